From an optimization exercise on the open Yosys and OpenROAD flow, aimed at small area; shortcuts taken in it are not production practice.
Where RTL was checked, it was by simulation tests only, not by an equivalence proof against the original.
Order is by start time. A run may have started before the one above it ended, and the first run may already hold edits.
Some runs may be left out. An edit can pass the tests and still lose a function that they never use.
For runs 5 to 9, 12 and 15 to 17, only the layout was checked, not whether the RTL still works.
Power is estimated from default activity; no workload was simulated.

<file path="flow/config.mk">
export PLATFORM = sky130hd
export DESIGN_NAME = TopModule
export DESIGN_NICKNAME = TopModule
export VERILOG_FILES = /design/flow/design.v
export SDC_FILE = /design/flow/constraint.sdc
export NUM_CORES = 4
export LEC_CHECK = 0
export CAP_MARGIN = 20
export CORE_MARGIN = 2
export CORE_UTILIZATION = 40
export PLACE_DENSITY = 0.6
export SLEW_MARGIN = 20
</file>
<file path="flow/constraint.sdc">
create_clock -name core_clock -period 20.0 [get_ports {Clk}]
set_input_delay 4.0000 -clock core_clock [delete_from_list [all_inputs] [get_ports {Clk}]]
set_output_delay 4.0000 -clock core_clock [all_outputs]
set_load 0.01 [all_outputs]
</file>
<file path="flow/design.v">
module Mux8Bit #(parameter WIDTH = 8)(
input [WIDTH-1:0] A,
input Sel,
output reg [WIDTH-1:0] Out);
always@(*)
    if(Sel)
        Out <= {WIDTH{1'b0}};
    else
        Out <= A;
endmodule
module Mux32Bit#(parameter WIDTH = 32)(
input [WIDTH-1:0] A,
input [WIDTH-1:0] B,
input Sel,
output reg [WIDTH-1:0] Out);
always@(*)
    if(Sel)
        Out <= B;
    else
        Out <= A;
endmodule
module Concatenator(InA, InB, InC, InD, InE, out);
  input [7:0] InA, InB, InC;
  input [3:0] InD, InE;
  output [31:0] out;
  assign out = {InE, InD, InC, InB, InA};
endmodule
module ALU(
input [7:0] A,
input [7:0] B,
input [3:0] Sel,
output reg [7:0] Out,
output reg [3:0] Flag);
always@(*)
begin
    Flag = 4'h0;  
    Out = 8'h00;
    case(Sel)
        4'h0: {Flag[1:1], Out} = A+B;
        4'h1: {Flag[3:3], Out} = A-B;
        4'h2: 
            begin
            if(A > 8'hF && B > 8'hF)  
                Flag[2:2] = 1'b1;
            Out = A*B;
            end
        4'h3: 
            begin
            if(A < B)
                Flag[3:3] = 1'b1;
            Out = (B == 8'h00) ? 8'h00 : A/B;
            end        
        4'h4: {Flag[1:1], Out} = A<<B;
        4'h5: {Out, Flag[1:1]} = A>>B;
        4'h6: Out = A & B;  
        4'h7: Out = A | B;  
        4'h8: Out = A ^ B;
        4'h9: Out = A ~^ B;
        4'hA: Out = ~(A & B);
        4'hB: Out = ~(A | B);
        default:
            begin
            Out = 8'h00;
            Flag = 4'h0;
            end
    endcase
    if(Out == 0 && Sel < 4'hC)
        Flag[0:0] = 1'b1;
end   
endmodule
module Memory #(parameter WIDTH = 8, DinLength = 32) (
input [DinLength-1:0] Din,
input [WIDTH-1:0] Addr,
input R_W,
input Valid,
input Reset,
input Clk,
output reg [DinLength-1:0] Dout);
localparam AW = $clog2(WIDTH);
integer res;
reg [DinLength-1:0] Mem [0: WIDTH-1];
always @(posedge Clk or posedge Reset)
begin
    if(Reset)
        begin
           for(res = 0; res < WIDTH; res = res+1)
            begin
                Mem[res] <= {DinLength{1'b0}};
            end 
           Dout <= {DinLength{1'b0}};
        end
    else if(Valid) 
    begin
        if (R_W == 1'b0)
        begin
            if(Addr < WIDTH)
                Dout <= Mem[Addr[AW-1:0]];
            else
                Dout <= {DinLength{1'b0}};
        end
        else if(R_W == 1'b1)
        begin
            if(Addr < WIDTH)
                Mem[Addr[AW-1:0]] <= Din;
        end 
    end
end
endmodule
module DecInputKey(
input InputKey,
input ValidCmd,
input Reset,
input Clk,
input Busy,
output reg Active,
output reg Mode);
reg CorrectInput;
reg[1:0] ns;
wire[1:0] cs;
assign cs = ns;
always@(posedge Clk or posedge Reset)
begin
    if(Reset)
    begin
        Active <= 1'b0;
        Mode <= 1'b0;
        CorrectInput <= 1'b0;
        ns <= 2'b00;
    end
    else
    begin
        if(ValidCmd)
            begin
                if(!CorrectInput)
                    casex({InputKey, cs})
                        3'b1_00: ns <= 2'b01;
                        3'b0_01: ns <= 2'b10;
                        3'b1_10: ns <= 2'b11;
                        3'b0_11: CorrectInput <= 1'b1;
                        default: ns<= 2'b00;
                    endcase
            end
        if(CorrectInput && !Busy)
        begin
            Active <=1'b1;
            Mode <= InputKey;
        end
    end
end
endmodule
module RW_flow(
input Active, Mode, ValidCmd, RW, Reset, Clk, TxDone,
output reg AccessMem, RWMem, SampleData, TxData, Busy);
reg [1:0] ns;
wire [1:0] cs;
reg [1:0] rwFlag;
reg rwen;
assign cs = ns;
always@(posedge Clk or posedge Reset)
begin
    if(Reset)
        begin
            AccessMem <= 1'b0;
            RWMem <= 1'b0;
            SampleData <= 1'b0;
            TxData <= 1'b0;
            Busy <= 1'b0;
            rwFlag <= 2'b00;
            ns <= 2'b00;
            rwen <= 1'b0;
        end
    else if (Mode == 1'b1 && rwFlag != 2'b10)
        begin
            rwFlag <= 2'b01;
            casex({cs, ValidCmd, Active, Mode, RW, TxDone})
              7'b00_1_1_1_0_x: {ns, AccessMem, RWMem, Busy, rwen} <= 6'b01_1_0_1_1;
              7'b00_1_1_1_1_x: {ns, AccessMem, RWMem, TxData, Busy,rwen} <= 7'b11_1_1_1_1_0;
              7'b01_x_1_1_x_0: {ns,SampleData, AccessMem} <= 4'b10_1_0;
              7'b10_x_1_x_x_0: {ns,TxData,SampleData} <= 4'b11_1_0;
              7'b11_x_1_x_x_x: begin TxData <= 1'b0; if ((TxDone && rwen) || (!RW && !rwen))begin {ns, Busy,TxData, AccessMem, RWMem} <= 6'b00_0_0_0_0; end end
              default: {ns, AccessMem, RWMem, SampleData, TxData, Busy, rwFlag} <= 9'b00_0_0_0_0_0_00;
            endcase
        end
   else if (Mode == 1'b0 && (rwFlag != 2'b01))
       begin
            rwFlag <= 2'b10;
            casex({cs, ValidCmd, Active, Mode,TxDone})
              6'b00_1_1_0_x: {ns, SampleData, Busy} <= 4'b01_1_1;
              6'b01_x_1_0_0: {ns, SampleData, TxData} <= 4'b10_0_1;
              6'b10_x_1_x_x: begin TxData <= 1'b0; if(TxDone) begin {ns, Busy} <= 4'b00_0;  end end          
              default: {AccessMem, RWMem, Busy, rwFlag} <= 7'b00_0_0_0_00;
            endcase
       end
end
endmodule
module FrequencyDivider(
input [31:0] Din,
input ConfigDiv, Reset, Clk, Enable,
output reg ClkOut,
output Tick);
reg [31:0] T;
reg [31:0] counter;
assign Tick = Enable && ((T == 32'd1) || (!ClkOut && (counter < T/2)));
always@(posedge Clk or posedge Reset)
begin
    if(Reset)
    begin
        ClkOut <= 1'b0;
        counter <= 1;
        T <= 32'd0;
    end
    else
    begin
        if(!Enable)
        begin
            ClkOut <= 1'b0;
            if(ConfigDiv)
                T <= Din;
        end
        else
        begin
            if(T == 1)
                ClkOut <= 1'b1;
            else
            begin
                counter <= counter + 1;
                if(counter >=(T-1))
                    counter <= 0;
                ClkOut <= (counter<T/2)?1'b1:1'b0;
            end
        end
    end     
end
endmodule
module SerialTransciever #(parameter WIDTH = 4)(
input [31:0] DataIn,
input Sample, StartTx, Reset, Clk, Tick,
output reg TxDone, TxBusy, 
output reg [WIDTH-1:0] Dout);
reg TxStart, DataValid;
reg [31:0] data;
reg [5:0] cnt;
reg TxStart_n, DataValid_n, TxDone_n, TxBusy_n;
reg [31:0] data_n;
reg [5:0] cnt_n;
reg [WIDTH-1:0] Dout_n;
always@(*)
begin
    TxStart_n = TxStart;
    DataValid_n = DataValid;
    TxDone_n = TxDone;
    TxBusy_n = TxBusy;
    data_n = data;
    cnt_n = cnt;
    Dout_n = Dout;
    if(Sample && !StartTx)
    begin
        data_n = DataIn;
        DataValid_n = 1'b1;
        TxStart_n = 1'b0;
        TxDone_n = 1'b0;
    end
    else if(!Sample && StartTx && DataValid)
    begin
        TxStart_n = 1'b1;
        TxBusy_n = 1'b1;
        TxDone_n = 1'b0;
    end
    if(Tick)
    begin
        TxDone_n = 1'b0;
        if(TxStart_n)
        begin
            if(cnt_n < 32)
            begin
                Dout_n = data_n[31:32-WIDTH];
                data_n = {data_n[31-WIDTH:0], {WIDTH{1'b0}}};
                cnt_n = cnt_n + WIDTH;
            end
            else
            begin
                data_n = {32{1'b0}};
                DataValid_n = 1'b0;
                Dout_n = {WIDTH{1'b0}};
                TxDone_n = 1'b1;
                TxStart_n = 1'b0;
                TxBusy_n = 1'b0;
                cnt_n = 0;
            end
        end
    end
end
always@(posedge Clk or posedge Reset)
begin
    if(Reset)
    begin
        TxDone <= 1'b0;
        TxBusy <= 1'b0;
        Dout <= {WIDTH{1'b0}};
        cnt <= 0;
        TxStart <= 1'b0;
        DataValid <= 1'b0;
        data <= {32{1'b0}};
    end
    else
    begin
        TxDone <= TxDone_n;
        TxBusy <= TxBusy_n;
        Dout <= Dout_n;
        cnt <= cnt_n;
        TxStart <= TxStart_n;
        DataValid <= DataValid_n;
        data <= data_n;
    end
end
endmodule
module TopModule(
input InputKey, ValidCmd, RWMem, ConfigDiv, Reset, Clk,
input[7:0] Addr, InA, InB,
input[3:0] Sel,
input[31:0] DIn,
output CalcActive, CalcMode, Busy, DOutValid, ClkTx,
output [3:0] DataOut);
wire [31:0] ConcatOutTmp, MemDout, TxDinTmp;
wire [7:0] MuxInATmp, MuxInBTmp, AluOutTmp; 
wire [3:0] MuxSelTmp, AluFlagTmp;
wire SampleData, CtrlTransferDataTmp, ClkTmp, Active, CtrlRWMemTmp, CtrlAccessMemTmp, CtrlModeTmp;
wire TxData, TxTick;
reg ResetTmp, RWTmp;
always@(*)
begin
    if(!Active && Reset)
        ResetTmp <= 1'b1;
    else
        ResetTmp <= 1'b0;
    if(Active && RWMem)
        RWTmp <= 1'b1;
    else
        RWTmp <= 1'b0;
end
assign CalcActive = Active;
assign CalcMode = CtrlModeTmp;
assign ClkTx = ClkTmp;
Mux8Bit #(8) MuxA_DUT(InA, ResetTmp, MuxInATmp);
Mux8Bit #(8) MuxB_DUT(InB, ResetTmp, MuxInBTmp);
Mux8Bit #(4) MuxSel_DUT(Sel, ResetTmp, MuxSelTmp);
ALU ALU_DUT(MuxInATmp, MuxInBTmp, MuxSelTmp, AluOutTmp, AluFlagTmp);
DecInputKey InputKey_DUT(InputKey, ValidCmd, Reset, Clk, Busy, Active, CtrlModeTmp);
RW_flow Controller_DUT(Active, CtrlModeTmp, ValidCmd, RWTmp, Reset, Clk, CtrlTransferDataTmp, CtrlAccessMemTmp, CtrlRWMemTmp, SampleData, TxData, Busy);
Concatenator Concatenator_DUT(MuxInATmp, MuxInBTmp, AluOutTmp, MuxSelTmp, AluFlagTmp, ConcatOutTmp);
Memory #(8, 32) Memory_DUT(ConcatOutTmp, Addr, CtrlRWMemTmp, CtrlAccessMemTmp, Reset, Clk, MemDout);
Mux32Bit #(32) Mux32Bit_DUT(ConcatOutTmp, MemDout,CtrlModeTmp, TxDinTmp);
SerialTransciever #(4) SerialTransciever_DUT(TxDinTmp, SampleData, TxData, Reset, Clk, TxTick, CtrlTransferDataTmp, DOutValid, DataOut);
FrequencyDivider FrequencyDivider_DUT(DIn, ConfigDiv, Reset, Clk, Active, ClkTmp, TxTick);
endmodule
</file>
<file path="flow/run.sh">
#!/bin/bash
# synth_recipe.tcl (not shown) runs the flow's synth.tcl, then flattens the netlist and writes it again
# the make line also repeats each setting of config.mk as NAME=value (left out here)
make -C /OpenROAD-flow-scripts/flow DESIGN_CONFIG=/design/flow/config.mk WORK_HOME=/design/flow/orfs CLKGATE_MAP_FILE= SYNTH_SCRIPT=/design/flow/synth_recipe.tcl finish
</file>
==> reports/metrics.yaml, run 1 <==
setup_viol: 0
p_sw_share_pct: 34.6
cts-root-buf: "clkbuf_16"
ant_nets: 0
num_vias: 21000
worst_slew_pin_slew_ns: 1.15
synthFlopType: "dfrtp_1"
numCtsBuffers: 46
drv_cap: 0
io_buffers: 74
final_common_cell: "nand2_1"
ys_async_sr_fraction_pct: 100
register_area_um2: 10300
layout-drive-gt1-share_pct: 7.83
path_max_fanout: 52
power_density_nw_per_um2: 96.9
fmax_ghz: 0.0608
fillers: 5908
r2r_cells: 44
slew_headroom_pct: 23.5
regToRegStartpoint: "InputKey_DUT.Active"
clk_pin_slew_ns: 0.06
met3_usage_pct: 2.67
reg2reg_to: "Memory_DUT.Mem[5][28]"
cp.required_ns: 20.50
clock_path_buffers: 3
cts.sinks: 412
die_area_um2: 63700
wl_um: 77400
drtIter0Drc: 1683
synth_cells: 2819
clockPowerShare_pct: 33.1
max-vdd-ir-drop_mv: 0.0604
fin_crit_ns: 16.46
cts_hold_buf: 0
synth_cell_types: 100
hp-start: "Memory_DUT.Mem[2][23]"
syn_area_um2: 24700
clock_latency_ns: 0.61
gp_congestion: 0.955
end_kind: "flop"
antenna_found_initial: 0
area_delta_synth_final_pct: 11.9
leakage_nw: 12.2
fin_nets: 3011
htree_num_levels: 2
postCtsSetupRepairBufs: 0
rsz0062_at_grt: "no"
busiest_layer: "met2"
ctsResizeCount: 0
r2r_slack_ns: 7.09
dieHeight_um: 252
outcome: "timing/DRC/antenna clean"
die_x_um: 252
num_rows: 91
power.switching_w: 0.000927
setup_tns_ns: 0
wl_per_cell_um: 21.4
io_pins: 75
hold_end: "Memory_DUT.Mem[2][23]"
via_per_inst: 5.82
mostFrequentLayoutCells: "nand2_1, dfrtp_1, o21ai_0"
groute.usage.overall_pct: 24.3
min_path_cells: 2
cp_common_cell: "ha_1"
grt_pass1_vias: 20500
grtUsageMet1_pct: 33.7
ys_ff_latch: 412
yosys_warnings: 11
grt_max_degree: 168
hold_viol_final: 0
overflow: 0
p_comb_share_pct: 29.1
synth_seq_area_share_pct: 41.8
min_period_over_period_pct: 82.3
core_um2: 61400
fin_skew_ns: 0.0495
initial_core_util_pct: 40.2
hold_ws_ns: 0.476
internal-power_w: 0.00175
crit_path_start_kind: "input port"
p_seq_share_pct: 37.9
syn_area_per_cell_um2: 8.76
globalRouteMet2Util_pct: 39.9
hpwlAfterDp_um: 50200
cts_tree: "done"
firstDrtPassIters: 5
grt_pass1_wl_um: 121000
antenna_cells: 0
multi_input_area_um2: 13100
hold_class: "flop to flop"
arrival_ns: 16.96
slew_violations: 0
slowest_stage: "a21oi_1"
drc: 0
max_stage_delay_ns: 0.75
path_class: "input port to flop"
synth_edf_count: 0
## logic make-up after synthesis
| logic type | synth area share (%) |
|---|---|
| mux | 2.94 |
| compound gates | 22.0 |
| flops | 41.8 |
| buf+inv | 5.32 |
| simple gates | 16.6 |
| fa+ha+maj | 8.33 |
| xor+xnor | 3.05 |
## synth_stat cells, drive strengths merged (7+ instances only)
master,count,area share [%]
nand2,464,7.1
dfrtp,411,42
o21ai,391,8.0
nor2,183,2.9
a21oi,160,3.2
clkbuf,150,2.3
ha,142,7.2
inv,132,2.0
a22oi,74,2.3
xnor2,60,2.1
nor3,50,1.1
buf,43,1.0
o221ai,35,1.3
nand3,34,0.69
mux2,32,1.5
and3,31,0.79
nand4,28,0.73
a21o,27,0.82
o21a,26,0.80
xor2,26,0.92
o211ai,24,0.81
mux2i,23,0.93
or3,23,0.59
nand2b,20,0.51
nor2b,20,0.54
a22o,19,0.67
nor4,16,0.52
o22ai,16,0.41
a211oi,14,0.43
a221o,14,0.57
fa,14,1.1
o31ai,12,0.36
a221oi,8,0.31
or2,7,0.18
or4,7,0.24
## power groups by stage
| stage | combinational [W] | clock, W | sequential (W) |
|---|---|---|---|
| 2_1_floorplan | 0.000553 | 0 | 0.00101 |
| 3_3_place_gp | 0.000752 | 0 | 0.00102 |
| 3_5_place_dp | 0.000771 | 0 | 0.00103 |
| 4_1_cts | 0.000775 | 0.000903 | 0.00101 |
| 5_1_grt | 0.000869 | 0.000935 | 0.00103 |
| 6_report | 0.000778 | 0.000885 | 0.00101 |
## layout make-up
| cell class | count | share of cell area, % |
|---|---|---|
| Clock inverter | 19 | 0.978 |
| Timing Repair Buffer | 115 | 4.00 |
| Sequential cell | 412 | 37.3 |
| Inverter | 132 | 1.82 |
| Tap cell | 790 | 3.58 |
| Clock buffer | 62 | 4.74 |
| Multi-Input combinational cell | 2082 | 47.6 |
## stage by stage
| step | std cells | utilization (%) | total power [W] | worst slack (ns) | cell area (um2) |
|---|---|---|---|---|---|
| final | 3612 | 45.0 | 0.00268 | 3.54 | 27600 |
| after global routing | 3612 | 45.0 | 0.00283 | 2.75 | 27600 |
| after detailed placement | 3528 | 42.3 | 0.00180 | 3.22 | 26000 |
| after floorplan | 2819 | - | 0.00156 | 4.54 | 24700 |
| after global placement | 3528 | 42.3 | 0.00178 | 3.61 | 26000 |
| after CTS | 3609 | 44.9 | 0.00269 | 3.80 | 27600 |
## worst max path at each step
stage | from | end | slack, ns | depth (start not counted)
2_1_floorplan | Reset | Controller_DUT.AccessMem | 4.54 | 1
5_1_grt | Reset | Memory_DUT.Mem[5][28] | 2.75 | 47
3_3_place_gp | Reset | Memory_DUT.Mem[0][28] | 3.61 | 45
3_5_place_dp | Reset | Memory_DUT.Mem[3][28] | 3.22 | 44
6_report | Reset | Memory_DUT.Mem[5][28] | 3.54 | 45
4_1_cts | Reset | Memory_DUT.Mem[5][28] | 3.80 | 44
## worst max-delay path: cells and delay by family
kind / cells / cell delay (ns)
and+or+nand+nor: 12 / 3.01
AOI/OAI and AO/OA: 19 / 4.56
buffers and inverters: 2 / 0.98
muxes: 5 / 1.77
adders and majority gates: 7 / 2.57
## layer usage
| layer | vias to the layer above | share of wire, % |
|---|---|---|
| met5 | - | 0 |
| met4 | 0 | 2.7 |
| met3 | 136 | 5.5 |
| met2 | 669 | 47 |
| met1 | 10300 | 45 |
| li1 | 9882 | - |
## sequential cells by signal (all words and copies together), names as in the netlist, 2 cells and up
signal	flops
Memory_DUT.Dout	32
SerialTransciever_DUT.cnt	4
SerialTransciever_DUT.data	32
InputKey_DUT.ns	2
Controller_DUT.ns	2
SerialTransciever_DUT.Dout	4
FrequencyDivider_DUT.T	32
Controller_DUT.rwFlag	2
Memory_DUT.Mem	256
FrequencyDivider_DUT.counter	32
==> run 2: changes to the inputs <==
==> flow/design.v (replaced) <==
module TopModule(
input InputKey, ValidCmd, RWMem, ConfigDiv, Reset, Clk,
input[7:0] Addr, InA, InB,
input[3:0] Sel,
input[31:0] DIn,
output CalcActive, CalcMode, Busy, DOutValid, ClkTx,
output [3:0] DataOut);
reg Active, Mode, CorrectInput;
reg [1:0] kst;
always @(posedge Clk or posedge Reset)
begin
    if (Reset)
    begin
        Active <= 1'b0;
        Mode <= 1'b0;
        CorrectInput <= 1'b0;
        kst <= 2'b00;
    end
    else
    begin
        if (ValidCmd && !CorrectInput)
            case ({InputKey, kst})
                3'b1_00: kst <= 2'b01;
                3'b0_01: kst <= 2'b10;
                3'b1_10: kst <= 2'b11;
                3'b0_11: CorrectInput <= 1'b1;
                default: kst <= 2'b00;
            endcase
        if (CorrectInput && !Busy)
        begin
            Active <= 1'b1;
            Mode <= InputKey;
        end
    end
end
reg AccessMem, RWMemC, SampleData, TxData, BusyR, rwen;
reg [1:0] rwFlag, cs;
wire TxDone;
wire RW = Active && RWMem;
assign Busy = BusyR;
always @(posedge Clk or posedge Reset)
begin
    if (Reset)
    begin
        AccessMem <= 1'b0;
        RWMemC <= 1'b0;
        SampleData <= 1'b0;
        TxData <= 1'b0;
        BusyR <= 1'b0;
        rwFlag <= 2'b00;
        cs <= 2'b00;
        rwen <= 1'b0;
    end
    else if (Mode == 1'b1 && rwFlag != 2'b10)
    begin
        rwFlag <= 2'b01;
        casex ({cs, ValidCmd, Active, RW, TxDone})
            6'b00_1_1_0_x: {cs, AccessMem, RWMemC, BusyR, rwen} <= 6'b01_1_0_1_1;
            6'b00_1_1_1_x: {cs, AccessMem, RWMemC, TxData, BusyR, rwen} <= 7'b11_1_1_1_1_0;
            6'b01_x_1_x_0: {cs, SampleData, AccessMem} <= 4'b10_1_0;
            6'b10_x_1_x_0: {cs, TxData, SampleData} <= 4'b11_1_0;
            6'b11_x_1_x_x: begin
                TxData <= 1'b0;
                if ((TxDone && rwen) || (!RW && !rwen))
                    {cs, BusyR, TxData, AccessMem, RWMemC} <= 6'b00_0_0_0_0;
            end
            default: {cs, AccessMem, RWMemC, SampleData, TxData, BusyR, rwFlag} <= 9'b00_0_0_0_0_0_00;
        endcase
    end
    else if (Mode == 1'b0 && rwFlag != 2'b01)
    begin
        rwFlag <= 2'b10;
        casex ({cs, ValidCmd, Active, TxDone})
            5'b00_1_1_x: {cs, SampleData, BusyR} <= 4'b01_1_1;
            5'b01_x_1_0: {cs, SampleData, TxData} <= 4'b10_0_1;
            5'b10_x_1_x: begin
                TxData <= 1'b0;
                if (TxDone)
                    {cs, BusyR} <= 3'b00_0;
            end
            default: {AccessMem, RWMemC, BusyR, rwFlag} <= 5'b0_0_0_00;
        endcase
    end
end
wire [19:0] wdata = {Sel, InB, InA};
wire inRange = (Addr[7:3] == 5'd0);
wire memWrite = AccessMem && RWMemC && inRange;
wire memRead = AccessMem && !RWMemC;
reg [19:0] m0, m1, m2, m3, m4, m5, m6, m7;
reg [7:0] mv;
reg [19:0] rdData;
reg rdValid;
always @(posedge Clk)
begin
    if (memWrite && Addr[2:0] == 3'd0) m0 <= wdata;
    if (memWrite && Addr[2:0] == 3'd1) m1 <= wdata;
    if (memWrite && Addr[2:0] == 3'd2) m2 <= wdata;
    if (memWrite && Addr[2:0] == 3'd3) m3 <= wdata;
    if (memWrite && Addr[2:0] == 3'd4) m4 <= wdata;
    if (memWrite && Addr[2:0] == 3'd5) m5 <= wdata;
    if (memWrite && Addr[2:0] == 3'd6) m6 <= wdata;
    if (memWrite && Addr[2:0] == 3'd7) m7 <= wdata;
end
reg [19:0] rdMux;
always @(*)
    case (Addr[2:0])
        3'd0: rdMux = m0;
        3'd1: rdMux = m1;
        3'd2: rdMux = m2;
        3'd3: rdMux = m3;
        3'd4: rdMux = m4;
        3'd5: rdMux = m5;
        3'd6: rdMux = m6;
        default: rdMux = m7;
    endcase
always @(posedge Clk)
    if (memRead)
        rdData <= rdMux;
always @(posedge Clk or posedge Reset)
begin
    if (Reset)
    begin
        mv <= 8'd0;
        rdValid <= 1'b0;
    end
    else
    begin
        if (memWrite)
            mv[Addr[2:0]] <= 1'b1;
        if (memRead)
            rdValid <= inRange && mv[Addr[2:0]];
    end
end
localparam PA = 2'd0, PB = 2'd1, PC = 2'd2;
reg [31:0] T;
reg ClkOut;
reg [1:0] ph;
reg [30:0] d;
wire [31:0] Tn = (!Active && ConfigDiv) ? DIn : T;
wire Thi0 = (T[31:2] == 30'd0);
wire Tis0 = Thi0 && T[1:0] == 2'd0;
wire Tis1 = Thi0 && T[1:0] == 2'd1;
wire Tis2 = Thi0 && T[1:0] == 2'd2;
wire dGt1 = (d[30:1] != 30'd0);
wire dHi0 = (d[30:2] == 29'd0);
wire dEnd = dHi0 && (T[0] ? d[1:0] == 2'd1 : d[1:0] == 2'd2);
wire lowC = !Tis0 && ((ph == PC) || (ph == PA && dGt1));    
wire TxTick = Active && (Tis1 || (!ClkOut && lowC));
always @(posedge Clk or posedge Reset)
begin
    if (Reset)
    begin
        T <= 32'd0;
        ClkOut <= 1'b0;
    end
    else
    begin
        T <= Tn;
        ClkOut <= Active && (Tis1 || lowC);
    end
end
always @(posedge Clk)
begin
    if (!Active)
    begin
        ph <= PA;
        d <= Tn[31:1];
    end
    else
        case (ph)
            PA: if (dGt1)
                    d <= d - 31'd1;
                else if (Tis2)
                    ph <= PC;
                else
                begin
                    ph <= PB;
                    d <= T[31:1];
                end
            PB: if (dEnd)
                    ph <= PC;
                else
                    d <= d - 31'd1;
            default:
            begin
                ph <= PA;
                d <= T[31:1];
            end
        endcase
end
assign ClkTx = ClkOut;
function [31:0] aluWord;
    input [19:0] raw;
    reg [7:0] A, B, Out, q;
    reg [3:0] S, Flag;
    reg [8:0] as;
    reg sub;
    reg [8:0] sx, sy;
    reg [8:0] r;
    integer i;
    begin
        A = raw[7:0];
        B = raw[15:8];
        S = raw[19:16];
        sub = (S != 4'd0);
        as = {1'b0, A} + {1'b0, B ^ {8{sub}}} + {8'd0, sub};
        sx = (S[0]) ? {1'b0, A} : {A[0], A[1], A[2], A[3], A[4], A[5], A[6], A[7], 1'b0};
        sy = (B[7:4] != 4'd0) ? 9'd0 : (sx >> B[3:0]);
        r = 9'd0;
        q = 8'd0;
        for (i = 7; i >= 0; i = i - 1)
        begin
            r = {r[7:0], A[i]};
            if (r >= {1'b0, B})
            begin
                r = r - {1'b0, B};
                q[i] = 1'b1;
            end
        end
        Flag = 4'h0;
        Out = 8'h00;
        case (S)
            4'h0: begin Out = as[7:0]; Flag[1] = as[8]; end
            4'h1: begin Out = as[7:0]; Flag[3] = !as[8]; end
            4'h2: begin Out = A * B; Flag[2] = (A[7:4] != 4'd0) && (B[7:4] != 4'd0); end
            4'h3: begin Out = (B == 8'd0) ? 8'd0 : q; Flag[3] = !as[8]; end
            4'h4: begin Out = {sy[1], sy[2], sy[3], sy[4], sy[5], sy[6], sy[7], sy[8]}; Flag[1] = sy[0]; end
            4'h5: begin Out = sy[8:1]; Flag[1] = sy[0]; end
            4'h6: Out = A & B;
            4'h7: Out = A | B;
            4'h8: Out = A ^ B;
            4'h9: Out = A ~^ B;
            4'hA: Out = ~(A & B);
            4'hB: Out = ~(A | B);
            default: Out = 8'h00;
        endcase
        if (Out == 8'd0 && S < 4'hC)
            Flag[0] = 1'b1;
        aluWord = {Flag, S, Out, B, A};
    end
endfunction
reg TxStart, DataValid, TxDoneR, TxBusy;
reg [3:0] Dout;
reg [3:0] cnt;        
reg [3:0] k;
reg [19:0] R;
assign TxDone = TxDoneR;
wire [19:0] dinRaw = Mode ? rdData : wdata;
wire dinNz = Mode ? rdValid : 1'b1;
wire [31:0] word = aluWord(R);
reg [3:0] nib;
always @(*)
    case (k[2:0])
        3'd0: nib = word[31:28];
        3'd1: nib = word[27:24];
        3'd2: nib = word[23:20];
        3'd3: nib = word[19:16];
        3'd4: nib = word[15:12];
        3'd5: nib = word[11:8];
        3'd6: nib = word[7:4];
        default: nib = word[3:0];
    endcase
reg TxStart_n, DataValid_n, TxDone_n, TxBusy_n, load;
reg [3:0] Dout_n, cnt_n, k_n;
always @(*)
begin
    TxStart_n = TxStart;
    DataValid_n = DataValid;
    TxDone_n = TxDoneR;
    TxBusy_n = TxBusy;
    Dout_n = Dout;
    cnt_n = cnt;
    k_n = k;
    load = 1'b0;
    if (SampleData && !TxData)
    begin
        load = 1'b1;
        k_n = dinNz ? 4'd0 : 4'd8;
        DataValid_n = 1'b1;
        TxStart_n = 1'b0;
        TxDone_n = 1'b0;
    end
    else if (!SampleData && TxData && DataValid)
    begin
        TxStart_n = 1'b1;
        TxBusy_n = 1'b1;
        TxDone_n = 1'b0;
    end
    if (TxTick)
    begin
        TxDone_n = 1'b0;
        if (TxStart_n)
        begin
            if (!cnt[3])
            begin
                Dout_n = k[3] ? 4'd0 : nib;
                k_n = k[3] ? 4'd8 : k + 4'd1;
                cnt_n = cnt + 4'd1;
            end
            else
            begin
                k_n = 4'd8;
                DataValid_n = 1'b0;
                Dout_n = 4'd0;
                TxDone_n = 1'b1;
                TxStart_n = 1'b0;
                TxBusy_n = 1'b0;
                cnt_n = 4'd0;
            end
        end
    end
end
always @(posedge Clk or posedge Reset)
begin
    if (Reset)
    begin
        TxStart <= 1'b0;
        DataValid <= 1'b0;
        TxDoneR <= 1'b0;
        TxBusy <= 1'b0;
        Dout <= 4'd0;
        cnt <= 4'd0;
        k <= 4'd8;
    end
    else
    begin
        TxStart <= TxStart_n;
        DataValid <= DataValid_n;
        TxDoneR <= TxDone_n;
        TxBusy <= TxBusy_n;
        Dout <= Dout_n;
        cnt <= cnt_n;
        k <= k_n;
    end
end
always @(posedge Clk)
    if (load)
        R <= dinRaw;
assign CalcActive = Active;
assign CalcMode = Mode;
assign DOutValid = TxBusy;
assign DataOut = Dout;
endmodule
==> run 2 against run 1 <==
Against the previous run:
- critical path depth grew 30
- still clean
- setup slack lost 1.8 ns
- critical path type is now flop to flop
- fmax shrank 10%
- sequential share of layout area grew 4.2 points
- via count shrank 34%
- highest routed layer is now met5
- die area shrank 23%
- first-iteration DRC count shrank 28%
==> reports/metrics.yaml, run 2 <==
outcome: "timing/DRC/antenna clean"
clock_latency_ns: 0.56
place_area_um2: 20300
grt_max_degree: 74
synthFlopType: "edfxtp_1"
layout-drive-gt1-share_pct: 11.7
slew_headroom_pct: 29.3
yosys_warnings: 1
fmax_ghz: 0.0547
firstDrtPassIters: 5
path_class: "flop to flop"
via_per_inst: 5.79
cts-root-buf: "clkbuf_16"
cp.required_ns: 20.50
fin_crit_ns: 18.28
clock_path_buffers: 3
core_um2: 46600
overflow: 0
synth_seq_area_share_pct: 46.7
fin_nets: 1981
synth_cell_types: 87
final_cell_area_um2: 21200
grt_pass1_wl_um: 76200
crit_path_start_kind: "flop"
numCtsBuffers: 29
num_rows: 79
reg.largest.list: "T x32, d x31"
io_buffers: 74
min_period_over_period_pct: 91.4
slowest_stage: "nor4_4"
slew_violations: 0
worst_slew_pin_slew_ns: 1.05
hpwlAfterDp_um: 32800
syn_area_per_cell_um2: 11.0
antenna_found_initial: 1
die_area_um2: 48900
end_kind: "flop"
wl_um: 47800
synthTopCellsByCount: "edfxtp_1, nand2_1, nor2_1"
synth_top_cell_by_area: "edfxtp_1"
final_common_cell: "edfxtp_1"
largest-register: "T"
drv_cap: 0
antenna_cells: 0
fin_skew_ns: 0.0100
area_delta_synth_final_pct: 12.5
ys_ff_latch: 306
setup_viol: 0
ys_async_sr_fraction_pct: 23.9
fillers: 4321
initial_core_util_pct: 40.5
wl_per_cell_um: 19.9
regToRegStartpoint: "R[12]"
hp-start: "mv[4]"
yosysMostFrequentCell: "edfxtp_1"
critPathLaunch: "R[12]"
rsz0062_at_grt: "no"
synth_cells: 1718
r2r_slack_ns: 1.72
synth_top_area_share_pct: 36.8
setup_tns_ns: 0
ant_nets: 0
leakage_nw: 7.94
io_pins: 75
max_stage_delay_ns: 0.63
utilization_pct: 45.6
cts_tree: "done"
instances_no_fill: 2404
num_vias: 13900
groute.usage.overall_pct: 19.2
grt_pass1_vias: 13800
dieHeight_um: 221
cts.sinks: 306
drtIter0Drc: 1204
synth_edf_count: 231
mostFrequentLayoutCells: "edfxtp_1, nand2_1, nor2_1"
clk_pin_slew_ns: 0.07
cp_common_cell: "o21ai_0"
drc: 0
hold_viol_final: 0
largest_reg_flops: 32
path_max_fanout: 14
gp_congestion: 0.896
power_density_nw_per_um2: 189
synth.area.top_cells: "edfxtp_1, dfrtp_1, ha_1, mux2_2, nand2_1"
die_x_um: 221
power_w: 0.00401
htree_num_levels: 1
dpl.cell_count: 2347
max-vdd-ir-drop_mv: 0.153
syn_area_um2: 18900
hold_class: "flop to flop"
arrival_ns: 18.77
## run 2: cell count changes after synthesis, sizes merged, moves of 46 or more
cell	delta
inv	-46
mux2	+70
nor2	-51
dfrtp	-339
nand2	-326
clkbuf	-87
a21oi	-94
edfxtp	+231
a22oi	-67
o21ai	-301
## run 2: final timing paths
path / end / cells after the start
max in group asynchronous: Active / 3
min in group asynchronous: T[9] / 3
worst max register to register: Dout[0] / 75
worst max-delay path: Dout[0] / 75
worst min register to register: mv[4] / 1
worst min-delay path: mv[4] / 1
## run 2: kinds of logic (layout without fill, tap and decap cells)
group                      count (synthesis)  after routing  share of synthesized area [%]
AOI/OAI and AO/OA                        403            403                           15.1
and+or+nand+nor                          480            480                           12.5
DFF                                      306            306                           46.7
buffers and inverters                    169            248                           3.57
xor gates and xnor gates                  82             82                           3.81
muxes                                    139            139                           8.38
adders and majority gates                139            139                           9.97
## run 2: layout make-up
cell class | count | area (um2) | share of cell area (%)
repair buffers | 108 | 1010 | 4.74
clock inverters | 20 | 173 | 0.813
flip-flops and latches | 306 | 8810 | 41.5
well taps | 607 | 759 | 3.58
multi-input cells | 1243 | 9420 | 44.4
inverters | 88 | 332 | 1.56
clock buffers | 32 | 737 | 3.47
## run 2: layer usage
layer / GRT usage [%] / vias to the layer above / part of all wire [%]
met5: 0 / - / 0.025
met1: 26.1 / 6887 / 45
met3: 1.91 / 83 / 4.4
met2: 32.1 / 400 / 48
met4: 6.37 / 2 / 2.7
li1: - / 6555 / -
## run 2: what timing repair did
| item | CTS | global route |
|---|---|---|
| gates resized for setup | 0 | 0 |
| hold buffers | 0 | 0 |
| setup buffers | 0 | 5 |
| endpoints found under the setup margin | 0 | 1 |
## run 2: critical path, delay by kind of cell (launching register included)
kind / cells / cell delay [ns]
DFF: 1 / 0.54
adders and majority gates: 7 / 1.86
and+or+nand+nor: 16 / 3.81
AOI/OAI and AO/OA: 41 / 9.98
muxes: 4 / 1.33
buffers and inverters: 7 / 0.65
## run 2: per-stage QoR
stage | hold WS [ns] | worst slack [ns]
2_1_floorplan | 0.423 | 4.51
3_3_place_gp | 0.434 | 2.40
3_5_place_dp | 0.447 | 1.66
4_1_cts | 0.460 | 1.58
5_1_grt | 0.471 | 0.0757
6_report | 0.457 | 1.72
## run 2: power by group
part           switching (W)  leakage [nW]  internal [W]
sequential          0.000122          3.02      0.000820
clock               0.000231         0.442      0.000303
combinational        0.00141          4.48       0.00112
==> run 3: changes to the inputs <==
--- a/flow/design.v
+++ b/flow/design.v
@@ -132,113 +132,54 @@
     end
 end
 localparam PA = 2'd0, PB = 2'd1, PC = 2'd2;
-reg [31:0] T;
+reg [31:0] T;         
+reg Tl;
 reg ClkOut;
 reg [1:0] ph;
 reg [30:0] d;
-wire [31:0] Tn = (!Active && ConfigDiv) ? DIn : T;
+wire Tload = !Active && ConfigDiv;
+wire [31:0] Tn = Tload ? DIn : T;
 wire Thi0 = (T[31:2] == 30'd0);
-wire Tis0 = Thi0 && T[1:0] == 2'd0;
-wire Tis1 = Thi0 && T[1:0] == 2'd1;
+wire Tis0 = !Tl || (Thi0 && T[1:0] == 2'd0);
+wire Tis1 = Tl && Thi0 && T[1:0] == 2'd1;
 wire Tis2 = Thi0 && T[1:0] == 2'd2;
 wire dGt1 = (d[30:1] != 30'd0);
 wire dHi0 = (d[30:2] == 29'd0);
 wire dEnd = dHi0 && (T[0] ? d[1:0] == 2'd1 : d[1:0] == 2'd2);
 wire lowC = !Tis0 && ((ph == PC) || (ph == PA && dGt1));    
 wire TxTick = Active && (Tis1 || (!ClkOut && lowC));
+wire dReload = !Active || ph == PC || (ph == PA && !dGt1);
 always @(posedge Clk or posedge Reset)
 begin
     if (Reset)
     begin
-        T <= 32'd0;
+        Tl <= 1'b0;
         ClkOut <= 1'b0;
     end
     else
     begin
-        T <= Tn;
+        if (Tload)
+            Tl <= 1'b1;
         ClkOut <= Active && (Tis1 || lowC);
     end
 end
 always @(posedge Clk)
 begin
+    T <= Tn;
+    d <= dReload ? Tn[31:1] : d - 31'd1;
     if (!Active)
-    begin
         ph <= PA;
-        d <= Tn[31:1];
-    end
     else
         case (ph)
-            PA: if (dGt1)
-                    d <= d - 31'd1;
-                else if (Tis2)
-                    ph <= PC;
-                else
-                begin
-                    ph <= PB;
-                    d <= T[31:1];
-                end
+            PA: if (!dGt1)
+                    ph <= Tis2 ? PC : PB;
             PB: if (dEnd)
                     ph <= PC;
-                else
-                    d <= d - 31'd1;
             default:
-            begin
                 ph <= PA;
-                d <= T[31:1];
-            end
         endcase
 end
 assign ClkTx = ClkOut;
-function [31:0] aluWord;
-    input [19:0] raw;
-    reg [7:0] A, B, Out, q;
-    reg [3:0] S, Flag;
-    reg [8:0] as;
-    reg sub;
-    reg [8:0] sx, sy;
-    reg [8:0] r;
-    integer i;
-    begin
-        A = raw[7:0];
-        B = raw[15:8];
-        S = raw[19:16];
-        sub = (S != 4'd0);
-        as = {1'b0, A} + {1'b0, B ^ {8{sub}}} + {8'd0, sub};
-        sx = (S[0]) ? {1'b0, A} : {A[0], A[1], A[2], A[3], A[4], A[5], A[6], A[7], 1'b0};
-        sy = (B[7:4] != 4'd0) ? 9'd0 : (sx >> B[3:0]);
-        r = 9'd0;
-        q = 8'd0;
-        for (i = 7; i >= 0; i = i - 1)
-        begin
-            r = {r[7:0], A[i]};
-            if (r >= {1'b0, B})
-            begin
-                r = r - {1'b0, B};
-                q[i] = 1'b1;
-            end
-        end
-        Flag = 4'h0;
-        Out = 8'h00;
-        case (S)
-            4'h0: begin Out = as[7:0]; Flag[1] = as[8]; end
-            4'h1: begin Out = as[7:0]; Flag[3] = !as[8]; end
-            4'h2: begin Out = A * B; Flag[2] = (A[7:4] != 4'd0) && (B[7:4] != 4'd0); end
-            4'h3: begin Out = (B == 8'd0) ? 8'd0 : q; Flag[3] = !as[8]; end
-            4'h4: begin Out = {sy[1], sy[2], sy[3], sy[4], sy[5], sy[6], sy[7], sy[8]}; Flag[1] = sy[0]; end
-            4'h5: begin Out = sy[8:1]; Flag[1] = sy[0]; end
-            4'h6: Out = A & B;
-            4'h7: Out = A | B;
-            4'h8: Out = A ^ B;
-            4'h9: Out = A ~^ B;
-            4'hA: Out = ~(A & B);
-            4'hB: Out = ~(A | B);
-            default: Out = 8'h00;
-        endcase
-        if (Out == 8'd0 && S < 4'hC)
-            Flag[0] = 1'b1;
-        aluWord = {Flag, S, Out, B, A};
-    end
-endfunction
 reg TxStart, DataValid, TxDoneR, TxBusy;
 reg [3:0] Dout;
 reg [3:0] cnt;        
@@ -247,7 +188,8 @@
 assign TxDone = TxDoneR;
 wire [19:0] dinRaw = Mode ? rdData : wdata;
 wire dinNz = Mode ? rdValid : 1'b1;
-wire [31:0] word = aluWord(R);
+wire [31:0] word;
+CalcALU alu(.raw(R), .word(word));
 reg [3:0] nib;
 always @(*)
     case (k[2:0])
@@ -341,3 +283,76 @@
 assign DOutValid = TxBusy;
 assign DataOut = Dout;
 endmodule
+module CalcALU(input [19:0] raw, output [31:0] word);
+  wire [7:0] A = raw[7:0];
+  wire [7:0] B = raw[15:8];
+  wire [3:0] S = raw[19:16];
+  genvar i, j;
+  wire sub = (S != 4'd0);
+  wire [7:0] Bx = B ^ {8{sub}};
+  wire [8:0] c;
+  wire [7:0] as;
+  assign c[0] = sub;
+  generate for (j = 0; j < 8; j = j + 1) begin : ad
+    assign as[j] = A[j] ^ Bx[j] ^ c[j];
+    assign c[j+1] = (A[j] & Bx[j]) | (c[j] & (A[j] ^ Bx[j]));
+  end endgenerate
+  wire [7:0] row [0:7];
+  assign row[0] = A & {8{B[0]}};
+  generate for (i = 1; i < 8; i = i + 1) begin : mr
+    wire [7:0] pp = (A << i) & {8{B[i]}};
+    wire [8:0] cc;
+    assign cc[0] = 1'b0;
+    for (j = 0; j < 8; j = j + 1) begin : b
+      assign row[i][j] = row[i-1][j] ^ pp[j] ^ cc[j];
+      assign cc[j+1] = (row[i-1][j] & pp[j]) | (cc[j] & (row[i-1][j] ^ pp[j]));
+    end
+  end endgenerate
+  wire [7:0] mul = row[7];
+  wire [7:0] q;
+  wire [7:0] rem [0:8];
+  assign rem[8] = 8'd0;
+  generate for (i = 7; i >= 0; i = i - 1) begin : dv
+    localparam W = 8 - i;
+    wire [W-1:0] x;
+    if (W == 1) assign x = A[i]; else assign x = {rem[i+1][W-2:0], A[i]};
+    wire [W:0] bw;
+    wire [W-1:0] df;
+    assign bw[0] = 1'b0;
+    for (j = 0; j < W; j = j + 1) begin : b
+      assign df[j] = x[j] ^ B[j] ^ bw[j];
+      assign bw[j+1] = (~x[j] & B[j]) | (~(x[j] ^ B[j]) & bw[j]);
+    end
+    wire hz;
+    if (W == 8) assign hz = 1'b1; else assign hz = ~|B[7:W];
+    assign q[i] = hz & ~bw[W];
+    wire [W-1:0] rn = q[i] ? df : x;
+    if (W == 8) assign rem[i] = rn; else assign rem[i] = {{(8-W){1'b0}}, rn};
+  end endgenerate
+  wire bz = (B == 8'd0);
+  wire [8:0] sx = S[0] ? {1'b0, A} : {A[0], A[1], A[2], A[3], A[4], A[5], A[6], A[7], 1'b0};
+  wire [8:0] sy = (B[7:4] != 4'd0) ? 9'd0 : (sx >> B[3:0]);
+  reg [7:0] Out;
+  reg [3:0] Flag;
+  always @(*)
+  begin
+    Flag = 4'h0;
+    case (S)
+      4'h0: begin Out = as; Flag[1] = c[8]; end
+      4'h1: begin Out = as; Flag[3] = !c[8]; end
+      4'h2: begin Out = mul; Flag[2] = (A[7:4] != 4'd0) && (B[7:4] != 4'd0); end
+      4'h3: begin Out = bz ? 8'd0 : q; Flag[3] = !c[8]; end
+      4'h4: begin Out = {sy[1], sy[2], sy[3], sy[4], sy[5], sy[6], sy[7], sy[8]}; Flag[1] = sy[0]; end
+      4'h5: begin Out = sy[8:1]; Flag[1] = sy[0]; end
+      4'h6: Out = A & B;
+      4'h7: Out = A | B;
+      4'h8: Out = A ^ B;
+      4'h9: Out = A ~^ B;
+      4'hA: Out = ~(A & B);
+      4'hB: Out = ~(A | B);
+      default: Out = 8'h00;
+    endcase
+    Flag[0] = (Out == 8'd0) && !(S[3] && S[2]);
+  end
+  assign word = {Flag, S, Out, B, A};
+endmodule
==> run 3 against run 2 <==
Against the previous run:
- still clean
- synthesized cell count decreased by 20%
- sequential share of layout area grew 2.9 points
- non-clock buffer count fell by 1
- critical path depth decreased by 19
- total power decreased by 25%
- fmax is 21% higher
- highest routed layer unchanged
==> reports/metrics.yaml, run 3 <==
outcome: "timing/DRC/antenna clean"
hold_class: "flop to flop"
initial_core_util_pct: 40.5
cts_hold_buf: 0
synth.area.top_cells: "edfxtp_1, mux2_2, dfxtp_1, dfrtp_1, fa_1"
cp.depth: 56
grtUsageMet1_pct: 25.3
gp_congestion: 0.918
ant_nets: 0
grt_max_degree: 51
drtIter0Drc: 909
yosysMostFrequentCell: "edfxtp_1"
io_pins: 75
io_buffers: 74
ys_ff_latch: 307
slew_violations: 0
mostFrequentLayoutCells: "edfxtp_1, mux2_2, nand2_1"
groute.usage.overall_pct: 19.2
crit_family: "adder cells"
setup_slack_ns: 4.86
drv_cap: 0
cp_common_cell: "fa_1"
synth_cells: 1378
synthTopCellsByCount: "edfxtp_1, mux2_2, nand2_1"
wl_per_cell_um: 20.8
setup_tns_ns: 0
slowest_stage: "edfxtp_1"
area_delta_synth_final_pct: 14.4
dieHeight_um: 207
largest_reg_flops: 32
cts.sinks: 307
hpwlAfterDp_um: 27200
r2r_slack_ns: 4.86
ctsResizeCount: 0
reg.largest.list: "T x32, d x31"
syn_area_per_cell_um2: 12.0
met3_usage_pct: 3.38
antenna_found_initial: 2
leakage_nw: 6.96
clk_pin_slew_ns: 0.06
syn_area_um2: 16500
cp.required_ns: 20.42
antenna_cells: 0
busiest_layer: "met2"
max-vdd-ir-drop_mv: 0.137
globalRouteMet2Util_pct: 32.0
synth_top_cell_by_area: "edfxtp_1"
grt_pass1_vias: 11300
layout-drive-gt1-share_pct: 16.5
core_um2: 40700
path_buf_inv: 6
pre_cts_slack_ns: 4.86
power_density_nw_per_um2: 159
wl_um: 41600
hold_end: "mv[5]"
largest-register: "T"
via_per_inst: 5.62
min_path_cells: 1
firstDrtPassIters: 6
num_vias: 11300
slew_headroom_pct: 27.6
final_common_cell: "edfxtp_1"
clock_latency_ns: 0.52
r2r_cells: 56
htree_num_levels: 2
drc: 0
cts_tree: "done"
register_area_um2: 8370
overflow: 0
ys_async_sr_fraction_pct: 13.7
arrival_ns: 15.56
grt_pass1_wl_um: 65200
worst_slew_pin_slew_ns: 1.09
rsz0062_at_grt: "no"
cts-root-buf: "clkbuf_16"
end_kind: "flop"
die_area_um2: 42900
synth_top_area_share_pct: 36.6
synthFlopType: "edfxtp_1"
reg2reg_to: "Dout[0]"
crit_path_start_kind: "flop"
path_class: "flop to flop"
hp-start: "mv[5]"
synth_seq_area_share_pct: 50.7
die_x_um: 207
max_stage_delay_ns: 0.69
fin_skew_ns: 0.0223
min_period_over_period_pct: 75.7
clock_path_buffers: 3
multi_input_area_um2: 7510
hold_viol_final: 0
fin_crit_ns: 15.14
fillers: 3730
yosys_warnings: 2
fmax_ghz: 0.0660
numCtsBuffers: 34
path_max_fanout: 12
synth_cell_types: 93
fin_nets: 1613
num_rows: 74
synth_edf_count: 201
postCtsSetupRepairBufs: 0
setup_viol: 0
regToRegStartpoint: "R[12]"
==> run 3: worst reg2reg max path, delay by kind of cell (launching register included) <==
family | cells | cell delay (ns)
flops | 1 | 0.69
buf+inv | 6 | 0.41
mux | 2 | 0.51
xor+xnor | 2 | 0.24
simple gates | 10 | 2.86
compound gates | 14 | 3.42
fa+ha+maj | 22 | 6.91
==> run 3: cell families after synthesis <==
logic type               Yosys count  share of synthesized area (%)
AO/OA/AOI/OAI                    243                           10.8
XOR/XNOR                          50                           2.65
adder cells (fa/ha/maj)          102                           9.60
buffers and inverters            150                           3.76
flip-flops                       307                           50.7
multiplexers                     153                           10.5
AND/OR/NAND/NOR                  373                           11.9
==> run 3: routing by layer <==
metal	share of wire [%]	wire length, um
met5	0.055	23
met4	3.1	1270
met3	5.3	2190
met2	48	20100
met1	43	18000
==> run 3: final cells by class <==
| class | count | area share [%] |
|---|---|---|
| inverters | 74 | 1.47 |
| flip-flops and latches | 307 | 44.4 |
| well taps | 532 | 3.53 |
| multi-input cells | 921 | 39.8 |
| clock buffers | 43 | 4.80 |
| repair buffers | 107 | 5.25 |
| clock inverters | 18 | 0.776 |
==> run 3: power breakdown <==
part	total [W]	internal [W]	switching [W]
combinational	0.00151	0.000642	0.000866
sequential	0.000898	0.000805	0.0000931
clock	0.000595	0.000348	0.000247
==> run 3: metrics by stage <==
stage | std cells | area (um2) | hold WS, ns | utilization, % | total power (W)
CTS | 2001 | 18900 | 0.457 | 46.3 | 0.00302
global placement | 1940 | 17800 | 0.440 | 43.7 | 0.00238
finish | 2002 | 18900 | 0.457 | 46.3 | 0.00300
floorplan | 1378 | 16500 | 0.423 | - | 0.00198
global route | 2002 | 18900 | 0.465 | 46.3 | 0.00325
detailed placement | 1940 | 17800 | 0.445 | 43.7 | 0.00241
==> run 3: worst max path at each step <==
stage | start | slack, ns | end
global route | R[12] | 3.63 | Dout[0]
CTS | R[12] | 4.81 | Dout[0]
detailed placement | R[12] | 4.86 | Dout[0]
finish | R[12] | 4.86 | Dout[0]
floorplan | R[12] | 6.18 | Dout[0]
global placement | R[12] | 5.42 | Dout[0]
==> run 4: changes to the inputs <==
--- a/flow/config.mk
+++ b/flow/config.mk
@@ -8,5 +8,7 @@
 export CAP_MARGIN = 20
 export CORE_MARGIN = 2
 export CORE_UTILIZATION = 40
+export CTS_BUF_LIST = sky130_fd_sc_hd__clkbuf_4
+export GPL_TIMING_DRIVEN = 0
 export PLACE_DENSITY = 0.6
 export SLEW_MARGIN = 20
==> run 4 against run 3 <==
Against the previous run:
- area after synthesis did not move
- clock skew up 0.026 ns
- final cell count grew 5.6%
- first-iteration DRC count rose by 8.0%
- largest power group unchanged
==> reports/metrics.yaml, run 4 <==
outcome: "timing/DRC/antenna clean"
hp-start: "mv[5]"
r2r_slack_ns: 4.06
wl_per_cell_um: 20.6
layout-drive-gt1-share_pct: 19.7
hold_end: "mv[5]"
max-vdd-ir-drop_mv: 0.111
largest_reg_flops: 32
hold_class: "flop to flop"
worst_slew_pin_slew_ns: 0.996
yosysMostFrequentCell: "edfxtp_1"
fin_crit_ns: 15.94
drc: 0
regToRegStartpoint: "R[7]"
synth_cell_types: 93
arrival_ns: 16.53
hpwlAfterDp_um: 30800
num_vias: 11700
ys_ff_latch: 307
rsz0062_at_grt: "no"
synth_edf_count: 201
setup_tns_ns: 0
path_class: "flop to flop"
drv_cap: 0
reg.largest.list: "T x32, d x31"
io_buffers: 74
clk_pin_slew_ns: 0.06
end_kind: "flop"
synth_cells: 1378
setup_viol: 0
area_delta_synth_final_pct: 14.7
antenna_found_initial: 3
reg2reg_to: "Dout[0]"
io_pins: 75
pre_cts_slack_ns: 4.17
slew_headroom_pct: 33.4
ctsResizeCount: 0
power_density_nw_per_um2: 156
setup_slack_ns: 4.06
cts.sinks: 307
synth_top_area_share_pct: 36.6
gp_congestion: 0.964
htree_num_levels: 3
postCtsSetupRepairBufs: 0
max_stage_delay_ns: 0.60
via_per_inst: 5.55
cts_tree: "done"
yosys_warnings: 2
path_max_fanout: 10
numCtsBuffers: 76
final_common_cell: "edfxtp_1"
clock_path_buffers: 3
synth_mux_area_share_pct: 10.5
grt_pass1_wl_um: 68300
slowest_stage: "clkbuf_1"
synth.area.top_cells: "edfxtp_1, mux2_2, dfxtp_1, dfrtp_1, fa_1"
grt_max_degree: 34
num_rows: 74
synth-compound-area-share_pct: 10.8
ys_async_sr_fraction_pct: 13.7
min_path_cells: 1
core_um2: 40700
dieHeight_um: 207
syn_area_per_cell_um2: 12.0
die_area_um2: 42900
fin_nets: 1701
cp.required_ns: 20.59
grt_pass1_vias: 12000
overflow: 0
die_x_um: 207
clock_latency_ns: 0.69
synthFlopType: "edfxtp_1"
initial_core_util_pct: 40.5
groute.usage.overall_pct: 20.4
synth_fa_ha_area_share_pct: 9.60
fin_skew_ns: 0.0482
cp_common_cell: "fa_1"
r2r_cells: 60
wl_um: 43600
cts_hold_buf: 0
mostFrequentLayoutCells: "edfxtp_1, mux2_2, nand2_1"
drtIter0Drc: 982
min_period_over_period_pct: 79.7
crit_path_start_kind: "flop"
synthTopCellsByCount: "edfxtp_1, mux2_2, nand2_1"
fmax_ghz: 0.0627
hold_ws_ns: 0.467
slew_violations: 0
ant_nets: 0
synth_top_family_by_area: "simple AND/OR/NAND/NOR gates"
firstDrtPassIters: 6
syn_area_um2: 16500
synth-simple-area-share_pct: 11.9
cts-root-buf: "clkbuf_4"
synthXorXnorAreaFrac_pct: 2.65
synth_seq_area_share_pct: 50.7
hold_viol_final: 0
largest-register: "T"
synth_top_cell_by_area: "edfxtp_1"
leakage_nw: 7.04
==> run 4: final cells by class <==
type                            instances  area (um2)
Buffer                                 76         343
Timing Repair Buffer                   77         796
Clock inverter                         19         125
Inverter                               74         278
Multi-Input combinational cell        921        7530
Tap cell                              532         666
Antenna cell                            1        2.50
Sequential cell                       307        8370
Fill cell                            3867       21800
Clock buffer                          108         811
==> run 4: critical path: cells and delay by family, from the launching register on <==
| family | cells | cell delay [ns] |
|---|---|---|
| adder cells (fa/ha/maj) | 23 | 7.21 |
| AO/OA/AOI/OAI | 14 | 3.45 |
| AND/OR/NAND/NOR | 9 | 2.03 |
| buffers and inverters | 10 | 1.76 |
| multiplexers | 2 | 0.60 |
| flip-flops | 1 | 0.53 |
| XOR/XNOR | 2 | 0.24 |
==> run 4: per-stage QoR <==
step	instances	power, W	area, um2	util [%]
after floorplan	1378	0.00198	16500	-
after CTS	2113	0.00297	18900	46.4
final	2115	0.00296	18900	46.4
after detailed placement	1986	0.00245	18000	44.1
after global routing	2115	0.00321	18900	46.4
after global placement	1984	0.00241	17900	43.9
==> run 4: layer usage <==
metal  wire length (um)  vias to the layer above  GRT usage [%]  part of all wire (%)
li1                   -                     5473              -                     -
met1              18800                     5803           26.2                    43
met2              21000                      382           34.0                    48
met3               2650                       80           4.35                   6.1
met4               1080                        4           7.24                   2.5
met5                 27                        -              0                 0.062
==> run 4: logic make-up after synthesis <==
kind of cell,count (synthesis)
DFF,307
xor gates and xnor gates,50
adders and majority gates,102
AOI/OAI and AO/OA,243
and+or+nand+nor,373
muxes,153
buffers and inverters,150
==> run 4: worst max-delay path by stage <==
stage | startpoint | to | slack (ns) | depth (start not counted)
detailed placement | R[7] | Dout[0] | 4.17 | 60
finish | R[7] | Dout[0] | 4.06 | 60
global placement | R[7] | Dout[0] | 4.28 | 60
floorplan | R[12] | Dout[0] | 6.18 | 59
global route | R[7] | Dout[0] | 3.06 | 60
CTS | R[7] | Dout[0] | 4.14 | 60
==> run 4: report_power, final <==
| group | switching [W] | total, W | internal, W |
|---|---|---|---|
| Sequential | 0.000121 | 0.000926 | 0.000805 |
| Clock | 0.000234 | 0.000507 | 0.000273 |
| Combinational | 0.000866 | 0.00152 | 0.000657 |
==> run 5: changes to the inputs <==
--- a/flow/design.v
+++ b/flow/design.v
@@ -88,8 +88,8 @@
 wire memRead = AccessMem && !RWMemC;
 reg [19:0] m0, m1, m2, m3, m4, m5, m6, m7;
 reg [7:0] mv;
-reg [19:0] rdData;
-reg rdValid;
+reg [2:0] rdAddr;      
+reg rdValid;           
 always @(posedge Clk)
 begin
     if (memWrite && Addr[2:0] == 3'd0) m0 <= wdata;
@@ -103,7 +103,7 @@
 end
 reg [19:0] rdMux;
 always @(*)
-    case (Addr[2:0])
+    case (rdAddr)
         3'd0: rdMux = m0;
         3'd1: rdMux = m1;
         3'd2: rdMux = m2;
@@ -115,7 +115,7 @@
     endcase
 always @(posedge Clk)
     if (memRead)
-        rdData <= rdMux;
+        rdAddr <= Addr[2:0];
 always @(posedge Clk or posedge Reset)
 begin
     if (Reset)
@@ -128,7 +128,7 @@
         if (memWrite)
             mv[Addr[2:0]] <= 1'b1;
         if (memRead)
-            rdValid <= inRange && mv[Addr[2:0]];
+            rdValid <= inRange;
     end
 end
 localparam PA = 2'd0, PB = 2'd1, PC = 2'd2;
@@ -186,8 +186,8 @@
 reg [3:0] k;
 reg [19:0] R;
 assign TxDone = TxDoneR;
-wire [19:0] dinRaw = Mode ? rdData : wdata;
-wire dinNz = Mode ? rdValid : 1'b1;
+wire [19:0] dinRaw = Mode ? rdMux : wdata;
+wire dinNz = Mode ? (rdValid && mv[rdAddr]) : 1'b1;
 wire [31:0] word;
 CalcALU alu(.raw(R), .word(word));
 reg [3:0] nib;
--- a/flow/config.mk
+++ b/flow/config.mk
@@ -8,7 +8,5 @@
 export CAP_MARGIN = 20
 export CORE_MARGIN = 2
 export CORE_UTILIZATION = 40
-export CTS_BUF_LIST = sky130_fd_sc_hd__clkbuf_4
-export GPL_TIMING_DRIVEN = 0
 export PLACE_DENSITY = 0.6
 export SLEW_MARGIN = 20
==> run 5 against run 4 <==
Against the previous run:
- combinational power up 9.9%
- count of clock-buffer cells in the layout is 65 lower
- utilization shrank 0.18 points
- total power increased by 4.5%
- fmax increased by 7.1%
- non-clock buffer count decreased by 51
- die area decreased by 2.7%
- final cell count decreased by 5.6%
- critical endpoint unchanged
- still clean on timing, DRC and antenna
- largest cell class unchanged
==> reports/metrics.yaml, run 5 <==
outcome: "timing/DRC/antenna clean"
met3_usage_pct: 2.42
mostFrequentLayoutCells: "edfxtp_1, nand2_1, nor2_1"
slowest_stage: "nor4_4"
fmax_ghz: 0.0672
arrival_ns: 15.38
clk_pin_slew_ns: 0.07
hold_viol_final: 0
critPathLaunch: "R[12]"
cts_tree: "done"
largest-register: "T"
max-vdd-ir-drop_mv: 0.114
area_delta_synth_final_pct: 14.4
num_vias: 11000
slew_headroom_pct: 36.6
path_class: "flop to flop"
yosys_warnings: 2
drc: 0
syn_area_um2: 16000
clock_latency_ns: 0.58
num_rows: 73
synthTopCellsByCount: "edfxtp_1, nand2_1, nor2_1"
power_density_nw_per_um2: 168
groute.usage.overall_pct: 19.0
fillers: 3650
synth_mux_area_share_pct: 11.8
cts_hold_buf: 0
hp-start: "mv[6]"
drtIter0Drc: 812
fin_nets: 1616
yosysMostFrequentCell: "edfxtp_1"
io_buffers: 74
die_area_um2: 41700
synth_top_cell_by_area: "edfxtp_1"
syn_area_per_cell_um2: 11.6
synth_top_area_share_pct: 34.4
cts-root-buf: "clkbuf_16"
cp_common_cell: "fa_1"
synth_top_family_by_area: "multiplexers"
slew_violations: 0
synth_edf_count: 184
initial_core_util_pct: 40.5
ctsResizeCount: 0
cp.required_ns: 20.49
synth_cells: 1385
wl_um: 39400
ys_ff_latch: 290
reg.largest.list: "T x32, d x31"
hold_ws_ns: 0.466
busiest_layer: "met2"
hold_class: "flop to flop"
grt_pass1_vias: 10800
firstDrtPassIters: 5
largest_reg_flops: 32
grt_max_degree: 55
die_x_um: 204
antenna_found_initial: 1
layout-drive-gt1-share_pct: 14.7
final_common_cell: "edfxtp_1"
wl_per_cell_um: 19.7
drv_cap: 0
grt_pass1_wl_um: 62100
numCtsBuffers: 30
gp_congestion: 0.922
io_pins: 75
globalRouteMet2Util_pct: 30.3
synth_fa_ha_area_share_pct: 9.80
synth_seq_area_share_pct: 49.0
ant_nets: 0
core_um2: 39600
utilization_pct: 46.3
dieHeight_um: 204
regToRegStartpoint: "R[12]"
synth_cell_types: 90
clock_path_buffers: 3
synth.area.top_cells: "edfxtp_1, dfxtp_1, dfrtp_1, mux2_2, fa_1"
crit_path_start_kind: "flop"
path_max_fanout: 13
fin_crit_ns: 14.88
synthXorXnorAreaFrac_pct: 2.73
max_stage_delay_ns: 0.83
leakage_nw: 6.92
synth-simple-area-share_pct: 11.7
fin_skew_ns: 0.0398
end_kind: "flop"
setup_viol: 0
min_period_over_period_pct: 74.4
htree_num_levels: 1
via_per_inst: 5.51
synthFlopType: "edfxtp_1"
cts.sinks: 290
worst_slew_pin_slew_ns: 0.950
overflow: 0
rsz0062_at_grt: "no"
setup_tns_ns: 0
ys_async_sr_fraction_pct: 14.5
grtUsageMet1_pct: 27.3
hpwlAfterDp_um: 26400
antenna_cells: 0
synth-compound-area-share_pct: 11.1
postCtsSetupRepairBufs: 0
[run 5: changes by cell type in the layout (fill, tap and decap cells not counted), moves of 24 or more]
cell	change
clkbuf_4	-108
clkbuf_1	-34
mux2_2	-35
a222oi_1	-24
clkbuf_16	+34
buf_4	+24
[run 5: stage by stage]
stage               cell area, um2  total power, W  instances  worst slack [ns]
finish                       18300         0.00309       1996              5.12
global route                 18300         0.00334       1996              4.24
CTS                          18300         0.00311       1996              5.17
detailed placement           17400         0.00255       1942              5.21
global placement             17400         0.00253       1942              5.42
floorplan                    16000         0.00208       1385              6.84
[run 5: kinds of logic (layout without fill, tap and decap cells)]
group                      count (synthesis)  in the layout
and+or+nand+nor                          371            371
DFF                                      290            290
AOI/OAI and AO/OA                        257            257
buffers and inverters                    162            248
muxes                                    154            154
adders and majority gates                101            101
xor gates and xnor gates                  50             50
[run 5: final timing paths]
| check | end | slack (ns) | depth (start not counted) |
|---|---|---|---|
| worst min register to register | mv[6] | 0.47 | 1 |
| min in group asynchronous | cnt[2] | 3.95 | 2 |
| worst max-delay path | Dout[0] | 5.12 | 57 |
| max in group asynchronous | ClkOut | 15.47 | 2 |
| worst max register to register | Dout[0] | 5.12 | 57 |
| worst min-delay path | mv[6] | 0.47 | 1 |
[run 5: critical path, delay by kind of cell, from the launching register on]
kind,cells,cell delay (ns)
compound gates,13,2.67
fa+ha+maj,21,6.96
buf+inv,6,0.66
simple gates,13,3.02
flops,1,0.63
mux,2,0.60
xor+xnor,2,0.23
[run 5: final cells by class]
class	count	area [um2]	share of cell area [%]
Sequential cell	290	7860	42.8
Timing Repair Buffer	102	951	5.18
Clock inverter	11	73.8	0.402
Tap cell	525	657	3.58
Clock buffer	43	905	4.93
Inverter	92	345	1.88
Multi-Input combinational cell	933	7550	41.2
[run 5: metal layers]
metal	vias up	wire [um]
li1	5199	-
met1	5455	18100
met2	274	18300
met3	62	2050
met4	2	892
met5	-	13
[run 5: power breakdown]
part | switching [W] | internal [W]
logic | 0.000946 | 0.000722
clock network | 0.000231 | 0.000315
registers | 0.000111 | 0.000763
==> run 6: changes to the inputs <==
==> flow/flow/run.sh (new file) <==
#!/bin/bash
# Standard ORFS layout with smaller port buffers and no CTS dummy loads.
set -euo pipefail
export BUFFER_PORTS_ARGS="-buffer_cell sky130_fd_sc_hd__buf_1"
export CTS_ARGS="-sink_clustering_enable -repair_clock_nets -dont_use_dummy_load"
bash standard.sh > standard.log 2>&1
==> flow/standard.sh (new file) <==
#!/bin/bash
# synth_recipe.tcl (not shown) runs the flow's synth.tcl, then flattens the netlist and writes it again
# the make line also repeats each setting of config.mk as NAME=value (left out here)
make -C /OpenROAD-flow-scripts/flow DESIGN_CONFIG=/design/flow/config.mk WORK_HOME=/design/flow/orfs CLKGATE_MAP_FILE= SYNTH_SCRIPT=/design/flow/synth_recipe.tcl "${@:-finish}"
removed: flow/run.sh
==> run 6 against run 5 <==
Against the previous run:
- first-iteration DRC count decreased by 0.25%
- clock skew is 0.012 ns lower
- die area is the same
- cell area fell by 3.7%
- critical endpoint unchanged
- sequential cell count did not move
- area after synthesis unchanged
==> reports/metrics.yaml, run 6 <==
synth_mux_area_share_pct: 11.8
via_per_inst: 5.58
r2r_slack_ns: 5.04
fmax_ghz: 0.0669
ctsResizeCount: 0
fin_nets: 1617
end_kind: "flop"
ys_ff_latch: 290
max-vdd-ir-drop_mv: 0.112
hpwlAfterDp_um: 26300
clock_latency_ns: 0.55
clk_pin_slew_ns: 0.06
final_common_cell: "edfxtp_1"
min_path_cells: 1
core_um2: 39600
overflow: 0
htree_num_levels: 1
yosys_warnings: 2
synth.area.top_cells: "edfxtp_1, dfxtp_1, dfrtp_1, mux2_2, fa_1"
pre_cts_slack_ns: 5.10
r2r_cells: 59
synth_top_cell_by_area: "edfxtp_1"
initial_core_util_pct: 40.5
worst_slew_pin_slew_ns: 0.925
arrival_ns: 15.43
hold_end: "mv[5]"
die_x_um: 204
dieHeight_um: 204
groute.usage.overall_pct: 18.9
fillers: 3702
setup_tns_ns: 0
synth_top_family_by_area: "multiplexers"
regToRegStartpoint: "R[12]"
setup_slack_ns: 5.04
hp-start: "mv[5]"
area_delta_synth_final_pct: 10.1
grt_max_degree: 53
largest-register: "T"
rsz0062_at_grt: "no"
hold_class: "flop to flop"
io_pins: 75
globalRouteMet2Util_pct: 30.6
setup_viol: 0
synth_fa_ha_area_share_pct: 9.80
grt_pass1_wl_um: 61600
crit_family: "adder cells"
slew_violations: 0
die_area_um2: 41700
synth_top_area_share_pct: 34.4
max_stage_delay_ns: 0.82
cp.required_ns: 20.47
synthFlopType: "edfxtp_1"
num_vias: 11000
cp_common_cell: "fa_1"
firstDrtPassIters: 5
hold_viol_final: 0
cts.sinks: 290
grt_pass1_vias: 10800
crit_path_start_kind: "flop"
synthTopCellsByCount: "edfxtp_1, nand2_1, nor2_1"
multi_input_area_um2: 7550
synthXorXnorAreaFrac_pct: 2.73
path_max_fanout: 13
outcome: "timing/DRC/antenna clean"
slowest_stage: "nor4_4"
antenna_cells: 0
numCtsBuffers: 30
synth_cell_types: 90
instances_no_fill: 1973
syn_area_per_cell_um2: 11.6
power_w: 0.00301
yosysMostFrequentCell: "edfxtp_1"
largest_reg_flops: 32
layout-drive-gt1-share_pct: 14.0
gp_congestion: 0.947
cts-root-buf: "clkbuf_16"
slew_headroom_pct: 38.3
dpl.cell_count: 1943
antenna_found_initial: 3
syn_area_um2: 16000
ys_async_sr_fraction_pct: 14.5
synth_cells: 1385
ant_nets: 0
clock_path_buffers: 3
num_rows: 73
min_period_over_period_pct: 74.8
fin_crit_ns: 14.96
synth-simple-area-share_pct: 11.7
register_area_um2: 7860
cts_hold_buf: 0
drc: 0
fin_skew_ns: 0.0274
leakage_nw: 6.60
utilization_pct: 44.6
synth-compound-area-share_pct: 11.1
wl_um: 39500
drv_cap: 0
reg2reg_to: "Dout[0]"
wl_per_cell_um: 20.0
mostFrequentLayoutCells: "edfxtp_1, nand2_1, nor2_1"
cts_tree: "done"
power_density_nw_per_um2: 170
grtUsageMet1_pct: 26.6
synth_seq_area_share_pct: 49.0
path_class: "flop to flop"
synth_edf_count: 184
postCtsSetupRepairBufs: 0
drtIter0Drc: 810
path_buf_inv: 6
busiest_layer: "met2"
met3_usage_pct: 2.65
io_buffers: 74
reg.largest.list: "T x32, d x31"
==> run 6: changes by cell type in the layout (fill, tap and decap cells not counted), sizes merged <==
cell,change
buf,+75
clkdlybuf4s50,-74
clkbuf,-13
clkinv,-9
clkinvlp,-1
inv,-1
==> run 6: kinds of logic (layout without fill, tap and decap cells) <==
family / after synthesis / count (layout)
and+or+nand+nor: 371 / 371
DFF: 290 / 290
AOI/OAI and AO/OA: 257 / 257
buffers and inverters: 162 / 225
muxes: 154 / 154
adders and majority gates: 101 / 101
xor gates and xnor gates: 50 / 50
==> run 6: through the flow <==
step	hold WS (ns)	cell area, um2
floorplan	0.423	16000
global placement	0.447	16900
detailed placement	0.450	16900
CTS	0.467	17700
global route	0.488	17700
finish	0.467	17700
==> run 6: cell type report <==
class / instances / share of cell area, %
well taps: 525 / 3.72
inverters: 92 / 1.96
clock buffers: 30 / 4.25
multi-input cells: 933 / 42.8
repair buffers: 103 / 2.81
flip-flops and latches: 290 / 44.5
==> run 6: metal layers <==
layer,up-vias,wire length (um)
met5,-,46
met1,5434,17700
met4,6,965
met3,75,2380
li1,5171,-
met2,330,18300
==> run 6: worst max-delay path by stage <==
stage,startpoint,to,slack [ns],depth (start not counted)
floorplan,R[12],Dout[0],6.84,60
finish,R[12],Dout[0],5.04,59
CTS,R[12],Dout[0],5.07,59
detailed placement,R[12],Dout[0],5.10,59
global route,R[12],Dout[0],4.06,59
global placement,R[12],Dout[0],5.42,59
==> run 6: worst reg2reg max path, delay by kind of cell, from the launching register on <==
kind / cells / cell delay, ns
xor+xnor: 2 / 0.23
simple gates: 14 / 3.10
mux: 1 / 0.37
flops: 1 / 0.61
compound gates: 14 / 2.99
fa+ha+maj: 22 / 7.18
buf+inv: 6 / 0.43
==> run 6: where the power goes <==
part | switching, W | internal, W
logic | 0.000962 | 0.000714
clock network | 0.000201 | 0.000261
registers | 0.000108 | 0.000764
total | 0.00127 | 0.00174
==> run 7: changes to the inputs <==
--- a/flow/design.v
+++ b/flow/design.v
@@ -101,18 +101,12 @@
     if (memWrite && Addr[2:0] == 3'd6) m6 <= wdata;
     if (memWrite && Addr[2:0] == 3'd7) m7 <= wdata;
 end
-reg [19:0] rdMux;
-always @(*)
-    case (rdAddr)
-        3'd0: rdMux = m0;
-        3'd1: rdMux = m1;
-        3'd2: rdMux = m2;
-        3'd3: rdMux = m3;
-        3'd4: rdMux = m4;
-        3'd5: rdMux = m5;
-        3'd6: rdMux = m6;
-        default: rdMux = m7;
-    endcase
+wire [7:0] rdSel = 8'd1 << rdAddr;
+wire [19:0] rdMux;
+genvar gb;
+generate for (gb = 0; gb < 20; gb = gb + 1) begin : rp
+    RdBit rb(.m({m7[gb], m6[gb], m5[gb], m4[gb], m3[gb], m2[gb], m1[gb], m0[gb]}), .s(rdSel), .o(rdMux[gb]));
+end endgenerate
 always @(posedge Clk)
     if (memRead)
         rdAddr <= Addr[2:0];
@@ -287,18 +281,75 @@
   wire [7:0] A = raw[7:0];
   wire [7:0] B = raw[15:8];
   wire [3:0] S = raw[19:16];
-  genvar i, j;
   wire sub = (S != 4'd0);
+  wire [7:0] as;
+  wire c8;
+  AluAddSub u_as(.A(A), .B(B), .sub(sub), .S(as), .co(c8));
+  wire [7:0] mul;
+  AluMul u_mul(.A(A), .B(B), .P(mul));
+  wire [7:0] q;
+  AluDiv u_div(.A(A), .B(B), .Q(q));
+  wire bSmall = (B[7:3] == 5'd0);
+  wire eAdd = (S[3:1] == 3'd0);
+  wire eMul = (S == 4'h2);
+  wire eDiv = (S == 4'h3) && (B != 8'd0);
+  wire eShl = (S == 4'h4);
+  wire eShr = (S == 4'h5);
+  wire [14:0] sh;
+  genvar j;
+  generate for (j = 0; j < 8; j = j + 1) begin : sl
+    assign sh[7 - j] = eShl && bSmall && (B[2:0] == j);
+  end
+  for (j = 0; j < 7; j = j + 1) begin : sr
+    assign sh[8 + j] = eShr && bSmall && (B[2:0] == j);
+  end endgenerate
+  wire [7:0] cs;
+  generate for (j = 0; j < 8; j = j + 1) begin : co
+    assign cs[j] = (eShl && B == 8 - j) || (eShr && bSmall && B[2:0] == j);
+  end endgenerate
+  reg [3:0] tt;
+  always @(*)
+    case (S)
+      4'h6: tt = 4'b1000;
+      4'h7: tt = 4'b1110;
+      4'h8: tt = 4'b0110;
+      4'h9: tt = 4'b1001;
+      4'hA: tt = 4'b0111;
+      4'hB: tt = 4'b0001;
+      default: tt = 4'b0000;
+    endcase
+  wire [7:0] Out;
+  genvar i;
+  generate for (i = 0; i < 8; i = i + 1) begin : ob
+    AluOutBit u_o(.v({as[i], mul[i], q[i]}), .e({eAdd, eMul, eDiv}), .A(A), .s(sh[7 - i +: 8]),
+                  .a(A[i]), .b(B[i]), .tt(tt), .o(Out[i]));
+  end endgenerate
+  wire [3:0] Flag;
+  assign Flag[0] = (Out == 8'd0) && !(S[3] && S[2]);
+  assign Flag[1] = (S == 4'h0 && c8) || (|(A & cs));
+  assign Flag[2] = eMul && (A[7:4] != 4'd0) && (B[7:4] != 4'd0);
+  assign Flag[3] = (S == 4'h1 || S == 4'h3) && !c8;
+  assign word = {Flag, S, Out, B, A};
+endmodule
+module AluOutBit(input [2:0] v, input [2:0] e, input [7:0] A, input [7:0] s,
+                 input a, input b, input [3:0] tt, output o);
+  assign o = (|(v & e)) | (|(A & s)) | tt[{a, b}];
+endmodule
+module AluAddSub(input [7:0] A, input [7:0] B, input sub, output [7:0] S, output co);
   wire [7:0] Bx = B ^ {8{sub}};
   wire [8:0] c;
-  wire [7:0] as;
   assign c[0] = sub;
+  genvar j;
   generate for (j = 0; j < 8; j = j + 1) begin : ad
-    assign as[j] = A[j] ^ Bx[j] ^ c[j];
+    assign S[j] = A[j] ^ Bx[j] ^ c[j];
     assign c[j+1] = (A[j] & Bx[j]) | (c[j] & (A[j] ^ Bx[j]));
   end endgenerate
+  assign co = c[8];
+endmodule
+module AluMul(input [7:0] A, input [7:0] B, output [7:0] P);
   wire [7:0] row [0:7];
   assign row[0] = A & {8{B[0]}};
+  genvar i, j;
   generate for (i = 1; i < 8; i = i + 1) begin : mr
     wire [7:0] pp = (A << i) & {8{B[i]}};
     wire [8:0] cc;
@@ -308,10 +359,12 @@
       assign cc[j+1] = (row[i-1][j] & pp[j]) | (cc[j] & (row[i-1][j] ^ pp[j]));
     end
   end endgenerate
-  wire [7:0] mul = row[7];
-  wire [7:0] q;
+  assign P = row[7];
+endmodule
+module AluDiv(input [7:0] A, input [7:0] B, output [7:0] Q);
   wire [7:0] rem [0:8];
   assign rem[8] = 8'd0;
+  genvar i, j;
   generate for (i = 7; i >= 0; i = i - 1) begin : dv
     localparam W = 8 - i;
     wire [W-1:0] x;
@@ -325,34 +378,11 @@
     end
     wire hz;
     if (W == 8) assign hz = 1'b1; else assign hz = ~|B[7:W];
-    assign q[i] = hz & ~bw[W];
-    wire [W-1:0] rn = q[i] ? df : x;
+    assign Q[i] = hz & ~bw[W];
+    wire [W-1:0] rn = Q[i] ? df : x;
     if (W == 8) assign rem[i] = rn; else assign rem[i] = {{(8-W){1'b0}}, rn};
   end endgenerate
-  wire bz = (B == 8'd0);
-  wire [8:0] sx = S[0] ? {1'b0, A} : {A[0], A[1], A[2], A[3], A[4], A[5], A[6], A[7], 1'b0};
-  wire [8:0] sy = (B[7:4] != 4'd0) ? 9'd0 : (sx >> B[3:0]);
-  reg [7:0] Out;
-  reg [3:0] Flag;
-  always @(*)
-  begin
-    Flag = 4'h0;
-    case (S)
-      4'h0: begin Out = as; Flag[1] = c[8]; end
-      4'h1: begin Out = as; Flag[3] = !c[8]; end
-      4'h2: begin Out = mul; Flag[2] = (A[7:4] != 4'd0) && (B[7:4] != 4'd0); end
-      4'h3: begin Out = bz ? 8'd0 : q; Flag[3] = !c[8]; end
-      4'h4: begin Out = {sy[1], sy[2], sy[3], sy[4], sy[5], sy[6], sy[7], sy[8]}; Flag[1] = sy[0]; end
-      4'h5: begin Out = sy[8:1]; Flag[1] = sy[0]; end
-      4'h6: Out = A & B;
-      4'h7: Out = A | B;
-      4'h8: Out = A ^ B;
-      4'h9: Out = A ~^ B;
-      4'hA: Out = ~(A & B);
-      4'hB: Out = ~(A | B);
-      default: Out = 8'h00;
-    endcase
-    Flag[0] = (Out == 8'd0) && !(S[3] && S[2]);
-  end
-  assign word = {Flag, S, Out, B, A};
+endmodule
+module RdBit(input [7:0] m, input [7:0] s, output o);
+assign o = |(m & s);
 endmodule
==> flow/flow/run.sh (replaced) <==
#!/bin/bash
# Standard ORFS layout with smaller port buffers, smaller clock buffers and
# no CTS dummy loads.
set -euo pipefail
export BUFFER_PORTS_ARGS="-buffer_cell sky130_fd_sc_hd__buf_1"
export CTS_ARGS="-sink_clustering_enable -repair_clock_nets -dont_use_dummy_load -buf_list sky130_fd_sc_hd__clkbuf_8 -sink_clustering_size 16 -sink_clustering_max_diameter 50"
bash standard.sh > standard.log 2>&1
--- a/flow/config.mk
+++ b/flow/config.mk
@@ -5,8 +5,10 @@
 export SDC_FILE = /design/flow/constraint.sdc
 export NUM_CORES = 4
 export LEC_CHECK = 0
-export CAP_MARGIN = 20
+export CAP_MARGIN = 0
 export CORE_MARGIN = 2
 export CORE_UTILIZATION = 40
 export PLACE_DENSITY = 0.6
-export SLEW_MARGIN = 20
+export SLEW_MARGIN = 0
+export SYNTH_HIERARCHICAL = 1
+export SYNTH_MINIMUM_KEEP_SIZE = 0
==> run 7 against run 6 <==
Against the previous run:
- sequential cell count stayed put
- fmax up 0.51%
- first-iteration DRC count up 9.3%
- hold slack gained 0.0080 ns
- synthesized cell count is 8.7% lower
- utilization decreased by 0.97 points
- cell area down 5.1%
- sequential power hardly changed
- non-clock buffer count is 1 lower
- sequential share of layout area increased by 2.4 points
- critical path depth grew 9
- largest cell class unchanged
- largest power group unchanged
- highest routed layer unchanged
==> reports/metrics.yaml, run 7 <==
cts_tree: "done"
clock_path_buffers: 3
rsz0062_at_grt: "no"
drc: 0
clk_pin_slew_ns: 0.09
synth_edf_count: 184
min_period_over_period_pct: 74.4
instances_no_fill: 1861
power.switching_w: 0.00103
highest_layer: "met5"
area_delta_synth_final_pct: 7.98
dr_wl_met2_um: 17400
register_area_um2: 7860
htree_num_levels: 1
synth_top_area_share_pct: 35.6
hold_viol_final: 0
fin_nets: 1488
clockPowerShare_pct: 12.5
setup_tns_ns: 0
synth_seq_area_share_pct: 50.6
num_vias: 10400
cp_common_cell: "fa_1"
initial_core_util_pct: 40.4
setup_viol: 0
cts.sinks: 290
antenna_found_initial: 2
io_pins: 75
largest-register: "T"
yosysMostFrequentCell: "edfxtp_1"
cts_hold_buf: 0
grt_max_degree: 43
syn_area_um2: 15500
p_seq_share_pct: 34.4
dieHeight_um: 201
core_um2: 38500
die_area_um2: 40400
final_cell_area_um2: 16800
path_buf_inv: 10
ctsResizeCount: 0
outcome: "timing/DRC/antenna clean"
p_comb_share_pct: 53.1
fmax_ghz: 0.0672
ys_async_sr_fraction_pct: 14.5
m1WireLength_um: 16300
fillers: 3632
crit_path_start_kind: "flop"
wl_per_cell_um: 19.6
hpwlAfterDp_um: 24100
ant_nets: 0
dpl.cell_count: 1832
largest_reg_flops: 32
leakage_nw: 6.09
max-vdd-ir-drop_mv: 0.0903
synth.area.top_cells: "edfxtp_1, dfxtp_1, dfrtp_1, mux2_2, fa_1"
wl_met3_um: 2050
synth_top_cell_by_area: "edfxtp_1"
fin_crit_ns: 14.88
groute.usage.overall_pct: 18.1
die_x_um: 201
max_stage_delay_ns: 0.81
clock_latency_ns: 0.61
num_rows: 72
firstDrtPassIters: 6
layout-drive-gt1-share_pct: 16.2
worst_slew_pin_slew_ns: 1.17
multi_input_area_um2: 7070
crit_family: "adder cells"
synth_cells: 1265
wl_um: 36500
grt_pass1_vias: 10500
gp_congestion: 0.839
overflow: 0
synthFlopType: "edfxtp_1"
power_density_nw_per_um2: 151
hold_class: "flop to flop"
cp.required_ns: 20.49
internal-power_w: 0.00150
reg.largest.list: "T x32, d x31"
r2r_slack_ns: 5.12
cts-root-buf: "clkbuf_8"
synth_cell_types: 89
via_per_inst: 5.61
postCtsSetupRepairBufs: 0
fin_skew_ns: 0.0474
end_kind: "flop"
slew_violations: 0
antenna_cells: 0
drtIter0Drc: 885
syn_area_per_cell_um2: 12.3
yosys_warnings: 10
final_common_cell: "edfxtp_1"
io_buffers: 74
grt_pass1_wl_um: 58600
synthTopCellsByCount: "edfxtp_1, a22oi_1, mux2_2"
drv_cap: 0
path_class: "flop to flop"
slew_headroom_pct: 22.1
ys_ff_latch: 290
path_max_fanout: 19
mostFrequentLayoutCells: "edfxtp_1, a22oi_1, mux2_2"
slowest_stage: "edfxtp_1"
p_sw_share_pct: 40.8
arrival_ns: 15.37
place_area_um2: 16400
numCtsBuffers: 29
==> run 7: per-module statistics from Yosys (local to each module, per instance), a selection <==
| module | flip-flops and latches | cell area (um2) | cells |
|---|---|---|---|
| AluDiv | 0 | 1300 | 153 |
| AluMul | 0 | 724 | 83 |
| CalcALU | 0 | 616 | 100 |
| AluAddSub | 0 | 280 | 30 |
| AluOutBit | 0 | 77.6 | 8 |
| RdBit | 0 | 36.3 | 5 |
==> run 7: cells by family (layout without fill, tap and decap cells) <==
family / after synthesis / after routing / share of synthesized area (%)
DFF: 290 / 290 / 50.6
adders and majority gates: 77 / 77 / 8.29
buffers and inverters: 132 / 210 / 3.97
and+or+nand+nor: 357 / 357 / 13.0
xor gates and xnor gates: 50 / 50 / 2.91
muxes: 125 / 125 / 10.1
AOI/OAI and AO/OA: 234 / 234 / 11.1
==> run 7: path summary, 6_finish.rpt <==
| check | start | end | cells after the start |
|---|---|---|---|
| setup / recovery | R[7] | Dout[0] | 68 |
| hold / removal | mv[7] | mv[7] | 1 |
| setup reg to reg | R[7] | Dout[0] | 68 |
| hold reg to reg | mv[7] | mv[7] | 1 |
| max in group asynchronous | Reset | k[0] | 2 |
| min in group asynchronous | Reset | k[1] | 2 |
==> run 7: stage by stage <==
step | power, W | setup WS [ns] | utilization (%) | hold WS [ns]
global placement | 0.00218 | 5.60 | 42.5 | 0.440
detailed placement | 0.00222 | 5.18 | 42.5 | 0.448
global route | 0.00275 | 3.91 | 43.6 | 0.487
CTS | 0.00255 | 5.06 | 43.6 | 0.477
floorplan | 0.00187 | 6.41 | - | 0.423
finish | 0.00253 | 5.12 | 43.6 | 0.475
==> run 7: power by group through the flow <==
stage | combinational (W) | clock, W | sequential [W]
2_1_floorplan | 0.000987 | 0 | 0.000887
3_3_place_gp | 0.00130 | 0 | 0.000880
3_5_place_dp | 0.00134 | 0 | 0.000884
4_1_cts | 0.00135 | 0.000328 | 0.000872
5_1_grt | 0.00152 | 0.000347 | 0.000891
6_report | 0.00135 | 0.000316 | 0.000871
==> run 7: cell type report <==
cell class / count / share of cell area, %
Sequential cell: 290 / 46.9
Multi-Input combinational cell: 843 / 42.2
Tap cell: 518 / 3.87
Timing Repair Buffer: 102 / 2.91
Clock buffer: 29 / 2.38
Inverter: 79 / 1.77
==> run 7: per-layer routing <==
| layer | track usage [%] | vias up |
|---|---|---|
| met5 | 0 | - |
| met1 | 25.1 | 5180 |
| met4 | 4.66 | 4 |
| met2 | 29.8 | 294 |
| li1 | - | 4898 |
| met3 | 2.65 | 61 |
==> run 7: worst register-to-register path: cells and delay by family, from the launching register on <==
kind	cells	cell delay (ns)
buffers and inverters	10	0.77
flip-flops	1	0.81
adder cells (fa/ha/maj)	22	7.09
AND/OR/NAND/NOR	20	3.26
AO/OA/AOI/OAI	14	2.55
multiplexers	2	0.29
==> run 8: changes to the inputs <==
==> flow/flow/run.sh (replaced) <==
#!/bin/bash
# Standard ORFS layout with smaller port buffers and no CTS dummy loads.
set -euo pipefail
export BUFFER_PORTS_ARGS="-buffer_cell sky130_fd_sc_hd__buf_1"
export CTS_ARGS="-sink_clustering_enable -repair_clock_nets -dont_use_dummy_load"
bash standard.sh > standard.log 2>&1
--- a/flow/config.mk
+++ b/flow/config.mk
@@ -5,10 +5,10 @@
 export SDC_FILE = /design/flow/constraint.sdc
 export NUM_CORES = 4
 export LEC_CHECK = 0
-export CAP_MARGIN = 0
+export CAP_MARGIN = 20
 export CORE_MARGIN = 2
 export CORE_UTILIZATION = 40
 export PLACE_DENSITY = 0.6
-export SLEW_MARGIN = 0
+export SLEW_MARGIN = 20
 export SYNTH_HIERARCHICAL = 1
 export SYNTH_MINIMUM_KEEP_SIZE = 0
==> run 8 against run 7 <==
Against the previous run:
- clock power is 44% higher
- wire length rose by 0.18%
- setup slack better by 0.027 ns
- non-clock buffer count up 1
- largest power group unchanged
- global-route usage about the same
==> reports/metrics.yaml, run 8 <==
outcome: "timing/DRC/antenna clean"
initial_core_util_pct: 40.4
rsz0062_at_grt: "no"
firstDrtPassIters: 8
final_common_cell: "edfxtp_1"
fillers: 3588
synth_top_area_share_pct: 35.6
worst_slew_pin_slew_ns: 1.14
drv_cap: 0
overflow: 0
antenna_cells: 0
path_class: "flop to flop"
crit_path_start_kind: "flop"
groute.usage.overall_pct: 18.1
die_area_um2: 40400
mostFrequentLayoutCells: "edfxtp_1, a22oi_1, mux2_2"
max-vdd-ir-drop_mv: 0.0991
hold_viol_final: 0
leakage_nw: 6.25
pre_cts_slack_ns: 5.18
busiest_layer: "met2"
clk_pin_slew_ns: 0.06
setup_slack_ns: 5.15
max_stage_delay_ns: 0.81
place_area_um2: 16400
core_um2: 38500
slowest_stage: "edfxtp_1"
internal-power_w: 0.00162
synth_edf_count: 184
synth_top_cell_by_area: "edfxtp_1"
clock_latency_ns: 0.55
p_sw_share_pct: 39.2
reg.largest.list: "T x32, d x31"
setup_viol: 0
synth_cells: 1265
power_density_nw_per_um2: 156
setup_tns_ns: 0
fmax_ghz: 0.0673
fin_nets: 1489
wl_um: 36600
p_seq_share_pct: 32.6
drc: 0
synth.area.top_cells: "edfxtp_1, dfxtp_1, dfrtp_1, mux2_2, fa_1"
largest-register: "T"
utilization_pct: 44.5
drtIter0Drc: 898
syn_area_um2: 15500
numCtsBuffers: 29
r2r_slack_ns: 5.15
synthTopCellsByCount: "edfxtp_1, a22oi_1, mux2_2"
p_comb_share_pct: 50.3
grt_pass1_vias: 10600
path_max_fanout: 19
arrival_ns: 15.33
io_pins: 75
synth_cell_types: 89
dieHeight_um: 201
regToRegStartpoint: "R[7]"
postCtsSetupRepairBufs: 0
ys_async_sr_fraction_pct: 14.5
synthFlopType: "edfxtp_1"
slew_violations: 0
cts_tree: "done"
ctsResizeCount: 0
yosysMostFrequentCell: "edfxtp_1"
min_period_over_period_pct: 74.3
io_buffers: 74
fin_skew_ns: 0.0213
hpwlAfterDp_um: 24100
ant_nets: 0
area_delta_synth_final_pct: 10.3
power.switching_w: 0.00105
final_cell_area_um2: 17100
clockPowerShare_pct: 17.1
fin_crit_ns: 14.85
end_kind: "flop"
grt_pass1_wl_um: 58600
grtUsageMet1_pct: 25.1
ys_ff_latch: 290
via_per_inst: 5.61
cts-root-buf: "clkbuf_16"
wl_per_cell_um: 19.7
globalRouteMet2Util_pct: 29.7
cp_common_cell: "fa_1"
cts_hold_buf: 0
clock_path_buffers: 3
cts.sinks: 290
num_rows: 72
hp-start: "mv[7]"
hold_class: "flop to flop"
syn_area_per_cell_um2: 12.3
yosys_warnings: 10
met3_usage_pct: 2.76
critPathLaunch: "R[7]"
layout-drive-gt1-share_pct: 16.2
grt_max_degree: 43
gp_congestion: 0.839
htree_num_levels: 1
num_vias: 10400
largest_reg_flops: 32
die_x_um: 201
cp.required_ns: 20.48
antenna_found_initial: 2
slew_headroom_pct: 24.2
synth_seq_area_share_pct: 50.6
==> run 8: cell counts after synthesis <==
Identical to the previous run, type by type.
==> run 8: path summary, 6_finish.rpt <==
path | endpoint | depth (start not counted)
min in group asynchronous | CorrectInput | 2
min | mv[7] | 1
max | Dout[0] | 68
max in group asynchronous | Dout[2] | 2
min reg2reg | mv[7] | 1
max reg2reg | Dout[0] | 68
==> run 8: layer usage <==
metal | share of wire [%] | vias up
met4 | 1.9 | 4
met2 | 48 | 322
li1 | - | 4909
met1 | 44 | 5157
met5 | 0.060 | -
met3 | 6.1 | 55
==> run 8: worst max-delay path, delay by kind of cell (launching register included) <==
kind	cells	cell delay, ns
adder cells (fa/ha/maj)	22	7.09
flip-flops	1	0.81
multiplexers	2	0.29
AND/OR/NAND/NOR	20	3.27
AO/OA/AOI/OAI	14	2.56
buffers and inverters	10	0.76
==> run 8: through the flow <==
step / power, W / std cells / hold slack, ns
global placement: 0.00218 / 1832 / 0.440
floorplan: 0.00187 / 1265 / 0.423
detailed placement: 0.00222 / 1832 / 0.448
CTS: 0.00270 / 1861 / 0.461
global route: 0.00290 / 1862 / 0.477
finish: 0.00267 / 1862 / 0.461
==> run 8: power groups by stage <==
stage | sequential (W) | clock [W] | combinational [W]
2_1_floorplan | 0.000887 | 0 | 0.000987
3_3_place_gp | 0.000880 | 0 | 0.00130
3_5_place_dp | 0.000884 | 0 | 0.00134
4_1_cts | 0.000873 | 0.000469 | 0.00135
5_1_grt | 0.000891 | 0.000490 | 0.00152
6_report | 0.000872 | 0.000456 | 0.00134
==> run 8: layout make-up <==
cell class	count	area, um2	share of cell area (%)
multi-input cells	843	7070	41.3
flip-flops and latches	290	7860	45.9
repair buffers	103	515	3.01
clock buffers	29	726	4.24
well taps	518	648	3.79
inverters	79	297	1.73
==> run 8: logic make-up (layout without fill, tap and decap cells) <==
family,after synthesis,count (layout),share of synthesized area [%]
adders and majority gates,77,77,8.29
buffers and inverters,132,211,3.97
DFF,290,290,50.6
AOI/OAI and AO/OA,234,234,11.1
muxes,125,125,10.1
xor gates and xnor gates,50,50,2.91
and+or+nand+nor,357,357,13.0
==> run 8: Yosys stat by module (local to each module, per instance), a selection <==
| module | cells | flip-flops and latches |
|---|---|---|
| AluMul | 83 | 0 |
| AluAddSub | 30 | 0 |
| AluDiv | 153 | 0 |
| RdBit | 5 | 0 |
| AluOutBit | 8 | 0 |
| TopModule | 735 | 290 |
==> run 9: changes to the inputs <==
--- a/flow/design.v
+++ b/flow/design.v
@@ -101,12 +101,6 @@
     if (memWrite && Addr[2:0] == 3'd6) m6 <= wdata;
     if (memWrite && Addr[2:0] == 3'd7) m7 <= wdata;
 end
-wire [7:0] rdSel = 8'd1 << rdAddr;
-wire [19:0] rdMux;
-genvar gb;
-generate for (gb = 0; gb < 20; gb = gb + 1) begin : rp
-    RdBit rb(.m({m7[gb], m6[gb], m5[gb], m4[gb], m3[gb], m2[gb], m1[gb], m0[gb]}), .s(rdSel), .o(rdMux[gb]));
-end endgenerate
 always @(posedge Clk)
     if (memRead)
         rdAddr <= Addr[2:0];
@@ -174,52 +168,53 @@
         endcase
 end
 assign ClkTx = ClkOut;
-reg TxStart, DataValid, TxDoneR, TxBusy;
-reg [3:0] Dout;
+reg TxStart, DataValid, TxDoneR;
 reg [3:0] cnt;        
-reg [3:0] k;
+reg z;                
+reg rp;               
 reg [19:0] R;
 assign TxDone = TxDoneR;
-wire [19:0] dinRaw = Mode ? rdMux : wdata;
+wire load = SampleData && !TxData;
+wire start = !SampleData && TxData && DataValid;
 wire dinNz = Mode ? (rdValid && mv[rdAddr]) : 1'b1;
+wire [8:0] srcSel = rp ? {1'b0, 8'd1 << rdAddr} : 9'h100;
+wire [19:0] src;
+genvar gb;
+generate for (gb = 0; gb < 20; gb = gb + 1) begin : sp
+    SrcBit sb(.m({R[gb], m7[gb], m6[gb], m5[gb], m4[gb], m3[gb], m2[gb], m1[gb], m0[gb]}), .s(srcSel), .o(src[gb]));
+end endgenerate
 wire [31:0] word;
-CalcALU alu(.raw(R), .word(word));
+CalcALU alu(.raw(src), .word(word));
 reg [3:0] nib;
 always @(*)
-    case (k[2:0])
-        3'd0: nib = word[31:28];
-        3'd1: nib = word[27:24];
-        3'd2: nib = word[23:20];
-        3'd3: nib = word[19:16];
-        3'd4: nib = word[15:12];
-        3'd5: nib = word[11:8];
-        3'd6: nib = word[7:4];
-        default: nib = word[3:0];
+    case (cnt)
+        4'd1: nib = word[31:28];
+        4'd2: nib = word[27:24];
+        4'd3: nib = word[23:20];
+        4'd4: nib = word[19:16];
+        4'd5: nib = word[15:12];
+        4'd6: nib = word[11:8];
+        4'd7: nib = word[7:4];
+        4'd8: nib = word[3:0];
+        default: nib = 4'd0;
     endcase
-reg TxStart_n, DataValid_n, TxDone_n, TxBusy_n, load;
-reg [3:0] Dout_n, cnt_n, k_n;
+reg TxStart_n, DataValid_n, TxDone_n;
+reg [3:0] cnt_n;
 always @(*)
 begin
     TxStart_n = TxStart;
     DataValid_n = DataValid;
     TxDone_n = TxDoneR;
-    TxBusy_n = TxBusy;
-    Dout_n = Dout;
     cnt_n = cnt;
-    k_n = k;
-    load = 1'b0;
-    if (SampleData && !TxData)
+    if (load)
     begin
-        load = 1'b1;
-        k_n = dinNz ? 4'd0 : 4'd8;
         DataValid_n = 1'b1;
         TxStart_n = 1'b0;
         TxDone_n = 1'b0;
     end
-    else if (!SampleData && TxData && DataValid)
+    else if (start)
     begin
         TxStart_n = 1'b1;
-        TxBusy_n = 1'b1;
         TxDone_n = 1'b0;
     end
     if (TxTick)
@@ -228,19 +223,12 @@
         if (TxStart_n)
         begin
             if (!cnt[3])
-            begin
-                Dout_n = k[3] ? 4'd0 : nib;
-                k_n = k[3] ? 4'd8 : k + 4'd1;
                 cnt_n = cnt + 4'd1;
-            end
             else
             begin
-                k_n = 4'd8;
                 DataValid_n = 1'b0;
-                Dout_n = 4'd0;
                 TxDone_n = 1'b1;
                 TxStart_n = 1'b0;
-                TxBusy_n = 1'b0;
                 cnt_n = 4'd0;
             end
         end
@@ -253,29 +241,30 @@
         TxStart <= 1'b0;
         DataValid <= 1'b0;
         TxDoneR <= 1'b0;
-        TxBusy <= 1'b0;
-        Dout <= 4'd0;
         cnt <= 4'd0;
-        k <= 4'd8;
     end
     else
     begin
         TxStart <= TxStart_n;
         DataValid <= DataValid_n;
         TxDoneR <= TxDone_n;
-        TxBusy <= TxBusy_n;
-        Dout <= Dout_n;
         cnt <= cnt_n;
-        k <= k_n;
     end
 end
 always @(posedge Clk)
+begin
     if (load)
-        R <= dinRaw;
+    begin
+        z <= !dinNz;
+        rp <= Mode;
+    end
+    if (load && !Mode)
+        R <= wdata;
+end
 assign CalcActive = Active;
 assign CalcMode = Mode;
-assign DOutValid = TxBusy;
-assign DataOut = Dout;
+assign DOutValid = TxStart;
+assign DataOut = (TxStart && !z) ? nib : 4'd0;
 endmodule
 module CalcALU(input [19:0] raw, output [31:0] word);
   wire [7:0] A = raw[7:0];
@@ -383,6 +372,6 @@
     if (W == 8) assign rem[i] = rn; else assign rem[i] = {{(8-W){1'b0}}, rn};
   end endgenerate
 endmodule
-module RdBit(input [7:0] m, input [7:0] s, output o);
+module SrcBit(input [8:0] m, input [8:0] s, output o);
 assign o = |(m & s);
 endmodule
==> flow/flow/run.sh (replaced) <==
#!/bin/bash
# Standard ORFS layout with smaller port buffers, smaller clock buffers and
# no CTS dummy loads.
set -euo pipefail
export BUFFER_PORTS_ARGS="-buffer_cell sky130_fd_sc_hd__buf_1"
export CTS_ARGS="-sink_clustering_enable -repair_clock_nets -dont_use_dummy_load -buf_list sky130_fd_sc_hd__clkbuf_8 -sink_clustering_size 16 -sink_clustering_max_diameter 50"
bash standard.sh > standard.log 2>&1
--- a/flow/config.mk
+++ b/flow/config.mk
@@ -5,10 +5,10 @@
 export SDC_FILE = /design/flow/constraint.sdc
 export NUM_CORES = 4
 export LEC_CHECK = 0
-export CAP_MARGIN = 20
+export CAP_MARGIN = 0
 export CORE_MARGIN = 2
 export CORE_UTILIZATION = 40
 export PLACE_DENSITY = 0.6
-export SLEW_MARGIN = 20
+export SLEW_MARGIN = 0
 export SYNTH_HIERARCHICAL = 1
 export SYNTH_MINIMUM_KEEP_SIZE = 0
==> run 9 against run 8 <==
Against the previous run:
- sequential cell count is 7 lower
- utilization up 0.32 points
- final cell count down 0.91%
- setup slack lost 4.4 ns
- first-iteration DRC count grew 4.2%
- critical path type is now flop to primary output
- area after synthesis down 3.1%
- largest cell class unchanged
==> reports/metrics.yaml, run 9 <==
outcome: "timing/DRC/antenna clean"
final_common_cell: "edfxtp_1"
crit_family: "adder cells"
path_buf_inv: 13
drtIter0Drc: 936
antenna_found_initial: 1
die_area_um2: 39200
num_rows: 71
fillers: 3474
hold_ws_ns: 0.474
io_buffers: 74
clk_pin_slew_ns: 0.08
met3_usage_pct: 1.98
slew_headroom_pct: 20.8
cts-root-buf: "clkbuf_8"
cts_tree: "done"
synthTopCellsByCount: "edfxtp_1, nand2_1, inv_1"
setup_tns_ns: 0
htree_num_levels: 1
max_stage_delay_ns: 0.55
layout-drive-gt1-share_pct: 18.0
overflow: 0
cts.sinks: 283
synth_cells: 1252
ys_ff_latch: 283
hold_viol_final: 0
synth_edf_count: 186
fin_skew_ns: 0.0499
io_pins: 75
register_area_um2: 7690
drc: 0
ys_async_sr_fraction_pct: 11.7
power.switching_w: 0.000978
yosysMostFrequentCell: "edfxtp_1"
power_w: 0.00240
dieHeight_um: 198
max-vdd-ir-drop_mv: 0.0744
via_per_inst: 5.73
gp_congestion: 0.834
groute.usage.overall_pct: 18.5
synth_cell_types: 91
area_delta_synth_final_pct: 11.2
slowest_stage: "or4_4"
cts_hold_buf: 0
setup_viol: 0
fin_crit_ns: 19.29
internal-power_w: 0.00142
wl_um: 36600
min_period_over_period_pct: 96.4
drv_cap: 0
path_max_fanout: 13
p_sw_share_pct: 40.8
antenna_cells: 0
globalRouteMet2Util_pct: 31.1
largest_reg_flops: 32
synth_top_area_share_pct: 37.1
num_vias: 10600
busiest_layer: "met2"
worst_slew_pin_slew_ns: 1.19
clock_latency_ns: 0.57
leakage_nw: 6.03
multi_input_area_um2: 6950
synth_top_cell_by_area: "edfxtp_1"
power_density_nw_per_um2: 143
hpwlAfterDp_um: 24400
initial_core_util_pct: 40.3
hold_class: "flop to flop"
arrival_ns: 15.29
synthFlopType: "edfxtp_1"
core_um2: 37300
fmax_ghz: 0.0518
clockPowerShare_pct: 12.4
largest-register: "T"
p_seq_share_pct: 33.5
mostFrequentLayoutCells: "edfxtp_1, nand2_1, inv_1"
end_kind: "primary output"
grt_pass1_wl_um: 57200
grt_max_degree: 60
synth_seq_area_share_pct: 51.1
ant_nets: 0
synth.area.top_cells: "edfxtp_1, dfxtp_1, fa_1, dfrtp_1, mux2_2"
yosys_warnings: 10
numCtsBuffers: 27
grt_pass1_vias: 10500
crit_path_start_kind: "flop"
fin_nets: 1515
syn_area_um2: 15000
p_comb_share_pct: 54.1
firstDrtPassIters: 10
reg.largest.list: "T x32, d x31"
wl_per_cell_um: 19.8
cp.required_ns: 16.00
clock_path_buffers: 3
slew_violations: 0
die_x_um: 198
pre_cts_slack_ns: -0.0290
grtUsageMet1_pct: 25.4
setup_slack_ns: 0.712
syn_area_per_cell_um2: 12.0
path_class: "flop to primary output"
run 9: changes by cell type after synthesis, sizes merged, moves of 9 or more:
cell / delta
nand2: +26
mux2: -58
a21oi: -10
nand3: +18
xor2: -9
a22o: +21
nand4: -20
xnor2: +9
o21ai: +37
a221oi: +16
a22oi: -57
a222oi: +21
run 9: what timing repair did:
action                     4_1_cts  5_1_grt
buffers inserted                 6       15
gates cloned                     1        1
pin swaps                        2       20
setup endpoints to repair        1        1
resized for setup               22       36
run 9: logic make-up (layout without fill, tap and decap cells):
family	Yosys count	in the layout	share of synthesized area, %
and+or+nand+nor	375	375	13.1
DFF	283	283	51.1
AOI/OAI and AO/OA	271	271	14.7
buffers and inverters	132	251	4.03
adders and majority gates	76	76	8.47
muxes	65	65	5.56
xor gates and xnor gates	50	50	3.00
run 9: routing by layer:
metal / share of wire (%) / routed length (um)
met1: 45 / 16300
met4: 2.2 / 798
met3: 5.3 / 1940
met2: 48 / 17500
met5: 0.036 / 13
run 9: through the flow:
stage,instances,utilization (%),cell area (um2)
floorplan,1252,-,15100
global placement,1795,42.8,16000
detailed placement,1795,42.8,16000
CTS,1829,44.2,16500
global route,1845,44.8,16700
finish,1845,44.8,16700
run 9: power by group through the flow:
| stage | Combinational (W) | Sequential [W] | Clock, W |
|---|---|---|---|
| finish | 0.00130 | 0.000802 | 0.000297 |
| global route | 0.00146 | 0.000815 | 0.000325 |
| CTS | 0.00123 | 0.000802 | 0.000308 |
| detailed placement | 0.00120 | 0.000813 | 0 |
| global placement | 0.00118 | 0.000810 | 0 |
| floorplan | 0.000913 | 0.000791 | 0 |
run 9: cell type report:
type | instances | area share [%]
Sequential cell | 283 | 46.0
Multi-Input combinational cell | 837 | 41.6
Timing Repair Buffer | 140 | 4.77
Tap cell | 474 | 3.55
Clock buffer | 27 | 2.22
Inverter | 84 | 1.89
run 9: final timing paths:
path | from | to | slack (ns) | cells past startpoint
min in group asynchronous | Reset | mv[4] | 3.49 | 3
max in group asynchronous | Reset | RWMemC | 16.18 | 3
worst min register to register | mv[5] | mv[5] | 0.47 | 1
worst max register to register | d[22] | d[0] | 17.19 | 7
worst min-delay path | mv[5] | mv[5] | 0.47 | 1
worst max-delay path | rp | DataOut[0] | 0.71 | 73
run 9: Yosys stat by module (local to each module, per instance):
module / times used / cells inside / flip-flops and latches / cell area [um2]
AluMul: 1 / 83 / 0 / 716
CalcALU: 1 / 100 / 0 / 616
AluOutBit: 8 / 8 / 0 / 77.6
SrcBit: 20 / 5 / 0 / 46.3
AluDiv: 1 / 157 / 0 / 1320
AluAddSub: 1 / 30 / 0 / 280
TopModule: 1 / 718 / 283 / 10600
==> run 10: changes to the inputs <==
--- a/flow/design.v
+++ b/flow/design.v
@@ -33,18 +33,18 @@
         end
     end
 end
-reg AccessMem, RWMemC, SampleData, TxData, BusyR, rwen;
+reg AccessMem, TxData, BusyR, rwen;
 reg [1:0] rwFlag, cs;
 wire TxDone;
 wire RW = Active && RWMem;
+wire RWMemC = AccessMem && cs[1];
+wire SampleData = cs[0] ^ (BusyR && rwFlag[0]);
 assign Busy = BusyR;
 always @(posedge Clk or posedge Reset)
 begin
     if (Reset)
     begin
         AccessMem <= 1'b0;
-        RWMemC <= 1'b0;
-        SampleData <= 1'b0;
         TxData <= 1'b0;
         BusyR <= 1'b0;
         rwFlag <= 2'b00;
@@ -55,30 +55,30 @@
     begin
         rwFlag <= 2'b01;
         casex ({cs, ValidCmd, Active, RW, TxDone})
-            6'b00_1_1_0_x: {cs, AccessMem, RWMemC, BusyR, rwen} <= 6'b01_1_0_1_1;
-            6'b00_1_1_1_x: {cs, AccessMem, RWMemC, TxData, BusyR, rwen} <= 7'b11_1_1_1_1_0;
-            6'b01_x_1_x_0: {cs, SampleData, AccessMem} <= 4'b10_1_0;
-            6'b10_x_1_x_0: {cs, TxData, SampleData} <= 4'b11_1_0;
+            6'b00_1_1_0_x: {cs, AccessMem, BusyR, rwen} <= 5'b01_1_1_1;
+            6'b00_1_1_1_x: {cs, AccessMem, TxData, BusyR, rwen} <= 6'b11_1_1_1_0;
+            6'b01_x_1_x_0: {cs, AccessMem} <= 3'b10_0;
+            6'b10_x_1_x_0: {cs, TxData} <= 3'b11_1;
             6'b11_x_1_x_x: begin
                 TxData <= 1'b0;
                 if ((TxDone && rwen) || (!RW && !rwen))
-                    {cs, BusyR, TxData, AccessMem, RWMemC} <= 6'b00_0_0_0_0;
+                    {cs, BusyR, TxData, AccessMem} <= 5'b00_0_0_0;
             end
-            default: {cs, AccessMem, RWMemC, SampleData, TxData, BusyR, rwFlag} <= 9'b00_0_0_0_0_0_00;
+            default: {cs, AccessMem, TxData, BusyR, rwFlag} <= 7'b00_0_0_0_00;
         endcase
     end
     else if (Mode == 1'b0 && rwFlag != 2'b01)
     begin
         rwFlag <= 2'b10;
         casex ({cs, ValidCmd, Active, TxDone})
-            5'b00_1_1_x: {cs, SampleData, BusyR} <= 4'b01_1_1;
-            5'b01_x_1_0: {cs, SampleData, TxData} <= 4'b10_0_1;
+            5'b00_1_1_x: {cs, BusyR} <= 3'b01_1;
+            5'b01_x_1_0: {cs, TxData} <= 3'b10_1;
             5'b10_x_1_x: begin
                 TxData <= 1'b0;
                 if (TxDone)
                     {cs, BusyR} <= 3'b00_0;
             end
-            default: {AccessMem, RWMemC, BusyR, rwFlag} <= 5'b0_0_0_00;
+            default: {AccessMem, BusyR, rwFlag} <= 4'b0_0_00;
         endcase
     end
 end
@@ -119,24 +119,24 @@
             rdValid <= inRange;
     end
 end
-localparam PA = 2'd0, PB = 2'd1, PC = 2'd2;
+localparam PA = 2'd0, PB = 2'd1, PC = 2'd2, P1 = 2'd3;
 reg [31:0] T;         
 reg Tl;
 reg ClkOut;
 reg [1:0] ph;
 reg [30:0] d;
 wire Tload = !Active && ConfigDiv;
-wire [31:0] Tn = Tload ? DIn : T;
 wire Thi0 = (T[31:2] == 30'd0);
 wire Tis0 = !Tl || (Thi0 && T[1:0] == 2'd0);
 wire Tis1 = Tl && Thi0 && T[1:0] == 2'd1;
 wire Tis2 = Thi0 && T[1:0] == 2'd2;
-wire dGt1 = (d[30:1] != 30'd0);
 wire dHi0 = (d[30:2] == 29'd0);
+wire dGe3 = !dHi0 || d[1:0] == 2'd3;
+wire dIs2 = dHi0 && d[1:0] == 2'd2;
 wire dEnd = dHi0 && (T[0] ? d[1:0] == 2'd1 : d[1:0] == 2'd2);
-wire lowC = !Tis0 && ((ph == PC) || (ph == PA && dGt1));    
+wire lowC = !Tis0 && ((ph == PC) || (ph == P1 && !Thi0) || (ph == PA && dGe3));    
 wire TxTick = Active && (Tis1 || (!ClkOut && lowC));
-wire dReload = !Active || ph == PC || (ph == PA && !dGt1);
+wire dReload = ph == P1 || (ph == PA && dIs2);
 always @(posedge Clk or posedge Reset)
 begin
     if (Reset)
@@ -153,22 +153,25 @@
 end
 always @(posedge Clk)
 begin
-    T <= Tn;
-    d <= dReload ? Tn[31:1] : d - 31'd1;
+    if (Tload)
+        T <= DIn;
+    d <= dReload ? T[31:1] : d - 31'd1;
     if (!Active)
-        ph <= PA;
+        ph <= P1;
     else
         case (ph)
-            PA: if (!dGt1)
-                    ph <= Tis2 ? PC : PB;
+            P1: ph <= Tis2 ? PC : (Thi0 ? PB : PA);
+            PA: if (dIs2)
+                    ph <= PB;
             PB: if (dEnd)
                     ph <= PC;
             default:
-                ph <= PA;
+                ph <= P1;
         endcase
 end
 assign ClkTx = ClkOut;
 reg TxStart, DataValid, TxDoneR;
+reg [3:0] Dout;
 reg [3:0] cnt;        
 reg z;                
 reg rp;               
@@ -187,25 +190,25 @@
 CalcALU alu(.raw(src), .word(word));
 reg [3:0] nib;
 always @(*)
-    case (cnt)
-        4'd1: nib = word[31:28];
-        4'd2: nib = word[27:24];
-        4'd3: nib = word[23:20];
-        4'd4: nib = word[19:16];
-        4'd5: nib = word[15:12];
-        4'd6: nib = word[11:8];
-        4'd7: nib = word[7:4];
-        4'd8: nib = word[3:0];
-        default: nib = 4'd0;
+    case (cnt[2:0])
+        3'd0: nib = word[31:28];
+        3'd1: nib = word[27:24];
+        3'd2: nib = word[23:20];
+        3'd3: nib = word[19:16];
+        3'd4: nib = word[15:12];
+        3'd5: nib = word[11:8];
+        3'd6: nib = word[7:4];
+        default: nib = word[3:0];
     endcase
 reg TxStart_n, DataValid_n, TxDone_n;
-reg [3:0] cnt_n;
+reg [3:0] cnt_n, Dout_n;
 always @(*)
 begin
     TxStart_n = TxStart;
     DataValid_n = DataValid;
     TxDone_n = TxDoneR;
     cnt_n = cnt;
+    Dout_n = Dout;
     if (load)
     begin
         DataValid_n = 1'b1;
@@ -223,9 +226,13 @@
         if (TxStart_n)
         begin
             if (!cnt[3])
+            begin
+                Dout_n = z ? 4'd0 : nib;
                 cnt_n = cnt + 4'd1;
+            end
             else
             begin
+                Dout_n = 4'd0;
                 DataValid_n = 1'b0;
                 TxDone_n = 1'b1;
                 TxStart_n = 1'b0;
@@ -242,6 +249,7 @@
         DataValid <= 1'b0;
         TxDoneR <= 1'b0;
         cnt <= 4'd0;
+        Dout <= 4'd0;
     end
     else
     begin
@@ -249,6 +257,7 @@
         DataValid <= DataValid_n;
         TxDoneR <= TxDone_n;
         cnt <= cnt_n;
+        Dout <= Dout_n;
     end
 end
 always @(posedge Clk)
@@ -264,7 +273,7 @@
 assign CalcActive = Active;
 assign CalcMode = Mode;
 assign DOutValid = TxStart;
-assign DataOut = (TxStart && !z) ? nib : 4'd0;
+assign DataOut = Dout;
 endmodule
 module CalcALU(input [19:0] raw, output [31:0] word);
   wire [7:0] A = raw[7:0];
==> run 10 against run 9 <==
Against the previous run:
- register-to-register slack worse by 15 ns
- clock power down 3%
- wire length fell by 5.8%
- sequential power is 2% lower
- area after synthesis barely moved
- die area about the same
- critical endpoint is now Dout[0]
- largest cell class unchanged
- largest power group unchanged
- highest routed layer is now met4
==> reports/metrics.yaml, run 10 <==
synthTopCellsByCount: "edfxtp_1, nor2_1, inv_1"
ys_async_sr_fraction_pct: 12.3
clk_pin_slew_ns: 0.07
num_vias: 10200
slew_headroom_pct: 21.6
fin_nets: 1441
syn_area_per_cell_um2: 12.5
min_path_cells: 1
drv_cap: 0
path_buf_inv: 9
drtIter0Drc: 876
ctsResizeCount: 0
syn_area_um2: 15000
synth_cell_types: 83
ant_nets: 0
htree_num_levels: 1
setup_viol: 0
fin_crit_ns: 17.95
slowest_stage: "nor2_1"
antenna_cells: 0
path_class: "flop to flop"
cts-root-buf: "clkbuf_8"
synth_cells: 1207
cts_hold_buf: 0
min_period_over_period_pct: 89.7
slew_violations: 0
reg.largest.list: "T x32, d x31"
hp-start: "mv[7]"
synth.area.top_cells: "edfxtp_1, dfrtp_1, fa_1, dfxtp_1, ha_1"
outcome: "timing/DRC/antenna clean"
dieHeight_um: 198
end_kind: "flop"
final_common_cell: "edfxtp_1"
largest_reg_flops: 32
rsz0062_at_grt: "no"
grt_pass1_wl_um: 55200
worst_slew_pin_slew_ns: 1.18
via_per_inst: 5.65
setup_tns_ns: 0
hold_class: "flop to flop"
layout-drive-gt1-share_pct: 11.4
yosysMostFrequentCell: "edfxtp_1"
synth_top_cell_by_area: "edfxtp_1"
fmax_ghz: 0.0557
fin_skew_ns: 0.0410
synth_edf_count: 217
area_delta_synth_final_pct: 8.59
max-vdd-ir-drop_mv: 0.108
cts_tree: "done"
drc: 0
yosys_warnings: 10
initial_core_util_pct: 40.2
wl_per_cell_um: 19.1
crit_family: "adder cells"
power_density_nw_per_um2: 173
clock_path_buffers: 3
io_pins: 75
path_max_fanout: 16
gp_congestion: 0.841
core_um2: 37400
reg2reg_to: "Dout[0]"
hpwlAfterDp_um: 22900
synth_seq_area_share_pct: 53.5
postCtsSetupRepairBufs: 0
hold_end: "mv[7]"
die_area_um2: 39200
groute.usage.overall_pct: 17.7
synthFlopType: "edfxtp_1"
power_w: 0.00283
wl_um: 34400
largest-register: "T"
r2r_slack_ns: 2.05
grt_max_degree: 62
leakage_nw: 5.85
ys_ff_latch: 285
synth_top_area_share_pct: 43.3
cp.required_ns: 20.46
r2r_cells: 69
clock_latency_ns: 0.56
cp_common_cell: "fa_1"
numCtsBuffers: 26
io_buffers: 74
die_x_um: 198
max_stage_delay_ns: 0.71
num_rows: 71
antenna_found_initial: 0
arrival_ns: 18.41
crit_path_start_kind: "flop"
hold_viol_final: 0
firstDrtPassIters: 10
mostFrequentLayoutCells: "edfxtp_1, nor2_1, inv_1"
regToRegStartpoint: "rdAddr[0]"
overflow: 0
cts.sinks: 285
grt_pass1_vias: 10100
==> run 10: changes by cell type in the layout (fill, tap and decap cells not counted), moves of 8 or more <==
cell      before  now
o21ai_0       42   17
edfxtp_1     186  217
nor2_1        62   83
o21ai_1       11    0
a22oi_1       45   37
dfxtp_1       64   33
nand2_1      102   76
fa_2          11    0
buf_4         59   30
fa_1          32   43
mux2_2        41   28
a21oi_1       18   42
nor4_1        14   24
==> run 10: where the power goes <==
group	total [W]	switching, W	internal (W)
clock	0.000287	0.000172	0.000116
sequential	0.000786	0.0000692	0.000717
combinational	0.00176	0.00100	0.000756
total	0.00283	0.00124	0.00159
==> run 10: worst reg2reg max path, delay by kind of cell (launching register included) <==
| kind | cells | cell delay, ns |
|---|---|---|
| flops | 1 | 0.45 |
| mux | 3 | 0.87 |
| fa+ha+maj | 23 | 7.19 |
| buf+inv | 9 | 0.68 |
| simple gates | 21 | 6.14 |
| compound gates | 13 | 2.52 |
==> run 10: per-module statistics from Yosys (local to each module, per instance) <==
module | cell area, um2 | flip-flops and latches
SrcBit | 46.3 | 0
AluDiv | 1310 | 0
CalcALU | 616 | 0
AluMul | 732 | 0
AluAddSub | 280 | 0
TopModule | 10600 | 285
AluOutBit | 77.6 | 0
==> run 10: how the worst max path moves through the flow <==
| stage | start | end | slack (ns) | depth (start not counted) |
|---|---|---|---|---|
| 2_1_floorplan | rdAddr[1] | Dout[0] | 2.79 | 70 |
| 3_3_place_gp | rdAddr[0] | Dout[0] | 2.62 | 69 |
| 3_5_place_dp | rdAddr[0] | Dout[0] | 2.14 | 69 |
| 4_1_cts | rdAddr[0] | Dout[0] | 2.07 | 69 |
| 5_1_grt | rdAddr[0] | Dout[0] | 0.47 | 69 |
| 6_report | rdAddr[0] | Dout[0] | 2.05 | 69 |
==> run 10: kinds of logic after synthesis <==
| group | count (synthesis) | share of synthesized area, % |
|---|---|---|
| adder cells (fa/ha/maj) | 78 | 8.63 |
| AND/OR/NAND/NOR | 369 | 12.9 |
| buffers and inverters | 122 | 3.63 |
| AO/OA/AOI/OAI | 253 | 13.9 |
| flip-flops | 285 | 53.5 |
| multiplexers | 51 | 4.46 |
| XOR/XNOR | 49 | 2.99 |
==> run 10: per-stage QoR <==
stage	hold WS, ns	instances	utilization, %	area, um2	setup slack (ns)
2_1_floorplan	0.423	1207	-	15000	2.79
3_3_place_gp	0.449	1780	42.7	16000	2.62
3_5_place_dp	0.460	1780	42.7	16000	2.14
4_1_cts	0.477	1806	43.7	16300	2.07
5_1_grt	0.485	1806	43.7	16300	0.472
6_report	0.470	1806	43.7	16300	2.05
==> run 10: per-layer routing <==
layer  wire length [um]  GRT usage (%)  part of all wire (%)
met4                531           4.01                   1.5
met2              16600           30.0                    48
met3               1650           1.46                   4.8
met5                  0              0                     0
met1              15700           24.8                    45
==> run 10: cell type report <==
type / count / area, um2
fillers: 3489 / 21100
flip-flops and latches: 285 / 8050
multi-input cells: 800 / 6490
well taps: 511 / 639
repair buffers: 104 / 503
clock buffers: 26 / 358
inverters: 80 / 300
==> run 11: changes to the inputs <==
==> flow/flow/run.sh (replaced) <==
#!/bin/bash
# Standard ORFS layout with smaller port buffers, smaller clock buffers and
# no CTS dummy loads.
set -euo pipefail
export BUFFER_PORTS_ARGS="-buffer_cell sky130_fd_sc_hd__buf_1"
export CTS_ARGS="-sink_clustering_enable -repair_clock_nets -dont_use_dummy_load -buf_list sky130_fd_sc_hd__clkbuf_4 -sink_clustering_size 10 -sink_clustering_max_diameter 35"
bash standard.sh > standard.log 2>&1
==> run 11 against run 10 <==
Against the previous run:
- area after synthesis is the same
- critical path depth is the same
- fmax shrank 0.40%
- first-iteration DRC count grew 18%
- total power shrank 0.52%
- clock skew grew 0.031 ns
- critical path type unchanged
==> reports/metrics.yaml, run 11 <==
fin_crit_ns: 18.02
min_period_over_period_pct: 90.1
die_area_um2: 39200
grt_max_degree: 62
hpwlAfterDp_um: 22900
hold_ws_ns: 0.476
leakage_nw: 5.84
power_density_nw_per_um2: 173
synth_seq_area_share_pct: 53.5
cp_common_cell: "fa_1"
final_cell_area_um2: 16300
r2r_cells: 69
numCtsBuffers: 40
num_rows: 71
hold_end: "mv[4]"
cp.required_ns: 20.54
synth_cells: 1207
ys_async_sr_fraction_pct: 12.3
end_kind: "flop"
cts-root-buf: "clkbuf_4"
io_buffers: 74
groute.usage.overall_pct: 18.0
gp_congestion: 0.841
synth.area.top_cells: "edfxtp_1, dfrtp_1, fa_1, dfxtp_1, ha_1"
yosysMostFrequentCell: "edfxtp_1"
hold_viol_final: 0
fmax_ghz: 0.0555
grtUsageMet1_pct: 24.7
cts_tree: "done"
place_area_um2: 16000
clock_path_buffers: 3
setup_viol: 0
core_um2: 37400
layout-drive-gt1-share_pct: 12.4
hp-start: "mv[4]"
yosys_warnings: 10
largest-register: "T"
arrival_ns: 18.56
mostFrequentLayoutCells: "edfxtp_1, nor2_1, inv_1"
max-vdd-ir-drop_mv: 0.111
firstDrtPassIters: 7
htree_num_levels: 2
fillers: 3503
drv_cap: 0
slew_violations: 0
min_path_cells: 1
synth_cell_types: 83
met3_usage_pct: 2.35
synth_edf_count: 217
path_max_fanout: 16
grt_pass1_wl_um: 55600
ant_nets: 0
reg.largest.list: "T x32, d x31"
clock_latency_ns: 0.67
slowest_stage: "nor2_1"
drtIter0Drc: 1034
path_class: "flop to flop"
reg2reg_to: "Dout[0]"
postCtsSetupRepairBufs: 0
io_pins: 75
wl_per_cell_um: 19.0
max_stage_delay_ns: 0.70
overflow: 0
synth_top_cell_by_area: "edfxtp_1"
fin_nets: 1455
cts.sinks: 285
cts_hold_buf: 0
wl_um: 34600
r2r_slack_ns: 1.98
fin_skew_ns: 0.0718
clk_pin_slew_ns: 0.11
syn_area_um2: 15000
rsz0062_at_grt: "no"
drc: 0
die_x_um: 198
largest_reg_flops: 32
syn_area_per_cell_um2: 12.5
antenna_found_initial: 1
final_common_cell: "edfxtp_1"
setup_tns_ns: 0
worst_slew_pin_slew_ns: 1.20
ctsResizeCount: 0
busiest_layer: "met2"
slew_headroom_pct: 20.0
outcome: "timing/DRC/antenna clean"
crit_path_start_kind: "flop"
ys_ff_latch: 285
area_delta_synth_final_pct: 8.22
globalRouteMet2Util_pct: 30.0
dieHeight_um: 198
synthFlopType: "edfxtp_1"
regToRegStartpoint: "rdAddr[0]"
via_per_inst: 5.65
grt_pass1_vias: 10300
synthTopCellsByCount: "edfxtp_1, nor2_1, inv_1"
num_vias: 10300
initial_core_util_pct: 40.2
hold_class: "flop to flop"
synth_top_area_share_pct: 43.3
==> run 11: cell types whose count changed in the layout (fill, tap and decap cells not counted), sizes merged <==
cell / delta
diode: +1
clkbuf: +14
==> run 11: area by class of cell <==
class                      count  area, um2  area share [%]
antenna                        1       2.50          0.0154
clock buffer                  40        300            1.84
inverter                      80        300            1.84
multi-input combinational    800       6490            39.8
sequential                   285       8050            49.4
tap                          511        639            3.93
timing repair buffer         104        503            3.09
==> run 11: routing by layer <==
layer / vias to the layer above / part of all wire (%) / wire length (um)
met5: - / 0 / 0
met4: 0 / 1.8 / 612
met3: 46 / 5.2 / 1810
met2: 328 / 48 / 16800
met1: 5077 / 45 / 15400
li1: 4829 / - / -
==> run 11: logic make-up (layout without fill, tap and decap cells) <==
| logic type | count (synthesis) | after routing | synth area share, % |
|---|---|---|---|
| AO/OA/AOI/OAI | 253 | 253 | 13.9 |
| XOR/XNOR | 49 | 49 | 2.99 |
| adder cells (fa/ha/maj) | 78 | 78 | 8.63 |
| buffers and inverters | 122 | 224 | 3.63 |
| flip-flops | 285 | 285 | 53.5 |
| multiplexers | 51 | 51 | 4.46 |
| other | 0 | 1 | 0 |
| AND/OR/NAND/NOR | 369 | 369 | 12.9 |
==> run 11: critical path, delay by kind of cell (launching register included) <==
family,cells,cell delay (ns)
adder cells (fa/ha/maj),23,7.22
AND/OR/NAND/NOR,21,6.12
AO/OA/AOI/OAI,13,2.54
multiplexers,3,0.87
buffers and inverters,9,0.67
flip-flops,1,0.47
==> run 11: report_power, final <==
group          switching [W]  internal (W)
sequential         0.0000695      0.000717
combinational        0.00100      0.000758
clock               0.000175     0.0000921
total                0.00125       0.00157
==> run 11: stage by stage <==
step / setup slack, ns / util [%] / total power (W) / instances
4_1_cts: 2.01 / 43.5 / 0.00284 / 1820
5_1_grt: 0.403 / 43.5 / 0.00308 / 1821
3_3_place_gp: 2.62 / 42.7 / 0.00251 / 1780
2_1_floorplan: 2.79 / - / 0.00211 / 1207
3_5_place_dp: 2.14 / 42.7 / 0.00255 / 1780
6_report: 1.98 / 43.5 / 0.00282 / 1821
==> run 11: modules after synthesis, one instance, submodules excluded <==
module | cells | times used
AluOutBit | 8 | 8
AluDiv | 160 | 1
TopModule | 670 | 1
AluAddSub | 30 | 1
AluMul | 83 | 1
CalcALU | 100 | 1
SrcBit | 5 | 20
==> run 11: worst max path at each step <==
| stage | startpoint | endpoint | slack (ns) | depth (start not counted) |
|---|---|---|---|---|
| floorplan | rdAddr[1] | Dout[0] | 2.79 | 70 |
| detailed placement | rdAddr[0] | Dout[0] | 2.14 | 69 |
| CTS | rdAddr[0] | Dout[0] | 2.01 | 69 |
| global placement | rdAddr[0] | Dout[0] | 2.62 | 69 |
| finish | rdAddr[0] | Dout[0] | 1.98 | 69 |
| global route | rdAddr[0] | Dout[0] | 0.40 | 69 |
==> run 12: changes to the inputs <==
--- a/flow/design.v
+++ b/flow/design.v
@@ -173,13 +173,12 @@
 reg TxStart, DataValid, TxDoneR;
 reg [3:0] Dout;
 reg [3:0] cnt;        
-reg z;                
 reg rp;               
 reg [19:0] R;
 assign TxDone = TxDoneR;
 wire load = SampleData && !TxData;
 wire start = !SampleData && TxData && DataValid;
-wire dinNz = Mode ? (rdValid && mv[rdAddr]) : 1'b1;
+wire z = rp && !(rdValid && mv[rdAddr]);
 wire [8:0] srcSel = rp ? {1'b0, 8'd1 << rdAddr} : 9'h100;
 wire [19:0] src;
 genvar gb;
@@ -263,10 +262,7 @@
 always @(posedge Clk)
 begin
     if (load)
-    begin
-        z <= !dinNz;
         rp <= Mode;
-    end
     if (load && !Mode)
         R <= wdata;
 end
--- a/flow/config.mk
+++ b/flow/config.mk
@@ -7,8 +7,8 @@
 export LEC_CHECK = 0
 export CAP_MARGIN = 0
 export CORE_MARGIN = 2
-export CORE_UTILIZATION = 40
-export PLACE_DENSITY = 0.6
+export CORE_UTILIZATION = 65
+export PLACE_DENSITY = 0.8
 export SLEW_MARGIN = 0
 export SYNTH_HIERARCHICAL = 1
 export SYNTH_MINIMUM_KEEP_SIZE = 0
==> run 12 against run 11 <==
Against the previous run:
- highest routed layer unchanged
- final cell count is 13% lower
- fmax fell by 2.3%
- non-clock buffer count fell by 2
- hold slack gained 0.0057 ns
- cell area decreased by 2.4%
- setup slack got worse by 0.42 ns
- clock power barely moved
- synthesized cell count shrank 0.50%
==> reports/metrics.yaml, run 12 <==
syn_area_per_cell_um2: 12.5
min_period_over_period_pct: 92.2
ant_nets: 0
outcome: "timing/DRC/antenna clean"
slowest_stage: "nor2_1"
core_um2: 22600
drc: 0
path_class: "flop to flop"
cp.required_ns: 20.51
gp_congestion: 0.894
synth_top_area_share_pct: 43.4
power_density_nw_per_um2: 149
cts_hold_buf: 0
drv_cap: 0
clk_pin_slew_ns: 0.09
synthTopCellsByCount: "edfxtp_1, nand2_1, inv_1"
hp-start: "T[13]"
slew_headroom_pct: 21.7
rsz0062_at_grt: "no"
clock_latency_ns: 0.67
synth_cell_types: 84
synth_top_family_by_area: "compound AO/OA/AOI/OAI gates"
clockPowerShare_pct: 11.2
grt_max_degree: 63
synthXorXnorAreaFrac_pct: 3.07
syn_area_um2: 15000
setup_viol: 0
fin_nets: 1449
multi_input_area_um2: 6420
p_seq_share_pct: 32.8
min_path_cells: 2
layout-drive-gt1-share_pct: 12.0
overflow: 0
ys_async_sr_fraction_pct: 12.3
synth_mux_area_share_pct: 4.07
cts-root-buf: "clkbuf_4"
yosysMostFrequentCell: "edfxtp_1"
via_per_inst: 6.49
regToRegStartpoint: "rdAddr[1]"
ys_ff_latch: 284
synth_edf_count: 216
groute.usage.overall_pct: 27.0
firstDrtPassIters: 9
fmax_ghz: 0.0542
power_w: 0.00237
path_max_fanout: 16
num_vias: 10300
max-vdd-ir-drop_mv: 0.0971
synth-simple-area-share_pct: 13.0
clock_path_buffers: 3
dieHeight_um: 156
slew_violations: 0
yosys_warnings: 10
cts_tree: "done"
fin_skew_ns: 0.131
end_kind: "flop"
fin_crit_ns: 18.44
synth_fa_ha_area_share_pct: 8.68
largest_reg_flops: 32
synth_seq_area_share_pct: 53.6
reg.largest.list: "T x32, d x31"
mostFrequentLayoutCells: "edfxtp_1, nand2_1, inv_1"
final_common_cell: "edfxtp_1"
max_stage_delay_ns: 0.79
synth-compound-area-share_pct: 13.9
io_buffers: 74
fillers: 1585
crit_path_start_kind: "flop"
initial_core_util_pct: 66.1
num_rows: 55
arrival_ns: 18.95
antenna_found_initial: 1
area_delta_synth_final_pct: 6.27
htree_num_levels: 2
postCtsSetupRepairBufs: 0
synth.area.top_cells: "edfxtp_1, dfrtp_1, fa_1, dfxtp_1, ha_1"
numCtsBuffers: 41
ctsResizeCount: 0
synth_cells: 1201
worst_slew_pin_slew_ns: 1.17
die_x_um: 156
cp_common_cell: "fa_1"
hpwlAfterDp_um: 21500
io_pins: 75
reg2reg_to: "Dout[0]"
setup_tns_ns: 0
r2r_slack_ns: 1.56
place_area_um2: 15600
wl_um: 32400
drtIter0Drc: 948
hold_viol_final: 0
cts.sinks: 284
p_comb_share_pct: 56.0
synthFlopType: "edfxtp_1"
grt_pass1_vias: 9978
grt_pass1_wl_um: 51500
largest-register: "T"
p_sw_share_pct: 41.8
power.switching_w: 0.000991
final_cell_area_um2: 15900
wl_per_cell_um: 20.4
hold_end: "d[12]"
die_area_um2: 24200
internal-power_w: 0.00138
r2r_cells: 71
leakage_nw: 5.73
hold_class: "flop to flop"
register_area_um2: 8020
synth_top_cell_by_area: "edfxtp_1"
==> run 12: cell count changes in the layout (fill, tap and decap cells not counted), sizes merged, moves of 3 or more <==
cell    delta
mux2       -4
a21o       +3
or3        -4
nand3b     +4
o21ai     +32
nand4      +4
a211oi     -5
o41ai      -5
nand2     +30
a21oi     -14
nor2      -32
a22oi      +5
inv        -3
==> run 12: area by class of cell <==
class                      instances  share of cell area [%]
tap                              285                    2.24
timing repair buffer             102                    3.07
multi-input combinational        799                    40.4
inverter                          77                    1.82
sequential                       284                    50.5
antenna                            1                  0.0157
clock buffer                      41                    1.94
==> run 12: cells by family after synthesis <==
| kind of cell | Yosys count |
|---|---|
| muxes | 44 |
| and+or+nand+nor | 364 |
| buffers and inverters | 118 |
| DFF | 284 |
| xor gates and xnor gates | 50 |
| adders and majority gates | 78 |
| AOI/OAI and AO/OA | 263 |
==> run 12: layer usage <==
metal,wire length (um),GRT usage (%)
met1,13600,37.4
met2,15300,44.2
met3,2500,4.39
met4,1040,9.04
met5,0,0
==> run 12: per-module statistics from Yosys (local to each module, per instance) <==
module | cell area, um2 | flops+latches | copies in the design
TopModule | 10500 | 284 | 1
AluDiv | 1310 | 0 | 1
AluMul | 732 | 0 | 1
CalcALU | 616 | 0 | 1
AluAddSub | 280 | 0 | 1
AluOutBit | 77.6 | 0 | 8
SrcBit | 46.3 | 0 | 20
==> run 12: worst max-delay path: cells and delay by family, from the launching register on <==
| kind | cells | cell delay, ns |
|---|---|---|
| DFF | 1 | 0.48 |
| AOI/OAI and AO/OA | 13 | 2.42 |
| adders and majority gates | 23 | 7.27 |
| muxes | 4 | 1.01 |
| and+or+nand+nor | 21 | 6.13 |
| buffers and inverters | 10 | 1.03 |
==> run 12: metrics by stage <==
step	std cells	utilization (%)	hold WS, ns	setup WS, ns
after global routing	1589	70.2	0.491	0.398
after floorplan	1201	-	0.423	3.42
final	1589	70.2	0.481	1.56
after detailed placement	1547	68.8	0.447	1.77
after CTS	1588	70.2	0.467	1.72
after global placement	1547	68.8	0.457	2.44
==> run 12: power by group through the flow <==
stage | clock (W) | combinational [W] | sequential, W
after floorplan | 0 | 0.00103 | 0.000771
after global placement | 0 | 0.00128 | 0.000786
after CTS | 0.000273 | 0.00132 | 0.000777
after global routing | 0.000293 | 0.00150 | 0.000788
final | 0.000265 | 0.00133 | 0.000778
after detailed placement | 0 | 0.00131 | 0.000789
==> run 12: worst max-delay path by stage <==
stage,from,to,cells after the start
final,rdAddr[1],Dout[0],71
after detailed placement,rdAddr[1],Dout[0],71
after global placement,rdAddr[1],Dout[0],71
after global routing,rdAddr[1],Dout[0],71
after floorplan,rdAddr[1],Dout[0],71
after CTS,rdAddr[1],Dout[0],71
==> run 13: changes to the inputs <==
--- a/flow/design.v
+++ b/flow/design.v
@@ -356,27 +356,62 @@
   assign P = row[7];
 endmodule
 module AluDiv(input [7:0] A, input [7:0] B, output [7:0] Q);
+  wire [7:0] nB = ~B;
   wire [7:0] rem [0:8];
   assign rem[8] = 8'd0;
   genvar i, j;
   generate for (i = 7; i >= 0; i = i - 1) begin : dv
     localparam W = 8 - i;
+    localparam INV = (W % 2 == 0);    
+    wire ai = INV ? ~A[i] : A[i];
     wire [W-1:0] x;
-    if (W == 1) assign x = A[i]; else assign x = {rem[i+1][W-2:0], A[i]};
-    wire [W:0] bw;
+    if (W == 1) assign x = ai; else assign x = {rem[i+1][W-2:0], ai};
+    wire [7:0] bb = INV ? B : nB;
+    wire [W:0] c;
     wire [W-1:0] df;
-    assign bw[0] = 1'b0;
     for (j = 0; j < W; j = j + 1) begin : b
-      assign df[j] = x[j] ^ B[j] ^ bw[j];
-      assign bw[j+1] = (~x[j] & B[j]) | (~(x[j] ^ B[j]) & bw[j]);
+      if (j == 0) begin : h
+        if (INV) begin : n
+          DivHalfI u(.x(x[0]), .b(bb[0]), .s(df[0]), .co(c[1]));
+        end else begin : p
+          DivHalfT u(.x(x[0]), .b(B[0]), .s(df[0]), .co(c[1]));
+        end
+      end else if (W == 8) begin : k
+        DivCarry u(.x(x[j]), .nb(bb[j]), .ci(c[j]), .co(c[j+1]));
+      end else begin : f
+        DivCell u(.x(x[j]), .nb(bb[j]), .ci(c[j]), .s(df[j]), .co(c[j+1]));
+      end
     end
     wire hz;
     if (W == 8) assign hz = 1'b1; else assign hz = ~|B[7:W];
-    assign Q[i] = hz & ~bw[W];
-    wire [W-1:0] rn = Q[i] ? df : x;
-    if (W == 8) assign rem[i] = rn; else assign rem[i] = {{(8-W){1'b0}}, rn};
+    assign Q[i] = hz & (INV ? ~c[W] : c[W]);
+    if (W == 8) assign rem[i] = 8'd0;
+    else begin : rs
+      wire [W-1:0] rn;
+      for (j = 0; j < W; j = j + 1) begin : m
+        DivMux u(.a(x[j]), .b(df[j]), .s(Q[i]), .o(rn[j]));
+      end
+      assign rem[i] = {{(8-W){1'b0}}, rn};
+    end
   end endgenerate
 endmodule
+module DivCell(input x, input nb, input ci, output s, output co);
+  assign {co, s} = x + nb + ci;
+endmodule
+module DivHalfT(input x, input b, output s, output co);
+  assign s = x ^ b;
+  assign co = x | ~b;
+endmodule
+module DivHalfI(input x, input b, output s, output co);
+  assign s = x ^ b;
+  assign co = x & b;
+endmodule
+module DivCarry(input x, input nb, input ci, output co);
+  assign co = (x & nb) | (x & ci) | (nb & ci);
+endmodule
+module DivMux(input a, input b, input s, output o);
+  assign o = !(s ? b : a);
+endmodule
 module SrcBit(input [8:0] m, input [8:0] s, output o);
 assign o = |(m & s);
 endmodule
--- a/flow/config.mk
+++ b/flow/config.mk
@@ -7,8 +7,8 @@
 export LEC_CHECK = 0
 export CAP_MARGIN = 0
 export CORE_MARGIN = 2
-export CORE_UTILIZATION = 65
-export PLACE_DENSITY = 0.8
+export CORE_UTILIZATION = 40
+export PLACE_DENSITY = 0.6
 export SLEW_MARGIN = 0
 export SYNTH_HIERARCHICAL = 1
 export SYNTH_MINIMUM_KEEP_SIZE = 0
==> run 13 against run 12 <==
Against the previous run:
- sequential power is 0.9% lower
- sequential cell count stayed put
- first-iteration DRC count is 20% lower
- global-route usage is 8.8 points lower
- die area is 58% higher
- critical path depth is 9 lower
- hold slack better by 0.0019 ns
- fmax is 0.48% lower
- largest power group unchanged
==> reports/metrics.yaml, run 13 <==
cts_hold_buf: 0
path_max_fanout: 20
synth.area.top_cells: "edfxtp_1, dfrtp_1, fa_1, dfxtp_1, mux2i_1"
multi_input_area_um2: 6240
register_area_um2: 8020
slew_violations: 0
pre_cts_slack_ns: 1.57
setup_slack_ns: 1.47
clk_pin_slew_ns: 0.11
clock_latency_ns: 0.69
synthFlopType: "edfxtp_1"
arrival_ns: 19.04
synth_edf_count: 216
cts.sinks: 284
worst_slew_pin_slew_ns: 1.18
synth_top_cell_by_area: "edfxtp_1"
initial_core_util_pct: 40.5
drv_cap: 0
cts-root-buf: "clkbuf_4"
fin_crit_ns: 18.53
die_x_um: 196
io_pins: 75
slowest_stage: "or4_4"
hold_viol_final: 0
critPathLaunch: "rdAddr[1]"
fmax_ghz: 0.0540
area_delta_synth_final_pct: 8.25
yosys_warnings: 10
mostFrequentLayoutCells: "edfxtp_1, nor2_1, buf_1"
synth_cell_types: 79
drc: 0
cp_common_cell: "fa_1"
numCtsBuffers: 41
cts_tree: "done"
synth_cells: 1158
fin_nets: 1406
power_w: 0.00218
reg.largest.list: "T x32, d x31"
synth_top_area_share_pct: 44.0
drtIter0Drc: 759
ant_nets: 0
largest-register: "T"
num_vias: 9871
htree_num_levels: 2
ys_ff_latch: 284
ctsResizeCount: 0
final_common_cell: "edfxtp_1"
firstDrtPassIters: 8
num_rows: 70
cp.required_ns: 20.51
slew_headroom_pct: 21.1
hold_class: "flop to flop"
dieHeight_um: 196
setup_viol: 0
grt_pass1_vias: 10000
setup_tns_ns: 0
hpwlAfterDp_um: 23200
io_buffers: 74
syn_area_per_cell_um2: 12.7
groute.usage.overall_pct: 18.3
hp-start: "mv[7]"
wl_per_cell_um: 19.9
antenna_found_initial: 2
clock_path_buffers: 3
outcome: "timing/DRC/antenna clean"
gp_congestion: 0.858
synth_seq_area_share_pct: 54.4
largest_reg_flops: 32
synthTopCellsByCount: "edfxtp_1, nor2_1, inv_1"
crit_path_start_kind: "flop"
rsz0062_at_grt: "no"
leakage_nw: 5.51
path_class: "flop to flop"
max-vdd-ir-drop_mv: 0.0785
yosysMostFrequentCell: "edfxtp_1"
grt_max_degree: 62
max_stage_delay_ns: 0.69
end_kind: "flop"
via_per_inst: 5.69
grt_pass1_wl_um: 55400
fin_skew_ns: 0.0669
wl_um: 34600
syn_area_um2: 14700
core_um2: 36400
regToRegStartpoint: "rdAddr[1]"
fillers: 3366
layout-drive-gt1-share_pct: 12.7
die_area_um2: 38400
power_density_nw_per_um2: 137
ys_async_sr_fraction_pct: 12.3
overflow: 0
min_period_over_period_pct: 92.6
postCtsSetupRepairBufs: 0
-- run 13: final cells by class --
class / count / area share, %
diodes: 1 / 0.0157
clock buffers: 41 / 1.93
inverters: 71 / 1.67
multi-input cells: 762 / 39.1
flip-flops and latches: 284 / 50.3
well taps: 468 / 3.67
repair buffers: 107 / 3.29
-- run 13: metal layers --
metal  wire, um  GRT usage, %  up-vias
li1           -             -     4630
met1      15500          25.8     4808
met2      16200          29.1      365
met3       2070          2.70       66
met4        808          5.95        2
met5         13             0        -
-- run 13: final timing paths --
| kind | to | slack, ns | cells after the start |
|---|---|---|---|
| worst max-delay path | Dout[0] | 1.47 | 62 |
| worst min-delay path | mv[7] | 0.48 | 1 |
| worst max register to register | Dout[0] | 1.47 | 62 |
| worst min register to register | mv[7] | 0.48 | 1 |
| max in group asynchronous | BusyR | 16.23 | 3 |
| min in group asynchronous | AccessMem | 3.39 | 3 |
-- run 13: modules after synthesis, one instance, submodules excluded --
module | cell area [um2] | cells inside | flops+latches | times used
AluAddSub | 280 | 30 | 0 | 1
AluDiv | 129 | 20 | 0 | 1
AluMul | 731 | 83 | 0 | 1
AluOutBit | 77.6 | 8 | 0 | 8
CalcALU | 616 | 100 | 0 | 1
DivCarry | 11.3 | 1 | 0 | 7
DivCell | 20.0 | 1 | 0 | 21
DivHalfI | 12.5 | 1 | 0 | 4
DivHalfT | 23.8 | 4 | 0 | 4
DivMux | 10.0 | 1 | 0 | 28
SrcBit | 46.3 | 5 | 0 | 20
TopModule | 10500 | 685 | 284 | 1
-- run 13: where the power goes --
| part | internal [W] | leakage (nW) | switching (W) |
|---|---|---|---|
| sequential | 0.000705 | 2.66 | 0.0000667 |
| combinational | 0.000489 | 2.66 | 0.000650 |
| clock | 0.0000942 | 0.189 | 0.000179 |
| total | 0.00129 | 5.51 | 0.000896 |
-- run 13: metrics by stage --
stage | instances | cell area [um2] | hold slack (ns) | utilization [%]
after floorplan | 1158 | 14700 | 0.429 | -
after global placement | 1692 | 15600 | 0.462 | 42.9
after detailed placement | 1692 | 15600 | 0.460 | 42.9
after CTS | 1733 | 16000 | 0.484 | 43.8
after global routing | 1734 | 16000 | 0.504 | 43.8
final | 1734 | 16000 | 0.483 | 43.8
-- run 13: worst max-delay path, delay by kind of cell (launching register included) --
kind | cells | cell delay [ns]
adder cells (fa/ha/maj) | 28 | 10.67
AND/OR/NAND/NOR | 15 | 3.94
multiplexers | 8 | 1.56
AO/OA/AOI/OAI | 8 | 1.27
buffers and inverters | 3 | 0.48
flip-flops | 1 | 0.45
-- run 13: cells by family (layout without fill, tap and decap cells) --
| kind of cell | count (synthesis) | after routing | share of synthesized area, % |
|---|---|---|---|
| AND/OR/NAND/NOR | 335 | 335 | 12.1 |
| flip-flops | 284 | 284 | 54.4 |
| AO/OA/AOI/OAI | 237 | 237 | 13.1 |
| buffers and inverters | 112 | 219 | 3.43 |
| adder cells (fa/ha/maj) | 80 | 80 | 8.92 |
| multiplexers | 62 | 62 | 5.10 |
| XOR/XNOR | 48 | 48 | 2.95 |
| other | 0 | 1 | 0 |
==> run 14: changes to the inputs <==
--- a/flow/config.mk
+++ b/flow/config.mk
@@ -7,8 +7,8 @@
 export LEC_CHECK = 0
 export CAP_MARGIN = 0
 export CORE_MARGIN = 2
-export CORE_UTILIZATION = 40
-export PLACE_DENSITY = 0.6
+export CORE_UTILIZATION = 65
+export PLACE_DENSITY = 0.8
 export SLEW_MARGIN = 0
 export SYNTH_HIERARCHICAL = 1
 export SYNTH_MINIMUM_KEEP_SIZE = 0
==> run 14 against run 13 <==
Against the previous run:
- still clean on timing, DRC and antenna
- highest routed layer is now met4
- combinational power about the same
- critical path depth unchanged
- sequential cell count unchanged
- total power is 1.2% lower
==> reports/metrics.yaml, run 14 <==
area_delta_synth_final_pct: 6.56
syn_area_per_cell_um2: 12.7
drv_cap: 0
path_buf_inv: 4
dpl.cell_count: 1506
pre_cts_slack_ns: 1.28
worst_slew_pin_slew_ns: 1.25
ctsResizeCount: 0
hpwlAfterDp_um: 21800
cts_hold_buf: 0
overflow: 0
largest_reg_flops: 32
cp.required_ns: 20.47
max-vdd-ir-drop_mv: 0.0838
power_w: 0.00216
grtUsageMet1_pct: 37.0
io_buffers: 74
drtIter0Drc: 969
yosysMostFrequentCell: "edfxtp_1"
synth_cells: 1158
cp_common_cell: "fa_1"
hold_class: "flop to flop"
instances_no_fill: 1549
slew_violations: 0
ys_ff_latch: 284
busiest_layer: "met2"
min_period_over_period_pct: 94.3
synth_fa_ha_area_share_pct: 8.92
htree_num_levels: 2
leakage_nw: 5.49
final_common_cell: "edfxtp_1"
synth_mux_area_share_pct: 5.10
cts_tree: "done"
slowest_stage: "or4_4"
min_path_cells: 1
hold_ws_ns: 0.464
r2r_cells: 62
antenna_found_initial: 2
ant_nets: 0
wl_per_cell_um: 21.1
groute.usage.overall_pct: 27.5
synth_top_area_share_pct: 44.0
fin_skew_ns: 0.0940
core_um2: 22400
grt_pass1_wl_um: 51400
drc: 0
firstDrtPassIters: 9
clk_pin_slew_ns: 0.08
initial_core_util_pct: 65.7
synth_edf_count: 216
path_max_fanout: 20
end_kind: "flop"
setup_tns_ns: 0
syn_area_um2: 14700
grt_max_degree: 62
layout-drive-gt1-share_pct: 12.5
outcome: "timing/DRC/antenna clean"
met3_usage_pct: 4.93
synth_top_cell_by_area: "edfxtp_1"
die_area_um2: 23900
mostFrequentLayoutCells: "edfxtp_1, nor2_1, buf_1"
via_per_inst: 6.51
synthFlopType: "edfxtp_1"
synth.area.top_cells: "edfxtp_1, dfrtp_1, fa_1, dfxtp_1, mux2i_1"
clock_latency_ns: 0.68
path_class: "flop to flop"
fin_nets: 1403
setup_slack_ns: 1.14
fin_crit_ns: 18.86
rsz0062_at_grt: "no"
largest-register: "T"
cts-root-buf: "clkbuf_4"
numCtsBuffers: 41
crit_family: "adder cells"
arrival_ns: 19.33
ys_async_sr_fraction_pct: 12.3
gp_congestion: 0.889
fmax_ghz: 0.0530
dieHeight_um: 155
power_density_nw_per_um2: 137
die_x_um: 155
setup_viol: 0
yosys_warnings: 10
postCtsSetupRepairBufs: 0
reg.largest.list: "T x32, d x31"
cp.depth: 62
max_stage_delay_ns: 0.78
synth_seq_area_share_pct: 54.4
globalRouteMet2Util_pct: 44.8
synth_top_family_by_area: "compound AO/OA/AOI/OAI gates"
synth_cell_types: 79
synthTopCellsByCount: "edfxtp_1, nor2_1, inv_1"
synth-simple-area-share_pct: 12.1
num_vias: 10100
hold_viol_final: 0
wl_um: 32700
io_pins: 75
num_rows: 55
clock_path_buffers: 3
crit_path_start_kind: "flop"
synth-compound-area-share_pct: 13.1
slew_headroom_pct: 16.8
cts.sinks: 284
synthXorXnorAreaFrac_pct: 2.95
grt_pass1_vias: 9939
[run 14: cell counts after synthesis]
No cell type changed its count.
[run 14: worst paths after layout]
kind                           start      end  slack (ns)
setup / recovery           rdAddr[1]  Dout[0]        1.14
hold / removal                cnt[3]  TxStart        0.46
setup reg to reg           rdAddr[1]  Dout[0]        1.14
hold reg to reg               cnt[3]  TxStart        0.46
max in group asynchronous      Reset    mv[3]       16.18
min in group asynchronous      Reset   kst[0]        3.40
[run 14: cell families (layout without fill, tap and decap cells)]
| family | Yosys count | in the layout |
|---|---|---|
| xor gates and xnor gates | 48 | 48 |
| DFF | 284 | 284 |
| other | 0 | 2 |
| AOI/OAI and AO/OA | 237 | 237 |
| muxes | 62 | 62 |
| adders and majority gates | 80 | 80 |
| buffers and inverters | 112 | 216 |
| and+or+nand+nor | 335 | 335 |
[run 14: routing by layer]
layer | vias up | wire length, um
met5 | - | 0
li1 | 4630 | -
met2 | 494 | 15700
met1 | 4874 | 13300
met3 | 93 | 2750
met4 | 0 | 1040
[run 14: cell type report]
cell class / count / area (um2)
clock buffer: 41 / 308
timing repair buffer: 104 / 503
multi-input combinational: 762 / 6240
antenna: 2 / 5.00
fill: 1610 / 6730
tap: 285 / 357
inverter: 71 / 267
sequential: 284 / 8020
[run 14: power by group]
| part | internal (W) | leakage (nW) | total [W] | switching, W |
|---|---|---|---|---|
| Combinational | 0.000483 | 2.64 | 0.00112 | 0.000635 |
| Clock | 0.0000942 | 0.189 | 0.000267 | 0.000173 |
| Sequential | 0.000705 | 2.66 | 0.000774 | 0.0000692 |
| Total | 0.00128 | 5.49 | 0.00216 | 0.000877 |
[run 14: per-stage QoR]
step	cell area [um2]	utilization, %
final	15700	70.0
after global routing	15700	70.0
after CTS	15700	70.0
after detailed placement	15400	68.6
after global placement	15400	68.6
after floorplan	14700	-
[run 14: per-module statistics from Yosys, one instance, submodules excluded, excerpt]
module,cells inside,flops+latches
DivMux,1,0
AluDiv,20,0
DivHalfI,1,0
CalcALU,100,0
AluMul,83,0
DivCell,1,0
AluOutBit,8,0
SrcBit,5,0
==> run 15: changes to the inputs <==
--- a/flow/design.v
+++ b/flow/design.v
@@ -399,8 +399,14 @@
   assign {co, s} = x + nb + ci;
 endmodule
 module DivHalfT(input x, input b, output s, output co);
-  assign s = x ^ b;
-  assign co = x | ~b;
+  DivXor ux(.a(x), .b(b), .y(s));
+  DivOrN uo(.a(x), .bn(b), .y(co));
+endmodule
+module DivXor(input a, input b, output y);
+  assign y = a ^ b;
+endmodule
+module DivOrN(input a, input bn, output y);
+  assign y = a | ~bn;
 endmodule
 module DivHalfI(input x, input b, output s, output co);
   assign s = x ^ b;
@@ -413,5 +419,12 @@
   assign o = !(s ? b : a);
 endmodule
 module SrcBit(input [8:0] m, input [8:0] s, output o);
-assign o = |(m & s);
+  wire n0, n1, n2;
+  Aoi222 u0(.a(m[0]), .b(s[0]), .c(m[1]), .d(s[1]), .e(m[2]), .f(s[2]), .y(n0));
+  Aoi222 u1(.a(m[3]), .b(s[3]), .c(m[4]), .d(s[4]), .e(m[5]), .f(s[5]), .y(n1));
+  Aoi222 u2(.a(m[6]), .b(s[6]), .c(m[7]), .d(s[7]), .e(m[8]), .f(s[8]), .y(n2));
+  assign o = ~(n0 & n1 & n2);
+endmodule
+module Aoi222(input a, input b, input c, input d, input e, input f, output y);
+  assign y = ~((a & b) | (c & d) | (e & f));
 endmodule
==> run 15 against run 14 <==
Against the previous run:
- still clean
- largest cell class unchanged
- hold slack better by 0.019 ns
- via count fell by 1.1%
- total power fell by 0.69%
==> reports/metrics.yaml, run 15 <==
outcome: "timing/DRC/antenna clean"
cp_common_cell: "fa_1"
syn_area_um2: 14500
arrival_ns: 19.09
yosysMostFrequentCell: "edfxtp_1"
layout-drive-gt1-share_pct: 10.7
slew_headroom_pct: 18.2
clockPowerShare_pct: 12.0
gp_congestion: 0.878
clk_pin_slew_ns: 0.10
fmax_ghz: 0.0538
reg.largest.list: "T x32, d x31"
cp.depth: 61
clock_path_buffers: 3
leakage_nw: 5.30
crit_family: "adder cells"
power_w: 0.00214
clock_latency_ns: 0.62
drv_cap: 0
p_seq_share_pct: 36.2
grt_max_degree: 62
crit_path_start_kind: "flop"
regToRegStartpoint: "rdAddr[1]"
synth_top_cell_by_area: "edfxtp_1"
synth_cells: 1130
final_common_cell: "edfxtp_1"
instances_no_fill: 1511
setup_tns_ns: 0
grt_pass1_vias: 10100
overflow: 0
antenna_found_initial: 1
max_stage_delay_ns: 0.76
hpwlAfterDp_um: 21800
max-vdd-ir-drop_mv: 0.0787
yosys_warnings: 10
setup_viol: 0
hold_ws_ns: 0.483
wl_um: 32400
synth_top_area_share_pct: 44.8
m1WireLength_um: 13100
synth_cell_types: 78
io_pins: 75
initial_core_util_pct: 66.3
core_um2: 21800
critPathLaunch: "rdAddr[1]"
fillers: 1529
die_x_um: 153
power.switching_w: 0.000865
io_buffers: 74
drc: 0
largest_reg_flops: 32
p_sw_share_pct: 40.3
die_area_um2: 23500
synthFlopType: "edfxtp_1"
drtIter0Drc: 1106
cts_tree: "done"
syn_area_per_cell_um2: 12.8
register_area_um2: 8020
dpl.cell_count: 1471
cts-root-buf: "clkbuf_4"
area_delta_synth_final_pct: 6.38
dieHeight_um: 153
internal-power_w: 0.00128
reg2reg_to: "Dout[0]"
fin_nets: 1367
groute.usage.overall_pct: 27.7
dr_wl_met2_um: 15700
r2r_slack_ns: 1.43
largest-register: "T"
slowest_stage: "or4_4"
power_density_nw_per_um2: 139
path_class: "flop to flop"
r2r_cells: 61
synth_edf_count: 216
ys_async_sr_fraction_pct: 12.3
path_buf_inv: 3
fin_crit_ns: 18.57
cp.required_ns: 20.52
multi_input_area_um2: 6020
ys_ff_latch: 284
min_period_over_period_pct: 92.9
ant_nets: 0
htree_num_levels: 2
fin_skew_ns: 0.0469
slew_violations: 0
hold_class: "flop to flop"
wl_met3_um: 2750
via_per_inst: 6.60
postCtsSetupRepairBufs: 0
cts_hold_buf: 0
grt_pass1_wl_um: 51900
p_comb_share_pct: 51.8
synthTopCellsByCount: "edfxtp_1, nor2_1, a222oi_1"
numCtsBuffers: 39
endpoint: "Dout[0]"
path_max_fanout: 12
highest_layer: "met4"
worst_slew_pin_slew_ns: 1.23
wl_per_cell_um: 21.4
cts.sinks: 284
synth.area.top_cells: "edfxtp_1, dfrtp_1, fa_1, a222oi_1, dfxtp_1"
num_vias: 9975
end_kind: "flop"
rsz0062_at_grt: "no"
num_rows: 54
synth_seq_area_share_pct: 55.4
ctsResizeCount: 0
hold_viol_final: 0
firstDrtPassIters: 8
mostFrequentLayoutCells: "edfxtp_1, nor2_1, buf_1"
[run 15: cell count changes in the layout (fill, tap and decap cells not counted), moves of 12 or more]
cell | before | now
a221oi_2 | 20 | 0
inv_1 | 71 | 59
a22oi_1 | 42 | 22
a222oi_1 | 29 | 69
a22o_1 | 28 | 8
[run 15: worst register-to-register path: cells and delay by family (launching register included)]
family                   cells  cell delay, ns
AND/OR/NAND/NOR             15            4.05
flip-flops                   1            0.46
AO/OA/AOI/OAI                7            1.25
multiplexers                 8            1.55
adder cells (fa/ha/maj)     28           10.71
buffers and inverters        3            0.46
[run 15: worst min path at each step]
stage | start | endpoint | slack [ns] | cells past startpoint
2_1_floorplan | mv[4] | mv[4] | 0.43 | 1
3_3_place_gp | mv[7] | mv[7] | 0.46 | 1
3_5_place_dp | mv[7] | mv[7] | 0.46 | 1
4_1_cts | mv[7] | mv[7] | 0.48 | 1
5_1_grt | mv[7] | mv[7] | 0.50 | 1
6_report | mv[7] | mv[7] | 0.48 | 1
[run 15: power by group through the flow]
stage | clock network (W) | logic (W) | registers [W]
2_1_floorplan | 0 | 0.000860 | 0.000764
3_3_place_gp | 0 | 0.00105 | 0.000784
3_5_place_dp | 0 | 0.00109 | 0.000787
4_1_cts | 0.000265 | 0.00110 | 0.000775
5_1_grt | 0.000287 | 0.00125 | 0.000787
6_report | 0.000257 | 0.00111 | 0.000776
[run 15: layout make-up]
cell class	instances	share of cell area, %
flip-flops and latches	284	52.1
well taps	280	2.27
diodes	1	0.0162
clock buffers	39	1.90
inverters	59	1.44
repair buffers	102	3.17
multi-input cells	746	39.1
[run 15: cell families after synthesis]
| family | synth area share, % |
|---|---|
| simple gates | 12.5 |
| flops | 55.4 |
| compound gates | 11.8 |
| buf+inv | 3.18 |
| fa+ha+maj | 8.74 |
| mux | 5.19 |
| xor+xnor | 3.24 |
[run 15: modules after synthesis, one instance, submodules excluded, a selection]
module     flops+latches  cells  times used  area [um2]
TopModule            284    685           1       10500
AluAddSub              0     30           1         280
AluDiv                 0     20           1         129
DivHalfI               0      1           4        12.5
DivCarry               0      1           7        11.3
DivMux                 0      1          28        10.0
DivXor                 0      1           4        8.76
DivOrN                 0      1           4        6.26
[run 15: metal layers]
layer / up-vias / track usage, %
met5: - / 0
met4: 0 / 10.0
met3: 71 / 4.37
met2: 478 / 45.4
met1: 4864 / 38.2
li1: 4562 / -
[run 15: metrics by stage]
stage	util, %	area, um2	worst slack, ns
2_1_floorplan	-	14500	1.54
3_3_place_gp	69.2	15100	2.00
3_5_place_dp	69.2	15100	1.49
4_1_cts	70.6	15400	1.51
5_1_grt	70.6	15400	0.585
6_report	70.6	15400	1.43
==> run 16: changes to the inputs <==
--- a/flow/design.v
+++ b/flow/design.v
@@ -187,18 +187,14 @@
 end endgenerate
 wire [31:0] word;
 CalcALU alu(.raw(src), .word(word));
-reg [3:0] nib;
-always @(*)
-    case (cnt[2:0])
-        3'd0: nib = word[31:28];
-        3'd1: nib = word[27:24];
-        3'd2: nib = word[23:20];
-        3'd3: nib = word[19:16];
-        3'd4: nib = word[15:12];
-        3'd5: nib = word[11:8];
-        3'd6: nib = word[7:4];
-        default: nib = word[3:0];
-    endcase
+wire [7:0] nibSel = z ? 8'd0 : (8'd1 << cnt[2:0]);
+wire [3:0] nib;
+genvar gn;
+generate for (gn = 0; gn < 4; gn = gn + 1) begin : nb
+    NibBit ub(.w({word[gn], word[4 + gn], word[8 + gn], word[12 + gn],
+                  word[16 + gn], word[20 + gn], word[24 + gn], word[28 + gn]}),
+              .s(nibSel), .o(nib[gn]));
+end endgenerate
 reg TxStart_n, DataValid_n, TxDone_n;
 reg [3:0] cnt_n, Dout_n;
 always @(*)
@@ -226,7 +222,7 @@
         begin
             if (!cnt[3])
             begin
-                Dout_n = z ? 4'd0 : nib;
+                Dout_n = nib;
                 cnt_n = cnt + 4'd1;
             end
             else
@@ -330,16 +326,22 @@
   assign o = (|(v & e)) | (|(A & s)) | tt[{a, b}];
 endmodule
 module AluAddSub(input [7:0] A, input [7:0] B, input sub, output [7:0] S, output co);
-  wire [7:0] Bx = B ^ {8{sub}};
   wire [8:0] c;
   assign c[0] = sub;
   genvar j;
   generate for (j = 0; j < 8; j = j + 1) begin : ad
-    assign S[j] = A[j] ^ Bx[j] ^ c[j];
-    assign c[j+1] = (A[j] & Bx[j]) | (c[j] & (A[j] ^ Bx[j]));
+    wire bx;
+    AddXor ux(.a(B[j]), .b(sub), .y(bx));
+    AddCell ua(.a(A[j]), .b(bx), .ci(c[j]), .s(S[j]), .co(c[j+1]));
   end endgenerate
   assign co = c[8];
 endmodule
+module AddXor(input a, input b, output y);
+  assign y = a ^ b;
+endmodule
+module AddCell(input a, input b, input ci, output s, output co);
+  assign {co, s} = a + b + ci;
+endmodule
 module AluMul(input [7:0] A, input [7:0] B, output [7:0] P);
   wire [7:0] row [0:7];
   assign row[0] = A & {8{B[0]}};
@@ -425,6 +427,13 @@
   Aoi222 u2(.a(m[6]), .b(s[6]), .c(m[7]), .d(s[7]), .e(m[8]), .f(s[8]), .y(n2));
   assign o = ~(n0 & n1 & n2);
 endmodule
+module NibBit(input [7:0] w, input [7:0] s, output o);
+  wire n0, n1, n2;
+  Aoi222 u0(.a(w[0]), .b(s[0]), .c(w[1]), .d(s[1]), .e(w[2]), .f(s[2]), .y(n0));
+  Aoi222 u1(.a(w[3]), .b(s[3]), .c(w[4]), .d(s[4]), .e(w[5]), .f(s[5]), .y(n1));
+  Aoi222 u2(.a(w[6]), .b(s[6]), .c(w[7]), .d(s[7]), .e(1'b0), .f(1'b0), .y(n2));
+  assign o = ~(n0 & n1 & n2);
+endmodule
 module Aoi222(input a, input b, input c, input d, input e, input f, output y);
   assign y = ~((a & b) | (c & d) | (e & f));
 endmodule
==> run 16 against run 15 <==
Against the previous run:
- cell area rose by 0.28%
- register-to-register slack improved by 0.14 ns
- combinational power rose by 7%
- via count rose by 1.5%
- first-iteration DRC count rose by 64%
- area after synthesis fell by 0.36%
- sequential share of layout area fell by 0.15 points
- utilization rose by 0.20 points
- largest cell class unchanged
- highest routed layer unchanged
==> reports/metrics.yaml, run 16 <==
yosysMostFrequentCell: "edfxtp_1"
highest_layer: "met4"
r2r_slack_ns: 1.57
syn_area_um2: 14400
internal-power_w: 0.00131
slowest_stage: "or4_4"
path_class: "flop to flop"
largest-register: "T"
clockPowerShare_pct: 11.8
p_sw_share_pct: 41.0
cp.required_ns: 20.48
numCtsBuffers: 40
power_density_nw_per_um2: 144
ctsResizeCount: 0
cts_hold_buf: 0
die_area_um2: 23400
multi_input_area_um2: 6050
hpwlAfterDp_um: 21400
hold_class: "flop to flop"
p_comb_share_pct: 53.3
regToRegStartpoint: "rdAddr[0]"
slew_violations: 0
layout-drive-gt1-share_pct: 10.5
htree_num_levels: 2
hold_end: "mv[5]"
syn_area_per_cell_um2: 12.9
dr_wl_met2_um: 15200
power.switching_w: 0.000914
fmax_ghz: 0.0543
initial_core_util_pct: 66.1
num_rows: 54
p_seq_share_pct: 34.9
outcome: "timing/DRC/antenna clean"
crit_path_start_kind: "flop"
postCtsSetupRepairBufs: 0
fillers: 1519
largest_reg_flops: 32
setup_tns_ns: 0
final_common_cell: "edfxtp_1"
hold_viol_final: 0
clock_path_buffers: 3
yosys_warnings: 10
path_max_fanout: 20
io_pins: 75
reg2reg_to: "Dout[0]"
synthTopCellsByCount: "edfxtp_1, nor2_1, a222oi_1"
cts_tree: "done"
synth_edf_count: 216
wl_um: 32300
m1WireLength_um: 12700
firstDrtPassIters: 12
fin_nets: 1366
synth_cell_types: 72
reg.largest.list: "T x32, d x31"
hp-start: "mv[5]"
worst_slew_pin_slew_ns: 1.26
io_buffers: 74
setup_viol: 0
dieHeight_um: 153
cp_common_cell: "fa_1"
hold_ws_ns: 0.489
drv_cap: 0
wl_per_cell_um: 21.4
max-vdd-ir-drop_mv: 0.0975
ys_ff_latch: 284
fin_crit_ns: 18.43
cts.sinks: 284
register_area_um2: 8020
drtIter0Drc: 1809
slew_headroom_pct: 16.2
rsz0062_at_grt: "no"
ys_async_sr_fraction_pct: 12.3
gp_congestion: 0.922
min_path_cells: 1
drc: 0
grt_pass1_wl_um: 51700
clock_latency_ns: 0.64
r2r_cells: 60
max_stage_delay_ns: 0.74
synthFlopType: "edfxtp_1"
die_x_um: 153
min_period_over_period_pct: 92.2
ant_nets: 0
instances_no_fill: 1510
antenna_found_initial: 2
area_delta_synth_final_pct: 7.07
overflow: 0
cts-root-buf: "clkbuf_4"
synth.area.top_cells: "edfxtp_1, fa_1, dfrtp_1, a222oi_1, dfxtp_1"
synth_top_cell_by_area: "edfxtp_1"
arrival_ns: 18.91
grt_max_degree: 62
mostFrequentLayoutCells: "edfxtp_1, a222oi_1, nor2_1"
groute.usage.overall_pct: 27.7
fin_skew_ns: 0.0897
synth_top_area_share_pct: 45.0
synth_seq_area_share_pct: 55.6
end_kind: "flop"
via_per_inst: 6.70
wl_met3_um: 3460
core_um2: 21800
dpl.cell_count: 1468
grt_pass1_vias: 9981
clk_pin_slew_ns: 0.09
leakage_nw: 5.38
num_vias: 10100
synth_cells: 1116
run 16: changes by cell type after synthesis, sizes merged, moves of 8 or more:
cell    delta
a21oi     -11
a222oi    +11
inv       -10
a22o       +8
and3       +8
xor2       +8
run 16: stage by stage:
step / area [um2] / util [%] / worst slack, ns / power, W
3_3_place_gp: 15100 / 69.4 / 2.20 / 0.00192
5_1_grt: 15400 / 70.8 / 0.546 / 0.00240
4_1_cts: 15400 / 70.8 / 1.50 / 0.00223
3_5_place_dp: 15100 / 69.4 / 1.59 / 0.00196
6_report: 15400 / 70.8 / 1.57 / 0.00223
2_1_floorplan: 14400 / - / 1.88 / 0.00166
run 16: how the worst max path moves through the flow:
stage | start | endpoint | slack, ns
4_1_cts | rdAddr[0] | Dout[0] | 1.50
5_1_grt | rdAddr[0] | Dout[0] | 0.55
2_1_floorplan | rdAddr[2] | Dout[0] | 1.88
3_5_place_dp | rdAddr[0] | Dout[0] | 1.59
6_report | rdAddr[0] | Dout[0] | 1.57
3_3_place_gp | rdAddr[0] | Dout[0] | 2.20
run 16: power groups by stage:
| stage | clock network [W] | registers [W] | logic [W] |
|---|---|---|---|
| 3_3_place_gp | 0 | 0.000784 | 0.00113 |
| 4_1_cts | 0.000268 | 0.000776 | 0.00118 |
| 6_report | 0.000262 | 0.000777 | 0.00119 |
| 2_1_floorplan | 0 | 0.000769 | 0.000892 |
| 3_5_place_dp | 0 | 0.000788 | 0.00117 |
| 5_1_grt | 0.000289 | 0.000787 | 0.00132 |
run 16: layout make-up:
| cell class | instances | share of cell area [%] |
|---|---|---|
| sequential | 284 | 51.9 |
| multi-input combinational | 747 | 39.2 |
| timing repair buffer | 108 | 3.45 |
| tap | 280 | 2.27 |
| clock buffer | 40 | 1.94 |
| inverter | 49 | 1.19 |
| antenna | 2 | 0.0324 |
run 16: cells by family after synthesis:
group	after synthesis	synth area share, %
compound gates	216	12.1
xor+xnor	54	3.37
fa+ha+maj	77	8.91
buf+inv	89	2.84
flops	284	55.6
mux	53	4.64
other cells	4	0.104
simple gates	339	12.5
run 16: per-module statistics from Yosys (local to each module, per instance), excerpt:
module   cells inside  flip-flops and latches  copies in the design  area (um2)
AluDiv             20                       0                     1         129
DivOrN              1                       0                     4        6.26
NibBit              2                       0                     4        8.76
AddXor              1                       0                     8        8.76
CalcALU           100                       0                     1         616
DivXor              1                       0                     4        8.76
AddCell             1                       0                     8        20.0
run 16: layer usage:
layer	global-route usage, %	vias to the layer above
li1	-	4563
met1	38.8	4839
met2	44.4	608
met3	5.16	114
met4	9.74	0
met5	0	-
run 16: worst max-delay path: cells and delay by family (launching register included):
family	cells	cell delay [ns]
flops	1	0.54
mux	7	1.25
fa+ha+maj	28	10.64
simple gates	16	4.04
buf+inv	4	0.70
compound gates	5	1.09
==> run 17: changes to the inputs <==
--- a/flow/config.mk
+++ b/flow/config.mk
@@ -8,6 +8,7 @@
 export CAP_MARGIN = 0
 export CORE_MARGIN = 2
 export CORE_UTILIZATION = 65
+export GPL_TIMING_DRIVEN = 0
 export PLACE_DENSITY = 0.8
 export SLEW_MARGIN = 0
 export SYNTH_HIERARCHICAL = 1
==> run 17 against run 16 <==
Against the previous run:
- via count increased by 0.40%
- sequential power is 0.8% lower
- first-iteration DRC count is 23% lower
- cell area rose by 2.1%
- sequential cell count unchanged
- non-clock buffer count grew 21
- wire length up 3.1%
- critical path depth shrank 1
- critical endpoint unchanged
- highest routed layer unchanged
==> reports/metrics.yaml, run 17 <==
synth_cells: 1116
overflow: 0
die_area_um2: 23400
cts.sinks: 284
synth.area.top_cells: "edfxtp_1, fa_1, dfrtp_1, a222oi_1, dfxtp_1"
utilization_pct: 72.2
p_comb_share_pct: 53.9
clock_latency_ns: 0.68
firstDrtPassIters: 13
numCtsBuffers: 41
arrival_ns: 19.44
crit_path_start_kind: "flop"
clock_path_buffers: 3
die_x_um: 153
synth_seq_area_share_pct: 55.6
postCtsSetupRepairBufs: 0
core_um2: 21800
synth-simple-area-share_pct: 12.5
synth-compound-area-share_pct: 12.1
num_vias: 10200
yosys_warnings: 10
clockPowerShare_pct: 11.8
synth_top_area_share_pct: 45.0
syn_area_um2: 14400
regToRegStartpoint: "rdAddr[0]"
slew_headroom_pct: 13.7
rsz0062_at_grt: "no"
place_area_um2: 15400
synthFlopType: "edfxtp_1"
r2r_slack_ns: 0.98
area_delta_synth_final_pct: 9.27
drv_cap: 0
hpwlAfterDp_um: 22800
setup_viol: 0
drc: 0
pre_cts_slack_ns: -0.156
leakage_nw: 5.49
slew_violations: 0
hold_class: "flop to flop"
largest-register: "T"
m1WireLength_um: 13200
initial_core_util_pct: 66.1
num_rows: 54
power_density_nw_per_um2: 143
clk_pin_slew_ns: 0.08
ys_ff_latch: 284
fin_nets: 1388
synth_fa_ha_area_share_pct: 8.91
fin_skew_ns: 0.148
highest_layer: "met4"
worst_slew_pin_slew_ns: 1.29
setup_slack_ns: 0.978
drtIter0Drc: 1388
layout-drive-gt1-share_pct: 12.1
wl_per_cell_um: 21.8
dpl.cell_count: 1489
cp.required_ns: 20.42
synth_top_cell_by_area: "edfxtp_1"
final_cell_area_um2: 15800
ys_async_sr_fraction_pct: 12.3
dieHeight_um: 153
grt_pass1_wl_um: 52900
synth_cell_types: 72
hold_end: "mv[2]"
min_period_over_period_pct: 95.1
cp_common_cell: "fa_1"
path_max_fanout: 13
hp-start: "mv[2]"
wl_met3_um: 3160
htree_num_levels: 2
min_path_cells: 1
fin_crit_ns: 19.02
path_class: "flop to flop"
max-vdd-ir-drop_mv: 0.0903
synth_top_family_by_area: "simple AND/OR/NAND/NOR gates"
wl_um: 33300
synth_edf_count: 216
synthTopCellsByCount: "edfxtp_1, nor2_1, a222oi_1"
mostFrequentLayoutCells: "edfxtp_1, a222oi_1, buf_1"
final_common_cell: "edfxtp_1"
outcome: "timing/DRC/antenna clean"
hold_viol_final: 0
max_stage_delay_ns: 0.67
instances_no_fill: 1531
slowest_stage: "or4_4"
r2r_cells: 59
ant_nets: 0
cts-root-buf: "clkbuf_4"
end_kind: "flop"
gp_congestion: 0.954
power.switching_w: 0.000920
cts_tree: "done"
p_sw_share_pct: 40.9
synthXorXnorAreaFrac_pct: 3.37
via_per_inst: 6.64
antenna_found_initial: 1
internal-power_w: 0.00133
p_seq_share_pct: 34.3
grt_pass1_vias: 10300
dr_wl_met2_um: 15800
groute.usage.overall_pct: 28.6
synth_mux_area_share_pct: 4.64
yosysMostFrequentCell: "edfxtp_1"
fmax_ghz: 0.0526
grt_max_degree: 36
reg2reg_to: "Dout[0]"
io_pins: 75
syn_area_per_cell_um2: 12.9
io_buffers: 74
largest_reg_flops: 32
reg.largest.list: "T x32, d x31"
[run 17: final cells by class]
cell class / instances / area, um2
buffer: 40 / 226
fill: 1477 / 6060
antenna: 1 / 2.50
timing repair buffer: 89 / 526
tap: 280 / 350
inverter: 49 / 184
clock buffer: 41 / 308
sequential: 284 / 8020
multi-input combinational: 747 / 6140
[run 17: what timing repair did]
item / in CTS / in global routing
gates resized for setup: 1 / 13
hold buffers: 0 / 0
endpoints found under the setup margin: 1 / 1
[run 17: logic make-up after synthesis]
logic type	after synthesis
AO/OA/AOI/OAI	216
XOR/XNOR	54
adder cells (fa/ha/maj)	77
buffers and inverters	89
flip-flops	284
multiplexers	53
other	4
AND/OR/NAND/NOR	339
[run 17: how the worst max path moves through the flow]
stage	from	endpoint	slack (ns)	cells after the start
finish	rdAddr[0]	Dout[0]	0.98	59
detailed placement	rdAddr[0]	Dout[0]	-0.16	59
CTS	rdAddr[0]	Dout[0]	0.07	59
floorplan	rdAddr[2]	Dout[0]	1.88	58
global placement	rdAddr[0]	Dout[0]	-1.56	58
global route	rdAddr[0]	Dout[0]	0.02	59
[run 17: metrics by stage]
| stage | hold slack [ns] | total power, W | setup TNS, ns |
|---|---|---|---|
| after global routing | 0.496 | 0.00242 | 0 |
| after CTS | 0.475 | 0.00224 | 0 |
| after detailed placement | 0.456 | 0.00197 | -0.156 |
| after floorplan | 0.432 | 0.00166 | 0 |
| after global placement | 0.445 | 0.00190 | -1.56 |
| final | 0.471 | 0.00225 | 0 |
[run 17: per-module statistics from Yosys (local to each module, per instance), a selection]
module     cell area, um2  flip-flops and latches  cells  copies in the design
DivMux               10.0                       0      1                    28
AluDiv                129                       0     20                     1
SrcBit               5.00                       0      1                    20
TopModule           10400                     284    665                     1
DivCarry             11.3                       0      1                     7
DivOrN               6.26                       0      1                     4
Aoi222               10.0                       0      1                    72
[run 17: critical path: cells and delay by family (launching register included)]
family / cells / cell delay [ns]
AO/OA/AOI/OAI: 5 / 1.31
adder cells (fa/ha/maj): 28 / 10.98
buffers and inverters: 3 / 0.64
flip-flops: 1 / 0.32
multiplexers: 7 / 1.36
AND/OR/NAND/NOR: 16 / 4.18
[run 17: layer usage]
layer	vias up	track usage, %
met5	-	0
met4	0	11.4
met3	105	6.07
met2	556	46.2
met1	4902	38.4
li1	4602	-
[run 17: power by group through the flow]
| stage | Clock (W) | Combinational (W) | Sequential, W |
|---|---|---|---|
| final | 0.000266 | 0.00121 | 0.000771 |
| after CTS | 0.000271 | 0.00120 | 0.000770 |
| after global routing | 0.000291 | 0.00135 | 0.000781 |
| after floorplan | 0 | 0.000892 | 0.000769 |
| after global placement | 0 | 0.00112 | 0.000779 |
| after detailed placement | 0 | 0.00119 | 0.000782 |
==> run 18: changes to the inputs <==
--- a/flow/design.v
+++ b/flow/design.v
@@ -343,20 +343,46 @@
   assign {co, s} = a + b + ci;
 endmodule
 module AluMul(input [7:0] A, input [7:0] B, output [7:0] P);
-  wire [7:0] row [0:7];
-  assign row[0] = A & {8{B[0]}};
+  wire [7:0] acc [0:7];
   genvar i, j;
-  generate for (i = 1; i < 8; i = i + 1) begin : mr
-    wire [7:0] pp = (A << i) & {8{B[i]}};
-    wire [8:0] cc;
-    assign cc[0] = 1'b0;
-    for (j = 0; j < 8; j = j + 1) begin : b
-      assign row[i][j] = row[i-1][j] ^ pp[j] ^ cc[j];
-      assign cc[j+1] = (row[i-1][j] & pp[j]) | (cc[j] & (row[i-1][j] ^ pp[j]));
+  generate for (j = 0; j < 8; j = j + 1) begin : r0
+    MulNand u(.a(A[j]), .b(B[0]), .y(acc[0][j]));
+  end
+  for (i = 1; i < 8; i = i + 1) begin : mr
+    wire [7:0] ppn;
+    wire [8:0] cn;    
+    for (j = 0; j < i; j = j + 1) begin : lo
+      assign acc[i][j] = acc[i-1][j];
+    end
+    for (j = i; j < 8; j = j + 1) begin : b
+      MulNand u(.a(A[j-i]), .b(B[i]), .y(ppn[j]));
+      if (j == i && j == 7) begin : t0
+        MulXnor2 s(.a(acc[i-1][j]), .b(ppn[j]), .y(acc[i][j]));
+      end else if (j == i) begin : h
+        MulHalfN s(.a(acc[i-1][j]), .b(ppn[j]), .s(acc[i][j]), .co(cn[j+1]));
+      end else if (j == 7) begin : t
+        MulXor3 s(.a(acc[i-1][j]), .b(ppn[j]), .c(cn[j]), .y(acc[i][j]));
+      end else begin : f
+        MulFull s(.a(acc[i-1][j]), .b(ppn[j]), .ci(cn[j]), .s(acc[i][j]), .co(cn[j+1]));
+      end
     end
   end endgenerate
-  assign P = row[7];
+  assign P = ~acc[7];
+endmodule
+module MulNand(input a, input b, output y); assign y = ~(a & b); endmodule
+module MulHalfN(input a, input b, output s, output co);
+  MulXnor2 us(.a(a), .b(b), .y(s));
+  MulOr2 uc(.a(a), .b(b), .y(co));
+endmodule
+module MulOr2(input a, input b, output y); assign y = a | b; endmodule
+module MulXnor2(input a, input b, output y); assign y = ~(a ^ b); endmodule
+module MulXor3(input a, input b, input c, output y);
+  wire ab;
+  MulXor2 u0(.a(a), .b(b), .y(ab));
+  MulXor2 u1(.a(ab), .b(c), .y(y));
 endmodule
+module MulXor2(input a, input b, output y); assign y = a ^ b; endmodule
+module MulFull(input a, input b, input ci, output s, output co); assign {co, s} = a + b + ci; endmodule
 module AluDiv(input [7:0] A, input [7:0] B, output [7:0] Q);
   wire [7:0] nB = ~B;
   wire [7:0] rem [0:8];
--- a/flow/config.mk
+++ b/flow/config.mk
@@ -7,9 +7,8 @@
 export LEC_CHECK = 0
 export CAP_MARGIN = 0
 export CORE_MARGIN = 2
-export CORE_UTILIZATION = 65
-export GPL_TIMING_DRIVEN = 0
-export PLACE_DENSITY = 0.8
+export CORE_UTILIZATION = 40
+export PLACE_DENSITY = 0.6
 export SLEW_MARGIN = 0
 export SYNTH_HIERARCHICAL = 1
 export SYNTH_MINIMUM_KEEP_SIZE = 0
==> run 18 against run 17 <==
Against the previous run:
- still clean
- cell area decreased by 0.95%
- area after synthesis is 0.21% lower
- critical path depth grew 4
- global-route usage is 11 points lower
- synthesized cell count grew 0.36%
- critical endpoint unchanged
- highest routed layer unchanged
- combinational power grew 4%
==> reports/metrics.yaml, run 18 <==
outcome: "timing/DRC/antenna clean"
drc: 0
fin_skew_ns: 0.0628
drv_cap: 0
wl_um: 32900
power_density_nw_per_um2: 147
hpwlAfterDp_um: 21900
grt_pass1_vias: 9715
clock_path_buffers: 3
syn_area_um2: 14400
fillers: 3253
dpl.cell_count: 1655
synthTopCellsByCount: "edfxtp_1, nand2_1, a222oi_1"
synthFlopType: "edfxtp_1"
area_delta_synth_final_pct: 8.46
hold_viol_final: 0
num_vias: 9771
cts_hold_buf: 0
gp_congestion: 0.926
drtIter0Drc: 1323
htree_num_levels: 2
end_kind: "flop"
max_stage_delay_ns: 0.68
cts_tree: "done"
slowest_stage: "nor2_1"
io_buffers: 74
synth_top_cell_by_area: "edfxtp_1"
yosysMostFrequentCell: "edfxtp_1"
setup_viol: 0
largest_reg_flops: 32
arrival_ns: 18.85
crit_path_start_kind: "flop"
clk_pin_slew_ns: 0.10
overflow: 0
ys_ff_latch: 284
die_x_um: 194
wl_met3_um: 2280
setup_tns_ns: 0
initial_core_util_pct: 40.6
clock_latency_ns: 0.66
hold_class: "flop to flop"
antenna_found_initial: 1
ant_nets: 0
wl_per_cell_um: 19.4
layout-drive-gt1-share_pct: 10.3
synth_cells: 1120
instances_no_fill: 1694
grt_max_degree: 51
register_area_um2: 8020
groute.usage.overall_pct: 17.6
numCtsBuffers: 38
leakage_nw: 5.24
r2r_slack_ns: 1.63
dr_wl_met2_um: 15900
synth.area.top_cells: "edfxtp_1, fa_1, dfrtp_1, a222oi_1, dfxtp_1"
cp.required_ns: 20.49
die_area_um2: 37500
postCtsSetupRepairBufs: 0
synth_seq_area_share_pct: 55.7
worst_slew_pin_slew_ns: 1.17
synth_top_area_share_pct: 45.1
largest-register: "T"
yosys_warnings: 10
syn_area_per_cell_um2: 12.9
mostFrequentLayoutCells: "edfxtp_1, nand2_1, a222oi_1"
grt_pass1_wl_um: 52900
rsz0062_at_grt: "no"
reg.largest.list: "T x32, d x31"
multi_input_area_um2: 6040
min_period_over_period_pct: 91.8
synth_cell_types: 68
fin_nets: 1365
m1WireLength_um: 13900
cts.sinks: 284
ys_async_sr_fraction_pct: 12.3
final_common_cell: "edfxtp_1"
firstDrtPassIters: 6
path_max_fanout: 18
dieHeight_um: 194
synth_edf_count: 216
fin_crit_ns: 18.37
power_w: 0.00229
via_per_inst: 5.77
ctsResizeCount: 0
highest_layer: "met4"
core_um2: 35500
io_pins: 75
slew_violations: 0
fmax_ghz: 0.0544
path_class: "flop to flop"
cp_common_cell: "fa_1"
hold_ws_ns: 0.471
cts-root-buf: "clkbuf_4"
num_rows: 69
max-vdd-ir-drop_mv: 0.137
slew_headroom_pct: 21.9
run 18: area by class of cell:
type / instances / share of cell area, %
flip-flops and latches: 284 / 51.4
inverters: 38 / 0.914
diodes: 1 / 0.0160
multi-input cells: 763 / 38.7
clock buffers: 38 / 1.83
well taps: 461 / 3.69
repair buffers: 109 / 3.46
run 18: cell families after synthesis:
group / count (synthesis) / share of synthesized area, %
compound gates: 212 / 11.8
xor+xnor: 62 / 3.77
fa+ha+maj: 72 / 8.49
buf+inv: 77 / 2.59
flops: 284 / 55.7
mux: 58 / 5.00
other cells: 4 / 0.104
simple gates: 351 / 12.5
run 18: per-module statistics from Yosys, one instance, submodules excluded, a selection:
module	copies in the design	flip-flops and latches	cells	area [um2]
AddCell	8	0	1	20.0
MulFull	15	0	1	20.0
DivHalfI	4	0	1	12.5
DivXor	4	0	1	8.76
AluMul	1	0	8	30.0
AluOutBit	8	0	8	77.6
MulNand	36	0	1	3.75
Aoi222	72	0	1	10.0
run 18: critical path: cells and delay by family (launching register included):
kind | cells | cell delay (ns)
AO/OA/AOI/OAI | 4 | 0.64
adder cells (fa/ha/maj) | 28 | 10.65
buffers and inverters | 5 | 1.03
flip-flops | 1 | 0.53
multiplexers | 8 | 1.51
AND/OR/NAND/NOR | 18 | 3.87
run 18: final timing paths:
| check | start | end | cells after the start |
|---|---|---|---|
| worst min-delay path | T[12] | d[11] | 2 |
| worst max-delay path | rdAddr[0] | Dout[0] | 63 |
| max in group asynchronous | Reset | rdValid | 3 |
| worst max register to register | rdAddr[0] | Dout[0] | 63 |
| min in group asynchronous | Reset | mv[4] | 3 |
| worst min register to register | T[12] | d[11] | 2 |
run 18: power by group:
part | leakage (nW) | internal [W] | switching [W]
Clock | 0.175 | 0.0000877 | 0.000170
Combinational | 2.41 | 0.000539 | 0.000717
Sequential | 2.66 | 0.000710 | 0.0000674
Total | 5.24 | 0.00134 | 0.000955
run 18: per-stage QoR:
stage | util, % | instance area [um2] | worst slack (ns)
CTS | 44.0 | 15600 | 1.58
floorplan | - | 14400 | 1.68
global placement | 43.2 | 15300 | 2.16
detailed placement | 43.2 | 15300 | 1.67
finish | 44.0 | 15600 | 1.63
global route | 44.0 | 15600 | 0.757
run 18: layer usage:
| layer | up-vias | global-route usage [%] |
|---|---|---|
| met1 | 4758 | 23.9 |
| met2 | 396 | 29.2 |
| met3 | 61 | 2.45 |
| met4 | 0 | 5.34 |
| li1 | 4556 | - |
| met5 | - | 0 |
==> run 19: changes to the inputs <==
--- a/flow/design.v
+++ b/flow/design.v
@@ -124,7 +124,9 @@
 reg Tl;
 reg ClkOut;
 reg [1:0] ph;
-reg [30:0] d;
+reg [30:0] dq;        
+wire [30:0] d = dq ^ 31'h55555555;
+wire [30:0] dqNext;
 wire Tload = !Active && ConfigDiv;
 wire Thi0 = (T[31:2] == 30'd0);
 wire Tis0 = !Tl || (Thi0 && T[1:0] == 2'd0);
@@ -137,6 +139,7 @@
 wire lowC = !Tis0 && ((ph == PC) || (ph == P1 && !Thi0) || (ph == PA && dGe3));    
 wire TxTick = Active && (Tis1 || (!ClkOut && lowC));
 wire dReload = ph == P1 || (ph == PA && dIs2);
+DownCount dcount(.dq(dq), .h(T[31:1]), .reload(dReload), .dqNext(dqNext));
 always @(posedge Clk or posedge Reset)
 begin
     if (Reset)
@@ -155,7 +158,7 @@
 begin
     if (Tload)
         T <= DIn;
-    d <= dReload ? T[31:1] : d - 31'd1;
+    dq <= dqNext;
     if (!Active)
         ph <= P1;
     else
@@ -463,3 +466,31 @@
 module Aoi222(input a, input b, input c, input d, input e, input f, output y);
   assign y = ~((a & b) | (c & d) | (e & f));
 endmodule
+module DownCount(input [30:0] dq, input [30:0] h, input reload, output [30:0] dqNext);
+  wire [31:0] y;
+  assign y[0] = 1'b1;
+  genvar i;
+  generate for (i = 0; i < 31; i = i + 1) begin : g
+    if (i % 2 == 0) begin : e
+      CntEven ub(.q(dq[i]), .y(y[i]), .h(h[i]), .r(reload), .qn(dqNext[i]));
+      CntNand uc(.a(dq[i]), .b(y[i]), .o(y[i+1]));
+    end else begin : o
+      CntOdd ub(.q(dq[i]), .y(y[i]), .h(h[i]), .r(reload), .qn(dqNext[i]));
+      CntNor uc(.a(dq[i]), .b(y[i]), .o(y[i+1]));
+    end
+  end endgenerate
+endmodule
+module CntEven(input q, input y, input h, input r, output qn);
+  wire t = ~(q ^ y);
+  assign qn = ~(r ? h : t);
+endmodule
+module CntOdd(input q, input y, input h, input r, output qn);
+  wire t = ~(q ^ y);
+  assign qn = r ? h : t;
+endmodule
+module CntNand(input a, input b, output o);
+  assign o = ~(a & b);
+endmodule
+module CntNor(input a, input b, output o);
+  assign o = ~(a | b);
+endmodule
==> run 19 against run 18 <==
Against the previous run:
- cell area down 0.36%
- still clean
- area after synthesis down 0.70%
- wire length up 1.8%
- critical endpoint unchanged
- combinational power up 6%
- final cell count down 2.1%
- die area down 0.69%
- largest cell class unchanged
- largest power group unchanged
==> reports/metrics.yaml, run 19 <==
arrival_ns: 18.86
initial_core_util_pct: 40.4
via_per_inst: 5.76
ys_ff_latch: 284
slew_violations: 0
groute.usage.overall_pct: 18.1
die_area_um2: 37300
cts_tree: "done"
end_kind: "flop"
synth_top_cell_by_area: "edfxtp_1"
synth.area.top_cells: "edfxtp_1, fa_1, dfrtp_1, a222oi_1, dfxtp_1"
fillers: 3260
cp_common_cell: "fa_1"
final_common_cell: "edfxtp_1"
area_delta_synth_final_pct: 8.83
highest_layer: "met5"
hpwlAfterDp_um: 22400
ctsResizeCount: 0
outcome: "timing/DRC/antenna clean"
synthFlopType: "edfxtp_1"
cts-root-buf: "clkbuf_4"
mostFrequentLayoutCells: "edfxtp_1, nand2_1, a222oi_1"
register_area_um2: 8020
synth_edf_count: 216
layout-drive-gt1-share_pct: 10.3
path_buf_inv: 4
max_stage_delay_ns: 0.77
utilization_pct: 44.0
core_um2: 35400
crit_path_start_kind: "flop"
fmax_ghz: 0.0544
wl_per_cell_um: 20.2
synthTopCellsByCount: "edfxtp_1, nand2_1, a222oi_1"
postCtsSetupRepairBufs: 0
wl_met3_um: 2490
num_vias: 9554
dieHeight_um: 193
grt_pass1_vias: 9449
firstDrtPassIters: 11
setup_tns_ns: 0
yosys_warnings: 10
clock_path_buffers: 3
fin_skew_ns: 0.0950
cts.sinks: 284
drtIter0Drc: 1211
synth_seq_area_share_pct: 56.1
syn_area_um2: 14300
overflow: 0
htree_num_levels: 2
synth_cells: 1076
min_period_over_period_pct: 91.9
m1WireLength_um: 14400
numCtsBuffers: 39
cts_hold_buf: 0
crit_family: "adder cells"
synth_cell_types: 76
hold_viol_final: 0
fin_nets: 1325
power_density_nw_per_um2: 152
leakage_nw: 5.26
max-vdd-ir-drop_mv: 0.0883
clock_latency_ns: 0.68
grt_max_degree: 36
largest_reg_flops: 32
rsz0062_at_grt: "no"
power_w: 0.00237
yosysMostFrequentCell: "edfxtp_1"
setup_viol: 0
syn_area_per_cell_um2: 13.3
num_rows: 69
gp_congestion: 0.858
synth_top_area_share_pct: 45.4
worst_slew_pin_slew_ns: 1.19
slowest_stage: "or4_4"
hold_ws_ns: 0.456
antenna_found_initial: 3
clk_pin_slew_ns: 0.10
path_class: "flop to flop"
slew_headroom_pct: 20.7
drv_cap: 0
path_max_fanout: 20
io_buffers: 74
ys_async_sr_fraction_pct: 12.3
ant_nets: 0
largest-register: "T"
reg.largest.list: "T x32, dq x31"
die_x_um: 193
cp.required_ns: 20.47
drc: 0
dr_wl_met2_um: 15800
hold_class: "flop to flop"
grt_pass1_wl_um: 52400
multi_input_area_um2: 5980
io_pins: 75
fin_crit_ns: 18.39
wl_um: 33500
[run 19: Yosys stat by module, one instance, submodules excluded, excerpt]
module / flip-flops and latches / cells / cell area [um2] / times used
MulXor2: 0 / 1 / 8.76 / 12
AluDiv: 0 / 20 / 129 / 1
DivXor: 0 / 1 / 8.76 / 4
TopModule: 284 / 516 / 9610 / 1
CntNand: 0 / 1 / 3.75 / 15
NibBit: 0 / 2 / 8.76 / 4
AluMul: 0 / 8 / 30.0 / 1
MulFull: 0 / 1 / 20.0 / 15
DivOrN: 0 / 1 / 6.26 / 4
DivCell: 0 / 1 / 20.0 / 21
DivHalfI: 0 / 1 / 12.5 / 4
MulOr2: 0 / 1 / 6.26 / 6
[run 19: path summary, 6_finish.rpt]
path | startpoint | endpoint | slack [ns] | depth (start not counted)
worst max-delay path | rdAddr[0] | Dout[0] | 1.61 | 60
max in group asynchronous | Reset | Dout[0] | 16.19 | 3
worst min-delay path | T[19] | dq[18] | 0.46 | 1
worst min register to register | T[19] | dq[18] | 0.46 | 1
worst max register to register | rdAddr[0] | Dout[0] | 1.61 | 60
min in group asynchronous | Reset | kst[0] | 3.42 | 3
[run 19: final cells by class]
cell class | instances | area share, %
repair buffers | 108 | 3.43
diodes | 1 | 0.0161
inverters | 40 | 0.965
flip-flops and latches | 284 | 51.6
clock buffers | 39 | 1.88
well taps | 461 | 3.71
multi-input cells | 725 | 38.4
[run 19: logic make-up (layout without fill, tap and decap cells)]
kind of cell    after synthesis  count (layout)  share of synthesized area, %
compound gates              203             203                          12.0
xor+xnor                     65              65                          3.98
fa+ha+maj                    68              68                          8.20
buf+inv                      72             187                          2.42
flops                       284             284                          56.1
mux                          65              65                          5.52
other cells                   5              11                         0.131
simple gates                314             314                          11.6
[run 19: routing by layer]
layer	up-vias	global-route usage (%)
met3	69	3.66
met1	4671	24.6
met4	4	6.32
li1	4436	-
met2	374	29.1
met5	-	0
[run 19: per-stage QoR]
stage	setup slack, ns	cells	instance area, um2
global route	0.663	1658	15600
floorplan	1.86	1081	14300
CTS	1.64	1657	15600
global placement	2.17	1618	15300
finish	1.61	1658	15600
detailed placement	1.75	1618	15300
[run 19: power breakdown]
part           switching, W  internal [W]  total (W)
sequential        0.0000653      0.000710   0.000776
clock              0.000177     0.0000898   0.000267
combinational      0.000763      0.000563    0.00133
total               0.00101       0.00136    0.00237
==> run 20: changes to the inputs <==
==> flow/flow/run.sh (replaced) <==
#!/bin/bash
# Standard ORFS layout with smaller port buffers, smaller clock buffers and
# no CTS dummy loads.
set -euo pipefail
# timing-driven placement, but keep none of its trial buffering
export GPL_KEEP_OVERFLOW=0
export BUFFER_PORTS_ARGS="-buffer_cell sky130_fd_sc_hd__buf_1"
export CTS_ARGS="-sink_clustering_enable -repair_clock_nets -dont_use_dummy_load -buf_list sky130_fd_sc_hd__clkbuf_4 -sink_clustering_size 10 -sink_clustering_max_diameter 35"
bash standard.sh > standard.log 2>&1
==> run 20 against run 19 <==
Against the previous run:
- non-clock buffer count fell by 23
- count of clock-buffer cells in the layout fell by 1
- global-route usage fell by 0.32 points
- register-to-register slack got worse by 0.47 ns
- sequential power barely moved
- still clean on timing, DRC and antenna
- largest cell class unchanged
- highest routed layer unchanged
- fmax fell by 2.5%
==> reports/metrics.yaml, run 20 <==
outcome: "timing/DRC/antenna clean"
dieHeight_um: 193
synth_top_area_share_pct: 45.4
yosys_warnings: 10
path_max_fanout: 13
grt_pass1_wl_um: 52000
min_period_over_period_pct: 94.3
numCtsBuffers: 38
clockPowerShare_pct: 11.2
cts_tree: "done"
antenna_found_initial: 3
internal-power_w: 0.00135
syn_area_per_cell_um2: 13.3
fin_crit_ns: 18.86
hold_ws_ns: 0.450
power_density_nw_per_um2: 149
largest_reg_flops: 32
utilization_pct: 43.9
max-vdd-ir-drop_mv: 0.0809
hpwlAfterDp_um: 22200
via_per_inst: 5.83
reg.largest.list: "T x32, dq x31"
synthTopCellsByCount: "edfxtp_1, nand2_1, a222oi_1"
fmax_ghz: 0.0530
setup_slack_ns: 1.14
yosysMostFrequentCell: "edfxtp_1"
synthFlopType: "edfxtp_1"
num_vias: 9523
clock_latency_ns: 0.65
wl_um: 32700
area_delta_synth_final_pct: 8.78
gp_congestion: 0.903
leakage_nw: 5.20
path_class: "flop to flop"
ys_ff_latch: 284
initial_core_util_pct: 40.4
die_area_um2: 37300
cts.sinks: 284
overflow: 0
multi_input_area_um2: 6070
max_stage_delay_ns: 0.66
postCtsSetupRepairBufs: 0
drc: 0
setup_viol: 0
cts-root-buf: "clkbuf_4"
drv_cap: 0
slew_headroom_pct: 13.1
cp.required_ns: 20.49
slew_violations: 0
final_common_cell: "edfxtp_1"
pre_cts_slack_ns: 0.226
ys_async_sr_fraction_pct: 12.3
cts_hold_buf: 0
num_rows: 69
worst_slew_pin_slew_ns: 1.30
io_pins: 75
synth_edf_count: 216
synth_top_cell_by_area: "edfxtp_1"
groute.usage.overall_pct: 17.8
end_kind: "flop"
cp_common_cell: "fa_1"
layout-drive-gt1-share_pct: 9.98
synth_seq_area_share_pct: 56.1
arrival_ns: 19.35
wl_per_cell_um: 20.0
synth_cell_types: 76
hold_class: "flop to flop"
grt_pass1_vias: 9463
clock_path_buffers: 3
mostFrequentLayoutCells: "edfxtp_1, nand2_1, a222oi_1"
io_buffers: 74
p_sw_share_pct: 41.7
synth_cells: 1076
register_area_um2: 8020
crit_path_start_kind: "flop"
fillers: 3266
ant_nets: 0
grt_max_degree: 36
syn_area_um2: 14300
firstDrtPassIters: 10
fin_skew_ns: 0.0612
power.switching_w: 0.000968
synth.area.top_cells: "edfxtp_1, fa_1, dfrtp_1, a222oi_1, dfxtp_1"
p_seq_share_pct: 33.4
clk_pin_slew_ns: 0.09
fin_nets: 1301
largest-register: "T"
p_comb_share_pct: 55.4
drtIter0Drc: 1279
hold_viol_final: 0
slowest_stage: "or4_4"
htree_num_levels: 2
core_um2: 35400
die_x_um: 193
-- run 20: changes by cell type in the layout (fill, tap and decap cells not counted), sizes merged --
| cell | before | now |
|---|---|---|
| clkbuf | 39 | 38 |
| buf | 108 | 85 |
-- run 20: modules after synthesis, one instance, submodules excluded, a selection --
module     cells  area [um2]  copies in the design
AddCell        1        20.0                     8
AluOutBit      8        77.6                     8
CntEven        2        18.8                    16
CntNor         1        3.75                    15
CntOdd         3        17.5                    15
DivMux         1        10.0                    28
DivXor         1        8.76                     4
MulXnor2       1        8.76                     7
TopModule    516        9610                     1
-- run 20: path summary, 6_finish.rpt --
| path | from | end | slack [ns] | cells past startpoint |
|---|---|---|---|---|
| worst max-delay path | rdAddr[0] | Dout[0] | 1.14 | 58 |
| worst max register to register | rdAddr[0] | Dout[0] | 1.14 | 58 |
| worst min register to register | T[9] | dq[8] | 0.45 | 1 |
| worst min-delay path | T[9] | dq[8] | 0.45 | 1 |
| max in group asynchronous | Reset | CorrectInput | 16.02 | 2 |
| min in group asynchronous | Reset | mv[5] | 3.49 | 2 |
-- run 20: area by class of cell --
type / count / area share (%)
antenna: 1 / 0.0161
clock buffer: 38 / 1.83
inverter: 40 / 0.966
multi-input combinational: 725 / 39.0
timing repair buffer: 85 / 2.86
sequential: 284 / 51.6
tap: 461 / 3.71
-- run 20: logic make-up after synthesis --
| kind of cell | synth area share (%) |
|---|---|
| xor+xnor | 3.98 |
| fa+ha+maj | 8.20 |
| simple gates | 11.6 |
| flops | 56.1 |
| buf+inv | 2.42 |
| other cells | 0.131 |
| compound gates | 12.0 |
| mux | 5.52 |
-- run 20: worst max-delay path: cells and delay by family (launching register included) --
| family | cells | cell delay [ns] |
|---|---|---|
| compound gates | 5 | 1.06 |
| fa+ha+maj | 28 | 10.81 |
| buf+inv | 2 | 0.25 |
| flops | 1 | 0.53 |
| mux | 7 | 1.47 |
| simple gates | 16 | 4.60 |
-- run 20: stage by stage --
| step | total power (W) | instance area (um2) | cells | TNS, ns |
|---|---|---|---|---|
| 2_1_floorplan | 0.00180 | 14300 | 1081 | 0 |
| 3_5_place_dp | 0.00207 | 15200 | 1595 | 0 |
| 6_report | 0.00232 | 15500 | 1634 | 0 |
| 5_1_grt | 0.00253 | 15500 | 1634 | -0.0203 |
| 4_1_cts | 0.00234 | 15500 | 1633 | 0 |
| 3_3_place_gp | 0.00204 | 15000 | 1584 | -0.911 |
-- run 20: timing repair --
action	CTS	global route
hold endpoints to repair	0	0
setup endpoints to repair	0	1
gates resized for setup	0	9
-- run 20: per-layer routing --
| layer | vias up | GRT usage [%] | share of wire [%] |
|---|---|---|---|
| met5 | - | 0 | 0.082 |
| met4 | 4 | 6.56 | 2.8 |
| met3 | 80 | 2.61 | 6.1 |
| met2 | 369 | 29.6 | 49 |
| met1 | 4687 | 23.8 | 42 |
| li1 | 4383 | - | - |
-- run 20: power by group through the flow --
stage / Sequential (W) / Clock, W / Combinational (W)
2_1_floorplan: 0.000769 / 0 / 0.00103
5_1_grt: 0.000787 / 0.000292 / 0.00145
3_5_place_dp: 0.000788 / 0 / 0.00128
3_3_place_gp: 0.000789 / 0 / 0.00125
6_report: 0.000776 / 0.000261 / 0.00129
4_1_cts: 0.000776 / 0.000271 / 0.00129
==> run 21: changes to the inputs <==
==> flow/flow/run.sh (replaced) <==
#!/bin/bash
# Standard ORFS layout with smaller port buffers, smaller clock buffers and
# no CTS dummy loads.
set -euo pipefail
export BUFFER_PORTS_ARGS="-buffer_cell sky130_fd_sc_hd__buf_1"
export CTS_ARGS="-sink_clustering_enable -repair_clock_nets -dont_use_dummy_load -buf_list sky130_fd_sc_hd__clkbuf_4 -sink_clustering_size 10 -sink_clustering_max_diameter 50"
bash standard.sh > standard.log 2>&1
==> run 21 against run 20 <==
Against the previous run:
- critical path depth up 2
- critical endpoint unchanged
- still clean on timing, DRC and antenna
- utilization fell by 0.056 points
- fmax is 3.1% higher
==> reports/metrics.yaml, run 21 <==
firstDrtPassIters: 7
ctsResizeCount: 0
synth_edf_count: 216
cp_common_cell: "fa_1"
synthTopCellsByCount: "edfxtp_1, nand2_1, a222oi_1"
postCtsSetupRepairBufs: 0
clock_latency_ns: 0.65
wl_um: 33400
num_vias: 9535
io_buffers: 74
wl_met3_um: 2400
cts_tree: "done"
largest-register: "T"
cts.sinks: 284
synthFlopType: "edfxtp_1"
drtIter0Drc: 1171
fin_nets: 1321
min_period_over_period_pct: 91.4
fin_crit_ns: 18.29
fillers: 3273
path_buf_inv: 4
grt_pass1_wl_um: 52200
mostFrequentLayoutCells: "edfxtp_1, nand2_1, a222oi_1"
die_area_um2: 37300
cp.depth: 60
wl_per_cell_um: 20.2
rsz0062_at_grt: "no"
multi_input_area_um2: 5980
ys_ff_latch: 284
fmax_ghz: 0.0547
dieHeight_um: 193
synth_cell_types: 76
crit_path_start_kind: "flop"
hpwlAfterDp_um: 22400
fin_skew_ns: 0.0396
hold_class: "flop to flop"
max-vdd-ir-drop_mv: 0.0938
max_stage_delay_ns: 0.76
layout-drive-gt1-share_pct: 9.98
hold_ws_ns: 0.463
ant_nets: 0
syn_area_per_cell_um2: 13.3
yosys_warnings: 10
crit_family: "adder cells"
io_pins: 75
die_x_um: 193
synth_seq_area_share_pct: 56.1
via_per_inst: 5.76
place_area_um2: 15300
clk_pin_slew_ns: 0.11
cts_hold_buf: 0
register_area_um2: 8020
final_cell_area_um2: 15500
groute.usage.overall_pct: 18.1
path_max_fanout: 20
pre_cts_slack_ns: 1.75
yosysMostFrequentCell: "edfxtp_1"
slew_headroom_pct: 21.3
highest_layer: "met5"
setup_tns_ns: 0
leakage_nw: 5.24
core_um2: 35400
end_kind: "flop"
m1WireLength_um: 14400
slew_violations: 0
r2r_cells: 60
min_path_cells: 1
synth_top_area_share_pct: 45.4
htree_num_levels: 2
reg.largest.list: "T x32, dq x31"
cp.required_ns: 20.54
path_class: "flop to flop"
synth_cells: 1076
overflow: 0
synth_top_cell_by_area: "edfxtp_1"
grt_max_degree: 36
drc: 0
gp_congestion: 0.858
drv_cap: 0
worst_slew_pin_slew_ns: 1.18
clock_path_buffers: 3
setup_slack_ns: 1.71
synth.area.top_cells: "edfxtp_1, fa_1, dfrtp_1, a222oi_1, dfxtp_1"
power_density_nw_per_um2: 152
dr_wl_met2_um: 15800
initial_core_util_pct: 40.4
outcome: "timing/DRC/antenna clean"
numCtsBuffers: 35
ys_async_sr_fraction_pct: 12.3
hold_viol_final: 0
arrival_ns: 18.82
cts-root-buf: "clkbuf_4"
largest_reg_flops: 32
antenna_found_initial: 3
grt_pass1_vias: 9418
slowest_stage: "or4_4"
setup_viol: 0
num_rows: 69
area_delta_synth_final_pct: 8.64
syn_area_um2: 14300
final_common_cell: "edfxtp_1"
## run 21: cell types whose count changed in the layout (fill, tap and decap cells not counted), moves of 2 or more
cell and delta:
buf_4 +34, nand3_2 -8, clkbuf_4 -3, nor2_4 -2, nand3_1 +8, buf_8 -5, buf_6 -4, nor4b_2 -2
nor4b_1 +2, nor2_1 +6, nor2_2 -4
## run 21: final timing paths
path / startpoint / to / slack (ns)
max: rdAddr[0] / Dout[0] / 1.71
min: T[25] / dq[24] / 0.46
max in group asynchronous: Reset / CorrectInput / 16.24
min in group asynchronous: Reset / rwFlag[0] / 3.42
min reg2reg: T[25] / dq[24] / 0.46
max reg2reg: rdAddr[0] / Dout[0] / 1.71
## run 21: logic make-up (layout without fill, tap and decap cells)
family / Yosys count / in the layout / synth area share [%]
simple gates: 314 / 314 / 11.6
flops: 284 / 284 / 56.1
compound gates: 203 / 203 / 12.0
buf+inv: 72 / 183 / 2.42
fa+ha+maj: 68 / 68 / 8.20
xor+xnor: 65 / 65 / 3.98
mux: 65 / 65 / 5.52
other cells: 5 / 12 / 0.131
## run 21: power by group
group	total (W)	internal [W]	switching (W)	leakage (nW)
registers	0.000775	0.000710	0.0000653	2.66
logic	0.00133	0.000562	0.000763	2.42
clock network	0.000255	0.0000812	0.000174	0.161
total	0.00236	0.00135	0.00100	5.24
## run 21: cell type report
type	instances	area share [%]
Antenna cell	2	0.0322
Clock buffer	35	1.69
Inverter	40	0.967
Multi-Input combinational cell	725	38.5
Sequential cell	284	51.7
Tap cell	461	3.71
Timing Repair Buffer	108	3.43
## run 21: worst reg2reg max path, delay by kind of cell (launching register included)
family | cells | cell delay, ns
adders and majority gates | 28 | 10.59
DFF | 1 | 0.55
AOI/OAI and AO/OA | 5 | 1.13
muxes | 7 | 1.24
and+or+nand+nor | 16 | 4.00
buffers and inverters | 4 | 0.70
## run 21: modules after synthesis, one instance, submodules excluded, a selection
module | area [um2] | copies in the design | cells
DivMux | 10.0 | 28 | 1
DivCell | 20.0 | 21 | 1
DownCount | 3.75 | 1 | 1
AddXor | 8.76 | 8 | 1
CalcALU | 616 | 1 | 100
DivHalfI | 12.5 | 4 | 1
DivCarry | 11.3 | 7 | 1
SrcBit | 5.00 | 20 | 1
NibBit | 8.76 | 4 | 2
MulNand | 3.75 | 36 | 1
TopModule | 9610 | 1 | 516
CntEven | 18.8 | 16 | 2
CntOdd | 17.5 | 15 | 3
MulXnor2 | 8.76 | 7 | 1
AluOutBit | 77.6 | 8 | 8
DivXor | 8.76 | 4 | 1
## run 21: per-stage QoR
| stage | std cells | total power [W] | utilization (%) |
|---|---|---|---|
| global route | 1654 | 0.00255 | 43.9 |
| floorplan | 1081 | 0.00180 | - |
| detailed placement | 1618 | 0.00211 | 43.1 |
| finish | 1655 | 0.00236 | 43.9 |
| global placement | 1618 | 0.00209 | 43.1 |
| CTS | 1653 | 0.00237 | 43.9 |
## run 21: per-layer routing
| layer | track usage, % | vias to the layer above |
|---|---|---|
| met3 | 3.86 | 63 |
| met2 | 29.1 | 383 |
| li1 | - | 4425 |
| met4 | 6.26 | 4 |
| met5 | 0 | - |
| met1 | 24.6 | 4660 |

## re-timing with driven ports
The flow's constraints put no driver on any port. The routed layouts listed below were extracted and timed again, unchanged, in two steps. Step 1 assumes that a clkbuf_16 drives the clock port and a buf_2 every other input. Step 2, shift: input delay + t, output delay - t, t = (earliest + latest rising clock arrival at the registers) / 2. This alone moves slack from input paths to output paths. Slacks: no drivers / after step 1 / after step 2; pairs: no drivers / after step 1.
run	t (ns)	setup slack, ns	worst hold slack (ns)	worst setup path at the end
run 1	0.639	3.543 / 3.568 / 2.929	0.476 / 0.476 / 0.476	input to register
run 2	0.603	1.723 / 1.723 / 1.723	0.457 / 0.457 / 0.457	register to register
run 3	0.561	4.858 / 4.858 / 4.858	0.457 / 0.457 / 0.457	register to register
run 4	0.716	4.058 / 4.058 / 4.058	0.467 / 0.467 / 0.467	register to register
run 5	0.607	5.118 / 5.118 / 5.118	0.466 / 0.466 / 0.466	register to register
run 6	0.582	5.043 / 5.043 / 5.043	0.467 / 0.467 / 0.467	register to register
run 7	0.626	5.119 / 5.119 / 5.119	0.475 / 0.475 / 0.475	register to register
run 8	0.589	5.147 / 5.147 / 5.147	0.461 / 0.461 / 0.461	register to register
run 9	0.601	0.712 / 0.666 / 1.267	0.474 / 0.474 / 0.474	register to output
run 10	0.572	2.050 / 2.050 / 2.050	0.470 / 0.470 / 0.470	register to register
run 11	0.685	1.979 / 1.979 / 1.979	0.476 / 0.476 / 0.476	register to register
run 12	0.651	1.561 / 1.561 / 1.561	0.481 / 0.481 / 0.481	register to register
run 13	0.696	1.472 / 1.472 / 1.472	0.483 / 0.483 / 0.483	register to register
run 14	0.649	1.135 / 1.135 / 1.135	0.464 / 0.464 / 0.464	register to register
run 15	0.639	1.427 / 1.427 / 1.427	0.483 / 0.483 / 0.483	register to register
run 16	0.644	1.569 / 1.569 / 1.569	0.489 / 0.489 / 0.489	register to register
run 17	0.643	0.978 / 0.978 / 0.978	0.471 / 0.471 / 0.471	register to register
run 18	0.665	1.634 / 1.634 / 1.634	0.471 / 0.471 / 0.471	register to register
run 19	0.675	1.613 / 1.613 / 1.613	0.456 / 0.456 / 0.456	register to register
run 20	0.648	1.139 / 1.139 / 1.139	0.450 / 0.450 / 0.450	register to register
run 21	0.677	1.714 / 1.714 / 1.714	0.463 / 0.463 / 0.463	register to register
After both steps setup and hold are still met in every run listed. For run 1, which loses most, drivers alone change the setup slack by +0.025 ns; drivers and shift together by -0.614 ns.
